Source: an optimization exercise on an open RTL-to-GDS flow (aim: small area). Production flows keep margins and buffers that such runs may drop.
At most, simulation tests tie the RTL to the original design; equivalence was not proved.
Runs are listed by start time; runs that overlapped did not see each other's results, and the first one shown may already differ from the original design.
Not every run is shown, and edits may drop behaviour that the tests do not exercise.
The RTL of runs 5 to 9 was laid out without a check of its function.

## run.sh

```bash
#!/bin/bash
# synth_recipe.tcl (not shown) runs the flow's synth.tcl, then flattens the netlist and writes it again
# the make line also repeats each setting of config.mk as NAME=value (left out here)
make -C /OpenROAD-flow-scripts/flow DESIGN_CONFIG=/design/flow/config.mk WORK_HOME=/design/flow/orfs CLKGATE_MAP_FILE= SYNTH_SCRIPT=/design/flow/synth_recipe.tcl finish
```

## config.mk

```make
export PLATFORM = sky130hd
export DESIGN_NAME = top
export DESIGN_NICKNAME = top
export VERILOG_FILES = /design/flow/design.v
export SDC_FILE = /design/flow/constraint.sdc
export NUM_CORES = 4
export LEC_CHECK = 0
export CAP_MARGIN = 20
export CORE_MARGIN = 2
export CORE_UTILIZATION = 40
export SLEW_MARGIN = 20
```

## constraint.sdc

```tcl
create_clock -name core_clock -period 10.0 [get_ports {clock_12MHz}]
set_input_delay 2.0000 -clock core_clock [delete_from_list [all_inputs] [get_ports {clock_12MHz}]]
set_output_delay 2.0000 -clock core_clock [all_outputs]
set_load 0.01 [all_outputs]
```

## design.v

```verilog
`timescale 1ns/1ps
module password_fsm(
    input CLK,              
    input RESET,
    input key_pulse,
    input [3:0] key_value,
    input lock_signal,      
    output reg [15:0] digit_mask,
    output reg pw_ok,
    output reg is_frozen,
    output reg [7:0] led_out 
);
    reg [3:0] pw_mem [3:0];
    reg [3:0] input_pw [3:0];
    reg [2:0] press_cnt;
    reg is_open;
    reg [1:0]  fail_cnt;      
    reg [27:0] freeze_timer;  
    reg [23:0] safe_timer; 
    parameter FREEZE_TIME = 28'd192_000; 
    parameter ONE_SEC = 28'd24_000;
    always @(posedge CLK or posedge RESET) begin
        if(RESET) begin
            press_cnt    <= 0;
            pw_ok        <= 0;
            is_open      <= 0;
            digit_mask   <= 16'hFFFF;
            safe_timer   <= 0;
            fail_cnt     <= 0;
            is_frozen    <= 0;
            freeze_timer <= 0;
            led_out      <= 8'hFF; 
            pw_mem[0] <= 4'd1; pw_mem[1] <= 4'd2;
            pw_mem[2] <= 4'd3; pw_mem[3] <= 4'd4;
        end
        else begin
            if(safe_timer < 24'd5_000) begin
                safe_timer <= safe_timer + 1;
            end
            else if(is_frozen) begin
                freeze_timer <= freeze_timer + 1;
                digit_mask   <= 16'hFFFF; 
                pw_ok        <= 0;
                if      (freeze_timer < ONE_SEC * 1) led_out <= 8'b00000000;  
                else if (freeze_timer < ONE_SEC * 2) led_out <= 8'b10000000;  
                else if (freeze_timer < ONE_SEC * 3) led_out <= 8'b11000000;  
                else if (freeze_timer < ONE_SEC * 4) led_out <= 8'b11100000;
                else if (freeze_timer < ONE_SEC * 5) led_out <= 8'b11110000;
                else if (freeze_timer < ONE_SEC * 6) led_out <= 8'b11111000;
                else if (freeze_timer < ONE_SEC * 7) led_out <= 8'b11111100;
                else                                 led_out <= 8'b11111110;  
                if(freeze_timer >= FREEZE_TIME) begin
                    is_frozen    <= 0;
                    fail_cnt     <= 0; 
                    freeze_timer <= 0;
                    press_cnt    <= 0; 
                    led_out      <= 8'hFF;  
                end
            end
            else if(is_open) begin
                 led_out <= 8'hFF;
                 if(lock_signal) begin
                    is_open    <= 0;
                    pw_ok      <= 0;
                    digit_mask <= 16'hFFFF; 
                    press_cnt  <= 0;
                    fail_cnt   <= 0; 
                 end
                 else begin
                    digit_mask <= 16'h0000;
                    pw_ok      <= 1;
                 end
            end
            else if(key_pulse) begin
                led_out <= 8'hFF;
                if(press_cnt >= 4) begin
                    press_cnt  <= 1;
                    digit_mask <= 16'h0FFF;
                    input_pw[0]<= key_value;
                    pw_ok      <= 0;
                end
                else begin
                    input_pw[press_cnt] <= key_value;
                    press_cnt <= press_cnt + 1;
                    case(press_cnt)
                        0: digit_mask <= 16'h0FFF;
                        1: digit_mask <= 16'h00FF;
                        2: digit_mask <= 16'h000F;
                        3: digit_mask <= 16'h0000;
                    endcase
                    if(press_cnt == 3) begin
                        if( input_pw[0] == pw_mem[0] &&
                            input_pw[1] == pw_mem[1] &&
                            input_pw[2] == pw_mem[2] &&
                            key_value   == pw_mem[3] ) begin
                            pw_ok    <= 1;
                            is_open  <= 1;
                            fail_cnt <= 0; 
                        end
                        else begin
                            pw_ok <= 0;
                            if(fail_cnt >= 2) begin
                                is_frozen    <= 1; 
                                freeze_timer <= 0;
                                press_cnt    <= 0; 
                                digit_mask   <= 16'hFFFF;
                                led_out      <= 8'h00; 
                            end
                            else begin
                                fail_cnt <= fail_cnt + 1; 
                            end
                        end
                    end
                end
            end
        end
    end
endmodule
`timescale 1ns / 1ps
module fnd_display(
    input CLK,
    input RESET,
    input [15:0] digit_mask,
    output reg [3:0] FND_COM,
    output reg [7:0] FND_DATA
);
    reg [15:0] cnt64k;
    reg [1:0] cnt4;
    always @(posedge CLK or posedge RESET) begin
        if (RESET)
            cnt64k <= 0;
        else if(cnt64k == 16'hffff)
            cnt64k <= 0;
        else
            cnt64k <= cnt64k + 1;
    end
    always @(posedge CLK or posedge RESET) begin
        if (RESET)
            cnt4 <= 0;
        else if(cnt64k == 16'hffff)
            cnt4 <= cnt4 + 1;
    end
    always @ (*) begin
        case(cnt4)
            2'b00: FND_COM = 4'b1000;
            2'b01: FND_COM = 4'b0100;
            2'b10: FND_COM = 4'b0010;
            2'b11: FND_COM = 4'b0001;
        endcase
    end
    function [7:0] encode;
        input [3:0] num;
        begin
            case(num)
                4'd0: encode = 8'b00000011;  
                default: encode = 8'b11111111;  
            endcase
        end
    endfunction
    always @ (*) begin
        case(cnt4)
            2'b00: FND_DATA = encode(digit_mask[15:12]);
            2'b01: FND_DATA = encode(digit_mask[11:8]);
            2'b10: FND_DATA = encode(digit_mask[7:4]);
            2'b11: FND_DATA = encode(digit_mask[3:0]);
        endcase
    end
endmodule
`timescale 1ns / 1ps
module textlcd(
    input        RESET,      
    input        CLK,        
    input        pw_ok,      
    input        is_frozen,    
    input [3:0]  key_value,   
    output wire  LCD_RS,      
    output wire  LCD_RW,      
    output reg   LCD_EN,      
    output wire [7:0] LCD_DATA
);
    reg [31:0]  cnt;      
    reg [10:0]  delay_lcdclk;
    reg [5:0]   count_lcd;
    reg [127:0] line_1;
    reg [127:0] line_2;
    reg [8:0]   set_data;
    reg [7:0]   key_ascii; 
    always @ (posedge CLK or posedge RESET) begin
        if (RESET) cnt <= 25'd0;
        else if (cnt < 25'd23999999) cnt <= cnt + 25'd1;
        else cnt <= 25'd0;
    end
    always @(*) begin
        if (key_value < 10) key_ascii = 8'h30 + key_value;
        else key_ascii = 8'h41 + (key_value - 10);
    end
    always @(posedge RESET or posedge CLK) begin
        if(RESET) begin
            delay_lcdclk <= 11'd0; count_lcd <= 6'd0; LCD_EN <= 1'b0;
        end else begin
            if (delay_lcdclk < 11'd2000) delay_lcdclk <=  delay_lcdclk + 11'd1;
            else delay_lcdclk <= 11'd0;
            if (delay_lcdclk == 11'd0) begin
                if (count_lcd < 6'd40) count_lcd <= count_lcd + 6'd1;
                else count_lcd <= 6'd7;
            end
            if (delay_lcdclk == 11'd200) LCD_EN <= 1'b1;
            else if (delay_lcdclk == 11'd1800) LCD_EN <= 1'b0;
        end
    end
    always @(*) begin
        if (RESET) begin
            line_1 <= {"ENTER PASSWORD  "}; 
            line_2 <= {"                "};
        end
        else if (is_frozen) begin
            line_1 <= {"   !! FREEZE !! "};
            line_2 <= {"   TRY LATER    "};
        end
        else if (pw_ok) begin
            line_1 <= {"      OPEN      "};
            line_2 <= {"                "};
        end
        else begin
            line_1 <= {"ENTER PASSWORD  "};
            line_2 <= {"KEY VALUE : ", key_ascii, "   "}; 
        end
    end
    always @(posedge RESET or posedge CLK) begin
        if (RESET) set_data <= 9'd0;
        else begin
            case (count_lcd)
                6'd0  : set_data <= {1'b0, 8'h38}; 
                6'd1  : set_data <= {1'b0, 8'h38}; 
                6'd2  : set_data <= {1'b0, 8'h0e}; 
                6'd3  : set_data <= {1'b0, 8'h06}; 
                6'd4  : set_data <= {1'b0, 8'h02}; 
                6'd5  : set_data <= {1'b0, 8'h01}; 
                6'd6  : set_data <= {1'b0, 8'h80}; 
                6'd7  : set_data <= {1'b1, line_1[127:120]};
                6'd8  : set_data <= {1'b1, line_1[119:112]};
                6'd9  : set_data <= {1'b1, line_1[111:104]};
                6'd10 : set_data <= {1'b1, line_1[103:96]};
                6'd11 : set_data <= {1'b1, line_1[95:88]};
                6'd12 : set_data <= {1'b1, line_1[87:80]};
                6'd13 : set_data <= {1'b1, line_1[79:72]};
                6'd14 : set_data <= {1'b1, line_1[71:64]};
                6'd15 : set_data <= {1'b1, line_1[63:56]};
                6'd16 : set_data <= {1'b1, line_1[55:48]};
                6'd17 : set_data <= {1'b1, line_1[47:40]};
                6'd18 : set_data <= {1'b1, line_1[39:32]};
                6'd19 : set_data <= {1'b1, line_1[31:24]};
                6'd20 : set_data <= {1'b1, line_1[23:16]};
                6'd21 : set_data <= {1'b1, line_1[15:8]};
                6'd22 : set_data <= {1'b1, line_1[7:0]};
                6'd23 : set_data <= {1'b0, 8'hc0}; 
                6'd24 : set_data <= {1'b1, line_2[127:120]};     
                6'd25 : set_data <= {1'b1, line_2[119:112]};
                6'd26 : set_data <= {1'b1, line_2[111:104]};
                6'd27 : set_data <= {1'b1, line_2[103:96]};
                6'd28 : set_data <= {1'b1, line_2[95:88]};  
                6'd29 : set_data <= {1'b1, line_2[87:80]};
                6'd30 : set_data <= {1'b1, line_2[79:72]};
                6'd31 : set_data <= {1'b1, line_2[71:64]};
                6'd32 : set_data <= {1'b1, line_2[63:56]};     
                6'd33 : set_data <= {1'b1, line_2[55:48]};
                6'd34 : set_data <= {1'b1, line_2[47:40]};
                6'd35 : set_data <= {1'b1, line_2[39:32]};
                6'd36 : set_data <= {1'b1, line_2[31:24]};     
                6'd37 : set_data <= {1'b1, line_2[23:16]};
                6'd38 : set_data <= {1'b1, line_2[15:8]};
                6'd39 : set_data <= {1'b1, line_2[7:0]};
                default : set_data <= {1'b0, 8'h02};
            endcase
        end
    end
    assign LCD_RS = set_data[8];
    assign LCD_RW = 1'b0;
    assign LCD_DATA = set_data[7:0];
endmodule
`timescale 1ns / 1ps
module door_lock_motor(
    input        CLK,        
    input        RESET,
    input        TRIGGER,     
    output reg [3:0] MOTOR_OUT,
    output reg   sequence_done 
);
    parameter SPEED_DELAY = 100; 
    parameter ROTATE_STEPS = 512; 
    parameter WAIT_DELAY = 24000;
    reg [2:0] state;
    parameter S_IDLE  = 3'd0;
    parameter S_LEFT  = 3'd1; 
    parameter S_WAIT  = 3'd2; 
    parameter S_RIGHT = 3'd3; 
    parameter S_STOP  = 3'd4; 
    reg [31:0] clk_cnt;   
    reg [31:0] step_cnt;  
    reg [2:0]  phase_idx; 
    always @(*) begin
        case (phase_idx)
            3'd0: MOTOR_OUT = 4'b1001;
            3'd1: MOTOR_OUT = 4'b1010;
            3'd2: MOTOR_OUT = 4'b0110;
            3'd3: MOTOR_OUT = 4'b0101;
            default: MOTOR_OUT = 4'b0000;
        endcase
    end
    always @(posedge CLK or posedge RESET) begin
        if (RESET) begin
            state     <= S_IDLE;
            clk_cnt   <= 0;
            step_cnt  <= 0;
            phase_idx <= 0;
            sequence_done <= 0;
        end
        else begin
            case (state)
                S_IDLE: begin
                    sequence_done <= 0; 
                    if (TRIGGER) begin
                        state    <= S_LEFT;
                        clk_cnt  <= 0;
                        step_cnt <= 0;
                    end
                end
                S_LEFT: begin
                    clk_cnt <= clk_cnt + 1;
                    if (clk_cnt >= SPEED_DELAY) begin
                        clk_cnt <= 0;
                        phase_idx <= phase_idx + 1;
                        if (phase_idx == 3) phase_idx <= 0;
                        step_cnt <= step_cnt + 1;
                        if (step_cnt >= ROTATE_STEPS) begin
                            state <= S_WAIT; 
                            clk_cnt <= 0;
                        end
                    end
                end
                S_WAIT: begin
                    clk_cnt <= clk_cnt + 1;
                    if (clk_cnt >= WAIT_DELAY) begin
                        state    <= S_RIGHT;
                        clk_cnt  <= 0;
                        step_cnt <= 0;
                    end
                end
                S_RIGHT: begin
                    clk_cnt <= clk_cnt + 1;
                    if (clk_cnt >= SPEED_DELAY) begin
                        clk_cnt <= 0;
                        if (phase_idx == 0) phase_idx <= 3;
                        else phase_idx <= phase_idx - 1;
                        step_cnt <= step_cnt + 1;
                        if (step_cnt >= ROTATE_STEPS) begin
                            state <= S_STOP; 
                        end
                    end
                end
                S_STOP: begin
                    sequence_done <= 1;
                    if (!TRIGGER) begin 
                        state <= S_IDLE;
                        sequence_done <= 0;
                    end
                end
            endcase
        end
    end
endmodule
`timescale 1ns / 1ps
module buzzer_ctrl(
    input CLK,              
    input RESET,
    input trigger_open,     
    input trigger_freeze,   
    output reg BUZZER       
);
    parameter [15:0] NOTE_DO      = 16'd117;   
    parameter [15:0] NOTE_MI      = 16'd93;    
    parameter [15:0] NOTE_SOL     = 16'd78;    
    parameter [15:0] NOTE_HIGH_DO = 16'd58;    
    parameter [15:0] NOTE_ALARM   = 16'd52;    
    parameter [15:0] SILENCE      = 16'd0;     
    reg [2:0] state;
    parameter S_IDLE        = 3'd0;
    parameter S_PLAY_OPEN   = 3'd1;
    parameter S_PLAY_FREEZE = 3'd2;
    parameter S_DONE        = 3'd3; 
    reg [15:0] tone_cnt;      
    reg [15:0] tone_max;      
    reg [27:0] duration_cnt;  
    reg [2:0]  note_index;    
    parameter TIME_0_1S = 28'd2_400;
    parameter TIME_0_2S = 28'd4_800;
    always @(posedge CLK or posedge RESET) begin
        if (RESET) begin
            tone_cnt <= 0;
            BUZZER   <= 1;  
        end
        else begin
            if (tone_max == 0) begin
                BUZZER   <= 1;  
                tone_cnt <= 0;
            end
            else begin
                if (tone_cnt >= tone_max) begin
                    tone_cnt <= 0;
                    BUZZER <= ~BUZZER;
                end
                else begin
                    tone_cnt <= tone_cnt + 1;
                end
            end
        end
    end
    always @(posedge CLK or posedge RESET) begin
        if (RESET) begin
            state        <= S_IDLE;
            duration_cnt <= 0;
            note_index   <= 0;
            tone_max     <= SILENCE;
        end
        else begin
            case (state)
                S_IDLE: begin
                    tone_max <= SILENCE;
                    duration_cnt <= 0;
                    note_index <= 0;
                    if (trigger_freeze) begin
                        state <= S_PLAY_FREEZE;
                    end
                    else if (trigger_open) begin
                        state <= S_PLAY_OPEN;
                    end
                end
                S_PLAY_OPEN: begin
                    duration_cnt <= duration_cnt + 1;
                    if (duration_cnt >= TIME_0_1S) begin
                        duration_cnt <= 0;
                        note_index <= note_index + 1;
                    end
                    case (note_index)
                        0: tone_max <= NOTE_DO;
                        1: tone_max <= NOTE_MI;
                        2: tone_max <= NOTE_SOL;
                        3: tone_max <= NOTE_HIGH_DO;
                        4: begin 
                            tone_max <= SILENCE;
                            state <= S_DONE; 
                           end
                    endcase
                end
                S_PLAY_FREEZE: begin
                    if (!trigger_freeze) begin
                        state <= S_IDLE;
                    end
                    else begin
                        duration_cnt <= duration_cnt + 1;
                        if (duration_cnt < TIME_0_2S) 
                            tone_max <= NOTE_ALARM; 
                        else if (duration_cnt < (TIME_0_2S * 2)) 
                            tone_max <= SILENCE;    
                        else 
                            duration_cnt <= 0;      
                    end
                end
                S_DONE: begin
                    tone_max <= SILENCE;
                    if (!trigger_open) begin
                        state <= S_IDLE;
                    end
                end
            endcase
        end
    end
endmodule
`timescale 1ns / 1ps
module top(
    input clock_12MHz,
    input RESET,
    input [8:0] KEY,      
    input Mode_Switch,
    output [7:0] LED,
    output [3:0] MOTOR_OUT, 
    output [3:0] FND_COM,
    output [7:0] FND_DATA,
    output BUZZER,
    output LCD_RS,
    output LCD_RW,
    output LCD_EN,
    output [7:0] LCD_DATA
);
    wire clock_24MHz = clock_12MHz;
    reg [17:0] debounce_cnt; 
    reg [8:0] key_filtered;    
    always @(posedge clock_24MHz or posedge RESET) begin
        if(RESET) begin
            debounce_cnt <= 0;
            key_filtered <= 9'd0;
        end
        else begin
            debounce_cnt <= debounce_cnt + 1;
            if (debounce_cnt == 18'd240) begin
                debounce_cnt <= 0;
                key_filtered <= KEY; 
            end
        end
    end
    reg [8:0] key_prev;
    always @(posedge clock_24MHz or posedge RESET) begin
        if(RESET) key_prev <= 9'd0;
        else      key_prev <= key_filtered; 
    end
    wire [8:0] key_edge_bus = (key_filtered & ~key_prev);
    wire key_pulse = |key_edge_bus; 
    reg [3:0] key_value_fsm;
    always @(*) begin
        key_value_fsm = 4'd0;
        if      (key_filtered[0]) key_value_fsm = 4'd1;
        else if (key_filtered[1]) key_value_fsm = 4'd2;
        else if (key_filtered[2]) key_value_fsm = 4'd3;
        else if (key_filtered[3]) key_value_fsm = 4'd4;
        else if (key_filtered[4]) key_value_fsm = 4'd5;
        else if (key_filtered[5]) key_value_fsm = 4'd6;
        else if (key_filtered[6]) key_value_fsm = 4'd7;
        else if (key_filtered[7]) key_value_fsm = 4'd8;
        else if (key_filtered[8]) key_value_fsm = 4'd9;
    end
    reg [3:0] key_value_lcd;
    always @(posedge clock_24MHz or posedge RESET) begin
        if(RESET) key_value_lcd <= 4'd0;
        else if(key_pulse) key_value_lcd <= key_value_fsm; 
    end
    wire [15:0] digit_mask;
    wire pw_ok;
    wire motor_finish_flag; 
    wire is_frozen_flag;
    password_fsm PWFSM(
        .CLK(clock_24MHz),
        .RESET(RESET),
        .key_pulse(key_pulse), 
        .key_value(key_value_fsm), 
        .lock_signal(motor_finish_flag), 
        .digit_mask(digit_mask),
        .pw_ok(pw_ok),
        .is_frozen(is_frozen_flag),
        .led_out(LED)
    );
    fnd_display FND(
        .CLK(clock_24MHz),
        .RESET(RESET),
        .digit_mask(digit_mask),
        .FND_COM(FND_COM),
        .FND_DATA(FND_DATA)
    );
    textlcd LCD(
        .RESET(RESET),
        .CLK(clock_24MHz),
        .pw_ok(pw_ok),
        .is_frozen(is_frozen_flag),
        .key_value(key_value_lcd),
        .LCD_RS(LCD_RS),
        .LCD_RW(LCD_RW),
        .LCD_EN(LCD_EN),
        .LCD_DATA(LCD_DATA)
    );
    door_lock_motor MOTOR(
        .CLK(clock_24MHz),
        .RESET(RESET),
        .TRIGGER(pw_ok),
        .MOTOR_OUT(MOTOR_OUT),
        .sequence_done(motor_finish_flag) 
    );
    buzzer_ctrl BUZZER_UNIT(
        .CLK(clock_24MHz),
        .RESET(RESET),
        .trigger_open(pw_ok),
        .trigger_freeze(is_frozen_flag),  
        .BUZZER(BUZZER)
    );
endmodule
```

==> flow_summary.toml, run 1 <==
[yosys]
yosysUniqueCellTypes = 78
synth_top_area_cell = "dfrtp_1"
synth_seq_cells = 309
yosysSeqAreaShare = 0.481
ys_warn_count = 8
synth_edf_count = 12
synth_area_sq_um = 16300
synth.top_cells.by_count = "272 x dfrtp_1, 221 x nor2_1, 149 x nand2_1"
synthesis.instances = 1760
avgSynthCellArea_sq_um = 9.24
yosysTopAreaCellShare = 0.418
synth_most_common_cell = "dfrtp_1"
synth.area.top_cells = "dfrtp_1 42%, nor2_1 5.1%, ha_1 4.3%"
yosys_most_used_dff = "dfrtp_1"
ys_async_sr_fraction = 0.961

[detailed_routing]
first_iter_violations = 614
vias = 12665
dr.pass1.iters = 5
viasPerCell = 5.45
wl_microns = 35300
wire_per_inst_microns = 15.2
ant_nets = 0
drc = 0

[clocking]
cts_buffers = 38
clk_latency_ns = 0.54
cts.htree.levels = 2
clockRootBuffer = "clkbuf_16"
cts_resized = 0
cts_tree = "built"
postCtsSetupRepairBufs = 0
cts_buffer_depth = 3
clk_pin_slew_ns = 0.05
cts_hold_buf = 0
clock-sinks = 309

[sta]
tightest_slew_ns = 0.945
fin_skew_ns = 0.0220
tns_ns = 0
finalSetupViolCount = 0
final.period_utilization = 0.495
finalMaxSlewViolations = 0
slew_headroom = 0.370
maxClockFrequency_mhz = 202
period_minus_slack_ns = 4.95
hold_viol_final = 0
rsz0062_at_grt = "false"

[die]
io_pins = 48
dieArea_sq_um = 42300
die_h_microns = 206
num_rows = 73
design.core.area_sq_um = 39900
die_x_microns = 206
start_util = 0.408

[critical_path]
start_kind = "input port"
crit_type = "in2reg"
crit_start = "RESET"
cp_max_fo = 37
reg2reg_depth = 8
crit_arrival_ns = 5.37
endpoint_kind = "register"
timing.rr.start = "MOTOR.state[2]"
cp.required_ns = 10.42

[min_path]
min_path_type = "reg2reg"
hold_start = "PWFSM.safe_timer[14]"
min_path_cells = 0

[grt]
overflow = 0
grt_usage = 0.172
grt_max_degree = 187
met1_usage = 0.241
globalRouteMet3Util = 0.0328
grt-busiest-layer = "met2"
grt_use_met2 = 0.268
first_global_vias = 12188
grt_pass1_wl_microns = 60400
antenna_found_initial = 0

[cells_and_area]
nets = 1839
area_growth_pct = 12.6
drive_gt1_frac = 0.0717
fillerInstances = 3734
antennaDiodeCount = 0
multi_input_area_sq_um = 7800
regArea_sq_um = 7820

[place]
io_buffers = 43
routabilityCongestion = 0.907
dp_hpwl_microns = 23100

[job]
maxCapViolCount = 0

[run_status]
status = "complete, no violations"
## per-layer routing
layer / vias up / wire [microns]
met5: - / 0
met4: 0 / 807
met3: 61 / 1690
met2: 272 / 15900
met1: 6086 / 17000
li1: 6246 / -
## area by class of cell
cell class	instances	share of cell area
Sequential cell	309	0.427
Multi-Input combinational cell	1290	0.426
Clock buffer	56	0.0606
Tap cell	525	0.0359
Timing Repair Buffer	55	0.0304
Inverter	77	0.0160
Clock inverter	12	0.00396
## layout by cell type (no fill, tap or decap), types with 34 or more instances in the layout
cell,synthesis,routed
a21oi_1,87,86
a31oi_1,35,35
and3_1,41,41
clkbuf_16,0,39
clkdlybuf4s50_1,0,43
dfrtp_1,272,272
ha_1,56,56
inv_1,77,76
nand2_1,149,149
nand3_1,101,101
nand4_1,46,46
nor2_1,221,220
nor3_1,40,40
nor4_1,34,34
o21ai_0,106,105
xnor2_1,42,42
xor2_1,68,68
## cells by family (layout without fill, tap and decap cells)
family,count (synthesis),count (layout),synth area share
simple gates,723,723,0.216
compound gates,372,372,0.145
flops,309,309,0.481
buf+inv,170,200,0.0430
xor+xnor,110,110,0.0592
fa+ha+maj,56,56,0.0431
mux,18,18,0.0119
other cells,2,11,0.000462
## state kept, by name (all words and copies together) (netlist names), 4 cells and up
register,count
PWFSM.input_pw,12
BUZZER_UNIT.tone_max,7
key_filtered,9
MOTOR.step_cnt,32
key_prev,9
BUZZER_UNIT.tone_cnt,16
MOTOR.clk_cnt,32
key_value_lcd,4
LCD.set_data,9
FND.cnt64k,16
PWFSM.safe_timer,24
PWFSM.digit_mask,16
LCD.delay_lcdclk,11
BUZZER_UNIT.duration_cnt,28
PWFSM.led_out,8
debounce_cnt,18
PWFSM.freeze_timer,28
LCD.count_lcd,6
## worst max-delay path, cell delays in order
cell	delay, ns
clkdlybuf4s50_1	0.81
clkinvlp_4	0.84
nand2_1	0.62
o22ai_1	0.16
a221o_1	0.42
a21oi_1	0.13
nand4_1	0.15
a31o_2	0.24
## worst paths after layout
path	to	slack (ns)
max reg2reg	MOTOR.state[0]	7.06
min in group asynchronous	key_value_lcd[1]	2.38
min reg2reg	PWFSM.safe_timer[14]	0.37
max in group asynchronous	PWFSM.safe_timer[21]	6.17
min	PWFSM.safe_timer[14]	0.37
max	LCD.set_data[1]	5.05
## metrics by stage
step	instance area, sq um	hold WS [ns]	setup WS, ns	util	std cells
after floorplan	16300	0.412	1.14	-	1769
after global placement	17100	0.366	4.44	0.428	2255
after detailed placement	17100	0.367	4.47	0.428	2255
after CTS	18300	0.381	5.03	0.458	2323
after global routing	18300	0.387	4.74	0.459	2324
final	18300	0.375	5.05	0.459	2324
Power of run 1 is not shown: the default activity estimate is doubtful for this run.
==> inputs of run 2 (changes only) <==
==> design.v (replaced) <==
`timescale 1ns / 1ps
module top(
    input clock_12MHz,
    input RESET,
    input [8:0] KEY,
    input Mode_Switch,
    output [7:0] LED,
    output [3:0] MOTOR_OUT,
    output [3:0] FND_COM,
    output [7:0] FND_DATA,
    output BUZZER,
    output LCD_RS,
    output LCD_RW,
    output LCD_EN,
    output [7:0] LCD_DATA
);
    wire clk = clock_12MHz;
    reg [7:0] deb;
    reg [8:0] kf;
    reg       p1, p2;
    wire tick = &deb[7:4];                  
    always @(posedge clk or posedge RESET) begin
        if (RESET) begin
            deb <= 8'd0; kf <= 9'd0; p1 <= 1'b0; p2 <= 1'b0;
        end else begin
            deb <= tick ? 8'd0 : deb + 8'd1;
            p1  <= tick & |(KEY & ~kf);
            p2  <= p1;
            if (tick) kf <= KEY;
        end
    end
    reg [3:0] kv;
    always @(*) begin
        kv = 4'd0;
        if      (kf[0]) kv = 4'd1;
        else if (kf[1]) kv = 4'd2;
        else if (kf[2]) kv = 4'd3;
        else if (kf[3]) kv = 4'd4;
        else if (kf[4]) kv = 4'd5;
        else if (kf[5]) kv = 4'd6;
        else if (kf[6]) kv = 4'd7;
        else if (kf[7]) kv = 4'd8;
        else if (kf[8]) kv = 4'd9;
    end
    reg [3:0] keyv;
    always @(posedge clk or posedge RESET) begin
        if (RESET) keyv <= 4'd0;
        else if (p2) keyv <= kv;
    end
    reg [17:0] sc;
    always @(posedge clk or posedge RESET) begin
        if (RESET) sc <= 18'd0;
        else sc <= sc + 18'd1;
    end
    reg [1:0] pc;        
    reg       full;      
    reg [1:0] fail;      
    reg       okc;       
    reg       opn;       
    reg       frz;       
    reg       frzd;      
    reg [2:0] mseg;      
    reg [18:0] q;        
    reg [2:0] lvl;       
    localparam IDLE = 3'd0, LEFT = 3'd1, WAIT = 3'd2, RIGHT = 3'd3, STOP = 3'd4;
    wire om = (mseg != IDLE);        
    wire [6:0] clk7 = q[6:0];
    wire [9:0] step = q[16:7];
    wire [13:0] ta  = q[13:0];
    wire [4:0]  tb  = q[18:14];
    wire keyact = p1 & (fail != 2'd3) & ~frz & ~opn;
    wire kv1 = kf[0];
    wire kv2 = ~kf[0] & kf[1];
    wire kv3 = ~kf[0] & ~kf[1] & kf[2];
    wire kv4 = ~kf[0] & ~kf[1] & ~kf[2] & kf[3];
    reg lvl_hit_f;
    always @(*) begin
        case (lvl)
            3'd0: lvl_hit_f = (tb == 5'd2)  && (ta == 14'd4796);
            3'd1: lvl_hit_f = (tb == 5'd4)  && (ta == 14'd9594);
            3'd2: lvl_hit_f = (tb == 5'd7)  && (ta == 14'd4791);
            3'd3: lvl_hit_f = (tb == 5'd9)  && (ta == 14'd9589);
            3'd4: lvl_hit_f = (tb == 5'd12) && (ta == 14'd4786);
            3'd5: lvl_hit_f = (tb == 5'd14) && (ta == 14'd9584);
            3'd6: lvl_hit_f = (tb == 5'd17) && (ta == 14'd4781);
            default: lvl_hit_f = 1'b0;
        endcase
    end
    wire frz_end = (tb == 5'd19) && (ta == 14'd9579);
    reg lvl_hit_o;
    always @(*) begin
        case (lvl)
            3'd0: lvl_hit_o = 1'b1;
            3'd1: lvl_hit_o = (step == 10'd23) && (clk7 == 7'd78);
            3'd2: lvl_hit_o = (step == 10'd47) && (clk7 == 7'd55);
            3'd3: lvl_hit_o = (step == 10'd71) && (clk7 == 7'd32);
            3'd4: lvl_hit_o = (step == 10'd95) && (clk7 == 7'd9);
            default: lvl_hit_o = 1'b0;
        endcase
    end
    wire clkwrap  = (clk7 == 7'd100);
    wire mtick    = clkwrap;
    wire left_end = (mseg == LEFT)  && mtick && (step == 10'd512);
    wire wait_end = (mseg == WAIT)  && (step == 10'd237) && (clk7 == 7'd63);
    wire right_end= (mseg == RIGHT) && mtick && (step == 10'd512);
    wire awrap = ~om & (ta == 14'd9600);
    wire c7    = om ? clkwrap : (&q[6:0]);
    wire c14   = om ? (c7 & (&q[13:7])) : awrap;
    wire [6:0] lo_n  = (om ? clkwrap : awrap) ? 7'd0 : q[6:0] + 7'd1;
    wire [6:0] mid_n = awrap ? 7'd0 : q[13:7] + {6'd0, c7};
    wire [4:0] hi_n  = q[18:14] + {4'd0, c14};
    always @(posedge clk) begin
        q <= {hi_n, mid_n, lo_n};
        if (keyact && pc == 2'd3 && !(okc && kv4) && fail == 2'd2) begin
            q   <= {5'd31, 14'd9599};
            lvl <= 3'd0;
        end else if (frz) begin
            if (lvl_hit_f) lvl <= lvl + 3'd1;
        end else if (opn && mseg == IDLE) begin
            q   <= 19'd0;
            lvl <= 3'd0;
        end else if (om) begin
            if (mseg == LEFT && lvl_hit_o) lvl <= lvl + 3'd1;
            if (left_end) q[16:7] <= 10'd0;
            if (wait_end) q <= 19'd0;
        end
    end
    always @(posedge clk) begin
        if (keyact) begin
            if (pc == 2'd0) okc <= kv1;
            else if (pc == 2'd1) okc <= okc & kv2;
            else if (pc == 2'd2) okc <= okc & kv3;
        end
    end
    always @(posedge clk or posedge RESET) begin
        if (RESET) begin
            pc <= 2'd0; full <= 1'b0; fail <= 2'd3; opn <= 1'b0; frz <= 1'b0;
            frzd <= 1'b0; mseg <= IDLE;
        end else begin
            frzd <= frz;
            if (fail == 2'd3) begin
                if (sc[12] & sc[9] & sc[8]) fail <= 2'd0;
            end
            if (frz) begin
                if (frz_end) begin
                    frz <= 1'b0; fail <= 2'd0; pc <= 2'd0;
                end
            end else if (opn) begin
                if (mseg == STOP && clk7[0]) begin
                    opn <= 1'b0; full <= 1'b0; pc <= 2'd0; fail <= 2'd0;
                end
            end else if (keyact) begin
                pc <= pc + 2'd1;
                full <= (pc == 2'd3);
                if (pc == 2'd3) begin
                    if (okc && kv4) begin
                        opn <= 1'b1; fail <= 2'd0;
                    end else if (fail == 2'd2) begin
                        frz <= 1'b1; full <= 1'b0;
                    end else begin
                        fail <= fail + 2'd1;
                    end
                end
            end
            case (mseg)
                IDLE:  if (opn) mseg <= LEFT;
                LEFT:  if (left_end) mseg <= WAIT;
                WAIT:  if (wait_end) mseg <= RIGHT;
                RIGHT: if (right_end) mseg <= STOP;
                default: if (!opn) mseg <= IDLE;
            endcase
        end
    end
    assign LED[0] = ~frz;
    assign LED[7] = ~frz | (lvl >= 3'd1);
    assign LED[6] = ~frz | (lvl >= 3'd2);
    assign LED[5] = ~frz | (lvl >= 3'd3);
    assign LED[4] = ~frz | (lvl >= 3'd4);
    assign LED[3] = ~frz | (lvl >= 3'd5);
    assign LED[2] = ~frz | (lvl >= 3'd6);
    assign LED[1] = ~frz | (lvl >= 3'd7);
    reg [1:0] ph;
    always @(*) begin
        case (mseg)
            LEFT:  ph = step[1:0];
            WAIT:  ph = 2'd1;
            RIGHT: ph = {step[1], ~step[0]};
            default: ph = 2'd0;
        endcase
    end
    assign MOTOR_OUT = {~ph[1], ph[1], ph[1] ^ ph[0], ~(ph[1] ^ ph[0])};
    wire [1:0] c4 = sc[17:16];
    wire zsel = full | (pc > c4);
    assign FND_COM  = {c4 == 2'd0, c4 == 2'd1, c4 == 2'd2, c4 == 2'd3};
    assign FND_DATA = {{6{~zsel}}, 2'b11};
    reg [6:0] tc;
    reg       bz;
    wire ton_o = om & (lvl >= 3'd1) & (lvl <= 3'd4);
    wire ton_f = frz & (ta < 14'd4800);
    reg  hit;
    always @(*) begin
        if (ton_f) hit = (tc >= 7'd52);
        else case (lvl)
            3'd1: hit = (tc >= 7'd117);
            3'd2: hit = (tc >= 7'd93);
            3'd3: hit = (tc >= 7'd78);
            default: hit = (tc >= 7'd58);
        endcase
    end
    always @(posedge clk) begin
        if (!(ton_o | ton_f) || hit) tc <= 7'd0;
        else tc <= tc + 7'd1;
    end
    always @(posedge clk or posedge RESET) begin
        if (RESET) bz <= 1'b1;
        else if (!(ton_o | ton_f)) bz <= 1'b1;
        else if (hit) bz <= ~bz;
    end
    assign BUZZER = bz;
    reg [10:0] dl;
    reg [5:0]  cl;       
    always @(posedge clk or posedge RESET) begin
        if (RESET) begin
            dl <= 11'd0; cl <= 6'd0;
        end else begin
            dl <= (dl == 11'd2000) ? 11'd0 : dl + 11'd1;
            if (dl == 11'd1) cl <= (cl == 6'd40) ? 6'd7 : cl + 6'd1;
        end
    end
    assign LCD_EN = (dl > 11'd200) && (dl <= 11'd1800);
    wire [7:0] kasc = {4'h3, keyv};
    reg [127:0] l1, l2;
    always @(*) begin
        if (frzd) begin
            l1 = "   !! FREEZE !! ";
            l2 = "   TRY LATER    ";
        end else if (om) begin
            l1 = "      OPEN      ";
            l2 = "                ";
        end else begin
            l1 = "ENTER PASSWORD  ";
            l2 = {"KEY VALUE : ", kasc, "   "};
        end
    end
    reg [8:0] sd;
    always @(*) begin
        case (cl)
            6'd0, 6'd1: sd = {1'b0, 8'h38};
            6'd2 : sd = {1'b0, 8'h0e};
            6'd3 : sd = {1'b0, 8'h06};
            6'd4 : sd = {1'b0, 8'h02};
            6'd5 : sd = {1'b0, 8'h01};
            6'd6 : sd = {1'b0, 8'h80};
            6'd23: sd = {1'b0, 8'hc0};
            default: begin
                if (cl >= 6'd7 && cl <= 6'd22)
                    sd = {1'b1, l1[8*(22-cl) +: 8]};
                else if (cl >= 6'd24 && cl <= 6'd39)
                    sd = {1'b1, l2[8*(39-cl) +: 8]};
                else
                    sd = {1'b0, 8'h02};
            end
        endcase
    end
    wire first = (dl == 11'd0) && (cl == 6'd0);
    assign LCD_RS   = sd[8] & ~first;
    assign LCD_DATA = sd[7:0] & {8{~first}};
    assign LCD_RW   = 1'b0;
endmodule
==> run 2 against run 1 <==
Compared with the run above: clock skew fell by 0.0094 ns; global-route usage rose by 1.0 points; non-clock buffer count fell by 7; synthesized cell count fell by 53%; fmax fell by 14%; worst setup slack got worse by 0.83 ns; still clean; register-to-register slack improved by 0.17 ns; utilization fell by 0.69 points; critical endpoint is now LCD_DATA[4].
==> flow_summary.toml, run 2 <==
[run_status]
status = "complete, no violations"

[min_path]
min_path_type = "reg2reg"
min_path_cells = 0

[cells_and_area]
mostFrequentLayoutCells = "67 x dfrtp_1, 64 x nor2_1, 62 x nand2_1"
drive_gt1_frac = 0.0534
final_common_cell = "dfrtp_1"
fin_cells = 1068
area_growth_pct = 10.9
nets = 889
fillerInstances = 1721
antennaDiodeCount = 0
reg_top3 = "q: 19 flops, sc: 18 flops, dl: 11 flops"
top_register = "q"
largest_register_ffs = 19
fin_area_sq_um = 7790

[yosys]
ys_async_sr_fraction = 0.700
synth_area_sq_um = 7020
yosysTopAreaCellShare = 0.239
yosys_most_used_dff = "dfrtp_1"
yosysUniqueCellTypes = 92
synth_most_common_cell = "dfrtp_1"
yosysSeqAreaShare = 0.337
synth.top_cells.by_count = "67 x dfrtp_1, 65 x nor2_1, 62 x nand2_1"
synth_seq_cells = 100
synth.area.top_cells = "dfrtp_1 24%, dfxtp_1 8.3%, ha_1 6.9%"
synthesis.instances = 830
synth_top_area_cell = "dfrtp_1"
avgSynthCellArea_sq_um = 8.46
synth_edf_count = 1
ys_warn_count = 1

[clocking]
clock-sinks = 100
cts.htree.levels = 3
clk_latency_ns = 0.36
cts_resized = 0
clockRootBuffer = "clkbuf_16"
postCtsSetupRepairBufs = 0
cts_hold_buf = 0
clk_pin_slew_ns = 0.07
cts_buffers = 9
cts_buffer_depth = 2
cts_tree = "built"

[sta]
final.period_utilization = 0.579
slew_headroom = 0.398
rsz0062_at_grt = "false"
tightest_slew_ns = 0.903
fin_skew_ns = 0.0126
maxClockFrequency_mhz = 173
tns_ns = 0
finalMaxSlewViolations = 0
period_minus_slack_ns = 5.79
finalSetupViolCount = 0
hold_viol_final = 0

[die]
num_rows = 48
die_x_microns = 137
dieArea_sq_um = 18600
die_h_microns = 137
io_pins = 48
start_util = 0.407
design.core.area_sq_um = 17200

[grt]
grt_pass1_wl_microns = 27600
antenna_found_initial = 0
overflow = 0
grt_usage = 0.182
grt_max_degree = 71
first_global_vias = 5461

[critical_path]
critPathBufInv = 4
endpoint_kind = "primary output"
critPathMaxStageDelay_ns = 0.58
cp_max_fo = 26
cp.depth = 10
critPathSlowestCell = "a2111oi_2"
cp.required_ns = 8.00
crit_family = "buffers and inverters"
reg2reg_slack_ns = 7.23
crit_arrival_ns = 3.79
crit_type = "reg2out"
path_cells = "buf_4 > inv_1 > ha_1 > inv_1 > ha_1 > a31oi_1 > a2111oi_2 > or3b_1 > a21oi_1 > clkdlybuf4s50_1"
reg2reg_depth = 9
start_kind = "register"

[detailed_routing]
vias = 5974
first_iter_violations = 653
wire_per_inst_microns = 15.5
dr.pass1.iters = 5
ant_nets = 0
drc = 0
viasPerCell = 5.59
wl_microns = 16500

[place]
dp_hpwl_microns = 11900
io_buffers = 43
routabilityCongestion = 0.903
place_inst = 1052
postPlaceCellArea_sq_um = 7470

[job]
maxCapViolCount = 0
## run 2: changes by cell type after synthesis, moves of 29 or more
cell      change
dfrtp_1     -205
nor2_1      -156
nand2_1      -87
nand3_1      -61
o21ai_0      -60
a21oi_1      -51
xor2_1       -48
clkbuf_1     -44
dfxtp_1      +29
## run 2: layout make-up
cell class	count	area (sq um)	share of cell area
Multi-Input combinational cell	627	4160	0.534
Tap cell	225	282	0.0361
Clock inverter	7	93.8	0.0120
Inverter	52	195	0.0251
Timing Repair Buffer	48	468	0.0601
Sequential cell	100	2370	0.304
Clock buffer	9	225	0.0289
## run 2: worst paths after layout
check / end / startpoint
worst max-delay path: LCD_DATA[4] / cl[3]
worst min-delay path: p2 / p1
worst max register to register: q[18] / mseg[2]
worst min register to register: p2 / p1
max in group asynchronous: frzd / RESET
min in group asynchronous: dl[8] / RESET
## run 2: routing by layer
metal | track usage | vias to the layer above | wire, microns
li1 | - | 2983 | -
met1 | 0.264 | 2831 | 8120
met2 | 0.280 | 145 | 7520
met3 | 0.0281 | 15 | 710
met4 | 0.0503 | 0 | 193
met5 | 0 | - | 0
## run 2: cells by family after synthesis
group,synth area share
buffers and inverters,0.0718
adder cells (fa/ha/maj),0.0695
flip-flops,0.337
XOR/XNOR,0.0711
multiplexers,0.0135
other,0.00107
AO/OA/AOI/OAI,0.190
AND/OR/NAND/NOR,0.246
## run 2: through the flow
stage / setup slack (ns) / utilization / hold WS, ns
2_1_floorplan: 5.31 / - / 0.366
3_3_place_gp: 4.61 / 0.433 / 0.411
3_5_place_dp: 4.61 / 0.433 / 0.409
4_1_cts: 4.22 / 0.452 / 0.430
5_1_grt: 3.95 / 0.452 / 0.440
6_report: 4.21 / 0.452 / 0.418
Power of run 2 is not shown: the default activity estimate is doubtful for this run.
==> inputs of run 3 (changes only) <==
==> flow/run.sh (new file) <==
#!/bin/bash
# Standard ORFS flow, with an area-oriented ABC script for the logic mapping step.
set -euo pipefail
HERE=$(pwd)
rm -rf scripts_mod
cp -r "$FLOW_HOME/scripts" scripts_mod
cp flow/abc.script scripts_mod/abc_speed.script
bash standard.sh SCRIPTS_DIR="$HERE/scripts_mod" finish > flow_make.log 2>&1
==> flow/abc.script (new file) <==
&get -n
&st
&deepsyn -T 60
&dch
&nf -a
&put
topo
==> standard.sh (new file) <==
#!/bin/bash
# synth_recipe.tcl (not shown) runs the flow's synth.tcl, then flattens the netlist and writes it again
# the make line also repeats each setting of config.mk as NAME=value (left out here)
make -C /OpenROAD-flow-scripts/flow DESIGN_CONFIG=/design/flow/config.mk WORK_HOME=/design/flow/orfs CLKGATE_MAP_FILE= SYNTH_SCRIPT=/design/flow/synth_recipe.tcl "${@:-finish}"
removed: run.sh
==> run 3 against run 2 <==
Compared with the run above: critical path depth unchanged; sequential cell count unchanged; count of clock-buffer cells in the layout grew 2; final area down 10%; fmax fell by 8.7%; still clean; via count fell by 9.4%; worst setup slack worse by 0.55 ns.
==> flow_summary.toml, run 3 <==
[detailed_routing]
wl_microns = 14600
first_iter_violations = 512
wire_per_inst_microns = 15.5
vias = 5411
drc = 0
viasPerCell = 5.74
dr.pass1.iters = 7
ant_nets = 0

[sta]
tns_ns = 0
hold_viol_final = 0
period_minus_slack_ns = 6.33
finalSetupViolCount = 0
slew_headroom = 0.405
whs_ns = 0.409
finalMaxSlewViolations = 0
final.period_utilization = 0.633
fin_skew_ns = 0.00886
tightest_slew_ns = 0.892
maxClockFrequency_mhz = 158
rsz0062_at_grt = "false"

[clocking]
cts_hold_buf = 0
postCtsSetupRepairBufs = 0
clockRootBuffer = "clkbuf_16"
cts_tree = "built"
cts_buffer_depth = 2
clock-sinks = 100
clk_latency_ns = 0.34
cts_resized = 0
cts_buffers = 9
clk_pin_slew_ns = 0.07
cts.htree.levels = 3

[yosys]
avgSynthCellArea_sq_um = 8.57
synth.top_cells.by_count = "81 x nand2_1, 78 x nor2_1, 67 x dfrtp_1"
synth_most_common_cell = "nand2_1"
synthAdderAreaFrac = 0.0806
yosysTopAreaCellShare = 0.277
synth_top_family_by_area = "simple AND/OR/NAND/NOR gates"
synth_top_area_cell = "dfrtp_1"
synth.area.top_cells = "dfrtp_1 28%, dfxtp_1 9.6%, ha_1 8.1%"
synth_edf_count = 1
synthesis.instances = 706
yosysSeqAreaShare = 0.391
synth_seq_cells = 100
synthXorXnorAreaFrac = 0.0506
ys_async_sr_fraction = 0.700
yosys_most_used_dff = "dfrtp_1"
synth_compound_area_frac = 0.188
yosys.area_share.simple = 0.245
synth_area_sq_um = 6050
ys_warn_count = 1
yosysUniqueCellTypes = 70
synth_mux_area_frac = 0.00537

[cells_and_area]
antennaDiodeCount = 0
final_common_cell = "nand2_1"
mostFrequentLayoutCells = "81 x nand2_1, 78 x nor2_1, 67 x dfrtp_1"
nets = 805
top_register = "q"
drive_gt1_frac = 0.0277
fin_cells = 943
fin_area_sq_um = 6970
area_growth_pct = 15.2
largest_register_ffs = 19
reg_top3 = "q: 19 flops, sc: 18 flops, dl: 11 flops"

[critical_path]
start_kind = "register"
crit_type = "reg2out"
crit_arrival_ns = 4.33
reg2reg_to = "q[13]"
endpoint_kind = "primary output"
reg2reg_depth = 12
cp_max_fo = 20
cp.required_ns = 8.00
timing.rr.start = "q[0]"
reg2reg_slack_ns = 7.28

[run_status]
status = "complete, no violations"

[grt]
grt_max_degree = 71
antenna_found_initial = 0
first_global_vias = 5202
overflow = 0
grt_pass1_wl_microns = 25200
grt_usage = 0.188

[place]
postPlaceCellArea_sq_um = 6670
place_inst = 927
io_buffers = 43
routabilityCongestion = 0.900
dp_hpwl_microns = 10600

[min_path]
whs_endpoint = "p2"
min_path_type = "reg2reg"
hold_start = "p1"
min_path_cells = 0

[die]
io_pins = 48
start_util = 0.413
design.core.area_sq_um = 14600
dieArea_sq_um = 16100
num_rows = 44
die_h_microns = 127
die_x_microns = 127

[job]
maxCapViolCount = 0
==> run 3: how the worst max path moves through the flow <==
stage	start	endpoint	slack, ns	cells past startpoint
global route	cl[0]	LCD_DATA[3]	3.34	9
floorplan	cl[0]	LCD_DATA[3]	5.23	8
finish	cl[0]	LCD_DATA[3]	3.67	10
CTS	cl[0]	LCD_DATA[3]	3.70	9
detailed placement	cl[0]	LCD_DATA[3]	4.08	9
global placement	cl[0]	LCD_DATA[3]	4.13	9
==> run 3: critical path: stages (launching register included) <==
cell and delay, ns:
dfrtp_1 0.77, ha_1 0.41, xor2_1 0.72, o21ai_0 0.21, a2bb2oi_1 0.24, a221oi_1 0.17, a221oi_1 0.40, nor2_1 0.08
a211o_1 0.28, a21oi_1 0.15, clkdlybuf4s50_1 0.56
==> run 3: cells by family (layout without fill, tap and decap cells) <==
| logic type | Yosys count | count (layout) |
|---|---|---|
| other | 2 | 3 |
| and+or+nand+nor | 297 | 297 |
| AOI/OAI and AO/OA | 176 | 176 |
| buffers and inverters | 54 | 106 |
| muxes | 3 | 3 |
| xor gates and xnor gates | 35 | 35 |
| DFF | 100 | 100 |
| adders and majority gates | 39 | 39 |
==> run 3: stage by stage <==
stage,util,setup slack [ns]
floorplan,-,5.23
global route,0.476,3.34
finish,0.476,3.67
detailed placement,0.455,4.08
CTS,0.476,3.70
global placement,0.455,4.13
==> run 3: cell type report <==
type | count | area [sq um]
Sequential cell | 100 | 2370
Fill cell | 1425 | 7670
Multi-Input combinational cell | 553 | 3460
Timing Repair Buffer | 44 | 438
Clock buffer | 11 | 243
Inverter | 46 | 173
Clock inverter | 5 | 58.8
Tap cell | 184 | 230
==> run 3: layer usage <==
| metal | global-route usage | vias up | share of wire |
|---|---|---|---|
| met4 | 0.0511 | 0 | 0.0099 |
| li1 | - | 2661 | - |
| met2 | 0.289 | 115 | 0.45 |
| met1 | 0.278 | 2622 | 0.51 |
| met5 | 0 | - | 0 |
| met3 | 0.0264 | 13 | 0.036 |
Power of run 3 is not shown: the default activity estimate is doubtful for this run.
==> inputs of run 4 (changes only) <==
==> flow/run.sh (replaced) <==
#!/bin/bash
# Standard ORFS flow, with an area-oriented ABC script for the logic mapping step
# and minimum-size port buffers.
set -euo pipefail
HERE=$(pwd)
rm -rf scripts_mod
cp -r "$FLOW_HOME/scripts" scripts_mod
cp flow/abc.script scripts_mod/abc_speed.script
bash standard.sh SCRIPTS_DIR="$HERE/scripts_mod" \
  BUFFER_PORTS_ARGS="-inputs -outputs -buffer_cell sky130_fd_sc_hd__buf_1" \
  finish > flow_make.log 2>&1
--- a/config.mk
+++ b/config.mk
@@ -9,3 +9,4 @@
 export CORE_MARGIN = 2
 export CORE_UTILIZATION = 40
+export CTS_BUF_LIST = sky130_fd_sc_hd__clkbuf_2 sky130_fd_sc_hd__clkbuf_4 sky130_fd_sc_hd__clkbuf_8
 export SLEW_MARGIN = 20
==> run 4 against run 3 <==
Compared with the run above: worst hold slack improved by 0.0014 ns; critical path depth fell by 1; sequential cell count did not move; die area did not move; clock skew rose by 0.0013 ns; worst setup slack improved by 0.35 ns; global-route usage fell by 0.068 points; final area fell by 5.6%; non-clock buffer count did not move.
==> flow_summary.toml, run 4 <==
[cells_and_area]
mostFrequentLayoutCells = "81 x nand2_1, 78 x nor2_1, 67 x dfrtp_1"
top_register = "q"
area_growth_pct = 8.72
drive_gt1_frac = 0.0277
reg_top3 = "q: 19 flops, sc: 18 flops, dl: 11 flops"
antennaDiodeCount = 0
nets = 805
final_common_cell = "nand2_1"
largest_register_ffs = 19

[clocking]
cts.htree.levels = 3
clk_pin_slew_ns = 0.10
cts_resized = 0
clk_latency_ns = 0.38
cts_buffer_depth = 2
clock-sinks = 100
cts_tree = "built"
cts_buffers = 9
postCtsSetupRepairBufs = 0
cts_hold_buf = 0
clockRootBuffer = "clkbuf_8"

[grt]
grt_usage = 0.187
overflow = 0
first_global_vias = 5205
grt_max_degree = 71
antenna_found_initial = 0
grt_pass1_wl_microns = 25000

[yosys]
yosysSeqAreaShare = 0.391
synth_seq_cells = 100
synth_compound_area_frac = 0.188
synth_mux_area_frac = 0.00537
synth_top_area_cell = "dfrtp_1"
avgSynthCellArea_sq_um = 8.57
synthAdderAreaFrac = 0.0806
yosysTopAreaCellShare = 0.277
synthesis.instances = 706
synth.area.top_cells = "dfrtp_1 28%, dfxtp_1 9.6%, ha_1 8.1%"
synth_most_common_cell = "nand2_1"
ys_warn_count = 1
synth_area_sq_um = 6050
synthXorXnorAreaFrac = 0.0506
synth.top_cells.by_count = "81 x nand2_1, 78 x nor2_1, 67 x dfrtp_1"
synth_edf_count = 1
yosys_most_used_dff = "dfrtp_1"
yosys.area_share.simple = 0.245
ys_async_sr_fraction = 0.700
synth_top_family_by_area = "simple AND/OR/NAND/NOR gates"
yosysUniqueCellTypes = 70

[detailed_routing]
dr.pass1.iters = 5
viasPerCell = 5.73
wire_per_inst_microns = 15.4
ant_nets = 0
wl_microns = 14500
drc = 0
first_iter_violations = 392
vias = 5400

[sta]
finalSetupViolCount = 0
hold_viol_final = 0
tns_ns = 0
tightest_slew_ns = 0.897
final.period_utilization = 0.599
slew_headroom = 0.402
maxClockFrequency_mhz = 167
finalMaxSlewViolations = 0
period_minus_slack_ns = 5.99
fin_skew_ns = 0.0101
rsz0062_at_grt = "false"

[critical_path]
start_kind = "register"
crit_type = "reg2out"
endpoint_kind = "primary output"
cp_max_fo = 20
crit_arrival_ns = 3.99
cp.required_ns = 8.00

[run_status]
status = "complete, no violations"

[min_path]
min_path_type = "reg2reg"

[place]
dp_hpwl_microns = 10500
io_buffers = 43
routabilityCongestion = 0.945

[die]
start_util = 0.413
design.core.area_sq_um = 14600
num_rows = 44
io_pins = 48
dieArea_sq_um = 16100
die_h_microns = 127
die_x_microns = 127

[job]
maxCapViolCount = 0
[run 4: cell counts after synthesis]
Identical to the previous run, type by type.
[run 4: path summary, 6_finish.rpt]
path,from,to,slack (ns),depth (start not counted)
min in group asynchronous,RESET,kf[5],1.85,3
hold reg to reg,p1,p2,0.41,0
setup / recovery,cl[0],LCD_DATA[3],4.01,9
hold / removal,p1,p2,0.41,0
setup reg to reg,q[0],q[13],7.32,12
max in group asynchronous,RESET,full,7.56,3
[run 4: logic make-up (layout without fill, tap and decap cells)]
logic type	Yosys count	after routing
DFF	100	100
AOI/OAI and AO/OA	176	176
and+or+nand+nor	297	297
xor gates and xnor gates	35	35
muxes	3	3
adders and majority gates	39	39
buffers and inverters	54	105
other	2	3
[run 4: area by class of cell]
class | count | area [sq um]
inverters | 46 | 173
well taps | 184 | 230
flip-flops and latches | 100 | 2370
multi-input cells | 553 | 3460
repair buffers | 44 | 169
clock buffers | 11 | 145
fillers | 1403 | 8060
clock inverters | 4 | 33.8
[run 4: stage by stage]
stage / hold slack (ns) / instance area, sq um / instances / util / setup slack [ns]
after floorplan: 0.367 / 6060 / 707 / - / 5.23
after global placement: 0.401 / 6400 / 927 / 0.437 / 4.52
after detailed placement: 0.398 / 6400 / 927 / 0.437 / 4.50
after CTS: 0.418 / 6580 / 942 / 0.449 / 4.06
after global routing: 0.439 / 6580 / 942 / 0.449 / 3.67
final: 0.410 / 6580 / 942 / 0.449 / 4.01
[run 4: worst max-delay path, stage by stage (launching register included)]
cell       delay (ns)
dfrtp_1          0.81
ha_1             0.42
xor2_1           0.68
nand2_1          0.18
a2bb2oi_1        0.18
a221oi_1         0.49
o221ai_1         0.26
a211o_1          0.28
a21oi_1          0.13
buf_1            0.16
[run 4: per-layer routing]
metal	share of wire	wire length [microns]	global-route usage
met1	0.48	7030	0.259
met2	0.44	6390	0.288
met3	0.056	806	0.0377
met4	0.019	277	0.0743
met5	0	0	0
Power of run 4 is not shown: the default activity estimate is doubtful for this run.
==> inputs of run 5 (changes only) <==
--- a/design.v
+++ b/design.v
@@ -19,10 +19,11 @@
     reg [8:0] kf;
     reg       p1, p2;
-    wire tick = &deb[7:4];                  
-    always @(posedge clk or posedge RESET) begin
-        if (RESET) begin
-            deb <= 8'd0; kf <= 9'd0; p1 <= 1'b0; p2 <= 1'b0;
-        end else begin
-            deb <= tick ? 8'd0 : deb + 8'd1;
+    wire tick = (deb == 8'h9b);
+    wire deb_fb = ~(deb[7] ^ deb[5] ^ deb[4] ^ deb[3]) ^ tick;
+    always @(posedge clk or posedge RESET) begin
+        if (RESET) begin
+            deb <= 8'h37; kf <= 9'd0; p1 <= 1'b0; p2 <= 1'b0;
+        end else begin
+            deb <= {deb[6:0], deb_fb};
             p1  <= tick & |(KEY & ~kf);
             p2  <= p1;
@@ -48,8 +49,17 @@
         else if (p2) keyv <= kv;
     end
-    reg [17:0] sc;
-    always @(posedge clk or posedge RESET) begin
-        if (RESET) sc <= 18'd0;
-        else sc <= sc + 18'd1;
+    reg [15:0] sc;
+    reg [1:0]  c4;
+    wire sc_ones = &sc[14:0];
+    wire sc_wrap = sc_ones & ~sc[15];
+    wire sc_fb   = ~(sc[15] ^ sc[14] ^ sc[12] ^ sc[3]) ^ sc_ones;
+    wire sc_safe = ((sc & 16'h147f) == 16'h0479);
+    always @(posedge clk or posedge RESET) begin
+        if (RESET) begin
+            sc <= 16'hffff; c4 <= 2'd0;
+        end else begin
+            sc <= {sc[14:0], sc_fb};
+            if (sc_wrap) c4 <= c4 + 2'd1;
+        end
     end
     reg [1:0] pc;        
@@ -77,32 +87,32 @@
     always @(*) begin
         case (lvl)
-            3'd0: lvl_hit_f = (tb == 5'd2)  && (ta == 14'd4796);
-            3'd1: lvl_hit_f = (tb == 5'd4)  && (ta == 14'd9594);
-            3'd2: lvl_hit_f = (tb == 5'd7)  && (ta == 14'd4791);
-            3'd3: lvl_hit_f = (tb == 5'd9)  && (ta == 14'd9589);
-            3'd4: lvl_hit_f = (tb == 5'd12) && (ta == 14'd4786);
-            3'd5: lvl_hit_f = (tb == 5'd14) && (ta == 14'd9584);
-            3'd6: lvl_hit_f = (tb == 5'd17) && (ta == 14'd4781);
+            3'd0: lvl_hit_f = q[2] & q[3] & q[4] & q[5] & q[7] & q[9] & q[12] & q[15];
+            3'd1: lvl_hit_f = q[1] & q[3] & q[4] & q[5] & q[6] & q[8] & q[10] & q[13] & ~q[15];
+            3'd2: lvl_hit_f = q[0] & q[1] & q[2] & q[4] & q[5] & q[7] & q[9] & q[12] & q[14] & q[15];
+            3'd3: lvl_hit_f = q[0] & q[2] & q[4] & q[5] & q[6] & q[8] & q[10] & q[13] & q[14] & ~q[15];
+            3'd4: lvl_hit_f = q[1] & q[4] & q[5] & q[7] & q[9] & q[12] & ~q[15];
+            3'd5: lvl_hit_f = q[4] & q[5] & q[6] & q[8] & q[10] & q[13] & q[15];
+            3'd6: lvl_hit_f = q[0] & q[2] & q[3] & q[5] & q[7] & q[9] & q[12] & q[14] & ~q[15];
             default: lvl_hit_f = 1'b0;
         endcase
     end
-    wire frz_end = (tb == 5'd19) && (ta == 14'd9579);
+    wire frz_end = q[0] & q[1] & ~q[2] & q[3] & q[5] & q[6] & q[8] & q[10] & q[13] & q[14] & q[15] & q[18];
     reg lvl_hit_o;
     always @(*) begin
         case (lvl)
             3'd0: lvl_hit_o = 1'b1;
-            3'd1: lvl_hit_o = (step == 10'd23) && (clk7 == 7'd78);
-            3'd2: lvl_hit_o = (step == 10'd47) && (clk7 == 7'd55);
-            3'd3: lvl_hit_o = (step == 10'd71) && (clk7 == 7'd32);
-            3'd4: lvl_hit_o = (step == 10'd95) && (clk7 == 7'd9);
+            3'd1: lvl_hit_o = q[1] & q[2] & q[3] & q[6] & q[7] & q[8] & q[9] & q[11];
+            3'd2: lvl_hit_o = q[0] & q[1] & q[2] & q[4] & q[5] & q[7] & q[8] & q[9] & q[10] & ~q[11];
+            3'd3: lvl_hit_o = q[5] & q[7] & q[8] & q[9] & q[13];
+            3'd4: lvl_hit_o = q[0] & q[3] & q[7] & q[8] & q[9] & q[10] & q[11];
             default: lvl_hit_o = 1'b0;
         endcase
     end
-    wire clkwrap  = (clk7 == 7'd100);
+    wire clkwrap  = clk7[6] & clk7[5] & clk7[2];      
     wire mtick    = clkwrap;
-    wire left_end = (mseg == LEFT)  && mtick && (step == 10'd512);
-    wire wait_end = (mseg == WAIT)  && (step == 10'd237) && (clk7 == 7'd63);
-    wire right_end= (mseg == RIGHT) && mtick && (step == 10'd512);
-    wire awrap = ~om & (ta == 14'd9600);
+    wire left_end = (mseg == LEFT)  && mtick && step[9];
+    wire wait_end = (mseg == WAIT)  && q[0] & q[1] & q[2] & q[3] & q[4] & q[5] & q[7] & q[9] & q[10] & q[12] & q[13] & q[14];
+    wire right_end= (mseg == RIGHT) && mtick && step[9];
+    wire awrap = ~om & ta[13] & ta[10] & ta[8] & ta[7];    
     wire c7    = om ? clkwrap : (&q[6:0]);
     wire c14   = om ? (c7 & (&q[13:7])) : awrap;
@@ -140,5 +150,5 @@
             frzd <= frz;
             if (fail == 2'd3) begin
-                if (sc[12] & sc[9] & sc[8]) fail <= 2'd0;
+                if (sc_safe) fail <= 2'd0;
             end
             if (frz) begin
@@ -190,5 +200,4 @@
     end
     assign MOTOR_OUT = {~ph[1], ph[1], ph[1] ^ ph[0], ~(ph[1] ^ ph[0])};
-    wire [1:0] c4 = sc[17:16];
     wire zsel = full | (pc > c4);
     assign FND_COM  = {c4 == 2'd0, c4 == 2'd1, c4 == 2'd2, c4 == 2'd3};
@@ -200,10 +209,10 @@
     reg  hit;
     always @(*) begin
-        if (ton_f) hit = (tc >= 7'd52);
+        if (ton_f) hit = tc[2] & tc[4] & tc[5];                                   
         else case (lvl)
-            3'd1: hit = (tc >= 7'd117);
-            3'd2: hit = (tc >= 7'd93);
-            3'd3: hit = (tc >= 7'd78);
-            default: hit = (tc >= 7'd58);
+            3'd1: hit = tc[0] & tc[2] & tc[4] & tc[5] & tc[6];                    
+            3'd2: hit = tc[0] & tc[2] & tc[3] & tc[4] & tc[6];                    
+            3'd3: hit = tc[6] & ((tc[3] & tc[2] & tc[1]) | tc[4]);                
+            default: hit = tc[1] & tc[3] & tc[4] & tc[5];                         
         endcase
     end
@@ -220,13 +229,20 @@
     reg [10:0] dl;
     reg [5:0]  cl;       
-    always @(posedge clk or posedge RESET) begin
-        if (RESET) begin
-            dl <= 11'd0; cl <= 6'd0;
-        end else begin
-            dl <= (dl == 11'd2000) ? 11'd0 : dl + 11'd1;
-            if (dl == 11'd1) cl <= (cl == 6'd40) ? 6'd7 : cl + 6'd1;
-        end
-    end
-    assign LCD_EN = (dl > 11'd200) && (dl <= 11'd1800);
+    reg        en;
+    wire dl_last = dl[0] & dl[1] & ~dl[2] & ~dl[3] & dl[4] & dl[5] & ~dl[6] & ~dl[7] & dl[8] & dl[9];
+    wire dl_1    = ~dl[0] & dl[2] & dl[3] & ~dl[4] & ~dl[5] & dl[6] & dl[7] & ~dl[8] & ~dl[9] & dl[10];
+    wire dl_200  = ~dl[0] & ~dl[2] & ~dl[3] & ~dl[5] & dl[6] & dl[9] & dl[10];
+    wire dl_1800 = dl[0] & ~dl[1] & dl[2] & dl[3] & dl[5] & dl[6] & dl[7] & ~dl[8] & ~dl[9] & dl[10];
+    wire dl_fb   = ~(dl[10] ^ dl[8]) ^ dl_last;
+    always @(posedge clk or posedge RESET) begin
+        if (RESET) begin
+            dl <= 11'h667; cl <= 6'd0; en <= 1'b0;
+        end else begin
+            dl <= {dl[9:0], dl_fb};
+            if (dl_1) cl <= (cl == 6'd40) ? 6'd7 : cl + 6'd1;
+            en <= dl_200 | (en & ~dl_1800);
+        end
+    end
+    assign LCD_EN = en;
     wire [7:0] kasc = {4'h3, keyv};
     reg [127:0] l1, l2;
@@ -263,5 +279,5 @@
         endcase
     end
-    wire first = (dl == 11'd0) && (cl == 6'd0);
+    wire first = dl[0] & (cl == 6'd0);    
     assign LCD_RS   = sd[8] & ~first;
     assign LCD_DATA = sd[7:0] & {8{~first}};
==> run 5 against run 4 <==
Compared with the run above: still clean on timing, DRC and antenna; clock skew up 0.0034 ns; critical path depth increased by 1; register-to-register slack got worse by 0.18 ns; worst setup slack improved by 0.26 ns; sequential share of layout area up 4.3 points; fmax increased by 4.6%; die area shrank 9.3%.
==> flow_summary.toml, run 5 <==
[min_path]
min_path_cells = 0
min_path_type = "reg2reg"

[clocking]
postCtsSetupRepairBufs = 0
cts_buffers = 9
clock-sinks = 101
clockRootBuffer = "clkbuf_8"
cts.htree.levels = 3
cts_tree = "built"
cts_hold_buf = 0
clk_latency_ns = 0.37
clk_pin_slew_ns = 0.10
cts_resized = 0
cts_buffer_depth = 2

[grt]
overflow = 0
grt_pass1_wl_microns = 20200
antenna_found_initial = 0
grt_max_degree = 72
first_global_vias = 4269
grt_usage = 0.169

[critical_path]
path_cells = "clkinv_1 > ha_1 > clkinv_1 > nor2_1 > a221o_1 > nor3b_1 > and2_0 > o2111ai_1 > nand3_1 > buf_1"
critPathMaxStageDelay_ns = 0.66
reg2reg_depth = 7
cp.required_ns = 8.00
endpoint_kind = "primary output"
crit_type = "reg2out"
crit_family = "simple AND/OR/NAND/NOR gates"
cp.depth = 10
critPathSlowestCell = "dfrtp_1"
start_kind = "register"
critPathBufInv = 3
crit_top_cell = "clkinv_1"
cp_max_fo = 15
crit_arrival_ns = 3.72

[yosys]
synth_compound_area_frac = 0.176
synth_mux_area_frac = 0.00983
synth_top_family_by_area = "simple AND/OR/NAND/NOR gates"
synth_area_sq_um = 5470
synth.top_cells.by_count = "70 x nand2_1, 46 x clkinv_1, 43 x o21ai_0"
yosysSeqAreaShare = 0.443
synth_edf_count = 1
yosysTopAreaCellShare = 0.183
synth_seq_cells = 101
avgSynthCellArea_sq_um = 9.22
synth.area.top_cells = "dfrtp_1 18%, dfstp_2 15%, dfxtp_1 11%"
ys_warn_count = 1
yosys.area_share.simple = 0.208
synth_most_common_cell = "nand2_1"
synthesis.instances = 594
synthAdderAreaFrac = 0.0800
synthXorXnorAreaFrac = 0.0384
yosysUniqueCellTypes = 65
yosys_most_used_dff = "dfrtp_1"
synth_top_area_cell = "dfrtp_1"
ys_async_sr_fraction = 0.703

[die]
start_util = 0.412
io_pins = 48
die_h_microns = 121
design.core.area_sq_um = 13300
num_rows = 42
die_x_microns = 121
dieArea_sq_um = 14600

[sta]
rsz0062_at_grt = "false"
period_minus_slack_ns = 5.72
final.period_utilization = 0.572
tns_ns = 0
slew_headroom = 0.434
tightest_slew_ns = 0.849
finalSetupViolCount = 0
fin_ws_ns = 4.28
fin_skew_ns = 0.0135
hold_viol_final = 0
maxClockFrequency_mhz = 175
finalMaxSlewViolations = 0

[place]
place_inst = 810
routabilityCongestion = 0.904
pre_cts_slack_ns = 4.78
io_buffers = 43
dp_hpwl_microns = 8820

[cells_and_area]
regArea_sq_um = 2430
final_common_cell = "nand2_1"
fin_util = 0.453
mostFrequentLayoutCells = "70 x nand2_1, 45 x clkinv_1, 43 x o21ai_0, 43 x buf_1, 42 x nor2_1"
multi_input_area_sq_um = 2830
drive_gt1_frac = 0.0815
reg_top3 = "q: 19 flops, sc: 16 flops, dl: 11 flops"
area_growth_pct = 10.1
nets = 692
largest_register_ffs = 19
fillerInstances = 1278
top_register = "q"
fin_cells = 826
antennaDiodeCount = 0

[detailed_routing]
dr.pass1.iters = 5
ant_nets = 0
wire_per_inst_microns = 14.5
wl_microns = 12000
viasPerCell = 5.58
vias = 4609
first_iter_violations = 381
drc = 0

[run_status]
status = "complete, no violations"

[job]
maxCapViolCount = 0
==> run 5: logic make-up after synthesis <==
family,count (synthesis)
buf+inv,54
compound gates,144
other cells,2
fa+ha+maj,35
simple gates,229
mux,5
xor+xnor,24
flops,101
==> run 5: final timing paths <==
check	startpoint	slack, ns	end
worst max-delay path	cl[0]	4.28	LCD_DATA[3]
worst min-delay path	deb[0]	0.37	deb[1]
worst max register to register	q[9]	7.14	tc[4]
worst min register to register	deb[0]	0.37	deb[1]
max in group asynchronous	RESET	7.60	full
min in group asynchronous	RESET	1.85	kf[3]
==> run 5: final cells by class <==
cell class                      instances  share of cell area
Inverter                               46              0.0286
Multi-Input combinational cell        440               0.469
Sequential cell                       101               0.403
Clock inverter                          6             0.00996
Timing Repair Buffer                   47              0.0318
Tap cell                              176              0.0365
Clock buffer                           10              0.0218
==> run 5: worst reg2reg max path, stage by stage (launching register included) <==
cell	delay, ns
dfxtp_1	0.38
and2_0	0.24
or4_1	0.50
a211oi_1	0.60
a311oi_1	0.12
o32ai_1	0.40
or2_0	0.39
nor3_1	0.11
==> run 5: routing by layer <==
layer  track usage  vias up  wire, microns
met5             0        -              0
met3        0.0324       15            586
met2         0.252      138           5400
met1         0.246     2194           5860
li1              -     2262              -
met4        0.0545        0            159
==> run 5: per-stage QoR <==
step | hold WS (ns) | instance area (sq um)
global route | 0.375 | 6030
finish | 0.370 | 6030
global placement | 0.356 | 5840
floorplan | 0.354 | 5480
detailed placement | 0.356 | 5840
CTS | 0.372 | 6030
Power of run 5 is not shown: the default activity estimate is doubtful for this run.
==> inputs of run 6 (changes only) <==
--- a/design.v
+++ b/design.v
@@ -70,9 +70,9 @@
     reg       frz;       
     reg       frzd;      
-    reg [2:0] mseg;      
+    reg       om;        
     reg [18:0] q;        
     reg [2:0] lvl;       
-    localparam IDLE = 3'd0, LEFT = 3'd1, WAIT = 3'd2, RIGHT = 3'd3, STOP = 3'd4;
-    wire om = (mseg != IDLE);        
+    localparam LEFT = 2'd0, WAIT = 2'd1, RIGHT = 2'd2, STOP = 2'd3;
+    wire [1:0] mseg = q[18:17];
     wire [6:0] clk7 = q[6:0];
     wire [9:0] step = q[16:7];
@@ -111,7 +111,7 @@
     wire clkwrap  = clk7[6] & clk7[5] & clk7[2];      
     wire mtick    = clkwrap;
-    wire left_end = (mseg == LEFT)  && mtick && step[9];
-    wire wait_end = (mseg == WAIT)  && q[0] & q[1] & q[2] & q[3] & q[4] & q[5] & q[7] & q[9] & q[10] & q[12] & q[13] & q[14];
-    wire right_end= (mseg == RIGHT) && mtick && step[9];
+    wire left_end = om && (mseg == LEFT)  && mtick && step[9];
+    wire wait_end = om && (mseg == WAIT)  && q[0] & q[1] & q[2] & q[3] & q[4] & q[5] & q[7] & q[9] & q[10] & q[12] & q[13] & q[14];
+    wire right_end= om && (mseg == RIGHT) && mtick && step[9];
     wire awrap = ~om & ta[13] & ta[10] & ta[8] & ta[7];    
     wire c7    = om ? clkwrap : (&q[6:0]);
@@ -127,11 +127,12 @@
         end else if (frz) begin
             if (lvl_hit_f) lvl <= lvl + 3'd1;
-        end else if (opn && mseg == IDLE) begin
+        end else if (opn && !om) begin
             q   <= 19'd0;
             lvl <= 3'd0;
         end else if (om) begin
             if (mseg == LEFT && lvl_hit_o) lvl <= lvl + 3'd1;
-            if (left_end) q[16:7] <= 10'd0;
-            if (wait_end) q <= 19'd0;
+            if (left_end) q[18:7] <= {WAIT, 10'd0};
+            if (wait_end) q <= {RIGHT, 17'd0};
+            if (right_end) q[18:17] <= STOP;
         end
     end
@@ -146,5 +147,5 @@
         if (RESET) begin
             pc <= 2'd0; full <= 1'b0; fail <= 2'd3; opn <= 1'b0; frz <= 1'b0;
-            frzd <= 1'b0; mseg <= IDLE;
+            frzd <= 1'b0; om <= 1'b0;
         end else begin
             frzd <= frz;
@@ -157,5 +158,5 @@
                 end
             end else if (opn) begin
-                if (mseg == STOP && clk7[0]) begin
+                if (om && mseg == STOP && clk7[0]) begin
                     opn <= 1'b0; full <= 1'b0; pc <= 2'd0; fail <= 2'd0;
                 end
@@ -173,11 +174,7 @@
                 end
             end
-            case (mseg)
-                IDLE:  if (opn) mseg <= LEFT;
-                LEFT:  if (left_end) mseg <= WAIT;
-                WAIT:  if (wait_end) mseg <= RIGHT;
-                RIGHT: if (right_end) mseg <= STOP;
-                default: if (!opn) mseg <= IDLE;
-            endcase
+            if (!om) begin
+                if (opn) om <= 1'b1;
+            end else if (mseg == STOP && !opn) om <= 1'b0;
         end
     end
@@ -192,5 +189,6 @@
     reg [1:0] ph;
     always @(*) begin
-        case (mseg)
+        if (!om) ph = 2'd0;
+        else case (mseg)
             LEFT:  ph = step[1:0];
             WAIT:  ph = 2'd1;
--- a/config.mk
+++ b/config.mk
@@ -9,4 +9,6 @@
 export CORE_MARGIN = 2
 export CORE_UTILIZATION = 40
-export CTS_BUF_LIST = sky130_fd_sc_hd__clkbuf_2 sky130_fd_sc_hd__clkbuf_4 sky130_fd_sc_hd__clkbuf_8
+export CTS_BUF_LIST = sky130_fd_sc_hd__clkbuf_16
+export CTS_CLUSTER_DIAMETER = 500
+export CTS_CLUSTER_SIZE = 100
 export SLEW_MARGIN = 20
==> run 6 against run 5 <==
Compared with the run above: sequential share of layout area decreased by 1.1 points; global-route usage increased by 1.0 points; register-to-register slack improved by 0.07 ns; routed wire length increased by 1.9%; via count decreased by 2.0%; first-iteration DRC count decreased by 25%; synthesized cell count increased by 0.34%; area after synthesis decreased by 1.1%; clock skew decreased by 0.0081 ns; worst setup slack got worse by 0.16 ns; die area decreased by 1.0%; utilization increased by 0.48 points.
==> flow_summary.toml, run 6 <==
[run_status]
status = "complete, no violations"

[sta]
slew_headroom = 0.405
rsz0062_at_grt = "false"
period_minus_slack_ns = 5.88
maxClockFrequency_mhz = 170
hold_viol_final = 0
finalSetupViolCount = 0
fin_skew_ns = 0.00541
tns_ns = 0
finalMaxSlewViolations = 0
tightest_slew_ns = 0.886
final.period_utilization = 0.588

[cells_and_area]
fin_area_sq_um = 6070
mostFrequentLayoutCells = "66 x nand2_1, 46 x nor2_1, 45 x o21ai_0"
final_common_cell = "nand2_1"
largest_register_ffs = 19
top_register = "q"
nets = 692
fillerInstances = 1303
drive_gt1_frac = 0.0708
antennaDiodeCount = 0
area_growth_pct = 12.0
reg_top3 = "q: 19 flops, sc: 16 flops, dl: 11 flops"

[clocking]
clk_pin_slew_ns = 0.06
cts.htree.levels = 3
clockRootBuffer = "clkbuf_16"
cts_buffers = 9
clk_latency_ns = 0.34
clock-sinks = 99
cts_hold_buf = 0
cts_buffer_depth = 2
postCtsSetupRepairBufs = 0
cts_resized = 0
cts_tree = "built"

[detailed_routing]
dr.pass1.iters = 4
ant_nets = 0
viasPerCell = 5.47
wl_microns = 12200
drc = 0
first_iter_violations = 286
vias = 4515
wire_per_inst_microns = 14.8

[critical_path]
crit_arrival_ns = 3.88
reg2reg_slack_ns = 7.21
endpoint_kind = "primary output"
cp.required_ns = 8.00
start_kind = "register"
cp_max_fo = 23
crit_type = "reg2out"

[yosys]
ys_warn_count = 1
yosysTopAreaCellShare = 0.176
synth_edf_count = 1
synth.area.top_cells = "dfrtp_1 18%, dfstp_2 15%, dfxtp_1 11%"
synth_area_sq_um = 5420
synth.top_cells.by_count = "66 x nand2_1, 46 x nor2_1, 45 x o21ai_0"
yosysSeqAreaShare = 0.439
avgSynthCellArea_sq_um = 9.09
synth_seq_cells = 99
synth_top_area_cell = "dfrtp_1"
yosysUniqueCellTypes = 60
synthesis.instances = 596
synth_most_common_cell = "nand2_1"
yosys_most_used_dff = "dfrtp_1"
ys_async_sr_fraction = 0.697

[grt]
first_global_vias = 4408
grt_max_degree = 70
antenna_found_initial = 0
grt_usage = 0.179
overflow = 0
grt_pass1_wl_microns = 21000

[die]
num_rows = 42
die_x_microns = 120
start_util = 0.409
design.core.area_sq_um = 13200
dieArea_sq_um = 14500
io_pins = 48
die_h_microns = 120

[place]
io_buffers = 43
postPlaceCellArea_sq_um = 5760
routabilityCongestion = 0.921
dp_hpwl_microns = 8810

[job]
maxCapViolCount = 0

[min_path]
min_path_type = "reg2reg"
## run 6: kinds of logic (layout without fill, tap and decap cells)
family                     Yosys count  after routing  synth area share
DFF                                 99             99             0.439
buffers and inverters               51            104            0.0409
and+or+nand+nor                    239            239             0.221
xor gates and xnor gates            26             26            0.0420
adders and majority gates           35             35            0.0809
other                                2              3           0.00139
AOI/OAI and AO/OA                  143            143             0.173
muxes                                1              1           0.00185
## run 6: cell type report
cell class	count	area, sq um	area share
Clock buffer	9	225	0.0371
Clock inverter	7	78.8	0.0130
Inverter	43	161	0.0266
Multi-Input combinational cell	447	2830	0.466
Sequential cell	99	2380	0.392
Tap cell	176	220	0.0363
Timing Repair Buffer	45	176	0.0291
## run 6: through the flow
| step | hold WS (ns) | utilization | std cells | setup slack, ns |
|---|---|---|---|---|
| after detailed placement | 0.356 | 0.435 | 810 | 4.53 |
| after floorplan | 0.354 | - | 597 | 5.04 |
| after global placement | 0.356 | 0.435 | 810 | 4.59 |
| after global routing | 0.368 | 0.458 | 826 | 3.82 |
| final | 0.366 | 0.458 | 826 | 4.12 |
| after CTS | 0.366 | 0.458 | 826 | 4.14 |
## run 6: layer usage
| metal | routed length [microns] | global-route usage |
|---|---|---|
| met5 | 0 | 0 |
| met4 | 230 | 0.0523 |
| met3 | 462 | 0.0439 |
| met2 | 6010 | 0.305 |
| met1 | 5520 | 0.226 |
## run 6: final timing paths
path | start | to | cells after the start
min in group asynchronous | RESET | deb[7] | 3
worst min register to register | sc[11] | sc[12] | 0
worst max-delay path | cl[0] | LCD_DATA[3] | 10
worst min-delay path | sc[11] | sc[12] | 0
max in group asynchronous | RESET | cl[5] | 3
worst max register to register | lvl[2] | lvl[1] | 9
## run 6: worst max-delay path, stage by stage (launching register included)
cell and delay, ns:
dfrtp_1 0.81, clkinv_1 0.29, ha_1 0.56, nand2b_1 0.19, a21oi_1 0.10, o311ai_0 0.57, nand2_1 0.16, a311o_1 0.36
a211oi_1 0.22, or2_0 0.13, buf_1 0.15
Power of run 6 is not shown: the default activity estimate is doubtful for this run.
==> inputs of run 7 (changes only) <==
--- a/config.mk
+++ b/config.mk
@@ -9,6 +9,6 @@
 export CORE_MARGIN = 2
 export CORE_UTILIZATION = 40
-export CTS_BUF_LIST = sky130_fd_sc_hd__clkbuf_16
-export CTS_CLUSTER_DIAMETER = 500
-export CTS_CLUSTER_SIZE = 100
+export CTS_BUF_LIST = sky130_fd_sc_hd__clkbuf_8
+export CTS_CLUSTER_DIAMETER = 100
+export CTS_CLUSTER_SIZE = 30
 export SLEW_MARGIN = 20
==> run 7 against run 6 <==
Compared with the run above: still clean on timing, DRC and antenna; worst hold slack is essentially flat; first-iteration DRC count fell by 19%; synthesized cell count unchanged.
==> flow_summary.toml, run 7 <==
[clocking]
cts_hold_buf = 0
cts_resized = 0
clockRootBuffer = "clkbuf_8"
cts_buffer_depth = 2
cts_buffers = 9
cts.htree.levels = 3
postCtsSetupRepairBufs = 0
clk_latency_ns = 0.37
clock-sinks = 99
cts_tree = "built"
clk_pin_slew_ns = 0.09

[critical_path]
start_kind = "register"
cp.required_ns = 8.00
cp_max_fo = 23
endpoint_kind = "primary output"
crit_arrival_ns = 3.91
crit_type = "reg2out"

[grt]
antenna_found_initial = 0
grt_pass1_wl_microns = 21000
first_global_vias = 4434
overflow = 0
grt_max_degree = 70
grt_use_met2 = 0.305
grt-busiest-layer = "met2"
globalRouteMet3Util = 0.0368
grt_usage = 0.179
met1_usage = 0.226

[place]
postPlaceCellArea_sq_um = 5760
place_inst = 810
pre_cts_slack_ns = 4.53
io_buffers = 43
dp_hpwl_microns = 8810
routabilityCongestion = 0.921

[cells_and_area]
mostFrequentLayoutCells = "66 x nand2_1, 46 x nor2_1, 45 x o21ai_0"
largest_register_ffs = 19
top_register = "q"
antennaDiodeCount = 0
drive_gt1_frac = 0.0738
final_common_cell = "nand2_1"
reg_top3 = "q: 19 flops, sc: 16 flops, dl: 11 flops"
nets = 692
fin_area_sq_um = 5990
fin_cells = 826
fillerInstances = 1318
area_growth_pct = 10.5

[yosys]
avgSynthCellArea_sq_um = 9.09
synth_seq_cells = 99
yosysTopAreaCellShare = 0.176
synth_top_area_cell = "dfrtp_1"
yosys_most_used_dff = "dfrtp_1"
synth.top_cells.by_count = "66 x nand2_1, 46 x nor2_1, 45 x o21ai_0"
synth_edf_count = 1
ys_async_sr_fraction = 0.697
ys_warn_count = 1
synth_most_common_cell = "nand2_1"
yosysUniqueCellTypes = 60
yosysSeqAreaShare = 0.439
synth.area.top_cells = "dfrtp_1 18%, dfstp_2 15%, dfxtp_1 11%"
synth_area_sq_um = 5420
synthesis.instances = 596

[run_status]
status = "complete, no violations"

[sta]
final.period_utilization = 0.591
hold_viol_final = 0
fin_ws_ns = 4.09
period_minus_slack_ns = 5.91
tns_ns = 0
fin_skew_ns = 0.00498
rsz0062_at_grt = "false"
finalSetupViolCount = 0
finalMaxSlewViolations = 0
maxClockFrequency_mhz = 169
tightest_slew_ns = 0.872
slew_headroom = 0.414

[detailed_routing]
drc = 0
dr.pass1.iters = 5
ant_nets = 0
vias = 4526
wl_microns = 12300
viasPerCell = 5.48
wire_per_inst_microns = 14.9
first_iter_violations = 231

[die]
die_h_microns = 120
io_pins = 48
dieArea_sq_um = 14500
die_x_microns = 120
design.core.area_sq_um = 13200
num_rows = 42
start_util = 0.409

[min_path]
min_path_type = "reg2reg"

[job]
maxCapViolCount = 0
-- run 7: worst max-delay path: stages, from the launching register on --
cell	delay (ns)
dfrtp_1	0.82
clkinv_1	0.29
ha_1	0.56
nand2b_1	0.18
a21oi_1	0.10
o311ai_0	0.57
nand2_1	0.16
a311o_1	0.36
a211oi_1	0.22
or2_0	0.13
buf_1	0.15
-- run 7: routing by layer --
layer | wire length (microns) | vias to the layer above
met5 | 0 | -
met4 | 252 | 0
met2 | 6000 | 86
li1 | - | 2250
met1 | 5620 | 2173
met3 | 444 | 17
-- run 7: layout make-up --
class                      count  area (sq um)  area share
multi-input combinational    447          2830       0.473
sequential                    99          2380       0.397
tap                          176           220      0.0368
timing repair buffer          45           176      0.0295
inverter                      43           161      0.0270
clock buffer                  11           151      0.0253
clock inverter                 5          71.3      0.0119
-- run 7: logic make-up (layout without fill, tap and decap cells) --
| kind of cell | Yosys count | in the layout | synth area share |
|---|---|---|---|
| and+or+nand+nor | 239 | 239 | 0.221 |
| DFF | 99 | 99 | 0.439 |
| other | 2 | 3 | 0.00139 |
| muxes | 1 | 1 | 0.00185 |
| AOI/OAI and AO/OA | 143 | 143 | 0.173 |
| adders and majority gates | 35 | 35 | 0.0809 |
| xor gates and xnor gates | 26 | 26 | 0.0420 |
| buffers and inverters | 51 | 104 | 0.0409 |
-- run 7: worst paths after layout --
kind | slack (ns) | endpoint | from | depth (start not counted)
setup / recovery | 4.09 | LCD_DATA[3] | cl[0] | 10
hold / removal | 0.37 | sc[12] | sc[11] | 0
setup reg to reg | 7.19 | lvl[1] | lvl[2] | 9
hold reg to reg | 0.37 | sc[12] | sc[11] | 0
max in group asynchronous | 7.59 | kf[7] | RESET | 3
min in group asynchronous | 1.87 | dl[8] | RESET | 3
-- run 7: through the flow --
stage	hold WS, ns	util
6_report	0.366	0.452
2_1_floorplan	0.354	-
5_1_grt	0.371	0.452
4_1_cts	0.367	0.452
3_3_place_gp	0.356	0.435
3_5_place_dp	0.356	0.435
Power of run 7 is not shown: the default activity estimate is doubtful for this run.
==> inputs of run 8 (changes only) <==
==> flow/run.sh (replaced) <==
#!/bin/bash
# Standard ORFS flow, with an area-oriented ABC script for the logic mapping
# step, minimum-size port buffers and a clock tree without dummy loads.
set -euo pipefail
HERE=$(pwd)
rm -rf scripts_mod
cp -r "$FLOW_HOME/scripts" scripts_mod
cp flow/abc.script scripts_mod/abc_speed.script
bash standard.sh SCRIPTS_DIR="$HERE/scripts_mod" \
  BUFFER_PORTS_ARGS="-inputs -outputs -buffer_cell sky130_fd_sc_hd__buf_1" \
  CTS_ARGS="-sink_clustering_enable -repair_clock_nets -dont_use_dummy_load -buf_list {sky130_fd_sc_hd__clkbuf_4 sky130_fd_sc_hd__clkbuf_8} -sink_clustering_size 12" \
  finish > flow_make.log 2>&1
--- a/config.mk
+++ b/config.mk
@@ -9,6 +9,3 @@
 export CORE_MARGIN = 2
 export CORE_UTILIZATION = 40
-export CTS_BUF_LIST = sky130_fd_sc_hd__clkbuf_8
-export CTS_CLUSTER_DIAMETER = 100
-export CTS_CLUSTER_SIZE = 30
 export SLEW_MARGIN = 20
==> run 8 against run 7 <==
Compared with the run above: clock skew is 0.023 ns higher; first-iteration DRC count increased by 53%; sequential cell count unchanged; global-route usage fell by 0.26 points; fmax increased by 3.5%; final area shrank 1.7%; still clean; critical path type unchanged; via count about the same; register-to-register slack better by 0.17 ns; count of clock-buffer cells in the layout is 2 lower; largest cell class unchanged; cell count is 2.3% lower; routed wire length down 1.1%.
==> flow_summary.toml, run 8 <==
[sta]
tightest_slew_ns = 0.927
final.period_utilization = 0.571
period_minus_slack_ns = 5.71
fin_skew_ns = 0.0278
maxClockFrequency_mhz = 175
rsz0062_at_grt = "false"
hold_viol_final = 0
slew_headroom = 0.377
tns_ns = 0
finalSetupViolCount = 0
finalMaxSlewViolations = 0

[job]
maxCapViolCount = 0

[yosys]
synth_edf_count = 1
yosysSeqAreaShare = 0.439
synth_area_sq_um = 5420
ys_warn_count = 1
avgSynthCellArea_sq_um = 9.27
synthesis.instances = 584
synth_top_area_cell = "dfrtp_1"
ys_async_sr_fraction = 0.697
yosysUniqueCellTypes = 62
synth.area.top_cells = "dfrtp_1 18%, dfstp_2 15%, dfxtp_1 11%"
yosysTopAreaCellShare = 0.176
synth_most_common_cell = "nand2_1"
synth.top_cells.by_count = "54 x nand2_1, 45 x o21ai_0, 44 x clkinv_1"
yosys_most_used_dff = "dfrtp_1"
synth_seq_cells = 99

[cells_and_area]
reg_top3 = "q: 19 flops, sc: 16 flops, dl: 11 flops"
nets = 680
largest_register_ffs = 19
mostFrequentLayoutCells = "54 x nand2_1, 45 x o21ai_0, 43 x clkinv_1, 43 x buf_1, 40 x nor2_1"
top_register = "q"
fillerInstances = 1326
area_growth_pct = 8.69
multi_input_area_sq_um = 2830
final_common_cell = "nand2_1"
regArea_sq_um = 2380
drive_gt1_frac = 0.0697
antennaDiodeCount = 0

[critical_path]
crit_type = "reg2out"
crit_arrival_ns = 3.71
start_kind = "register"
endpoint_kind = "primary output"
cp_max_fo = 23
reg2reg_depth = 9
cp.required_ns = 8.00

[place]
dp_hpwl_microns = 8860
io_buffers = 43
routabilityCongestion = 0.886

[grt]
grt_max_degree = 70
grt_usage = 0.176
first_global_vias = 4301
antenna_found_initial = 0
overflow = 0
grt_pass1_wl_microns = 20700

[clocking]
cts_hold_buf = 0
cts_resized = 0
cts_buffer_depth = 2
cts.htree.levels = 3
cts_tree = "built"
clock-sinks = 99
postCtsSetupRepairBufs = 0
clk_latency_ns = 0.37
clockRootBuffer = "clkbuf_8"
clk_pin_slew_ns = 0.09
cts_buffers = 9

[detailed_routing]
ant_nets = 0
first_iter_violations = 353
viasPerCell = 5.61
dr.pass1.iters = 5
wl_microns = 12200
vias = 4527
drc = 0
wire_per_inst_microns = 15.1

[die]
dieArea_sq_um = 14500
die_x_microns = 120
num_rows = 42
die_h_microns = 120
design.core.area_sq_um = 13200
io_pins = 48
start_util = 0.409

[run_status]
status = "complete, no violations"

[min_path]
min_path_type = "reg2reg"
min_path_cells = 0
run 8: cell types whose count changed in the layout (fill, tap and decap cells not counted), moves of 4 or more:
cell	change
and4_1	+5
nand2_1	-12
nor2_1	-6
nor2b_1	-4
nor3_1	-7
o221ai_1	+4
run 8: cells by family (layout without fill, tap and decap cells):
family / count (synthesis) / count (layout) / share of synthesized area
fa+ha+maj: 35 / 35 / 0.0809
mux: 1 / 1 / 0.00208
flops: 99 / 99 / 0.439
simple gates: 218 / 218 / 0.206
xor+xnor: 28 / 28 / 0.0453
buf+inv: 52 / 98 / 0.0416
other cells: 2 / 3 / 0.00139
compound gates: 149 / 149 / 0.184
run 8: per-stage QoR:
stage / setup WS (ns) / hold WS [ns] / cells / instance area [sq um] / util
after detailed placement: 4.70 / 0.356 / 798 / 5760 / 0.435
after global placement: 4.71 / 0.357 / 798 / 5760 / 0.435
after global routing: 4.02 / 0.369 / 807 / 5890 / 0.445
after CTS: 4.29 / 0.364 / 807 / 5890 / 0.445
final: 4.29 / 0.364 / 807 / 5890 / 0.445
after floorplan: 5.31 / 0.354 / 585 / 5420 / -
run 8: area by class of cell:
cell class              instances  area share
flip-flops and latches         99       0.404
well taps                     176      0.0374
clock buffers                   9      0.0210
repair buffers                 45      0.0300
inverters                      44      0.0281
multi-input cells             434       0.480
run 8: critical path, stage by stage (launching register included):
cell and delay [ns]:
dfrtp_1 0.79, clkinv_1 0.26, ha_1 0.31, a2111oi_0 0.38, o21ai_0 0.34, a2111o_1 0.51, a211oi_1 0.31, o31a_1 0.16
o221ai_1 0.14, buf_1 0.16
run 8: per-layer routing:
layer	vias to the layer above	share of wire	GRT usage	routed length [microns]
li1	2228	-	-	-
met1	2178	0.48	0.242	5870
met2	114	0.46	0.282	5620
met3	7	0.046	0.0373	563
met4	0	0.0099	0.0501	121
met5	-	0	0	0
run 8: worst paths after layout:
kind                              from     endpoint  slack [ns]
max in group asynchronous        RESET           en        7.56
min in group asynchronous        RESET       deb[6]        1.85
worst max register to register  lvl[2]       lvl[1]        7.36
worst min register to register  sc[13]       sc[14]        0.36
worst max-delay path             cl[0]  LCD_DATA[3]        4.29
worst min-delay path            sc[13]       sc[14]        0.36
Power of run 8 is not shown: the default activity estimate is doubtful for this run.
==> inputs of run 9 (changes only) <==
--- a/flow/run.sh
+++ b/flow/run.sh
@@ -9,4 +9,4 @@
 bash standard.sh SCRIPTS_DIR="$HERE/scripts_mod" \
   BUFFER_PORTS_ARGS="-inputs -outputs -buffer_cell sky130_fd_sc_hd__buf_1" \
-  CTS_ARGS="-sink_clustering_enable -repair_clock_nets -dont_use_dummy_load -buf_list {sky130_fd_sc_hd__clkbuf_4 sky130_fd_sc_hd__clkbuf_8} -sink_clustering_size 12" \
+  CTS_ARGS="-sink_clustering_enable -repair_clock_nets -dont_use_dummy_load -buf_list sky130_fd_sc_hd__clkbuf_8" \
   finish > flow_make.log 2>&1
==> run 9 against run 8 <==
Compared with the run above: largest cell class unchanged; routed wire length shrank 0.52%; cell count grew 1.5%; global-route usage grew 0.12 points; sequential cell count is the same; non-clock buffer count is the same; synthesized cell count grew 2.1%; first-iteration DRC count shrank 33%; area after synthesis is the same; utilization is the same; fmax shrank 3.2%.
==> flow_summary.toml, run 9 <==
[cells_and_area]
reg_top3 = "q: 19 flops, sc: 16 flops, dl: 11 flops"
drive_gt1_frac = 0.0684
nets = 692
fin_area_sq_um = 5890
antennaDiodeCount = 0
largest_register_ffs = 19
mostFrequentLayoutCells = "66 x nand2_1, 46 x nor2_1, 45 x o21ai_0"
area_growth_pct = 8.69
final_common_cell = "nand2_1"
fin_cells = 819
top_register = "q"

[critical_path]
cp.required_ns = 8.00
reg2reg_to = "lvl[1]"
crit_type = "reg2out"
cp-endpoint = "LCD_DATA[3]"
timing.rr.start = "lvl[2]"
endpoint_kind = "primary output"
crit_arrival_ns = 3.90
start_kind = "register"
reg2reg_depth = 9
crit_start = "cl[0]"
reg2reg_slack_ns = 7.21
cp_max_fo = 23

[clocking]
clk_latency_ns = 0.36
postCtsSetupRepairBufs = 0
clk_pin_slew_ns = 0.08
cts_buffer_depth = 2
cts_buffers = 9
clock-sinks = 99
cts_tree = "built"
cts.htree.levels = 3
cts_hold_buf = 0
clockRootBuffer = "clkbuf_8"
cts_resized = 0

[detailed_routing]
vias = 4530
wire_per_inst_microns = 14.8
viasPerCell = 5.53
drc = 0
first_iter_violations = 236
wl_microns = 12100
ant_nets = 0
dr.pass1.iters = 5

[sta]
slew_headroom = 0.408
maxClockFrequency_mhz = 169
fin_ws_ns = 4.10
fin_skew_ns = 0.0109
hold_viol_final = 0
finalMaxSlewViolations = 0
rsz0062_at_grt = "false"
period_minus_slack_ns = 5.90
final.period_utilization = 0.590
tightest_slew_ns = 0.882
tns_ns = 0
finalSetupViolCount = 0

[grt]
antenna_found_initial = 0
overflow = 0
grt_pass1_wl_microns = 20900
grt_usage = 0.178
first_global_vias = 4371
grt_max_degree = 70

[die]
dieArea_sq_um = 14500
design.core.area_sq_um = 13200
die_h_microns = 120
io_pins = 48
num_rows = 42
start_util = 0.409
die_x_microns = 120

[yosys]
yosysSeqAreaShare = 0.439
synthesis.instances = 596
synth_top_area_cell = "dfrtp_1"
synth_edf_count = 1
synth.area.top_cells = "dfrtp_1 18%, dfstp_2 15%, dfxtp_1 11%"
synth_most_common_cell = "nand2_1"
yosysUniqueCellTypes = 60
synth_area_sq_um = 5420
ys_async_sr_fraction = 0.697
synth.top_cells.by_count = "66 x nand2_1, 46 x nor2_1, 45 x o21ai_0"
yosys_most_used_dff = "dfrtp_1"
avgSynthCellArea_sq_um = 9.09
ys_warn_count = 1
synth_seq_cells = 99
yosysTopAreaCellShare = 0.176

[job]
maxCapViolCount = 0

[place]
io_buffers = 43
pre_cts_slack_ns = 4.53
routabilityCongestion = 0.921
place_inst = 810
dp_hpwl_microns = 8810
postPlaceCellArea_sq_um = 5760

[run_status]
status = "complete, no violations"

[min_path]
min_path_type = "reg2reg"
## run 9: cell count changes after synthesis, sizes merged, moves of 3 or more
cell | before | now
o221ai | 4 | 0
o31a | 3 | 0
nand2 | 54 | 66
nand3 | 33 | 30
nor2b | 5 | 9
o31ai | 8 | 5
nor3 | 15 | 22
o211ai | 5 | 2
and4 | 7 | 2
nor2 | 40 | 46
a211o | 1 | 4
## run 9: per-layer routing
| layer | global-route usage | wire length [microns] | share of wire |
|---|---|---|---|
| met1 | 0.227 | 5540 | 0.46 |
| met3 | 0.0415 | 482 | 0.040 |
| met4 | 0.0458 | 155 | 0.013 |
| met5 | 0 | 0 | 0 |
| met2 | 0.303 | 5940 | 0.49 |
## run 9: kinds of logic after synthesis
logic type                 after synthesis  synth area share
AOI/OAI and AO/OA                      143             0.173
xor gates and xnor gates                26            0.0420
adders and majority gates               35            0.0809
buffers and inverters                   51            0.0409
DFF                                     99             0.439
muxes                                    1           0.00185
other                                    2           0.00139
and+or+nand+nor                        239             0.221
## run 9: how the worst min path moves through the flow
| stage | start | to | cells past startpoint |
|---|---|---|---|
| 5_1_grt | sc[9] | sc[10] | 0 |
| 3_5_place_dp | sc[9] | sc[10] | 0 |
| 6_report | sc[13] | sc[14] | 0 |
| 2_1_floorplan | sc[10] | sc[11] | 0 |
| 4_1_cts | sc[9] | sc[10] | 0 |
| 3_3_place_gp | deb[1] | deb[2] | 0 |
## run 9: layout make-up
cell class                 count  area [sq um]
fill                        1325          7360
multi-input combinational    447          2830
sequential                    99          2380
tap                          176           220
timing repair buffer          45           176
inverter                      43           161
clock buffer                   9           124
## run 9: per-stage QoR
stage / hold slack (ns) / utilization
floorplan: 0.354 / -
global placement: 0.356 / 0.435
detailed placement: 0.356 / 0.435
CTS: 0.369 / 0.445
global route: 0.372 / 0.445
finish: 0.369 / 0.445
## run 9: critical path: stages (launching register included)
cell	delay (ns)
dfrtp_1	0.81
clkinv_1	0.29
ha_1	0.56
nand2b_1	0.19
a21oi_1	0.10
o311ai_0	0.57
nand2_1	0.16
a311o_1	0.36
a211oi_1	0.22
or2_0	0.13
buf_1	0.15
Power of run 9 is not shown: the default activity estimate is doubtful for this run.
==> inputs of run 10 (changes only) <==
--- a/design.v
+++ b/design.v
@@ -23,9 +23,8 @@
     always @(posedge clk or posedge RESET) begin
         if (RESET) begin
-            deb <= 8'h37; kf <= 9'd0; p1 <= 1'b0; p2 <= 1'b0;
+            deb <= 8'h37; kf <= 9'd0; p1 <= 1'b0;
         end else begin
             deb <= {deb[6:0], deb_fb};
             p1  <= tick & |(KEY & ~kf);
-            p2  <= p1;
             if (tick) kf <= KEY;
         end
@@ -44,4 +43,5 @@
         else if (kf[8]) kv = 4'd9;
     end
+    always @(posedge clk) p2 <= p1;
     reg [3:0] keyv;
     always @(posedge clk or posedge RESET) begin
@@ -112,5 +112,5 @@
     wire mtick    = clkwrap;
     wire left_end = om && (mseg == LEFT)  && mtick && step[9];
-    wire wait_end = om && (mseg == WAIT)  && q[0] & q[1] & q[2] & q[3] & q[4] & q[5] & q[7] & q[9] & q[10] & q[12] & q[13] & q[14];
+    wire wait_end = om && (mseg == WAIT)  && q[0] & q[1] & q[2] & q[3] & q[4] & q[5] & q[8] & q[9] & q[10] & q[12] & q[13] & q[14];   
     wire right_end= om && (mseg == RIGHT) && mtick && step[9];
     wire awrap = ~om & ta[13] & ta[10] & ta[8] & ta[7];    
@@ -132,5 +132,5 @@
         end else if (om) begin
             if (mseg == LEFT && lvl_hit_o) lvl <= lvl + 3'd1;
-            if (left_end) q[18:7] <= {WAIT, 10'd0};
+            if (left_end) q[17] <= 1'b1;      
             if (wait_end) q <= {RIGHT, 17'd0};
             if (right_end) q[18:17] <= STOP;
@@ -147,7 +147,6 @@
         if (RESET) begin
             pc <= 2'd0; full <= 1'b0; fail <= 2'd3; opn <= 1'b0; frz <= 1'b0;
-            frzd <= 1'b0; om <= 1'b0;
-        end else begin
-            frzd <= frz;
+            om <= 1'b0;
+        end else begin
             if (fail == 2'd3) begin
                 if (sc_safe) fail <= 2'd0;
@@ -179,4 +178,5 @@
         end
     end
+    always @(posedge clk) frzd <= frz;
     assign LED[0] = ~frz;
     assign LED[7] = ~frz | (lvl >= 3'd1);
==> run 10 against run 9 <==
Compared with the run above: highest routed layer unchanged; critical path depth stayed put; worst hold slack got worse by 0.015 ns; cell count rose by 0.49%; worst setup slack lost 0.0089 ns; critical path type unchanged; sequential cell count did not move; via count grew 0.24%; routed wire length shrank 0.69%.
==> flow_summary.toml, run 10 <==
[yosys]
synth_most_common_cell = "nand2_1"
synth_top_area_cell = "dfrtp_1"
synth_edf_count = 1
synth.area.top_cells = "dfrtp_1 17%, dfstp_2 15%, dfxtp_1 11%"
ys_async_sr_fraction = 0.677
yosysSeqAreaShare = 0.436
yosysTopAreaCellShare = 0.166
avgSynthCellArea_sq_um = 9.05
yosys_most_used_dff = "dfrtp_1"
yosysUniqueCellTypes = 62
ys_warn_count = 1
synthesis.instances = 600
synth_seq_cells = 99
synth.top_cells.by_count = "64 x nand2_1, 49 x nor2_1, 47 x o21ai_0"
synth_area_sq_um = 5430

[critical_path]
endpoint_kind = "primary output"
cp_max_fo = 19
cp.required_ns = 8.00
critPathSlowestCell = "dfrtp_1"
crit_type = "reg2out"
start_kind = "register"
crit_arrival_ns = 3.91
crit_top_cell = "clkinv_1"
crit_family = "compound AO/OA/AOI/OAI gates"
critPathBufInv = 3
reg2reg_slack_ns = 7.40
path_cells = "clkinv_1 > ha_1 > clkinv_1 > xnor3_1 > o211ai_1 > a21oi_1 > nor3_1 > o311a_1 > o41a_1 > buf_1"
critPathMaxStageDelay_ns = 0.73

[sta]
finalSetupViolCount = 0
rsz0062_at_grt = "false"
fin_skew_ns = 0.0184
slew_headroom = 0.459
hold_viol_final = 0
final.period_utilization = 0.591
maxClockFrequency_mhz = 169
tightest_slew_ns = 0.804
finalMaxSlewViolations = 0
period_minus_slack_ns = 5.91
tns_ns = 0

[detailed_routing]
vias = 4541
first_iter_violations = 358
wire_per_inst_microns = 14.6
wl_microns = 12000
dr.pass1.iters = 5
ant_nets = 0
drc = 0
viasPerCell = 5.52

[die]
io_pins = 48
design.core.area_sq_um = 13200
start_util = 0.410
num_rows = 42
dieArea_sq_um = 14500
die_h_microns = 121
die_x_microns = 121

[grt]
overflow = 0
antenna_found_initial = 0
grt_usage = 0.179
grt_pass1_wl_microns = 21100
first_global_vias = 4375
grt_max_degree = 68

[place]
dp_hpwl_microns = 8900
routabilityCongestion = 0.882
io_buffers = 43

[cells_and_area]
drive_gt1_frac = 0.0680
regArea_sq_um = 2370
antennaDiodeCount = 0
largest_register_ffs = 19
reg_top3 = "q: 19 flops, sc: 16 flops, dl: 11 flops"
multi_input_area_sq_um = 2840
final_common_cell = "nand2_1"
top_register = "q"
area_growth_pct = 8.66
nets = 696
mostFrequentLayoutCells = "64 x nand2_1, 49 x nor2_1, 47 x o21ai_0"
fillerInstances = 1350

[clocking]
cts_hold_buf = 0
cts_buffer_depth = 2
cts_tree = "built"
cts.htree.levels = 3
clockRootBuffer = "clkbuf_8"
clock-sinks = 99
postCtsSetupRepairBufs = 0
cts_buffers = 9
clk_pin_slew_ns = 0.09
clk_latency_ns = 0.38
cts_resized = 0

[min_path]
min_path_type = "reg2reg"

[run_status]
status = "complete, no violations"

[job]
maxCapViolCount = 0
-- run 10: changes by cell type after synthesis, sizes merged, moves of 3 or more --
cell    delta
a22o       -3
and3       -4
nand3b     -3
and4       +5
o31a       +3
or3b       -3
mux2       +3
a31oi      +3
xnor2      -3
a32o       -3
a221oi     -3
nor2       +3
o31ai      +3
clkinv     +3
-- run 10: cell type report --
type / instances / share of cell area
Clock buffer: 9 / 0.0210
Inverter: 46 / 0.0293
Multi-Input combinational cell: 448 / 0.482
Sequential cell: 99 / 0.401
Tap cell: 176 / 0.0373
Timing Repair Buffer: 45 / 0.0299
-- run 10: logic make-up after synthesis --
kind of cell             count (synthesis)  share of synthesized area
buffers and inverters                   54                     0.0429
AND/OR/NAND/NOR                        238                      0.220
multiplexers                             5                    0.00991
adder cells (fa/ha/maj)                 35                     0.0806
AO/OA/AOI/OAI                          144                      0.170
XOR/XNOR                                23                     0.0396
other                                    2                    0.00138
flip-flops                              99                      0.436
-- run 10: metal layers --
metal / share of wire / vias to the layer above / GRT usage
met4: 0.014 / 0 / 0.0560
met3: 0.054 / 10 / 0.0481
met2: 0.44 / 103 / 0.267
met5: 0 / - / 0
met1: 0.49 / 2184 / 0.252
li1: - / 2244 / -
-- run 10: stage by stage --
step           instances  setup slack, ns  cell area, sq um  hold WS, ns   util
3_5_place_dp         814             4.60              5780        0.356  0.436
4_1_cts              823             4.13              5900        0.360  0.446
2_1_floorplan        601             5.18              5430        0.354      -
5_1_grt              823             3.81              5900        0.364  0.446
3_3_place_gp         814             4.65              5780        0.356  0.436
6_report             823             4.09              5900        0.355  0.446
-- run 10: final timing paths --
path,endpoint,from,cells after the start
max reg2reg,lvl[0],lvl[2],8
min in group asynchronous,c4[1],RESET,3
min,sc[2],sc[1],0
max,LCD_DATA[1],cl[1],10
min reg2reg,sc[2],sc[1],0
max in group asynchronous,dl[3],RESET,3
Power of run 10 is not shown: the default activity estimate is doubtful for this run.
==> inputs of run 11 (changes only) <==
--- a/flow/run.sh
+++ b/flow/run.sh
@@ -9,4 +9,4 @@
 bash standard.sh SCRIPTS_DIR="$HERE/scripts_mod" \
   BUFFER_PORTS_ARGS="-inputs -outputs -buffer_cell sky130_fd_sc_hd__buf_1" \
-  CTS_ARGS="-sink_clustering_enable -repair_clock_nets -dont_use_dummy_load -buf_list sky130_fd_sc_hd__clkbuf_8" \
+  CTS_ARGS="-sink_clustering_enable -repair_clock_nets -dont_use_dummy_load -root_buf sky130_fd_sc_hd__clkbuf_8 -buf_list sky130_fd_sc_hd__clkbuf_4 -sink_clustering_size 10 -sink_clustering_max_diameter 50" \
   finish > flow_make.log 2>&1
==> run 11 against run 10 <==
Compared with the run above: final area unchanged; worst setup slack unchanged; utilization unchanged; critical endpoint unchanged; largest cell class unchanged; highest routed layer unchanged.
==> flow_summary.toml, run 11 <==
[detailed_routing]
wire_per_inst_microns = 14.6
drc = 0
ant_nets = 0
vias = 4541
wl_microns = 12000
first_iter_violations = 358
dr.pass1.iters = 5
viasPerCell = 5.52

[yosys]
synthXorXnorAreaFrac = 0.0396
synth_mux_area_frac = 0.00991
yosysTopAreaCellShare = 0.166
yosysUniqueCellTypes = 62
yosys.area_share.simple = 0.220
yosysSeqAreaShare = 0.436
synthAdderAreaFrac = 0.0806
synth.area.top_cells = "dfrtp_1 17%, dfstp_2 15%, dfxtp_1 11%"
synth_edf_count = 1
synth_area_sq_um = 5430
synth_top_family_by_area = "simple AND/OR/NAND/NOR gates"
synth_top_area_cell = "dfrtp_1"
synth_compound_area_frac = 0.170
yosys_most_used_dff = "dfrtp_1"
avgSynthCellArea_sq_um = 9.05
ys_warn_count = 1
synth_most_common_cell = "nand2_1"
synthesis.instances = 600
ys_async_sr_fraction = 0.677
synth_seq_cells = 99
synth.top_cells.by_count = "64 x nand2_1, 49 x nor2_1, 47 x o21ai_0"

[critical_path]
crit_top_cell = "clkinv_1"
timing.rr.start = "lvl[2]"
start_kind = "register"
crit_family = "compound AO/OA/AOI/OAI gates"
endpoint_kind = "primary output"
critPathBufInv = 3
reg2reg_to = "lvl[0]"
reg2reg_slack_ns = 7.40
critPathSlowestCell = "dfrtp_1"
cp_max_fo = 19
crit_arrival_ns = 3.91
crit_type = "reg2out"
cp.required_ns = 8.00
path_cells = "clkinv_1 > ha_1 > clkinv_1 > xnor3_1 > o211ai_1 > a21oi_1 > nor3_1 > o311a_1 > o41a_1 > buf_1"
reg2reg_depth = 8
critPathMaxStageDelay_ns = 0.73

[die]
die_x_microns = 121
design.core.area_sq_um = 13200
dieArea_sq_um = 14500
start_util = 0.410
io_pins = 48
die_h_microns = 121
num_rows = 42

[sta]
fin_skew_ns = 0.0184
finalMaxSlewViolations = 0
rsz0062_at_grt = "false"
finalSetupViolCount = 0
slew_headroom = 0.459
maxClockFrequency_mhz = 169
tightest_slew_ns = 0.804
hold_viol_final = 0
period_minus_slack_ns = 5.91
final.period_utilization = 0.591
tns_ns = 0

[grt]
met1_usage = 0.252
grt_usage = 0.179
first_global_vias = 4375
grt_pass1_wl_microns = 21100
grt_max_degree = 68
antenna_found_initial = 0
grt_use_met2 = 0.267
overflow = 0
grt-busiest-layer = "met2"
globalRouteMet3Util = 0.0481

[clocking]
clk_latency_ns = 0.38
cts_tree = "built"
cts_resized = 0
cts_buffer_depth = 2
postCtsSetupRepairBufs = 0
cts_hold_buf = 0
clock-sinks = 99
clockRootBuffer = "clkbuf_8"
cts.htree.levels = 3
clk_pin_slew_ns = 0.09
cts_buffers = 9

[place]
io_buffers = 43
dp_hpwl_microns = 8900
routabilityCongestion = 0.882

[min_path]
min_path_type = "reg2reg"
min_path_cells = 0
hold_start = "sc[1]"
whs_endpoint = "sc[2]"

[cells_and_area]
reg_top3 = "q: 19 flops, sc: 16 flops, dl: 11 flops"
largest_register_ffs = 19
antennaDiodeCount = 0
mostFrequentLayoutCells = "64 x nand2_1, 49 x nor2_1, 47 x o21ai_0"
final_common_cell = "nand2_1"
nets = 696
drive_gt1_frac = 0.0680
area_growth_pct = 8.66
top_register = "q"

[job]
maxCapViolCount = 0

[run_status]
status = "complete, no violations"
-- run 11: cell counts after synthesis --
Identical to the previous run, type by type.
-- run 11: final cells by class --
type | count | area, sq um
Multi-Input combinational cell | 448 | 2840
Clock buffer | 9 | 124
Tap cell | 176 | 220
Timing Repair Buffer | 45 | 176
Sequential cell | 99 | 2370
Fill cell | 1350 | 7340
Inverter | 46 | 173
-- run 11: kinds of logic (layout without fill, tap and decap cells) --
group / after synthesis / after routing
AO/OA/AOI/OAI: 144 / 144
multiplexers: 5 / 5
AND/OR/NAND/NOR: 238 / 238
buffers and inverters: 54 / 100
adder cells (fa/ha/maj): 35 / 35
other: 2 / 3
XOR/XNOR: 23 / 23
flip-flops: 99 / 99
-- run 11: worst max path at each step --
stage,start,end,slack [ns],depth (start not counted)
3_3_place_gp,cl[0],LCD_DATA[1],4.65,10
2_1_floorplan,cl[0],LCD_DATA[1],5.18,9
4_1_cts,cl[1],LCD_DATA[1],4.13,10
6_report,cl[1],LCD_DATA[1],4.09,10
5_1_grt,cl[1],LCD_DATA[1],3.81,10
3_5_place_dp,cl[1],LCD_DATA[1],4.60,10
-- run 11: through the flow --
stage / setup slack [ns] / hold slack [ns] / area, sq um / util / std cells
after CTS: 4.13 / 0.360 / 5900 / 0.446 / 823
after global placement: 4.65 / 0.356 / 5780 / 0.436 / 814
after detailed placement: 4.60 / 0.356 / 5780 / 0.436 / 814
after global routing: 3.81 / 0.364 / 5900 / 0.446 / 823
final: 4.09 / 0.355 / 5900 / 0.446 / 823
after floorplan: 5.18 / 0.354 / 5430 / - / 601
-- run 11: layer usage --
metal	part of all wire	up-vias
met4	0.014	0
met1	0.49	2184
met2	0.44	103
li1	-	2244
met5	0	-
met3	0.054	10
Power of run 11 is not shown: the default activity estimate is doubtful for this run.
==> inputs of run 12 (changes only) <==
--- a/design.v
+++ b/design.v
@@ -235,8 +235,8 @@
     always @(posedge clk or posedge RESET) begin
         if (RESET) begin
-            dl <= 11'h667; cl <= 6'd0; en <= 1'b0;
+            dl <= 11'h667; cl <= 6'd63; en <= 1'b0;
         end else begin
             dl <= {dl[9:0], dl_fb};
-            if (dl_1) cl <= (cl == 6'd40) ? 6'd7 : cl + 6'd1;
+            if (dl_1 | (&cl)) cl <= (cl == 6'd40) ? 6'd7 : cl + 6'd1;
             en <= dl_200 | (en & ~dl_1800);
         end
@@ -260,4 +260,5 @@
     always @(*) begin
         case (cl)
+            6'd63: sd = 9'd0;
             6'd0, 6'd1: sd = {1'b0, 8'h38};
             6'd2 : sd = {1'b0, 8'h0e};
@@ -277,7 +278,6 @@
         endcase
     end
-    wire first = dl[0] & (cl == 6'd0);    
-    assign LCD_RS   = sd[8] & ~first;
-    assign LCD_DATA = sd[7:0] & {8{~first}};
+    assign LCD_RS   = sd[8];
+    assign LCD_DATA = sd[7:0];
     assign LCD_RW   = 1'b0;
 endmodule
--- a/flow/run.sh
+++ b/flow/run.sh
@@ -9,4 +9,4 @@
 bash standard.sh SCRIPTS_DIR="$HERE/scripts_mod" \
   BUFFER_PORTS_ARGS="-inputs -outputs -buffer_cell sky130_fd_sc_hd__buf_1" \
-  CTS_ARGS="-sink_clustering_enable -repair_clock_nets -dont_use_dummy_load -root_buf sky130_fd_sc_hd__clkbuf_8 -buf_list sky130_fd_sc_hd__clkbuf_4 -sink_clustering_size 10 -sink_clustering_max_diameter 50" \
+  CTS_ARGS="-sink_clustering_enable -repair_clock_nets -dont_use_dummy_load -buf_list sky130_fd_sc_hd__clkbuf_8" \
   finish > flow_make.log 2>&1
==> flow/abc.script (replaced) <==
&get -n
&st
&deepsyn -T 240
&dch
&nf -a
&put
topo
==> run 12 against run 11 <==
Compared with the run above: via count decreased by 1.2%; clock skew is 0.010 ns higher; critical endpoint is now LCD_DATA[6]; sequential cell count is the same; non-clock buffer count is the same.
==> flow_summary.toml, run 12 <==
[run_status]
status = "complete, no violations"

[detailed_routing]
ant_nets = 0
vias = 4485
viasPerCell = 5.52
wl_met3_microns = 579
drt-met1-wl_microns = 5930
wire_per_inst_microns = 14.7
met2WireLength_microns = 5250
first_iter_violations = 337
top_layer_used = "met4"
drc = 0
dr.pass1.iters = 5
wl_microns = 11900

[yosys]
synth.area.top_cells = "dfstp_2 18%, dfrtp_1 14%, dfxtp_1 12%"
yosysUniqueCellTypes = 58
ys_async_sr_fraction = 0.677
avgSynthCellArea_sq_um = 9.12
yosys_most_used_dff = "dfstp_2"
synth_most_common_cell = "nand2_1"
yosysTopAreaCellShare = 0.181
synth_seq_cells = 99
yosysSeqAreaShare = 0.442
synth_area_sq_um = 5370
synth.top_cells.by_count = "72 x nand2_1, 50 x clkinv_1, 46 x o21ai_0"
ys_warn_count = 1
synth_edf_count = 1
synthesis.instances = 589
synth_top_area_cell = "dfstp_2"

[grt]
first_global_vias = 4335
overflow = 0
grt_max_degree = 68
grt_usage = 0.175
antenna_found_initial = 0
grt_pass1_wl_microns = 20500

[sta]
fin_ws_ns = 4.04
maxClockFrequency_mhz = 168
final.period_utilization = 0.596
finalSetupViolCount = 0
slew_headroom = 0.456
rsz0062_at_grt = "false"
finalMaxSlewViolations = 0
hold_viol_final = 0
tns_ns = 0
period_minus_slack_ns = 5.96
tightest_slew_ns = 0.816
fin_skew_ns = 0.0289

[place]
dp_hpwl_microns = 8770
pre_cts_slack_ns = 4.54
io_buffers = 43
routabilityCongestion = 0.848

[clocking]
clk_latency_ns = 0.37
cts.htree.levels = 3
cts_hold_buf = 0
cts_buffer_depth = 2
postCtsSetupRepairBufs = 0
cts_resized = 0
clk_pin_slew_ns = 0.10
cts_buffers = 9
clockRootBuffer = "clkbuf_8"
cts_tree = "built"
clock-sinks = 99

[min_path]
hold_start = "sc[0]"
min_path_type = "reg2reg"

[critical_path]
crit_start = "cl[0]"
cp.required_ns = 8.00
crit_type = "reg2out"
crit_arrival_ns = 3.96
start_kind = "register"
timing.rr.start = "om"
endpoint_kind = "primary output"
cp_max_fo = 18

[cells_and_area]
drive_gt1_frac = 0.0786
nets = 685
final_common_cell = "nand2_1"
top_register = "q"
reg_top3 = "q: 19 flops, sc: 16 flops, dl: 11 flops"
area_growth_pct = 8.76
largest_register_ffs = 19
fin_util = 0.443
mostFrequentLayoutCells = "72 x nand2_1, 49 x clkinv_1, 46 x o21ai_0"
antennaDiodeCount = 0

[job]
maxCapViolCount = 0

[die]
design.core.area_sq_um = 13200
io_pins = 48
start_util = 0.407
num_rows = 42
dieArea_sq_um = 14400
die_h_microns = 120
die_x_microns = 120
run 12: cell type report:
class	count	area (sq um)
fillers	1307	7350
clock buffers	9	124
multi-input cells	433	2760
well taps	176	220
repair buffers	45	176
flip-flops and latches	99	2370
inverters	50	188
run 12: cells by family after synthesis:
group                    share of synthesized area
flip-flops                                   0.442
XOR/XNOR                                    0.0375
AO/OA/AOI/OAI                                0.188
adder cells (fa/ha/maj)                     0.0815
other                                      0.00140
buffers and inverters                       0.0461
AND/OR/NAND/NOR                              0.201
multiplexers                               0.00186
run 12: path summary, 6_finish.rpt:
| kind | to | depth (start not counted) | slack, ns |
|---|---|---|---|
| min reg2reg | sc[1] | 0 | 0.36 |
| max reg2reg | q[5] | 7 | 7.49 |
| max | LCD_DATA[6] | 10 | 4.04 |
| max in group asynchronous | om | 3 | 7.62 |
| min in group asynchronous | kf[0] | 3 | 1.85 |
| min | sc[1] | 0 | 0.36 |
run 12: metal layers:
layer / vias to the layer above / track usage
li1: 2239 / -
met1: 2113 / 0.247
met2: 119 / 0.269
met3: 14 / 0.0328
met4: 0 / 0.0603
met5: - / 0
run 12: worst max-delay path, cell delays in order, from the launching register on:
cell      delay, ns
dfstp_2        0.74
clkinv_1       0.30
ha_1           0.32
o21ai_0        0.40
nand4_1        0.21
nor4_1         0.59
nor4b_1        0.33
o31ai_1        0.14
a31oi_1        0.27
a211o_1        0.13
buf_1          0.15
run 12: stage by stage:
step	area [sq um]	hold slack, ns	std cells
detailed placement	5720	0.357	803
CTS	5840	0.359	812
finish	5840	0.357	812
floorplan	5370	0.354	590
global route	5840	0.354	812
global placement	5720	0.356	803
Power of run 12 is not shown: the default activity estimate is doubtful for this run.
==> inputs of run 13 (changes only) <==
--- a/design.v
+++ b/design.v
@@ -49,5 +49,6 @@
         else if (p2) keyv <= kv;
     end
-    reg [15:0] sc;
+    reg [15:0] scn;                   
+    wire [15:0] sc = ~scn;
     reg [1:0]  c4;
     wire sc_ones = &sc[14:0];
@@ -57,7 +58,7 @@
     always @(posedge clk or posedge RESET) begin
         if (RESET) begin
-            sc <= 16'hffff; c4 <= 2'd0;
-        end else begin
-            sc <= {sc[14:0], sc_fb};
+            scn <= 16'h0000; c4 <= 2'd0;
+        end else begin
+            scn <= ~{sc[14:0], sc_fb};
             if (sc_wrap) c4 <= c4 + 2'd1;
         end
@@ -65,5 +66,6 @@
     reg [1:0] pc;        
     reg       full;      
-    reg [1:0] fail;      
+    reg [1:0] failn;     
+    wire [1:0] fail = ~failn;    
     reg       okc;       
     reg       opn;       
@@ -146,17 +148,17 @@
     always @(posedge clk or posedge RESET) begin
         if (RESET) begin
-            pc <= 2'd0; full <= 1'b0; fail <= 2'd3; opn <= 1'b0; frz <= 1'b0;
+            pc <= 2'd0; full <= 1'b0; failn <= ~(2'd3); opn <= 1'b0; frz <= 1'b0;
             om <= 1'b0;
         end else begin
             if (fail == 2'd3) begin
-                if (sc_safe) fail <= 2'd0;
+                if (sc_safe) failn <= ~(2'd0);
             end
             if (frz) begin
                 if (frz_end) begin
-                    frz <= 1'b0; fail <= 2'd0; pc <= 2'd0;
+                    frz <= 1'b0; failn <= ~(2'd0); pc <= 2'd0;
                 end
             end else if (opn) begin
                 if (om && mseg == STOP && clk7[0]) begin
-                    opn <= 1'b0; full <= 1'b0; pc <= 2'd0; fail <= 2'd0;
+                    opn <= 1'b0; full <= 1'b0; pc <= 2'd0; failn <= ~(2'd0);
                 end
             end else if (keyact) begin
@@ -165,9 +167,9 @@
                 if (pc == 2'd3) begin
                     if (okc && kv4) begin
-                        opn <= 1'b1; fail <= 2'd0;
+                        opn <= 1'b1; failn <= ~(2'd0);
                     end else if (fail == 2'd2) begin
                         frz <= 1'b1; full <= 1'b0;
                     end else begin
-                        fail <= fail + 2'd1;
+                        failn <= ~(fail + 2'd1);
                     end
                 end
@@ -201,5 +203,5 @@
     assign FND_COM  = {c4 == 2'd0, c4 == 2'd1, c4 == 2'd2, c4 == 2'd3};
     assign FND_DATA = {{6{~zsel}}, 2'b11};
-    reg [6:0] tc;
+    reg [6:0] tc;        
     reg       bz;
     wire ton_o = om & (lvl >= 3'd1) & (lvl <= 3'd4);
@@ -207,15 +209,16 @@
     reg  hit;
     always @(*) begin
-        if (ton_f) hit = tc[2] & tc[4] & tc[5];                                   
+        if (ton_f) hit = tc[0] & tc[2] & tc[3] & ~tc[5];                          
         else case (lvl)
-            3'd1: hit = tc[0] & tc[2] & tc[4] & tc[5] & tc[6];                    
-            3'd2: hit = tc[0] & tc[2] & tc[3] & tc[4] & tc[6];                    
-            3'd3: hit = tc[6] & ((tc[3] & tc[2] & tc[1]) | tc[4]);                
-            default: hit = tc[1] & tc[3] & tc[4] & tc[5];                         
+            3'd1: hit = tc[0] & tc[1] & tc[2] & tc[4] & tc[5] & tc[6];            
+            3'd2: hit = tc[1] & tc[2] & tc[4] & tc[5] & tc[6];                    
+            3'd3: hit = (tc[1] & ~tc[2] & tc[3] & ~tc[4] & tc[5] & tc[6])         
+                      | (tc[0] & tc[1] & tc[3] & tc[4] & tc[5]);                  
+            default: hit = ~tc[0] & tc[3] & tc[5] & tc[6];                        
         endcase
     end
     always @(posedge clk) begin
         if (!(ton_o | ton_f) || hit) tc <= 7'd0;
-        else tc <= tc + 7'd1;
+        else tc <= {tc[5:0], ~(tc[6] ^ tc[0])};
     end
     always @(posedge clk or posedge RESET) begin
@@ -226,5 +229,6 @@
     assign BUZZER = bz;
     reg [10:0] dl;
-    reg [5:0]  cl;       
+    reg [5:0]  cln;      
+    wire [5:0] cl = ~cln;       
     reg        en;
     wire dl_last = dl[0] & dl[1] & ~dl[2] & ~dl[3] & dl[4] & dl[5] & ~dl[6] & ~dl[7] & dl[8] & dl[9];
@@ -235,8 +239,8 @@
     always @(posedge clk or posedge RESET) begin
         if (RESET) begin
-            dl <= 11'h667; cl <= 6'd63; en <= 1'b0;
+            dl <= 11'h667; cln <= 6'd0; en <= 1'b0;
         end else begin
             dl <= {dl[9:0], dl_fb};
-            if (dl_1 | (&cl)) cl <= (cl == 6'd40) ? 6'd7 : cl + 6'd1;
+            if (dl_1 | (&cl)) cln <= ~((cl == 6'd40) ? 6'd7 : cl + 6'd1);
             en <= dl_200 | (en & ~dl_1800);
         end
==> run 13 against run 12 <==
Compared with the run above: largest cell class unchanged; sequential cell count is the same; highest routed layer unchanged; first-iteration DRC count grew 6.8%; synthesized cell count shrank 4.2%.
==> flow_summary.toml, run 13 <==
[yosys]
synth_top_area_cell = "dfrtp_1"
synth.area.top_cells = "dfrtp_1 26%, dfxtp_1 12%, ha_1 8.1%"
synth_mux_area_frac = 0.0192
synth_seq_cells = 99
yosys.area_share.simple = 0.206
avgSynthCellArea_sq_um = 9.36
yosysUniqueCellTypes = 60
synth_compound_area_frac = 0.170
yosys_most_used_dff = "dfrtp_1"
synthXorXnorAreaFrac = 0.0365
synthesis.instances = 564
synth_most_common_cell = "dfrtp_1"
synth_edf_count = 1
synth_top_family_by_area = "simple AND/OR/NAND/NOR gates"
synth_area_sq_um = 5280
ys_async_sr_fraction = 0.677
synth.top_cells.by_count = "54 x dfrtp_1, 49 x nand2_1, 43 x clkinv_1"
yosysSeqAreaShare = 0.444
synthAdderAreaFrac = 0.0806
ys_warn_count = 1
yosysTopAreaCellShare = 0.256

[cells_and_area]
final_common_cell = "dfrtp_1"
fin_area_sq_um = 5740
top_register = "q"
reg_top3 = "q: 19 flops, scn: 16 flops, dl: 11 flops"
drive_gt1_frac = 0.0426
nets = 659
antennaDiodeCount = 0
mostFrequentLayoutCells = "54 x dfrtp_1, 49 x nand2_1, 43 x buf_1"
area_growth_pct = 8.82
fin_util = 0.450
largest_register_ffs = 19

[detailed_routing]
first_iter_violations = 360
vias = 4332
wl_microns = 11400
wire_per_inst_microns = 14.5
dr.pass1.iters = 5
ant_nets = 0
viasPerCell = 5.53
drc = 0

[place]
postPlaceCellArea_sq_um = 5620
dp_hpwl_microns = 8330
io_buffers = 43
routabilityCongestion = 0.906

[clocking]
clk_pin_slew_ns = 0.11
clock-sinks = 99
clockRootBuffer = "clkbuf_8"
clk_latency_ns = 0.38
postCtsSetupRepairBufs = 0
cts.htree.levels = 3
cts_hold_buf = 0
cts_resized = 0
cts_buffer_depth = 2
cts_buffers = 9
cts_tree = "built"

[critical_path]
cp_max_fo = 20
start_kind = "register"
timing.rr.start = "lvl[1]"
endpoint_kind = "primary output"
crit_type = "reg2out"
crit_start = "cln[0]"
reg2reg_depth = 11
reg2reg_to = "bz"
cp.required_ns = 8.00
cp-endpoint = "LCD_DATA[3]"
crit_arrival_ns = 4.55
reg2reg_slack_ns = 7.02

[grt]
grt_usage = 0.168
globalRouteMet3Util = 0.0259
grt_max_degree = 53
grt_pass1_wl_microns = 19500
met1_usage = 0.228
first_global_vias = 4100
grt_use_met2 = 0.265
overflow = 0
antenna_found_initial = 0
grt-busiest-layer = "met2"

[die]
io_pins = 48
die_x_microns = 119
die_h_microns = 119
num_rows = 41
dieArea_sq_um = 14100
start_util = 0.413
design.core.area_sq_um = 12800

[sta]
hold_viol_final = 0
whs_ns = 0.367
fin_skew_ns = 0.0386
maxClockFrequency_mhz = 153
finalMaxSlewViolations = 0
tns_ns = 0
rsz0062_at_grt = "false"
finalSetupViolCount = 0
final.period_utilization = 0.655
tightest_slew_ns = 0.695
slew_headroom = 0.537
period_minus_slack_ns = 6.55

[run_status]
status = "complete, no violations"

[min_path]
hold_start = "scn[9]"
min_path_type = "reg2reg"

[job]
maxCapViolCount = 0
==> run 13: changes by cell type in the layout (fill, tap and decap cells not counted), moves of 6 or more <==
cell	before	now
and2_0	4	12
mux2_1	0	9
clkinv_1	49	42
and4_1	7	1
a21oi_1	24	30
dfstp_2	37	13
dfrtp_1	30	54
nand2_1	72	49
==> run 13: logic make-up (layout without fill, tap and decap cells) <==
group / count (synthesis) / in the layout
AO/OA/AOI/OAI: 140 / 140
XOR/XNOR: 22 / 22
adder cells (fa/ha/maj): 34 / 34
buffers and inverters: 51 / 97
flip-flops: 99 / 99
multiplexers: 9 / 9
other: 2 / 3
AND/OR/NAND/NOR: 207 / 207
==> run 13: routing by layer <==
layer / vias up / part of all wire
met2: 107 / 0.45
met5: - / 0
met4: 0 / 0.019
li1: 2129 / -
met1: 2083 / 0.49
met3: 13 / 0.035
==> run 13: layout make-up <==
| type | count | area, sq um |
|---|---|---|
| Clock buffer | 9 | 124 |
| Fill cell | 1216 | 7030 |
| Inverter | 43 | 161 |
| Multi-Input combinational cell | 415 | 2720 |
| Sequential cell | 99 | 2340 |
| Tap cell | 172 | 215 |
| Timing Repair Buffer | 45 | 176 |
==> run 13: worst min-delay path by stage <==
| stage | to | slack [ns] | depth (start not counted) |
|---|---|---|---|
| 2_1_floorplan | scn[7] | 0.35 | 0 |
| 3_3_place_gp | deb[2] | 0.36 | 0 |
| 3_5_place_dp | deb[2] | 0.36 | 0 |
| 4_1_cts | deb[2] | 0.37 | 0 |
| 5_1_grt | deb[2] | 0.38 | 0 |
| 6_report | scn[10] | 0.37 | 0 |
==> run 13: worst max-delay path, stage by stage, from the launching register on <==
cell,delay (ns)
dfrtp_1,0.74
clkinv_1,0.35
ha_1,0.39
nor3b_1,0.21
a22oi_1,0.32
nand4_1,0.15
or3b_1,0.46
a21oi_1,0.30
a31oi_1,0.20
o2111a_1,0.31
or4_1,0.51
nand4_1,0.08
buf_1,0.16
==> run 13: metrics by stage <==
| step | cells | setup slack, ns |
|---|---|---|
| 6_report | 783 | 3.45 |
| 5_1_grt | 783 | 3.03 |
| 4_1_cts | 783 | 3.46 |
| 3_5_place_dp | 774 | 3.87 |
| 3_3_place_gp | 774 | 3.96 |
| 2_1_floorplan | 565 | 4.57 |
Power of run 13 is not shown: the default activity estimate is doubtful for this run.
==> inputs of run 14 (changes only) <==
--- a/config.mk
+++ b/config.mk
@@ -8,4 +8,4 @@
 export CAP_MARGIN = 20
 export CORE_MARGIN = 2
-export CORE_UTILIZATION = 40
+export CORE_UTILIZATION = 65
 export SLEW_MARGIN = 20
==> run 14 against run 13 <==
Compared with the run above: utilization up 27 points; still clean; count of clock-buffer cells in the layout unchanged; first-iteration DRC count down 26%; largest cell class unchanged; global-route usage up 10 points; fmax up 0.75%; via count about the same; sequential share of layout area up 0.62 points; synthesized cell count unchanged; critical path depth unchanged; area after synthesis unchanged; non-clock buffer count down 1; worst hold slack worse by 0.0027 ns.
==> flow_summary.toml, run 14 <==
[detailed_routing]
dr.pass1.iters = 5
vias = 4331
wire_per_inst_microns = 15.3
wl_microns = 10900
viasPerCell = 6.08
drc = 0
first_iter_violations = 265
ant_nets = 0

[clocking]
clock-sinks = 99
clk_pin_slew_ns = 0.10
clk_latency_ns = 0.37
cts.htree.levels = 3
cts_buffer_depth = 2
cts_buffers = 9
clockRootBuffer = "clkbuf_8"
cts_tree = "built"
cts_resized = 0
postCtsSetupRepairBufs = 0
cts_hold_buf = 0

[yosys]
synth_seq_cells = 99
ys_warn_count = 1
yosysTopAreaCellShare = 0.256
yosys_most_used_dff = "dfrtp_1"
synth_edf_count = 1
synth.area.top_cells = "dfrtp_1 26%, dfxtp_1 12%, ha_1 8.1%"
synth_most_common_cell = "dfrtp_1"
yosysSeqAreaShare = 0.444
synth_top_area_cell = "dfrtp_1"
yosysUniqueCellTypes = 60
synth.top_cells.by_count = "54 x dfrtp_1, 49 x nand2_1, 43 x clkinv_1"
synthesis.instances = 564
ys_async_sr_fraction = 0.677
synth_area_sq_um = 5280
avgSynthCellArea_sq_um = 9.36

[run_status]
status = "complete, no violations"

[cells_and_area]
nets = 658
mostFrequentLayoutCells = "54 x dfrtp_1, 49 x nand2_1, 43 x buf_1"
final_common_cell = "dfrtp_1"
multi_input_area_sq_um = 2730
reg_top3 = "q: 19 flops, scn: 16 flops, dl: 11 flops"
drive_gt1_frac = 0.0410
area_growth_pct = 7.19
fin_cells = 712
fillerInstances = 579
largest_register_ffs = 19
top_register = "q"
fin_util = 0.724
antennaDiodeCount = 0
regArea_sq_um = 2340

[grt]
overflow = 0
antenna_found_initial = 0
grt_max_degree = 68
grt_pass1_wl_microns = 19000
grt_usage = 0.269
first_global_vias = 4065

[place]
place_inst = 703
dp_hpwl_microns = 7840
io_buffers = 43
routabilityCongestion = 0.946

[sta]
tightest_slew_ns = 0.806
maxClockFrequency_mhz = 154
hold_viol_final = 0
final.period_utilization = 0.650
fin_skew_ns = 0.0400
finalMaxSlewViolations = 0
rsz0062_at_grt = "false"
whs_ns = 0.364
period_minus_slack_ns = 6.50
finalSetupViolCount = 0
slew_headroom = 0.463
tns_ns = 0

[critical_path]
crit_top_cell = "nand4_1"
endpoint_kind = "primary output"
crit_start = "cln[0]"
crit_arrival_ns = 4.50
crit_type = "reg2out"
start_kind = "register"
path_cells = "clkinv_1 > ha_1 > nor3b_1 > a22oi_1 > nand4_1 > or3b_1 > a21oi_1 > a31oi_1 > o2111a_1 > or4_1 > nand4_1 > buf_1"
cp_max_fo = 20
critPathSlowestCell = "dfrtp_1"
timing.rr.start = "lvl[1]"
cp.required_ns = 8.00
critPathMaxStageDelay_ns = 0.73

[die]
num_rows = 32
io_pins = 48
die_x_microns = 94.1
die_h_microns = 94.1
start_util = 0.676
dieArea_sq_um = 8850
design.core.area_sq_um = 7810

[min_path]
min_path_type = "reg2reg"
hold_start = "deb[0]"

[job]
maxCapViolCount = 0
[run 14: cell counts after synthesis]
Identical to the previous run, type by type.
[run 14: through the flow]
| stage | instance area [sq um] | setup slack, ns |
|---|---|---|
| CTS | 5660 | 3.53 |
| global route | 5660 | 3.21 |
| floorplan | 5280 | 4.57 |
| global placement | 5520 | 4.02 |
| detailed placement | 5530 | 3.91 |
| finish | 5660 | 3.50 |
[run 14: worst paths after layout]
check	end	slack (ns)	depth (start not counted)
worst min register to register	deb[1]	0.36	0
max in group asynchronous	cln[0]	7.61	3
worst min-delay path	deb[1]	0.36	0
min in group asynchronous	dl[8]	1.83	3
worst max register to register	bz	6.99	11
worst max-delay path	LCD_DATA[3]	3.50	12
[run 14: worst max-delay path, delay by kind of cell (launching register included)]
kind                     cells  cell delay [ns]
AO/OA/AOI/OAI                4             1.16
buffers and inverters        2             0.48
AND/OR/NAND/NOR              5             1.42
flip-flops                   1             0.73
adder cells (fa/ha/maj)      1             0.39
[run 14: area by class of cell]
type	instances	area share
Tap cell	102	0.0226
Clock buffer	9	0.0219
Sequential cell	99	0.414
Timing Repair Buffer	44	0.0299
Inverter	43	0.0285
Multi-Input combinational cell	415	0.483
[run 14: cell families after synthesis]
logic type,synth area share
multiplexers,0.0192
buffers and inverters,0.0420
flip-flops,0.444
other,0.00142
AND/OR/NAND/NOR,0.206
AO/OA/AOI/OAI,0.170
adder cells (fa/ha/maj),0.0806
XOR/XNOR,0.0365
[run 14: per-layer routing]
layer / routed length [microns] / GRT usage / part of all wire / vias up
met1: 5100 / 0.369 / 0.47 / 2071
li1: - / - / - / 2119
met5: 0 / 0 / 0 / -
met4: 121 / 0.0761 / 0.011 / 0
met2: 5140 / 0.432 / 0.47 / 125
met3: 533 / 0.0562 / 0.049 / 16
Power of run 14 is not shown: the default activity estimate is doubtful for this run.
==> inputs of run 15 (changes only) <==
--- a/design.v
+++ b/design.v
@@ -75,5 +75,5 @@
     reg [18:0] q;        
     reg [2:0] lvl;       
-    localparam LEFT = 2'd0, WAIT = 2'd1, RIGHT = 2'd2, STOP = 2'd3;
+    localparam LEFT = 2'd0, WAIT = 2'd1, RIGHT = 2'd3;
     wire [1:0] mseg = q[18:17];
     wire [6:0] clk7 = q[6:0];
@@ -89,15 +89,15 @@
     always @(*) begin
         case (lvl)
-            3'd0: lvl_hit_f = q[2] & q[3] & q[4] & q[5] & q[7] & q[9] & q[12] & q[15];
-            3'd1: lvl_hit_f = q[1] & q[3] & q[4] & q[5] & q[6] & q[8] & q[10] & q[13] & ~q[15];
-            3'd2: lvl_hit_f = q[0] & q[1] & q[2] & q[4] & q[5] & q[7] & q[9] & q[12] & q[14] & q[15];
-            3'd3: lvl_hit_f = q[0] & q[2] & q[4] & q[5] & q[6] & q[8] & q[10] & q[13] & q[14] & ~q[15];
-            3'd4: lvl_hit_f = q[1] & q[4] & q[5] & q[7] & q[9] & q[12] & ~q[15];
-            3'd5: lvl_hit_f = q[4] & q[5] & q[6] & q[8] & q[10] & q[13] & q[15];
-            3'd6: lvl_hit_f = q[0] & q[2] & q[3] & q[5] & q[7] & q[9] & q[12] & q[14] & ~q[15];
+            3'd0: lvl_hit_f = q[1] & q[2] & q[3] & q[4] & q[5] & q[7] & q[9] & q[12] & q[15];              
+            3'd1: lvl_hit_f = q[2] & q[3] & q[4] & q[5] & q[6] & q[8] & q[10] & q[13] & ~q[15];            
+            3'd2: lvl_hit_f = q[0] & q[3] & q[4] & q[5] & q[7] & q[9] & q[12] & q[14] & q[15];             
+            3'd3: lvl_hit_f = q[0] & q[1] & q[2] & q[4] & q[5] & q[6] & q[8] & q[10] & q[13] & q[14] & q[17];  
+            3'd4: lvl_hit_f = q[2] & q[4] & q[5] & q[7] & q[9] & q[12] & q[16];                            
+            3'd5: lvl_hit_f = q[1] & q[4] & q[5] & q[6] & q[8] & q[10] & q[13] & q[15];                    
+            3'd6: lvl_hit_f = q[0] & q[1] & q[2] & q[3] & q[5] & q[7] & q[9] & q[12] & q[14] & ~q[17];     
             default: lvl_hit_f = 1'b0;
         endcase
     end
-    wire frz_end = q[0] & q[1] & ~q[2] & q[3] & q[5] & q[6] & q[8] & q[10] & q[13] & q[14] & q[15] & q[18];
+    wire frz_end = q[0] & q[2] & q[3] & q[5] & q[6] & q[8] & q[10] & q[13] & q[14] & q[15] & q[18];
     reg lvl_hit_o;
     always @(*) begin
@@ -115,5 +115,5 @@
     wire left_end = om && (mseg == LEFT)  && mtick && step[9];
     wire wait_end = om && (mseg == WAIT)  && q[0] & q[1] & q[2] & q[3] & q[4] & q[5] & q[8] & q[9] & q[10] & q[12] & q[13] & q[14];   
-    wire right_end= om && (mseg == RIGHT) && mtick && step[9];
+    wire mstop    = om && (mseg == RIGHT) && step[9] && step[0];
     wire awrap = ~om & ta[13] & ta[10] & ta[8] & ta[7];    
     wire c7    = om ? clkwrap : (&q[6:0]);
@@ -125,5 +125,5 @@
         q <= {hi_n, mid_n, lo_n};
         if (keyact && pc == 2'd3 && !(okc && kv4) && fail == 2'd2) begin
-            q   <= {5'd31, 14'd9599};
+            q   <= 19'd0;
             lvl <= 3'd0;
         end else if (frz) begin
@@ -136,5 +136,4 @@
             if (left_end) q[17] <= 1'b1;      
             if (wait_end) q <= {RIGHT, 17'd0};
-            if (right_end) q[18:17] <= STOP;
         end
     end
@@ -159,5 +158,5 @@
                 end
             end else if (opn) begin
-                if (om && mseg == STOP && clk7[0]) begin
+                if (mstop && clk7[0]) begin
                     opn <= 1'b0; full <= 1'b0; pc <= 2'd0; failn <= ~(2'd0);
                 end
@@ -177,5 +176,5 @@
             if (!om) begin
                 if (opn) om <= 1'b1;
-            end else if (mseg == STOP && !opn) om <= 1'b0;
+            end else if (mstop && !opn) om <= 1'b0;
         end
     end
@@ -206,5 +205,5 @@
     reg       bz;
     wire ton_o = om & (lvl >= 3'd1) & (lvl <= 3'd4);
-    wire ton_f = frz & (ta < 14'd4800);
+    wire ton_f = frz & (|ta[13:1]) & (ta < 14'd4800);    
     reg  hit;
     always @(*) begin
==> flow/run.sh (replaced) <==
#!/bin/bash
# Standard ORFS flow, with an area-oriented ABC script for the logic mapping
# step, minimum-size buffers on ports and a clock tree without dummy loads.
set -euo pipefail
HERE=$(pwd)
rm -rf scripts_mod
cp -r "$FLOW_HOME/scripts" scripts_mod
cp flow/abc.script scripts_mod/abc_speed.script
bash standard.sh SCRIPTS_DIR="$HERE/scripts_mod" \
  MIN_BUF_CELL_AND_PORTS="sky130_fd_sc_hd__buf_1 A X" \
  BUFFER_PORTS_ARGS="-inputs -outputs -buffer_cell sky130_fd_sc_hd__buf_1" \
  CTS_ARGS="-sink_clustering_enable -repair_clock_nets -dont_use_dummy_load -buf_list sky130_fd_sc_hd__clkbuf_8" \
  finish > flow_make.log 2>&1
==> run 15 against run 14 <==
Compared with the run above: still clean; critical path depth is 3 lower; final area rose by 1.7%; register-to-register slack worse by 0.33 ns; cell count up 3.5%; first-iteration DRC count down 13%; via count rose by 4.4%; non-clock buffer count is 1 higher; largest cell class unchanged; highest routed layer unchanged.
==> flow_summary.toml, run 15 <==
[yosys]
avgSynthCellArea_sq_um = 9.13
synth_edf_count = 1
yosysUniqueCellTypes = 66
synth_seq_cells = 99
ys_async_sr_fraction = 0.677
yosys_most_used_dff = "dfrtp_1"
synth_top_area_cell = "dfrtp_1"
ys_warn_count = 1
synth_most_common_cell = "dfrtp_1"
synth.top_cells.by_count = "54 x dfrtp_1, 51 x nor2_1, 46 x clkinv_1, 46 x nand2_1, 33 x ha_1"
synth.area.top_cells = "dfrtp_1 25%, dfxtp_1 12%, ha_1 7.7%"
yosysSeqAreaShare = 0.439
synthesis.instances = 585
synth_area_sq_um = 5340
yosysTopAreaCellShare = 0.253

[die]
num_rows = 33
die_h_microns = 94.7
design.core.area_sq_um = 8090
die_x_microns = 94.7
dieArea_sq_um = 8960
start_util = 0.660
io_pins = 48

[sta]
maxClockFrequency_mhz = 161
tns_ns = 0
hold_viol_final = 0
finalSetupViolCount = 0
fin_skew_ns = 0.0452
period_minus_slack_ns = 6.22
tightest_slew_ns = 0.887
rsz0062_at_grt = "false"
final.period_utilization = 0.622
finalMaxSlewViolations = 0
slew_headroom = 0.408

[cells_and_area]
nets = 679
antennaDiodeCount = 0
top_register = "q"
mostFrequentLayoutCells = "54 x dfrtp_1, 51 x nor2_1, 46 x nand2_1"
largest_register_ffs = 19
fin_area_sq_um = 5750
final_common_cell = "dfrtp_1"
drive_gt1_frac = 0.0411
fin_cells = 737
reg_top3 = "q: 19 flops, scn: 16 flops, dl: 11 flops"
area_growth_pct = 7.71

[detailed_routing]
drc = 0
viasPerCell = 6.14
wire_per_inst_microns = 16.2
first_iter_violations = 230
vias = 4523
dr.pass1.iters = 5
wl_microns = 11900
ant_nets = 0

[grt]
grt_use_met2 = 0.477
globalRouteMet3Util = 0.0503
first_global_vias = 4322
grt_usage = 0.281
grt_pass1_wl_microns = 20000
met1_usage = 0.360
overflow = 0
grt-busiest-layer = "met2"
antenna_found_initial = 0
grt_max_degree = 68

[clocking]
cts_buffers = 9
clk_latency_ns = 0.37
cts_buffer_depth = 2
cts_tree = "built"
clock-sinks = 99
cts.htree.levels = 3
postCtsSetupRepairBufs = 0
cts_hold_buf = 0
cts_resized = 0
clockRootBuffer = "clkbuf_8"
clk_pin_slew_ns = 0.09

[place]
io_buffers = 43
place_inst = 728
postPlaceCellArea_sq_um = 5630
dp_hpwl_microns = 8630
routabilityCongestion = 0.905

[critical_path]
cp.required_ns = 8.00
critPathMaxStageDelay_ns = 0.78
cp_max_fo = 21
crit_arrival_ns = 4.22
critPathBufInv = 2
endpoint_kind = "primary output"
crit_type = "reg2out"
critPathSlowestCell = "dfrtp_1"
path_cells = "clkinv_1 > ha_1 > nor3b_1 > a221o_1 > nor4b_1 > nand4_1 > or3_1 > o311ai_0 > buf_1"
crit_family = "simple AND/OR/NAND/NOR gates"
start_kind = "register"

[min_path]
min_path_type = "reg2reg"

[run_status]
status = "complete, no violations"

[job]
maxCapViolCount = 0
[run 15: cell count changes in the layout (fill, tap and decap cells not counted), sizes merged, moves of 5 or more]
cell,before,now
and4,1,6
o21ai,41,32
o22ai,4,12
nor3,11,19
o211ai,8,2
and3,4,12
nor2,36,51
o311ai,0,5
nor4,7,12
mux2,9,2
[run 15: logic make-up (layout without fill, tap and decap cells)]
kind of cell / Yosys count / after routing / share of synthesized area
flops: 99 / 99 / 0.439
mux: 5 / 5 / 0.00984
buf+inv: 54 / 100 / 0.0379
simple gates: 240 / 240 / 0.238
xor+xnor: 18 / 18 / 0.0321
other cells: 2 / 3 / 0.00141
fa+ha+maj: 33 / 33 / 0.0773
compound gates: 134 / 134 / 0.165
[run 15: cell type report]
class	count	area [sq um]
Clock buffer	9	124
Tap cell	105	131
Sequential cell	99	2340
Timing Repair Buffer	45	176
Inverter	46	173
Multi-Input combinational cell	433	2810
Fill cell	668	2340
[run 15: metrics by stage]
stage	hold WS (ns)	util	worst slack [ns]
global route	0.342	0.711	3.53
detailed placement	0.357	0.696	4.23
CTS	0.349	0.711	3.85
finish	0.347	0.711	3.78
global placement	0.356	0.696	4.29
floorplan	0.352	-	4.80
[run 15: worst reg2reg max path, stage by stage, from the launching register on]
cell       delay, ns
dfrtp_1         0.42
clkinv_1        0.09
ha_1            0.24
or4b_1          0.59
a2111oi_0       0.64
nor2_1          0.23
nand2_1         0.14
or2_0           0.42
o21bai_1        0.31
nor3_1          0.12
[run 15: per-layer routing]
metal,vias to the layer above,part of all wire
li1,2205,-
met1,2158,0.42
met3,19,0.054
met2,141,0.51
met4,0,0.017
met5,-,0
[run 15: worst paths after layout]
kind | slack, ns | start | cells past startpoint | to
max | 3.78 | cln[0] | 9 | LCD_DATA[0]
max in group asynchronous | 7.59 | RESET | 3 | cln[1]
min | 0.35 | deb[1] | 0 | deb[2]
max reg2reg | 6.66 | failn[0] | 9 | q[3]
min reg2reg | 0.35 | deb[1] | 0 | deb[2]
min in group asynchronous | 1.82 | RESET | 3 | c4[1]
Power of run 15 is not shown: the default activity estimate is doubtful for this run.
==> inputs of run 16 (changes only) <==
==> flow/run.sh (replaced) <==
#!/bin/bash
# Standard ORFS flow with these changes:
#  - logic mapping uses an area-oriented ABC script (&deepsyn then &nf -a);
#    synthesis runs with several deepsyn seeds and the smallest netlist is kept
#    (registers are the same in every run: ABC only remaps the logic);
#  - minimum-size buffers on ports; clock tree without dummy loads.
# Each tool's output goes to a log file in this folder (and ORFS's own logs).
set -euo pipefail
HERE=$(pwd)
COMMON=(MIN_BUF_CELL_AND_PORTS="sky130_fd_sc_hd__buf_1 A X"
        BUFFER_PORTS_ARGS="-inputs -outputs -buffer_cell sky130_fd_sc_hd__buf_1"
        CTS_ARGS="-sink_clustering_enable -repair_clock_nets -dont_use_dummy_load -buf_list sky130_fd_sc_hd__clkbuf_8")
SEEDS="1 2 3 4 5 6 7 8"
for S in $SEEDS; do
  rm -rf "scripts_s$S" "syn_s$S"
  cp -r "$FLOW_HOME/scripts" "scripts_s$S"
  sed "s/SEED/$S/" flow/abc.script.in > "scripts_s$S/abc_speed.script"
done
run_synth() {
  local S=$1
  bash standard.sh SCRIPTS_DIR="$HERE/scripts_s$S" WORK_HOME="$HERE/syn_s$S" "${COMMON[@]}" synth \
    > "synth_s$S.log" 2>&1 || echo "synth seed $S failed" >> synth_s$S.log
}
set -- $SEEDS
while [ $# -gt 0 ]; do
  for S in $1 ${2:-} ${3:-} ${4:-}; do run_synth $S & done
  wait
  shift $(( $# < 4 ? $# : 4 ))
done
BEST=""; BESTA=""
for S in $SEEDS; do
  R="syn_s$S/reports/sky130hd/top/base/synth_stat.txt"
  [ -f "syn_s$S/results/sky130hd/top/base/1_synth.odb" ] || continue
  A=$(awk '/Chip area for module/ {print $NF}' "$R")
  echo "seed $S area $A" >> synth_choice.log
  if [ -z "$BEST" ] || awk "BEGIN{exit !($A < $BESTA)}"; then BEST=$S; BESTA=$A; fi
done
echo "best seed $BEST area $BESTA" >> synth_choice.log
rm -rf orfs
cp -a "syn_s$BEST" orfs
bash standard.sh SCRIPTS_DIR="$HERE/scripts_s$BEST" "${COMMON[@]}" finish > flow_make.log 2>&1
==> flow/abc.script.in (new file) <==
&get -n
&st
&deepsyn -T 90 -S SEED
&dch
&nf -a
&put
topo
removed: flow/abc.script
==> run 16 against run 15 <==
Compared with the run above: worst setup slack got worse by 0.085 ns; critical path type unchanged; global-route usage decreased by 0.28 points; first-iteration DRC count decreased by 3.9%; final area fell by 2.0%; still clean on timing, DRC and antenna; via count about the same; register-to-register slack improved by 0.72 ns; cell count is 0.14% higher; largest cell class unchanged; routed wire length is 4.1% lower.
==> flow_summary.toml, run 16 <==
[critical_path]
critPathSlowestCell = "dfrtp_1"
cp.required_ns = 8.00
crit_arrival_ns = 4.30
crit_type = "reg2out"
endpoint_kind = "primary output"
reg2reg_to = "lvl[0]"
crit_start = "cln[0]"
critPathMaxStageDelay_ns = 0.73
reg2reg_depth = 10
reg2reg_slack_ns = 7.38
timing.rr.start = "lvl[0]"
cp-endpoint = "LCD_DATA[1]"
start_kind = "register"
cp_max_fo = 19
path_cells = "clkinv_1 > ha_1 > xnor2_1 > mux2i_1 > a32oi_1 > a21oi_1 > o21a_1 > o21ai_0 > nand4b_1 > a221oi_1 > o211ai_1 > buf_1"

[die]
io_pins = 48
start_util = 0.673
die_x_microns = 93.6
design.core.area_sq_um = 7770
dieArea_sq_um = 8770
num_rows = 32
die_h_microns = 93.6

[sta]
hold_viol_final = 0
tightest_slew_ns = 0.827
maxClockFrequency_mhz = 159
finalMaxSlewViolations = 0
tns_ns = 0
slew_headroom = 0.448
fin_skew_ns = 0.0366
fin_ws_ns = 3.70
finalSetupViolCount = 0
final.period_utilization = 0.630
rsz0062_at_grt = "false"
period_minus_slack_ns = 6.30

[cells_and_area]
multi_input_area_sq_um = 2690
nets = 683
area_growth_pct = 7.90
antennaDiodeCount = 0
drive_gt1_frac = 0.0425
regArea_sq_um = 2340
reg_top3 = "q: 19 flops, scn: 16 flops, dl: 11 flops"
top_register = "q"
largest_register_ffs = 19
final_common_cell = "nand2_1"
fillerInstances = 621
mostFrequentLayoutCells = "72 x nand2_1, 54 x dfrtp_1, 51 x nor2_1"

[detailed_routing]
wl_microns = 11400
dr.pass1.iters = 5
first_iter_violations = 221
ant_nets = 0
vias = 4526
drc = 0
viasPerCell = 6.13
wire_per_inst_microns = 15.5

[grt]
grt_use_met2 = 0.475
antenna_found_initial = 0
overflow = 0
grt_max_degree = 68
grt-busiest-layer = "met2"
grt_pass1_wl_microns = 19700
globalRouteMet3Util = 0.0435
grt_usage = 0.278
first_global_vias = 4273
met1_usage = 0.369

[yosys]
synth.top_cells.by_count = "72 x nand2_1, 54 x dfrtp_1, 51 x nor2_1"
yosysUniqueCellTypes = 60
yosysSeqAreaShare = 0.449
synth_seq_cells = 99
yosysTopAreaCellShare = 0.259
synth.area.top_cells = "dfrtp_1 26%, dfxtp_1 12%, ha_1 7.9%"
synth_area_sq_um = 5220
synth_edf_count = 1
synth_top_area_cell = "dfrtp_1"
avgSynthCellArea_sq_um = 8.88
ys_warn_count = 1
ys_async_sr_fraction = 0.677
synth_most_common_cell = "nand2_1"
yosys_most_used_dff = "dfrtp_1"
synthesis.instances = 588

[place]
io_buffers = 43
dp_hpwl_microns = 8300
routabilityCongestion = 0.955
pre_cts_slack_ns = 4.15

[job]
maxCapViolCount = 0

[clocking]
cts_buffers = 9
cts_tree = "built"
cts_hold_buf = 0
clockRootBuffer = "clkbuf_8"
cts.htree.levels = 3
clock-sinks = 99
postCtsSetupRepairBufs = 0
clk_latency_ns = 0.36
cts_resized = 0
clk_pin_slew_ns = 0.10
cts_buffer_depth = 2

[run_status]
status = "complete, no violations"

[min_path]
min_path_type = "reg2reg"
==> run 16: cell count changes after synthesis, sizes merged, moves of 4 or more <==
cell / previous run / this run
a21oi: 29 / 34
and3: 12 / 7
nand2: 46 / 72
nand2b: 8 / 4
nand3: 21 / 26
nor3: 19 / 14
o21ai: 32 / 42
o311ai: 5 / 1
o31a: 4 / 0
or2: 8 / 2
xnor2: 9 / 14
==> run 16: cell type report <==
| class | count | share of cell area |
|---|---|---|
| Inverter | 46 | 0.0306 |
| Multi-Input combinational cell | 436 | 0.477 |
| Tap cell | 102 | 0.0226 |
| Sequential cell | 99 | 0.416 |
| Clock buffer | 9 | 0.0220 |
| Timing Repair Buffer | 46 | 0.0322 |
==> run 16: stage by stage <==
stage / utilization / std cells / hold slack, ns / instance area (sq um)
2_1_floorplan: - / 589 / 0.354 / 5230
3_3_place_gp: 0.709 / 728 / 0.356 / 5510
3_5_place_dp: 0.709 / 728 / 0.355 / 5510
4_1_cts: 0.725 / 737 / 0.365 / 5630
5_1_grt: 0.726 / 738 / 0.375 / 5640
6_report: 0.726 / 738 / 0.361 / 5640
==> run 16: cells by family (layout without fill, tap and decap cells) <==
| logic type | after synthesis | in the layout | share of synthesized area |
|---|---|---|---|
| muxes | 3 | 3 | 0.00623 |
| adders and majority gates | 33 | 33 | 0.0790 |
| AOI/OAI and AO/OA | 138 | 138 | 0.165 |
| and+or+nand+nor | 238 | 238 | 0.226 |
| DFF | 99 | 99 | 0.449 |
| buffers and inverters | 54 | 101 | 0.0388 |
| other | 2 | 3 | 0.00144 |
| xor gates and xnor gates | 21 | 21 | 0.0352 |
==> run 16: worst max-delay path: cells and delay by family, from the launching register on <==
family | cells | cell delay, ns
muxes | 1 | 0.19
and+or+nand+nor | 1 | 0.17
AOI/OAI and AO/OA | 6 | 1.42
adders and majority gates | 1 | 0.40
xor gates and xnor gates | 1 | 0.49
DFF | 1 | 0.73
buffers and inverters | 2 | 0.53
==> run 16: routing by layer <==
metal	part of all wire	up-vias
met5	0	-
met4	0.016	0
met3	0.059	20
met2	0.49	163
met1	0.43	2147
li1	-	2196
==> run 16: worst min path at each step <==
stage | slack [ns] | start | to | depth (start not counted)
final | 0.36 | scn[5] | scn[6] | 0
after global routing | 0.38 | deb[0] | deb[1] | 0
after CTS | 0.36 | scn[5] | scn[6] | 0
after detailed placement | 0.36 | deb[0] | deb[1] | 0
after global placement | 0.36 | deb[0] | deb[1] | 0
after floorplan | 0.35 | deb[1] | deb[2] | 0
Power of run 16 is not shown: the default activity estimate is doubtful for this run.
==> inputs of run 17 (changes only) <==
==> flow/run.sh (replaced) <==
#!/bin/bash
# Standard ORFS flow, with an area-oriented ABC script for the logic mapping
# step, minimum-size buffers on ports and a clock tree without dummy loads.
set -euo pipefail
HERE=$(pwd)
rm -rf scripts_mod
cp -r "$FLOW_HOME/scripts" scripts_mod
cp flow/abc.script scripts_mod/abc_speed.script
bash standard.sh SCRIPTS_DIR="$HERE/scripts_mod" \
  MIN_BUF_CELL_AND_PORTS="sky130_fd_sc_hd__buf_1 A X" \
  BUFFER_PORTS_ARGS="-inputs -outputs -buffer_cell sky130_fd_sc_hd__buf_1" \
  CTS_ARGS="-sink_clustering_enable -repair_clock_nets -dont_use_dummy_load -buf_list sky130_fd_sc_hd__clkbuf_8 -sink_buffer_max_cap_derate 1.0 -sink_clustering_size 30" \
  finish > flow_make.log 2>&1
==> flow/abc.script (new file) <==
&get -n
&st
&deepsyn -T 30
&dch
&nf -a
&put
topo
removed: flow/abc.script.in
==> run 17 against run 16 <==
Compared with the run above: critical path depth down 2; cell count is the same; count of clock-buffer cells in the layout unchanged; non-clock buffer count is 1 lower; routed wire length rose by 2.9%; fmax is 1.5% higher.
==> flow_summary.toml, run 17 <==
[run_status]
status = "complete, no violations"

[critical_path]
timing.rr.start = "cln[0]"
reg2reg_slack_ns = 7.20
critPathMaxStageDelay_ns = 0.80
cp.required_ns = 8.00
critPathSlowestCell = "dfrtp_1"
crit_type = "reg2out"
cp_max_fo = 22
endpoint_kind = "primary output"
reg2reg_depth = 8
crit_arrival_ns = 4.21
reg2reg_to = "cln[2]"
path_cells = "clkinv_1 > ha_1 > or3b_1 > o221ai_1 > a2111oi_0 > nand4b_1 > a21oi_1 > nand3_1 > a32oi_1 > buf_1"
start_kind = "register"

[clocking]
postCtsSetupRepairBufs = 0
cts_tree = "built"
cts_hold_buf = 0
clk_pin_slew_ns = 0.11
clk_latency_ns = 0.36
cts.htree.levels = 3
cts_buffer_depth = 2
cts_resized = 0
cts_buffers = 9
clock-sinks = 99
clockRootBuffer = "clkbuf_8"

[yosys]
synth_mux_area_frac = 0.00399
synth_area_sq_um = 5330
synth.area.top_cells = "dfrtp_1 25%, dfxtp_1 12%, ha_1 7.8%"
yosysSeqAreaShare = 0.440
synthAdderAreaFrac = 0.0775
ys_warn_count = 1
ys_async_sr_fraction = 0.677
synth_seq_cells = 99
yosys.area_share.simple = 0.214
synth.top_cells.by_count = "54 x dfrtp_1, 53 x nand2_1, 51 x clkinv_1"
synth_top_family_by_area = "simple AND/OR/NAND/NOR gates"
synth_compound_area_frac = 0.187
yosys_most_used_dff = "dfrtp_1"
yosysUniqueCellTypes = 64
yosysTopAreaCellShare = 0.254
synthesis.instances = 586
synth_edf_count = 1
synthXorXnorAreaFrac = 0.0345
avgSynthCellArea_sq_um = 9.09
synth_most_common_cell = "dfrtp_1"
synth_top_area_cell = "dfrtp_1"

[sta]
rsz0062_at_grt = "false"
period_minus_slack_ns = 6.21
tns_ns = 0
hold_viol_final = 0
tightest_slew_ns = 0.809
finalMaxSlewViolations = 0
final.period_utilization = 0.621
finalSetupViolCount = 0
slew_headroom = 0.461
fin_skew_ns = 0.0390
maxClockFrequency_mhz = 161

[min_path]
hold_start = "scn[8]"
min_path_type = "reg2reg"
whs_endpoint = "scn[9]"
min_path_cells = 0

[cells_and_area]
nets = 680
largest_register_ffs = 19
reg_top3 = "q: 19 flops, scn: 16 flops, dl: 11 flops"
mostFrequentLayoutCells = "54 x dfrtp_1, 53 x nand2_1, 50 x clkinv_1"
drive_gt1_frac = 0.0411
top_register = "q"
final_common_cell = "dfrtp_1"
antennaDiodeCount = 0
area_growth_pct = 7.73

[detailed_routing]
vias = 4614
first_iter_violations = 213
wire_per_inst_microns = 16.0
wl_microns = 11800
dr.pass1.iters = 5
viasPerCell = 6.25
drc = 0
ant_nets = 0

[die]
die_h_microns = 94.5
io_pins = 48
dieArea_sq_um = 8930
die_x_microns = 94.5
design.core.area_sq_um = 8090
start_util = 0.658
num_rows = 33

[place]
io_buffers = 43
routabilityCongestion = 0.970
dp_hpwl_microns = 8780

[grt]
grt_max_degree = 68
antenna_found_initial = 0
first_global_vias = 4289
grt_usage = 0.279
overflow = 0
grt_pass1_wl_microns = 19900

[job]
maxCapViolCount = 0
[run 17: cell types whose count changed after synthesis, sizes merged, moves of 4 or more]
cell    change
a21oi       -7
nand3b      +4
nor2        -7
nand2      -19
nand3       +4
clkinv      +5
and2        -6
a31o        +5
[run 17: worst max path at each step]
stage	start	endpoint	slack (ns)	depth (start not counted)
after floorplan	cln[0]	LCD_DATA[1]	4.62	9
after global placement	cln[0]	LCD_DATA[1]	4.28	10
after detailed placement	cln[0]	LCD_DATA[1]	4.23	10
after CTS	cln[0]	LCD_DATA[1]	3.87	10
after global routing	cln[0]	LCD_DATA[1]	3.48	10
final	cln[0]	LCD_DATA[1]	3.79	10
[run 17: logic make-up after synthesis]
group / after synthesis
AO/OA/AOI/OAI: 150
XOR/XNOR: 21
adder cells (fa/ha/maj): 33
buffers and inverters: 59
flip-flops: 99
multiplexers: 2
other: 2
AND/OR/NAND/NOR: 220
[run 17: metal layers]
metal  wire, microns  global-route usage  vias up
met2            5880               0.476      155
li1                -                   -     2241
met1            5080               0.362     2190
met3             560              0.0479       28
met4             255              0.0918        0
met5               0                   0        -
[run 17: stage by stage]
step | std cells | instance area, sq um | setup slack, ns | hold slack [ns] | util
final | 738 | 5740 | 3.79 | 0.360 | 0.709
after CTS | 738 | 5740 | 3.87 | 0.369 | 0.709
after global placement | 729 | 5610 | 4.28 | 0.356 | 0.694
after floorplan | 587 | 5330 | 4.62 | 0.352 | -
after detailed placement | 729 | 5610 | 4.23 | 0.363 | 0.694
after global routing | 738 | 5740 | 3.48 | 0.362 | 0.709
[run 17: area by class of cell]
cell class	count	area, sq um
Fill cell	635	2350
Clock buffer	9	124
Sequential cell	99	2340
Inverter	51	191
Tap cell	105	131
Multi-Input combinational cell	429	2770
Timing Repair Buffer	45	176
[run 17: critical path, delay by kind of cell, from the launching register on]
| kind | cells | cell delay, ns |
|---|---|---|
| simple gates | 3 | 0.70 |
| flops | 1 | 0.80 |
| buf+inv | 2 | 0.50 |
| fa+ha+maj | 1 | 0.38 |
| compound gates | 4 | 1.49 |
Power of run 17 is not shown: the default activity estimate is doubtful for this run.
==> inputs of run 18 (changes only) <==
--- a/flow/run.sh
+++ b/flow/run.sh
@@ -10,4 +10,4 @@
   MIN_BUF_CELL_AND_PORTS="sky130_fd_sc_hd__buf_1 A X" \
   BUFFER_PORTS_ARGS="-inputs -outputs -buffer_cell sky130_fd_sc_hd__buf_1" \
-  CTS_ARGS="-sink_clustering_enable -repair_clock_nets -dont_use_dummy_load -buf_list sky130_fd_sc_hd__clkbuf_8 -sink_buffer_max_cap_derate 1.0 -sink_clustering_size 30" \
+  CTS_ARGS="-sink_clustering_enable -repair_clock_nets -dont_use_dummy_load -buf_list sky130_fd_sc_hd__clkbuf_8 -sink_clustering_size 30 -sink_clustering_max_diameter 300" \
   finish > flow_make.log 2>&1
==> run 18 against run 17 <==
Compared with the run above: count of clock-buffer cells in the layout is the same; utilization is the same; die area is the same; cell count is the same; area after synthesis is the same; register-to-register slack is essentially flat.
==> flow_summary.toml, run 18 <==
[cells_and_area]
largest_register_ffs = 19
drive_gt1_frac = 0.0411
top_register = "q"
fin_area_sq_um = 5740
fin_cells = 738
antennaDiodeCount = 0
reg_top3 = "q: 19 flops, scn: 16 flops, dl: 11 flops"
area_growth_pct = 7.73
nets = 680
mostFrequentLayoutCells = "54 x dfrtp_1, 53 x nand2_1, 50 x clkinv_1"
final_common_cell = "dfrtp_1"
fillerInstances = 635

[sta]
finalSetupViolCount = 0
hold_viol_final = 0
final.period_utilization = 0.621
rsz0062_at_grt = "false"
tightest_slew_ns = 0.809
whs_ns = 0.360
maxClockFrequency_mhz = 161
slew_headroom = 0.461
period_minus_slack_ns = 6.21
finalMaxSlewViolations = 0
fin_skew_ns = 0.0390
tns_ns = 0

[die]
die_h_microns = 94.5
die_x_microns = 94.5
io_pins = 48
num_rows = 33
start_util = 0.658
design.core.area_sq_um = 8090
dieArea_sq_um = 8930

[run_status]
status = "complete, no violations"

[critical_path]
cp_max_fo = 22
endpoint_kind = "primary output"
crit_arrival_ns = 4.21
cp.required_ns = 8.00
crit_type = "reg2out"
start_kind = "register"

[clocking]
cts_tree = "built"
clock-sinks = 99
cts_buffer_depth = 2
clk_pin_slew_ns = 0.11
clk_latency_ns = 0.36
cts_buffers = 9
cts_hold_buf = 0
cts.htree.levels = 3
clockRootBuffer = "clkbuf_8"
postCtsSetupRepairBufs = 0
cts_resized = 0

[place]
postPlaceCellArea_sq_um = 5610
io_buffers = 43
place_inst = 729
dp_hpwl_microns = 8780
routabilityCongestion = 0.970

[grt]
grt_usage = 0.279
overflow = 0
grt_max_degree = 68
grt_pass1_wl_microns = 19900
first_global_vias = 4289
antenna_found_initial = 0

[detailed_routing]
top_layer_used = "met4"
ant_nets = 0
wire_per_inst_microns = 16.0
drc = 0
wl_microns = 11800
dr.pass1.iters = 5
first_iter_violations = 213
wl_met3_microns = 560
drt-met1-wl_microns = 5080
met2WireLength_microns = 5880
viasPerCell = 6.25
vias = 4614

[yosys]
avgSynthCellArea_sq_um = 9.09
yosysSeqAreaShare = 0.440
synth_most_common_cell = "dfrtp_1"
ys_warn_count = 1
synth_area_sq_um = 5330
synth_seq_cells = 99
synth_edf_count = 1
yosysTopAreaCellShare = 0.254
synth_top_area_cell = "dfrtp_1"
yosys_most_used_dff = "dfrtp_1"
yosysUniqueCellTypes = 64
ys_async_sr_fraction = 0.677
synth.top_cells.by_count = "54 x dfrtp_1, 53 x nand2_1, 51 x clkinv_1"
synthesis.instances = 586
synth.area.top_cells = "dfrtp_1 25%, dfxtp_1 12%, ha_1 7.8%"

[job]
maxCapViolCount = 0

[min_path]
min_path_type = "reg2reg"
-- run 18: through the flow --
step,utilization,setup WS (ns)
floorplan,-,4.62
global placement,0.694,4.28
detailed placement,0.694,4.23
CTS,0.709,3.87
global route,0.709,3.48
finish,0.709,3.79
-- run 18: final cells by class --
| class | count | area, sq um | area share |
|---|---|---|---|
| Inverter | 51 | 191 | 0.0334 |
| Sequential cell | 99 | 2340 | 0.408 |
| Multi-Input combinational cell | 429 | 2770 | 0.483 |
| Tap cell | 105 | 131 | 0.0229 |
| Timing Repair Buffer | 45 | 176 | 0.0307 |
| Clock buffer | 9 | 124 | 0.0216 |
-- run 18: worst max-delay path: stages (launching register included) --
cell and delay (ns):
dfrtp_1 0.80, clkinv_1 0.33, ha_1 0.38, or3b_1 0.28
o221ai_1 0.18, a2111oi_0 0.67, nand4b_1 0.26, a21oi_1 0.39
nand3_1 0.16, a32oi_1 0.25, buf_1 0.17
-- run 18: cell families after synthesis --
logic type,share of synthesized area
compound gates,0.187
simple gates,0.214
other cells,0.00141
buf+inv,0.0416
flops,0.440
fa+ha+maj,0.0775
xor+xnor,0.0345
mux,0.00399
-- run 18: final timing paths --
kind / startpoint / slack (ns) / cells past startpoint / to
max: cln[0] / 3.79 / 10 / LCD_DATA[1]
min: scn[8] / 0.36 / 0 / scn[9]
max reg2reg: cln[0] / 7.20 / 8 / cln[2]
min reg2reg: scn[8] / 0.36 / 0 / scn[9]
max in group asynchronous: RESET / 7.59 / 3 / keyv[3]
min in group asynchronous: RESET / 1.83 / 3 / kf[3]
-- run 18: metal layers --
metal,up-vias,track usage
li1,2241,-
met3,28,0.0479
met4,0,0.0918
met1,2190,0.362
met5,-,0
met2,155,0.476
Power of run 18 is not shown: the default activity estimate is doubtful for this run.
==> inputs of run 19 (changes only) <==
--- a/design.v
+++ b/design.v
@@ -232,14 +232,13 @@
     reg        en;
     wire dl_last = dl[0] & dl[1] & ~dl[2] & ~dl[3] & dl[4] & dl[5] & ~dl[6] & ~dl[7] & dl[8] & dl[9];
-    wire dl_1    = ~dl[0] & dl[2] & dl[3] & ~dl[4] & ~dl[5] & dl[6] & dl[7] & ~dl[8] & ~dl[9] & dl[10];
-    wire dl_200  = ~dl[0] & ~dl[2] & ~dl[3] & ~dl[5] & dl[6] & dl[9] & dl[10];
-    wire dl_1800 = dl[0] & ~dl[1] & dl[2] & dl[3] & dl[5] & dl[6] & dl[7] & ~dl[8] & ~dl[9] & dl[10];
+    wire dl_200  = ~dl[0] & ~dl[1] & ~dl[3] & dl[4] & dl[7] & dl[8] & ~dl[9];
+    wire dl_1800 = dl[0] & dl[1] & ~dl[2] & dl[4] & dl[5] & ~dl[6] & ~dl[7] & dl[8] & ~dl[9] & ~dl[10];
     wire dl_fb   = ~(dl[10] ^ dl[8]) ^ dl_last;
     always @(posedge clk or posedge RESET) begin
         if (RESET) begin
-            dl <= 11'h667; cln <= 6'd0; en <= 1'b0;
+            dl <= 11'h599; cln <= 6'd0; en <= 1'b0;
         end else begin
             dl <= {dl[9:0], dl_fb};
-            if (dl_1 | (&cl)) cln <= ~((cl == 6'd40) ? 6'd7 : cl + 6'd1);
+            if (dl_last | (&cl)) cln <= ~((cl == 6'd40) ? 6'd7 : cl + 6'd1);
             en <= dl_200 | (en & ~dl_1800);
         end
==> flow/run.sh (replaced) <==
#!/bin/bash
# Standard ORFS flow with these changes:
#  - logic mapping uses an area-oriented ABC script (&deepsyn then &nf -a);
#    synthesis runs with several deepsyn seeds and the smallest netlist is kept
#    (registers are the same in every run: ABC only remaps the logic);
#  - minimum-size buffers on ports; clock tree without dummy loads.
# Each tool's output goes to a log file in this folder (and ORFS's own logs).
set -euo pipefail
HERE=$(pwd)
COMMON=(MIN_BUF_CELL_AND_PORTS="sky130_fd_sc_hd__buf_1 A X"
        BUFFER_PORTS_ARGS="-inputs -outputs -buffer_cell sky130_fd_sc_hd__buf_1"
        CTS_ARGS="-sink_clustering_enable -repair_clock_nets -dont_use_dummy_load -buf_list sky130_fd_sc_hd__clkbuf_8")
SEEDS="1 2 3 4 5 6 7 8 9 10 11 12"
for S in $SEEDS; do
  rm -rf "scripts_s$S" "syn_s$S"
  cp -r "$FLOW_HOME/scripts" "scripts_s$S"
  sed "s/SEED/$S/" flow/abc.script.in > "scripts_s$S/abc_speed.script"
done
run_synth() {
  local S=$1
  bash standard.sh SCRIPTS_DIR="$HERE/scripts_s$S" WORK_HOME="$HERE/syn_s$S" "${COMMON[@]}" synth \
    > "synth_s$S.log" 2>&1 || echo "synth seed $S failed" >> synth_s$S.log
}
set -- $SEEDS
while [ $# -gt 0 ]; do
  for S in $1 ${2:-} ${3:-} ${4:-}; do run_synth $S & done
  wait
  shift $(( $# < 4 ? $# : 4 ))
done
BEST=""; BESTA=""
for S in $SEEDS; do
  R="syn_s$S/reports/sky130hd/top/base/synth_stat.txt"
  [ -f "syn_s$S/results/sky130hd/top/base/1_synth.odb" ] || continue
  A=$(awk '/Chip area for module/ {print $NF}' "$R")
  echo "seed $S area $A" >> synth_choice.log
  if [ -z "$BEST" ] || awk "BEGIN{exit !($A < $BESTA)}"; then BEST=$S; BESTA=$A; fi
done
echo "best seed $BEST area $BESTA" >> synth_choice.log
rm -rf orfs
cp -a "syn_s$BEST" orfs
bash standard.sh SCRIPTS_DIR="$HERE/scripts_s$BEST" "${COMMON[@]}" finish > flow_make.log 2>&1
==> flow/abc.script.in (new file) <==
&get -n
&st
&deepsyn -T 90 -S SEED
&dch
&nf -a
&put
topo
removed: flow/abc.script
==> run 19 against run 18 <==
Compared with the run above: still clean; area after synthesis decreased by 1.9%; sequential share of layout area increased by 0.75 points; register-to-register slack got worse by 0.22 ns; count of clock-buffer cells in the layout unchanged; synthesized cell count increased by 1.5%; non-clock buffer count unchanged; routed wire length decreased by 7.3%; cell count increased by 0.81%; critical endpoint is now LCD_DATA[4]; largest cell class unchanged; highest routed layer unchanged.
==> flow_summary.toml, run 19 <==
[die]
design.core.area_sq_um = 7770
die_x_microns = 93.6
io_pins = 48
start_util = 0.673
dieArea_sq_um = 8770
num_rows = 32
die_h_microns = 93.6

[clocking]
cts_tree = "built"
clock-sinks = 99
clockRootBuffer = "clkbuf_8"
cts_resized = 0
cts_hold_buf = 0
clk_latency_ns = 0.35
postCtsSetupRepairBufs = 0
cts_buffers = 9
cts.htree.levels = 3
cts_buffer_depth = 2
clk_pin_slew_ns = 0.07

[cells_and_area]
final_common_cell = "nand2_1"
fin_cells = 744
fin_area_sq_um = 5630
nets = 689
mostFrequentLayoutCells = "70 x nand2_1, 61 x nor2_1, 55 x dfrtp_1"
area_growth_pct = 7.81
top_register = "q"
largest_register_ffs = 19
reg_top3 = "q: 19 flops, scn: 16 flops, dl: 11 flops"
fillerInstances = 636
drive_gt1_frac = 0.0389
antennaDiodeCount = 0

[detailed_routing]
vias = 4500
wl_microns = 10900
wire_per_inst_microns = 14.7
dr.pass1.iters = 5
ant_nets = 0
first_iter_violations = 291
drc = 0
viasPerCell = 6.05

[place]
io_buffers = 43
dp_hpwl_microns = 8100
routabilityCongestion = 0.910
postPlaceCellArea_sq_um = 5510
place_inst = 735

[sta]
rsz0062_at_grt = "false"
finalMaxSlewViolations = 0
fin_skew_ns = 0.0371
slew_headroom = 0.465
hold_viol_final = 0
tightest_slew_ns = 0.803
period_minus_slack_ns = 5.98
final.period_utilization = 0.598
maxClockFrequency_mhz = 167
finalSetupViolCount = 0
tns_ns = 0

[yosys]
ys_async_sr_fraction = 0.677
yosysUniqueCellTypes = 59
synthesis.instances = 595
synth_seq_cells = 99
synth_edf_count = 1
synth_area_sq_um = 5220
yosys_most_used_dff = "dfrtp_1"
synth_most_common_cell = "nand2_1"
ys_warn_count = 1
synth_top_area_cell = "dfrtp_1"
synth.area.top_cells = "dfrtp_1 26%, dfxtp_1 12%, ha_1 7.9%"
synth.top_cells.by_count = "70 x nand2_1, 61 x nor2_1, 55 x dfrtp_1"
yosysSeqAreaShare = 0.448
yosysTopAreaCellShare = 0.263
avgSynthCellArea_sq_um = 8.78

[job]
maxCapViolCount = 0

[critical_path]
cp_max_fo = 20
crit_type = "reg2out"
start_kind = "register"
path_cells = "clkinv_1 > ha_1 > or2_0 > a21oi_1 > or2_0 > nor2_1 > o221ai_1 > a31oi_1 > and2_0 > o41ai_1 > buf_1"
crit_top_cell = "or2_0"
critPathMaxStageDelay_ns = 0.72
endpoint_kind = "primary output"
critPathSlowestCell = "dfrtp_1"
cp.required_ns = 8.00
critPathBufInv = 2
crit_arrival_ns = 3.98
crit_family = "compound AO/OA/AOI/OAI gates"

[grt]
overflow = 0
first_global_vias = 4148
grt_max_degree = 68
grt_usage = 0.263
grt_pass1_wl_microns = 18800
antenna_found_initial = 0

[min_path]
min_path_type = "reg2reg"

[run_status]
status = "complete, no violations"
-- run 19: through the flow --
| step | setup slack, ns | utilization | hold WS [ns] |
|---|---|---|---|
| 2_1_floorplan | 4.98 | - | 0.346 |
| 3_3_place_gp | 4.53 | 0.709 | 0.351 |
| 3_5_place_dp | 4.46 | 0.709 | 0.355 |
| 4_1_cts | 4.08 | 0.725 | 0.358 |
| 5_1_grt | 3.67 | 0.725 | 0.371 |
| 6_report | 4.02 | 0.725 | 0.359 |
-- run 19: path summary, 6_finish.rpt --
check,start,endpoint,slack [ns],depth (start not counted)
max in group asynchronous,RESET,kf[7],7.59,3
setup reg to reg,failn[0],q[3],6.98,11
hold reg to reg,scn[6],scn[7],0.36,0
hold / removal,scn[6],scn[7],0.36,0
min in group asynchronous,RESET,en,1.86,3
setup / recovery,cln[0],LCD_DATA[4],4.02,11
-- run 19: logic make-up after synthesis --
logic type / synth area share
AND/OR/NAND/NOR: 0.238
AO/OA/AOI/OAI: 0.168
buffers and inverters: 0.0381
multiplexers: 0.00407
XOR/XNOR: 0.0235
flip-flops: 0.448
other: 0.00144
adder cells (fa/ha/maj): 0.0790
-- run 19: cell type report --
class | instances | area (sq um) | area share
flip-flops and latches | 99 | 2340 | 0.416
multi-input cells | 444 | 2690 | 0.478
well taps | 102 | 128 | 0.0227
repair buffers | 45 | 176 | 0.0313
inverters | 45 | 169 | 0.0300
clock buffers | 9 | 124 | 0.0220
-- run 19: per-layer routing --
metal / routed length, microns / GRT usage
met1: 4900 / 0.360
met2: 5270 / 0.442
met3: 619 / 0.0395
met4: 117 / 0.0688
met5: 0 / 0
Power of run 19 is not shown: the default activity estimate is doubtful for this run.
==> inputs of run 20 (changes only) <==
==> flow/abc.script.in (replaced) <==
&get -n
&st
&deepsyn -T 90 -S SEED
&dch
&nf -a -p -R 1000 -F 8 -A 6
&put
topo
==> run 20 against run 19 <==
Compared with the run above: still clean; final area down 1.6%; first-iteration DRC count down 0.34%; synthesized cell count down 5.4%; non-clock buffer count unchanged; critical path type unchanged.
==> flow_summary.toml, run 20 <==
[run_status]
status = "complete, no violations"

[die]
die_x_microns = 92.9
design.core.area_sq_um = 7690
io_pins = 48
dieArea_sq_um = 8630
start_util = 0.668
num_rows = 32
die_h_microns = 92.9

[cells_and_area]
antennaDiodeCount = 0
nets = 657
final_common_cell = "nand2_1"
reg_top3 = "q: 19 flops, scn: 16 flops, dl: 11 flops"
drive_gt1_frac = 0.0410
largest_register_ffs = 19
mostFrequentLayoutCells = "62 x nand2_1, 55 x dfrtp_1, 47 x nor2_1"
area_growth_pct = 7.94
top_register = "q"
fin_cells = 712

[sta]
period_minus_slack_ns = 6.07
hold_viol_final = 0
tightest_slew_ns = 0.804
finalSetupViolCount = 0
final.period_utilization = 0.607
finalMaxSlewViolations = 0
rsz0062_at_grt = "false"
tns_ns = 0
slew_headroom = 0.464
maxClockFrequency_mhz = 165
whs_ns = 0.366
fin_skew_ns = 0.0338

[place]
dp_hpwl_microns = 7940
place_inst = 703
routabilityCongestion = 0.919
io_buffers = 43

[grt]
grt-busiest-layer = "met2"
overflow = 0
grt_usage = 0.265
met1_usage = 0.369
grt_max_degree = 68
first_global_vias = 3989
antenna_found_initial = 0
grt_use_met2 = 0.438
grt_pass1_wl_microns = 18600
globalRouteMet3Util = 0.0407

[yosys]
yosysTopAreaCellShare = 0.268
synth_top_area_cell = "dfrtp_1"
synthesis.instances = 563
ys_warn_count = 1
synth.top_cells.by_count = "62 x nand2_1, 55 x dfrtp_1, 47 x nor2_1"
synth.area.top_cells = "dfrtp_1 27%, dfxtp_1 12%, ha_1 8.0%"
avgSynthCellArea_sq_um = 9.12
yosysSeqAreaShare = 0.456
synth_edf_count = 1
ys_async_sr_fraction = 0.677
synth_most_common_cell = "nand2_1"
yosysUniqueCellTypes = 59
yosys_most_used_dff = "dfrtp_1"
synth_area_sq_um = 5140
synth_seq_cells = 99

[clocking]
cts_buffers = 9
clk_latency_ns = 0.37
clock-sinks = 99
cts_tree = "built"
cts_resized = 0
cts_buffer_depth = 2
clockRootBuffer = "clkbuf_8"
clk_pin_slew_ns = 0.11
cts_hold_buf = 0
cts.htree.levels = 3
postCtsSetupRepairBufs = 0

[critical_path]
cp_max_fo = 18
critPathSlowestCell = "dfrtp_1"
endpoint_kind = "primary output"
reg2reg_depth = 10
timing.rr.start = "failn[0]"
reg2reg_slack_ns = 7.14
cp.required_ns = 8.00
crit_top_cell = "o21ai_0"
crit_arrival_ns = 4.07
path_cells = "clkinv_1 > ha_1 > xor2_1 > o21ai_0 > o21ai_0 > nor3_1 > nand2b_1 > or3_1 > o31ai_1 > buf_1"
crit_type = "reg2out"
critPathMaxStageDelay_ns = 0.71
start_kind = "register"
crit_start = "cln[0]"
critPathBufInv = 2
crit_family = "flip-flops"
cp.depth = 10
reg2reg_to = "q[10]"
cp-endpoint = "LCD_DATA[3]"

[job]
maxCapViolCount = 0

[detailed_routing]
wire_per_inst_microns = 15.4
first_iter_violations = 290
drc = 0
wl_microns = 11000
dr.pass1.iters = 8
vias = 4406
ant_nets = 0
viasPerCell = 6.19

[min_path]
min_path_type = "reg2reg"
min_path_cells = 0
## run 20: cell types whose count changed in the layout (fill, tap and decap cells not counted), sizes merged, moves of 4 or more
| cell | previous run | this run |
|---|---|---|
| xnor2 | 9 | 13 |
| a21o | 6 | 2 |
| and2 | 11 | 4 |
| nor3b | 1 | 5 |
| clkinv | 44 | 34 |
| nand2 | 70 | 62 |
| nor2 | 61 | 47 |
| a31oi | 16 | 12 |
| nor4 | 10 | 14 |
## run 20: through the flow
| stage | utilization | worst slack (ns) | cell area (sq um) |
|---|---|---|---|
| finish | 0.721 | 3.93 | 5540 |
| global route | 0.721 | 3.58 | 5540 |
| CTS | 0.721 | 4.04 | 5540 |
| detailed placement | 0.705 | 4.41 | 5420 |
| global placement | 0.705 | 4.49 | 5420 |
| floorplan | - | 5.04 | 5140 |
## run 20: kinds of logic (layout without fill, tap and decap cells)
kind of cell	after synthesis	after routing	synth area share
compound gates	136	136	0.167
xor+xnor	20	20	0.0341
fa+ha+maj	33	33	0.0804
buf+inv	43	89	0.0314
flops	99	99	0.456
mux	3	3	0.00609
other cells	2	3	0.00146
simple gates	227	227	0.223
## run 20: how the worst min path moves through the flow
stage,endpoint,slack [ns],start
floorplan,p2,0.35,p1
global placement,scn[7],0.36,scn[6]
finish,dl[7],0.37,dl[6]
global route,dl[7],0.36,dl[6]
CTS,dl[7],0.36,dl[6]
detailed placement,deb[2],0.36,deb[1]
## run 20: area by class of cell
| class | instances | area, sq um |
|---|---|---|
| inverter | 35 | 131 |
| fill | 609 | 2140 |
| timing repair buffer | 45 | 176 |
| multi-input combinational | 422 | 2640 |
| sequential | 99 | 2340 |
| clock buffer | 9 | 124 |
| tap | 102 | 128 |
## run 20: metal layers
metal  share of wire  routed length [microns]
met5               0                        0
met4           0.014                      150
met3           0.063                      692
met2            0.48                     5250
met1            0.44                     4880
## run 20: worst reg2reg max path: cells and delay by family (launching register included)
family / cells / cell delay, ns
compound gates: 1 / 0.23
simple gates: 7 / 1.80
fa+ha+maj: 1 / 0.23
buf+inv: 1 / 0.08
flops: 1 / 0.40
Power of run 20 is not shown: the default activity estimate is doubtful for this run.
==> inputs of run 21 (changes only) <==
--- a/design.v
+++ b/design.v
@@ -232,13 +232,14 @@
     reg        en;
     wire dl_last = dl[0] & dl[1] & ~dl[2] & ~dl[3] & dl[4] & dl[5] & ~dl[6] & ~dl[7] & dl[8] & dl[9];
-    wire dl_200  = ~dl[0] & ~dl[1] & ~dl[3] & dl[4] & dl[7] & dl[8] & ~dl[9];
-    wire dl_1800 = dl[0] & dl[1] & ~dl[2] & dl[4] & dl[5] & ~dl[6] & ~dl[7] & dl[8] & ~dl[9] & ~dl[10];
+    wire dl_1    = ~dl[0] & dl[2] & dl[3] & ~dl[4] & ~dl[5] & dl[6] & dl[7] & ~dl[8] & ~dl[9] & dl[10];
+    wire dl_200  = ~dl[0] & ~dl[2] & ~dl[3] & ~dl[5] & dl[6] & dl[9] & dl[10];
+    wire dl_1800 = dl[0] & ~dl[1] & dl[2] & dl[3] & dl[5] & dl[6] & dl[7] & ~dl[8] & ~dl[9] & dl[10];
     wire dl_fb   = ~(dl[10] ^ dl[8]) ^ dl_last;
     always @(posedge clk or posedge RESET) begin
         if (RESET) begin
-            dl <= 11'h599; cln <= 6'd0; en <= 1'b0;
+            dl <= 11'h667; cln <= 6'd0; en <= 1'b0;
         end else begin
             dl <= {dl[9:0], dl_fb};
-            if (dl_last | (&cl)) cln <= ~((cl == 6'd40) ? 6'd7 : cl + 6'd1);
+            if (dl_1 | (&cl)) cln <= ~((cl == 6'd40) ? 6'd7 : cl + 6'd1);
             en <= dl_200 | (en & ~dl_1800);
         end
==> flow/run.sh (replaced) <==
#!/bin/bash
# Standard ORFS flow, with an area-oriented ABC script for the logic mapping
# step, minimum-size buffers on ports and a clock tree without dummy loads.
set -euo pipefail
HERE=$(pwd)
rm -rf scripts_mod
cp -r "$FLOW_HOME/scripts" scripts_mod
cp flow/abc.script scripts_mod/abc_speed.script
bash standard.sh SCRIPTS_DIR="$HERE/scripts_mod" \
  MIN_BUF_CELL_AND_PORTS="sky130_fd_sc_hd__buf_1 A X" \
  BUFFER_PORTS_ARGS="-inputs -outputs -buffer_cell sky130_fd_sc_hd__buf_1" \
  CTS_ARGS="-sink_clustering_enable -dont_use_dummy_load -root_buf sky130_fd_sc_hd__clkbuf_8 -buf_list sky130_fd_sc_hd__clkbuf_4 -sink_clustering_size 8" \
  finish > flow_make.log 2>&1
==> flow/abc.script (new file) <==
&get -n
&st
&deepsyn -T 30
&dch
&nf -a
&put
topo
removed: flow/abc.script.in
==> run 21 against run 20 <==
Compared with the run above: worst hold slack got worse by 0.0054 ns; sequential cell count did not move; fmax shrank 2.2%; non-clock buffer count stayed put; worst setup slack worse by 0.14 ns; die area grew 3.5%; cell count grew 3.7%; final area grew 3.5%; largest cell class unchanged.
==> flow_summary.toml, run 21 <==
[cells_and_area]
antennaDiodeCount = 0
fillerInstances = 635
final_common_cell = "dfrtp_1"
nets = 680
reg_top3 = "q: 19 flops, scn: 16 flops, dl: 11 flops"
mostFrequentLayoutCells = "54 x dfrtp_1, 53 x nand2_1, 50 x clkinv_1"
area_growth_pct = 7.73
drive_gt1_frac = 0.0411
largest_register_ffs = 19
top_register = "q"

[yosys]
yosysUniqueCellTypes = 64
synth_top_area_cell = "dfrtp_1"
synth.area.top_cells = "dfrtp_1 25%, dfxtp_1 12%, ha_1 7.8%"
synth.top_cells.by_count = "54 x dfrtp_1, 53 x nand2_1, 51 x clkinv_1"
avgSynthCellArea_sq_um = 9.09
synth_edf_count = 1
synth_most_common_cell = "dfrtp_1"
ys_async_sr_fraction = 0.677
synthesis.instances = 586
ys_warn_count = 1
yosys_most_used_dff = "dfrtp_1"
synth_area_sq_um = 5330
yosysTopAreaCellShare = 0.254
yosysSeqAreaShare = 0.440
synth_seq_cells = 99

[critical_path]
timing.rr.start = "cln[0]"
crit_type = "reg2out"
endpoint_kind = "primary output"
start_kind = "register"
crit_arrival_ns = 4.21
cp_max_fo = 22
reg2reg_depth = 8
reg2reg_to = "cln[2]"
reg2reg_slack_ns = 7.20
cp.required_ns = 8.00

[sta]
period_minus_slack_ns = 6.21
maxClockFrequency_mhz = 161
fin_skew_ns = 0.0390
slew_headroom = 0.461
tns_ns = 0
rsz0062_at_grt = "false"
tightest_slew_ns = 0.809
hold_viol_final = 0
finalMaxSlewViolations = 0
finalSetupViolCount = 0
final.period_utilization = 0.621

[clocking]
cts_hold_buf = 0
clockRootBuffer = "clkbuf_8"
cts_tree = "built"
cts_resized = 0
cts.htree.levels = 3
clk_latency_ns = 0.36
cts_buffers = 9
cts_buffer_depth = 2
clock-sinks = 99
clk_pin_slew_ns = 0.11
postCtsSetupRepairBufs = 0

[grt]
grt_usage = 0.279
overflow = 0
grt_max_degree = 68
grt_use_met2 = 0.476
grt-busiest-layer = "met2"
globalRouteMet3Util = 0.0479
met1_usage = 0.362
antenna_found_initial = 0
grt_pass1_wl_microns = 19900
first_global_vias = 4289

[detailed_routing]
vias = 4614
first_iter_violations = 213
wl_microns = 11800
ant_nets = 0
drc = 0
dr.pass1.iters = 5
wire_per_inst_microns = 16.0
viasPerCell = 6.25

[run_status]
status = "complete, no violations"

[min_path]
whs_endpoint = "scn[9]"
min_path_cells = 0
hold_start = "scn[8]"
min_path_type = "reg2reg"

[die]
design.core.area_sq_um = 8090
die_h_microns = 94.5
die_x_microns = 94.5
start_util = 0.658
io_pins = 48
num_rows = 33
dieArea_sq_um = 8930

[place]
dp_hpwl_microns = 8780
routabilityCongestion = 0.970
io_buffers = 43

[job]
maxCapViolCount = 0
[run 21: metrics by stage]
| step | instance area [sq um] | hold slack, ns | utilization | cells | setup WS (ns) |
|---|---|---|---|---|---|
| floorplan | 5330 | 0.352 | - | 587 | 4.62 |
| global placement | 5610 | 0.356 | 0.694 | 729 | 4.28 |
| detailed placement | 5610 | 0.363 | 0.694 | 729 | 4.23 |
| CTS | 5740 | 0.369 | 0.709 | 738 | 3.87 |
| global route | 5740 | 0.362 | 0.709 | 738 | 3.48 |
| finish | 5740 | 0.360 | 0.709 | 738 | 3.79 |
[run 21: cells by family (layout without fill, tap and decap cells)]
logic type / count (synthesis) / count (layout) / synth area share
flops: 99 / 99 / 0.440
buf+inv: 59 / 105 / 0.0416
simple gates: 220 / 220 / 0.214
compound gates: 150 / 150 / 0.187
xor+xnor: 21 / 21 / 0.0345
mux: 2 / 2 / 0.00399
other cells: 2 / 3 / 0.00141
fa+ha+maj: 33 / 33 / 0.0775
[run 21: worst max path at each step]
stage	from	end	slack (ns)	cells after the start
floorplan	cln[0]	LCD_DATA[1]	4.62	9
finish	cln[0]	LCD_DATA[1]	3.79	10
detailed placement	cln[0]	LCD_DATA[1]	4.23	10
global route	cln[0]	LCD_DATA[1]	3.48	10
global placement	cln[0]	LCD_DATA[1]	4.28	10
CTS	cln[0]	LCD_DATA[1]	3.87	10
[run 21: cell type report]
cell class	count	area, sq um	share of cell area
Tap cell	105	131	0.0229
Timing Repair Buffer	45	176	0.0307
Clock buffer	9	124	0.0216
Multi-Input combinational cell	429	2770	0.483
Sequential cell	99	2340	0.408
Inverter	51	191	0.0334
[run 21: per-layer routing]
metal	share of wire	up-vias
met2	0.50	155
met1	0.43	2190
met5	0	-
li1	-	2241
met4	0.022	0
met3	0.048	28
[run 21: worst max-delay path, cell delays in order, from the launching register on]
cell and delay (ns):
dfrtp_1 0.80, clkinv_1 0.33, ha_1 0.38, or3b_1 0.28
o221ai_1 0.18, a2111oi_0 0.67, nand4b_1 0.26, a21oi_1 0.39
nand3_1 0.16, a32oi_1 0.25, buf_1 0.17
Power of run 21 is not shown: the default activity estimate is doubtful for this run.
==> inputs of run 22 (changes only) <==
--- a/design.v
+++ b/design.v
@@ -232,14 +232,13 @@
     reg        en;
     wire dl_last = dl[0] & dl[1] & ~dl[2] & ~dl[3] & dl[4] & dl[5] & ~dl[6] & ~dl[7] & dl[8] & dl[9];
-    wire dl_1    = ~dl[0] & dl[2] & dl[3] & ~dl[4] & ~dl[5] & dl[6] & dl[7] & ~dl[8] & ~dl[9] & dl[10];
-    wire dl_200  = ~dl[0] & ~dl[2] & ~dl[3] & ~dl[5] & dl[6] & dl[9] & dl[10];
-    wire dl_1800 = dl[0] & ~dl[1] & dl[2] & dl[3] & dl[5] & dl[6] & dl[7] & ~dl[8] & ~dl[9] & dl[10];
+    wire dl_200  = ~dl[0] & ~dl[1] & ~dl[3] & dl[4] & dl[7] & dl[8] & ~dl[9];
+    wire dl_1800 = dl[0] & dl[1] & ~dl[2] & dl[4] & dl[5] & ~dl[6] & ~dl[7] & dl[8] & ~dl[9] & ~dl[10];
     wire dl_fb   = ~(dl[10] ^ dl[8]) ^ dl_last;
     always @(posedge clk or posedge RESET) begin
         if (RESET) begin
-            dl <= 11'h667; cln <= 6'd0; en <= 1'b0;
+            dl <= 11'h599; cln <= 6'd0; en <= 1'b0;
         end else begin
             dl <= {dl[9:0], dl_fb};
-            if (dl_1 | (&cl)) cln <= ~((cl == 6'd40) ? 6'd7 : cl + 6'd1);
+            if (dl_last | (&cl)) cln <= ~((cl == 6'd40) ? 6'd7 : cl + 6'd1);
             en <= dl_200 | (en & ~dl_1800);
         end
==> flow/run.sh (replaced) <==
#!/bin/bash
# Standard ORFS flow with these changes:
#  - logic mapping uses an area-oriented ABC script (&deepsyn then &nf -a);
#    synthesis runs with several deepsyn seeds and the smallest netlist is kept
#    (registers are the same in every run: ABC only remaps the logic);
#  - minimum-size buffers on ports; clock tree without dummy loads.
# Each tool's output goes to a log file in this folder (and ORFS's own logs).
set -euo pipefail
HERE=$(pwd)
COMMON=(MIN_BUF_CELL_AND_PORTS="sky130_fd_sc_hd__buf_1 A X"
        BUFFER_PORTS_ARGS="-inputs -outputs -buffer_cell sky130_fd_sc_hd__buf_1"
        CTS_ARGS="-sink_clustering_enable -repair_clock_nets -dont_use_dummy_load -buf_list sky130_fd_sc_hd__clkbuf_8")
SEEDS="1 2 3 4 5 6 7 8 9 10 11 12 13 14 15 16"
for S in $SEEDS; do
  rm -rf "scripts_s$S" "syn_s$S"
  cp -r "$FLOW_HOME/scripts" "scripts_s$S"
  sed "s/SEED/$S/" flow/abc.script.in > "scripts_s$S/abc_speed.script"
done
run_synth() {
  local S=$1
  bash standard.sh SCRIPTS_DIR="$HERE/scripts_s$S" WORK_HOME="$HERE/syn_s$S" "${COMMON[@]}" synth \
    > "synth_s$S.log" 2>&1 || echo "synth seed $S failed" >> synth_s$S.log
}
set -- $SEEDS
while [ $# -gt 0 ]; do
  for S in $1 ${2:-} ${3:-} ${4:-}; do run_synth $S & done
  wait
  shift $(( $# < 4 ? $# : 4 ))
done
BEST=""; BESTA=""
for S in $SEEDS; do
  R="syn_s$S/reports/sky130hd/top/base/synth_stat.txt"
  [ -f "syn_s$S/results/sky130hd/top/base/1_synth.odb" ] || continue
  A=$(awk '/Chip area for module/ {print $NF}' "$R")
  echo "seed $S area $A" >> synth_choice.log
  if [ -z "$BEST" ] || awk "BEGIN{exit !($A < $BESTA)}"; then BEST=$S; BESTA=$A; fi
done
echo "best seed $BEST area $BESTA" >> synth_choice.log
rm -rf orfs
cp -a "syn_s$BEST" orfs
bash standard.sh SCRIPTS_DIR="$HERE/scripts_s$BEST" "${COMMON[@]}" finish > flow_make.log 2>&1
==> flow/abc.script.in (new file) <==
&get -n
&st
&deepsyn -T 120 -S SEED
&dch
&nf -a -p -R 1000 -F 8 -A 6
&put
topo
removed: flow/abc.script
==> run 22 against run 21 <==
Compared with the run above: critical path depth increased by 4; clock skew decreased by 0.011 ns; still clean; highest routed layer unchanged; worst setup slack improved by 0.11 ns; synthesized cell count decreased by 3.9%; count of clock-buffer cells in the layout unchanged; via count decreased by 5.4%; first-iteration DRC count decreased by 0.47%; sequential cell count unchanged; fmax increased by 1.8%; area after synthesis decreased by 4.2%; cell count decreased by 3.5%.
==> flow_summary.toml, run 22 <==
[run_status]
status = "complete, no violations"

[yosys]
yosys_most_used_dff = "dfrtp_1"
synth_edf_count = 1
ys_warn_count = 1
synth_area_sq_um = 5100
yosysTopAreaCellShare = 0.270
synth.top_cells.by_count = "55 x dfrtp_1, 55 x o21ai_0, 48 x nand2_1"
avgSynthCellArea_sq_um = 9.07
synth_seq_cells = 99
synth.area.top_cells = "dfrtp_1 27%, dfxtp_1 12%, ha_1 8.1%"
yosysUniqueCellTypes = 55
yosysSeqAreaShare = 0.459
synthesis.instances = 563
synth_top_area_cell = "dfrtp_1"
ys_async_sr_fraction = 0.677

[grt]
grt_pass1_wl_microns = 19100
globalRouteMet3Util = 0.0578
grt_usage = 0.275
met1_usage = 0.355
overflow = 0
grt_max_degree = 68
grt_use_met2 = 0.464
first_global_vias = 4150
grt-busiest-layer = "met2"
antenna_found_initial = 0

[clocking]
cts_buffer_depth = 2
clk_pin_slew_ns = 0.10
postCtsSetupRepairBufs = 0
cts.htree.levels = 3
clock-sinks = 99
cts_hold_buf = 0
cts_tree = "built"
clockRootBuffer = "clkbuf_8"
cts_resized = 0
cts_buffers = 9
clk_latency_ns = 0.36

[critical_path]
crit_type = "reg2out"
critPathMaxStageDelay_ns = 0.73
endpoint_kind = "primary output"
critPathBufInv = 2
crit_arrival_ns = 4.10
start_kind = "register"
cp_max_fo = 19
cp.required_ns = 8.00
path_cells = "clkinv_1 > ha_1 > nand2b_1 > nor3_1 > a41o_1 > nand2b_1 > nor3_1 > a21boi_0 > nand2_1 > a21oi_1 > nand2_1 > o211ai_1 > o311ai_0 > buf_1"
crit_family = "compound AO/OA/AOI/OAI gates"
critPathSlowestCell = "dfrtp_1"

[sta]
slew_headroom = 0.367
maxClockFrequency_mhz = 164
period_minus_slack_ns = 6.10
fin_skew_ns = 0.0277
finalSetupViolCount = 0
fin_ws_ns = 3.90
hold_viol_final = 0
rsz0062_at_grt = "false"
final.period_utilization = 0.610
tightest_slew_ns = 0.942
finalMaxSlewViolations = 0
tns_ns = 0

[min_path]
min_path_type = "reg2reg"

[detailed_routing]
drc = 0
first_iter_violations = 212
ant_nets = 0
viasPerCell = 6.13
wl_microns = 11000
wire_per_inst_microns = 15.4
vias = 4363
dr.pass1.iters = 5

[die]
die_x_microns = 92.6
num_rows = 32
io_pins = 48
design.core.area_sq_um = 7690
die_h_microns = 92.6
dieArea_sq_um = 8580
start_util = 0.664

[cells_and_area]
reg_top3 = "q: 19 flops, scn: 16 flops, dl: 11 flops"
drive_gt1_frac = 0.0410
largest_register_ffs = 19
antennaDiodeCount = 0
area_growth_pct = 7.99
mostFrequentLayoutCells = "55 x o21ai_0, 55 x dfrtp_1, 48 x nand2_1"
top_register = "q"
nets = 657

[place]
io_buffers = 43
routabilityCongestion = 0.898
dp_hpwl_microns = 7860
pre_cts_slack_ns = 4.37

[job]
maxCapViolCount = 0
-- run 22: final cells by class --
cell class,instances,area (sq um)
multi-input cells,413,2580
flip-flops and latches,99,2340
fillers,585,2170
repair buffers,45,176
inverters,44,165
well taps,102,128
clock buffers,9,124
-- run 22: worst paths after layout --
kind,from,end,slack [ns],depth (start not counted)
hold / removal,deb[0],deb[1],0.33,0
hold reg to reg,deb[0],deb[1],0.33,0
setup reg to reg,lvl[2],tc[4],7.43,10
max in group asynchronous,RESET,deb[7],7.60,3
setup / recovery,cln[0],LCD_DATA[2],3.90,14
min in group asynchronous,RESET,pc[1],1.85,3
-- run 22: cells by family after synthesis --
logic type	after synthesis	share of synthesized area
DFF	99	0.459
other	2	0.00147
adders and majority gates	33	0.0809
xor gates and xnor gates	15	0.0257
AOI/OAI and AO/OA	148	0.177
buffers and inverters	52	0.0382
and+or+nand+nor	214	0.218
-- run 22: per-layer routing --
metal  vias to the layer above  share of wire
li1                       2140              -
met1                      2058           0.44
met2                       139           0.48
met3                        26          0.053
met4                         0          0.024
met5                         -              0
-- run 22: worst reg2reg max path: stages, from the launching register on --
cell and delay (ns):
dfxtp_1 0.52, clkinv_1 0.27, ha_1 0.35, clkinv_1 0.12, o21ai_0 0.08, nor4_1 0.24
o21bai_1 0.14, a21oi_1 0.09, a21oi_1 0.18, or2_0 0.36, nor2b_1 0.10
-- run 22: per-stage QoR --
stage | area (sq um) | std cells | util | hold slack (ns)
4_1_cts | 5510 | 712 | 0.717 | 0.334
3_3_place_gp | 5390 | 703 | 0.701 | 0.355
5_1_grt | 5510 | 712 | 0.717 | 0.326
2_1_floorplan | 5110 | 564 | - | 0.347
6_report | 5510 | 712 | 0.717 | 0.333
3_5_place_dp | 5390 | 703 | 0.701 | 0.356
Power of run 22 is not shown: the default activity estimate is doubtful for this run.

==> port drivers added, routing unchanged <==
Ports are ideal in the flow. The routed layouts listed here were re-timed in OpenROAD.
Step 1, drivers: a clkbuf_16 drives clock_12MHz and a buf_2 each remaining input, both assumed.
Step 2 adds t to the input delays and takes it off the output delays; t is the mean of the earliest and latest rising clock arrival at the registers after step 1. Input paths then give back, and output paths get back, about the clock's delay inside the block.
a / b / c = ideal / step 1 / step 2; a / b = the first two.
run | shift t [ns] | slack for setup (ns) | hold WS [ns] | worst register clock-pin slew, ns
run 1 | 0.583 | 5.048 / 5.077 / 4.494 | 0.375 / 0.375 / 0.375 | 0.06 / 0.06
run 2 | 0.393 | 4.214 / 4.172 / 4.565 | 0.418 / 0.418 / 0.418 | 0.08 / 0.08
run 3 | 0.377 | 3.666 / 3.624 / 4.001 | 0.409 / 0.409 / 0.409 | 0.07 / 0.07
run 4 | 0.413 | 4.013 / 3.976 / 4.389 | 0.410 / 0.410 / 0.410 | 0.10 / 0.10
run 5 | 0.396 | 4.276 / 4.241 / 4.637 | 0.370 / 0.370 / 0.370 | 0.11 / 0.11
run 6 | 0.384 | 4.119 / 4.076 / 4.459 | 0.366 / 0.366 / 0.366 | 0.06 / 0.06
run 7 | 0.403 | 4.086 / 4.050 / 4.453 | 0.366 / 0.366 / 0.366 | 0.09 / 0.09
run 8 | 0.393 | 4.287 / 4.251 / 4.644 | 0.364 / 0.364 / 0.364 | 0.09 / 0.09
run 9 | 0.398 | 4.099 / 4.061 / 4.458 | 0.369 / 0.369 / 0.369 | 0.08 / 0.08
run 10 | 0.400 | 4.090 / 4.056 / 4.456 | 0.355 / 0.355 / 0.355 | 0.09 / 0.09
run 11 | 0.400 | 4.090 / 4.056 / 4.456 | 0.355 / 0.355 / 0.355 | 0.09 / 0.09
run 12 | 0.392 | 4.045 / 4.010 / 4.403 | 0.357 / 0.357 / 0.357 | 0.10 / 0.10
run 13 | 0.398 | 3.454 / 3.419 / 3.817 | 0.367 / 0.367 / 0.367 | 0.11 / 0.11
run 14 | 0.382 | 3.503 / 3.468 / 3.850 | 0.364 / 0.364 / 0.364 | 0.11 / 0.11
run 15 | 0.383 | 3.785 / 3.753 / 4.135 | 0.347 / 0.347 / 0.347 | 0.11 / 0.11
run 16 | 0.375 | 3.700 / 3.668 / 4.043 | 0.361 / 0.361 / 0.361 | 0.10 / 0.10
run 17 | 0.377 | 3.791 / 3.756 / 4.133 | 0.360 / 0.360 / 0.360 | 0.11 / 0.11
run 18 | 0.377 | 3.791 / 3.756 / 4.133 | 0.360 / 0.360 / 0.360 | 0.11 / 0.11
run 19 | 0.366 | 4.018 / 3.987 / 4.353 | 0.359 / 0.359 / 0.359 | 0.10 / 0.10
run 20 | 0.378 | 3.928 / 3.896 / 4.274 | 0.366 / 0.366 / 0.366 | 0.11 / 0.11
run 21 | 0.377 | 3.791 / 3.756 / 4.133 | 0.360 / 0.360 / 0.360 | 0.11 / 0.11
run 22 | 0.376 | 3.900 / 3.869 / 4.244 | 0.333 / 0.333 / 0.333 | 0.10 / 0.10
After both steps every run listed still meets setup and hold. The setup slack of run 1, which loses most, moves by +0.029 ns with the drivers and by -0.554 ns with both steps.
